Context: an optimization exercise on an open-source flow, tuned for small area, a short achievable clock period and few clock cycles per item. The choices shown serve that exercise and are no tape-out recipe.
At most, simulation tests tie the RTL to the original design; equivalence was not proved.
Order is by start time. A run may have started before the one above it ended, and the first run may already hold edits.
Some runs may be left out. An edit can pass the tests and still lose a function that they never use.
For run 2, only the layout was checked, not whether the RTL still works.
Power and IR drop assume default switching activity.

==> flow/design.v <==
`timescale 1ns / 1ps
module calc_frac_bits(
    input [9:0] Frac_in,
    output [3:0] Frac_out
    );
    reg [3:0] frac;
    assign Frac_out = frac;
    always @(*) begin
        if(Frac_in[9]) frac <= Frac_in[8:5];
        else if(Frac_in[8]) frac <= Frac_in[7:4];
        else if(Frac_in[7]) frac <= Frac_in[6:3];
        else if(Frac_in[6]) frac <= Frac_in[5:2];
        else if(Frac_in[5]) frac <= Frac_in[4:1];
        else frac <= Frac_in[3:0];
    end
endmodule
`timescale 1ns / 1ps
module mac(
    input Clk,
    input [7:0] Ain,
    input [7:0] B,
    input [7:0] C,
    input Reset,
    input Load,
    output Done,
    output [7:0] Aout
    );
    reg [4:0] ns;
    wire [3:0] cs = ns[3:0];
    reg stop;
    wire [3:0] frac_wire;
    wire [7:0]BC;
    reg [2:0]expB;
    reg [2:0]expC;
    reg [12:0] sum;
    reg [12:0] operand;
    reg [2:0] sum_exp;
    reg sum_sign_bit;
    reg [2:0] shift;
    reg [9:0] product;
    reg [3:0] exp_adder;
    reg sign_bit;
    reg [3:0]sum_frac;
    reg [7:0] result;
    calc_frac_bits fraction(product, frac_wire);
    assign BC = {sign_bit, exp_adder[2:0], frac_wire};
    assign Aout = result;
    assign Done = stop;
    always @(posedge Clk) begin
        if(Reset) begin
            product <= 0;
            result <= Ain;
            sum <= 0;
            sum_exp <= 0;
            sum_sign_bit <= 0;
            exp_adder <= 0;
            sign_bit <= 0;
            expB <= 0;
            expC <= 0;
            ns <= 0;
        end
        else begin
            case(cs)
            0: begin
                stop <= 1;
                if(Load) ns <= 1;
                else ns <= 0;
                end
            1: begin 
                stop <= 0;
                if(B == 0 || C== 0) begin
                    sign_bit <= 0;
                    exp_adder <= 0;
                    product <= 0;
                    ns <= 3;
                end
                else begin 
                    product <= {7'h1, B[3:0]} * {7'h1, C[3:0]};
                    expB <= B[6:4]- 3;
                    expC <= C[6:4]- 3;
                    sign_bit <= B[7] ^ C[7];
                    ns <= 2;
                end
                end
            2: begin  
                ns <= 3;
                exp_adder <= expB + expC + 3 + product[9];
                end
            3: begin
                if(result == 0) begin 
                    result <= BC;
                    ns <= 0;
                end
                else if(BC == 0) begin
                    result <= result;
                    ns <= 0;
                end
                else begin
                    if(result[6:4] > BC[6:4])begin
                        sum <= {2'b01, result[3:0], 7'h00};
                        operand <= {2'b01, BC[3:0], 7'h00};
                        shift <= result[6:4] - BC[6:4];
                        sum_sign_bit <= result[7];
                        sum_exp <= result[6:4];
                    end
                    else if(BC[6:4] > result[6:4]) begin
                        sum <= {2'b01, BC[3:0], 7'h00};
                        operand <= {2'b01, result[3:0], 7'h00};
                        shift <= BC[6:4] - result[6:4];
                        sum_sign_bit <= BC[7];
                        sum_exp <= BC[6:4];
                    end
                    else if(result[3:0] > BC[3:0])begin
                        sum <= {2'b01, result[3:0], 7'h00};
                        operand <= {2'b01, BC[3:0], 7'h00};
                        shift <= result[6:4] - BC[6:4];
                        sum_sign_bit <= result[7];
                        sum_exp <= result[6:4];
                    end
                    else begin
                        sum <= {2'b01, BC[3:0], 7'h00};
                        operand <= {2'b01, result[3:0], 7'h00};
                        shift <= BC[6:4] - result[6:4];
                        sum_sign_bit <= BC[7];
                        sum_exp <= BC[6:4];
                    end
                    ns <= 7;
                end
                end
            4: begin 
                sum <= sum + operand;
                ns <= 6;
                end
            5: begin 
                sum <= sum - operand;
                ns <= 6;
                end
            6: begin 
                if(sum[12]) begin 
                    sum_exp <= sum_exp + 1;
                    sum_frac <= sum[11:8];
                end
                else if(sum[11]) begin
                    sum_exp <= sum_exp;
                    sum_frac <= sum[10:7];
                end
                else if(sum[10]) begin
                    sum_exp <= sum_exp - 1;
                    sum_frac <= sum[9:6];
                end
                else if(sum[9]) begin
                    sum_exp <= sum_exp - 2;
                    sum_frac <= sum[8:5];
                end
                else begin
                    sum_exp <= sum_exp - 3;
                    sum_frac <= sum[7:4];
                end
                ns <= 8;
                end
            7: begin 
                operand <= operand >> shift;
                if(result[7] == BC[7]) ns <= 4;
                else ns <= 5;
                end   
            8: begin 
                result <= {sum_sign_bit, sum_exp, sum_frac};
                ns <= 0;
            end
            default: begin
                ns <= 0;
                end
            endcase
        end
    end
endmodule
`timescale 1ns / 1ps
module matrix(
    input clk,
    input [7:0] A00,
    input [7:0] A01,
    input [7:0] A02,
    input [7:0] A10,
    input [7:0] A11,
    input [7:0] A12,
    input [7:0] A20,
    input [7:0] A21,
    input [7:0] A22,
    input [7:0] B00,
    input [7:0] B01,
    input [7:0] B02,
    input [7:0] B10,
    input [7:0] B11,
    input [7:0] B12,
    input [7:0] B20,
    input [7:0] B21,
    input [7:0] B22,
    output[7:0] Out00,
    output[7:0] Out01,
    output[7:0] Out02,
    output[7:0] Out10,
    output[7:0] Out11,
    output[7:0] Out12,
    output[7:0] Out20,
    output[7:0] Out21,
    output[7:0] Out22,
    input Reset,
    input Load,
    output reg Done
    );
    wire [7:0] Aout;
    reg [7:0] B_00;
    reg [7:0] B_01;
    reg [7:0] B_02;
    reg [7:0] B_10;
    reg [7:0] B_11;
    reg [7:0] B_12;
    reg [7:0] B_20;
    reg [7:0] B_21;
    reg [7:0] B_22;
    reg [7:0] C_00;
    reg [7:0] C_01;
    reg [7:0] C_02;
    reg [7:0] C_10;
    reg [7:0] C_11;
    reg [7:0] C_12;
    reg [7:0] C_20;
    reg [7:0] C_21;
    reg [7:0] C_22;
    reg [8:0] load_mac;
    wire [8:0] done_mac;
    reg [3:0] cs;
    reg [3:0] ns;
    reg [3:0] rs;
    mac mac_00(.Clk(clk), .Ain(8'd0), .B(B_00), .C(C_00), .Reset(Reset), .Load(load_mac[0]), .Done(done_mac[0]), .Aout(Out00));
    mac mac_01(.Clk(clk), .Ain(8'd0), .B(B_01), .C(C_01), .Reset(Reset), .Load(load_mac[1]), .Done(done_mac[1]), .Aout(Out01));
    mac mac_02(.Clk(clk), .Ain(8'd0), .B(B_02), .C(C_02), .Reset(Reset), .Load(load_mac[2]), .Done(done_mac[2]), .Aout(Out02));
    mac mac_10(.Clk(clk), .Ain(8'd0), .B(B_10), .C(C_10), .Reset(Reset), .Load(load_mac[3]), .Done(done_mac[3]), .Aout(Out10));
    mac mac_11(.Clk(clk), .Ain(8'd0), .B(B_11), .C(C_11), .Reset(Reset), .Load(load_mac[4]), .Done(done_mac[4]), .Aout(Out11));
    mac mac_12(.Clk(clk), .Ain(8'd0), .B(B_12), .C(C_12), .Reset(Reset), .Load(load_mac[5]), .Done(done_mac[5]), .Aout(Out12));
    mac mac_20(.Clk(clk), .Ain(8'd0), .B(B_20), .C(C_20), .Reset(Reset), .Load(load_mac[6]), .Done(done_mac[6]), .Aout(Out20));
    mac mac_21(.Clk(clk), .Ain(8'd0), .B(B_21), .C(C_21), .Reset(Reset), .Load(load_mac[7]), .Done(done_mac[7]), .Aout(Out21));
    mac mac_22(.Clk(clk), .Ain(8'd0), .B(B_22), .C(C_22), .Reset(Reset), .Load(load_mac[8]), .Done(done_mac[8]), .Aout(Out22));
    always @(*) begin
        ns = cs;
        load_mac = 9'b000000000;
        Done = (cs == 4'd0);
        if(Reset) begin
            ns = 4'd0;
        end
        else begin
            case(cs)
            0: ns = Load ? 4'd1 : 4'd0;
            1: begin
                load_mac = 9'b000000001;
                ns = 4'd8;
            end
            2: begin
                load_mac = 9'b000001011;
                ns = 4'd8;
            end
            3: begin
                load_mac = 9'b001011111;
                ns = 4'd8;
            end
            4: begin
                load_mac = 9'b011111110;
                ns = 4'd8;
            end
            5: begin
                load_mac = 9'b111110100;
                ns = 4'd8;
            end
            6: begin
                load_mac = 9'b110100000;
                ns = 4'd8;
            end
            7: begin
                load_mac = 9'b100000000;
                ns = 4'd8;
            end
            8: ns = 4'd9;
            9: ns = (done_mac == 9'h1FF) ? rs : 4'd9;
            default: ns = 4'd0;
            endcase
        end
    end
    always @(posedge clk) begin
        cs <= ns;
        case(cs)
            1: begin
                B_00 <= A00;
                C_00 <= B00;
                rs <= 4'd2;
            end
            2: begin
                B_00 <= B10;
                C_00 <= A01;
                B_01 <= B01;
                C_01 <= A00;
                B_10 <= B00;
                C_10 <= A10;
                rs <= 4'd3;
            end
            3: begin
                B_00 <= B20;
                C_00 <= A02;
                B_01 <= B11;
                C_01 <= A01;
                B_10 <= B10;
                C_10 <= A11;
                B_02 <= B02;
                C_02 <= A00;
                B_11 <= B01;
                C_11 <= A10;
                B_20 <= B00;
                C_20 <= A20;
                rs <= 4'd4;
            end
            4: begin
                B_01 <= B21;
                C_01 <= A02;
                B_10 <= B20;
                C_10 <= A12;
                B_02 <= B12;
                C_02 <= A01;
                B_11 <= B11;
                C_11 <= A11;
                B_20 <= B10;
                C_20 <= A21;
                B_12 <= B02;
                C_12 <= A10;
                B_21 <= B01;
                C_21 <= A20;
                rs <= 4'd5;
            end
            5: begin
                B_02 <= B22;
                C_02 <= A02;
                B_11 <= B21;
                C_11 <= A12;
                B_20 <= B20;
                C_20 <= A22;
                B_12 <= B12;
                C_12 <= A11;
                B_21 <= B11;
                C_21 <= A21;
                B_22 <= B02;
                C_22 <= A20;
                rs <= 4'd6;
            end
            6: begin
                B_12 <= B22;
                C_12 <= A12;
                B_21 <= B21;
                C_21 <= A22;
                B_22 <= B12;
                C_22 <= A21;
                rs <= 4'd7;
            end
            7: begin
                B_22 <= B22;
                C_22 <= A22;
                rs <= 4'd0;
            end
            default: ;
        endcase
    end
endmodule
==> flow/run.sh <==
#!/bin/bash
# synth_recipe.tcl (not shown) runs the flow's synth.tcl, then flattens the netlist and writes it again
# the make line also repeats each setting of config.mk as NAME=value (left out here)
make -C /OpenROAD-flow-scripts/flow DESIGN_CONFIG=/design/flow/config.mk WORK_HOME=/design/flow/orfs CLKGATE_MAP_FILE= SYNTH_SCRIPT=/design/flow/synth_recipe.tcl finish
==> flow/config.mk <==
export PLATFORM = sky130hd
export DESIGN_NAME = matrix
export DESIGN_NICKNAME = matrix
export VERILOG_FILES = /design/flow/design.v
export SDC_FILE = /design/flow/constraint.sdc
export NUM_CORES = 4
export LEC_CHECK = 0
export CAP_MARGIN = 20
export CORE_MARGIN = 2
export CORE_UTILIZATION = 40
export SLEW_MARGIN = 20
==> flow/constraint.sdc <==
create_clock -name core_clock -period 5.0 [get_ports {clk}]
set_input_delay 1.0000 -clock core_clock [delete_from_list [all_inputs] [get_ports {clk}]]
set_output_delay 1.0000 -clock core_clock [all_outputs]
set_load 0.01 [all_outputs]
==> results of run 1 <==
flip-flops by register name, indices dropped and copies added (netlist names), 13 cells and up:
name,count
mac_10.operand,13
mac_00.sum,13
mac_12.operand,13
mac_22.sum,13
mac_02.operand,13
mac_22.operand,13
mac_12.sum,13
mac_00.operand,13
mac_11.sum,13
mac_11.operand,13
mac_02.sum,13
mac_10.sum,13
mac_20.sum,13
mac_20.operand,13
mac_21.sum,13
mac_01.operand,13
mac_01.sum,13
mac_21.operand,13
stage by stage:
stage	instance area [um2]	utilization (%)
after global placement	62400	42.8
after CTS	65500	44.9
final	65500	44.9
after global routing	65500	44.9
after floorplan	58700	-
after detailed placement	62400	42.8
worst max-delay path: cells and delay by family (launching register included):
family,cells,cell delay (ns)
compound gates,4,1.08
fa+ha+maj,4,1.84
buf+inv,2,0.10
flops,1,0.49
simple gates,3,0.51
layout make-up:
type	count	area, um2
well taps	1917	2400
inverters	527	1980
clock inverters	36	269
repair buffers	282	2700
multi-input cells	5080	36300
clock buffers	143	2830
flip-flops and latches	781	19000
fillers	14200	80200
diodes	5	12.5
worst min path at each step:
stage / slack [ns] / cells past startpoint / end
finish: 0.45 / 2 / mac_01.product[0]
global placement: 0.43 / 1 / cs[1]
floorplan: 0.42 / 1 / cs[1]
CTS: 0.45 / 2 / mac_01.product[0]
detailed placement: 0.45 / 2 / mac_01.product[0]
global route: 0.47 / 2 / mac_01.product[0]
report_power, final:
| group | internal [uW] | switching, uW |
|---|---|---|
| registers | 6720 | 128 |
| clock network | 4010 | 2920 |
| logic | 718 | 997 |
| total | 11400 | 4040 |
metal layers:
layer  GRT usage, %  share of wire, %  up-vias
met1           30.8                46    23900
met2           34.8                45     1393
li1               -                 -    24400
met5              0              0.11        -
met3           3.72               6.8      228
met4           5.96               2.2       30
cell usage in the layout (no fill, tap or decap), types with 79 or more instances in the layout:
cell type and count:
and3_1 79, inv_1 519, ha_1 441, fa_1 117, nand3_1 178, xor2_1 81, a21oi_1 593, nand2_1 609
nor2b_1 87, dfxtp_1 444, xnor2_1 210, nor2_1 601, mux2i_1 230, and2_1 123, a22oi_1 151, nor3_1 153
edfxtp_1 336, clkdlybuf4s50_1 218, o21ai_0 259, clkbuf_16 101
logic make-up after synthesis:
family | share of synthesized area [%]
AND/OR/NAND/NOR | 18.4
adder cells (fa/ha/maj) | 13.4
AO/OA/AOI/OAI | 18.9
XOR/XNOR | 4.34
buffers and inverters | 5.99
flip-flops | 32.3
multiplexers | 6.66
==> out/results.tsv, run 1 <==
metric	value	unit
worstSetupStartpointType	register	
dieArea	150000	um2
yosysWarnings	3	
grt_pass1_vias	47900	
min_from	mac_01.product[0]	
worst-setup-path-type	reg -> reg	
min_period	4.09	ns
drc_errors	0	
max_stage_delay	0.56	ns
num_rows	140	
routed_via_density	5.70	
antenna_found_initial	29	
fin_nets	7473	
p_per_area	237	nW/um2
syn_nets	7474	
die_w	387	um
grt_max_degree	108	
relSlewSlack	27.4	%
worstSetupEndpointType	register	
syn_avg_cell_area	8.68	um2
post-synth-top-count-cell	nand2_1	
crit_start	C_21[3]	
grt.total_usage	22.0	%
setup_ws	0.915	ns
tightest_slew	1.09	ns
ys_types	114	
r2r_start	C_21[3]	
grt_pass1_wl	269	mm
vdd_drop_max	0.233	mV
cts_resized	0	
crit_required	5.63	ns
wl_per_cell	19.3	um
dieHeight	387	um
final_layout_size_suffix_gt1_share	6.45	%
ys.flop_type	dfxtp_1	
coreArea	146000	um2
p_leak	0.0253	uW
grt_overflow	0	
synth_top_area_cell	edfxtp_1	
postSynthCellCount	6769	
pre_cts_slack	0.977	ns
r2r_slack	0.91	ns
rr_worst_depth	13	
synth_common_cells	610 x nand2_1, 604 x nor2_1, 593 x a21oi_1, 521 x inv_1, 445 x dfxtp_1	
io_pins	220	
start_util	40.3	%
htreeDepth	3	
arrival	4.71	ns
ys_ff_latch	781	
instances_no_fill	8771	
synth_top_area_share	17.2	%
cts-root-buf	clkbuf_16	
cts_buffers	96	
cp_max_fo	6	
drt_iter0_drc	4015	
clock_path_buffers	3	
fin_skew	0.0452	ns
drt_first_pass_iters	8	
setup_violations	0	
worstPathCellList	and2_1 -> fa_1 -> inv_1 -> fa_1 -> fa_1 -> inv_1 -> ha_1 -> a21oi_1 -> o21bai_1 -> a2111oi_0 -> nor3_1 -> nand4b_1 -> a21oi_1	
syn_area	58700	um2
synthToLayoutAreaGrowth	11.5	%
drt-total-wl	169	mm
dp_cells	8586	
cts_tree	done	
max_freq	245	MHz
cts_sinks	781	
maxCapViolCount	0	
clk_pin_slew	0.06	ns
async_reset_ff_share	0	%
path_common_cell	fa_1	
fin_tns_setup	0	ns
rsz0062_at_grt	false	
timing.final.crit_share	81.7	%
synthTopCellsByArea	edfxtp_1 17%, dfxtp_1 15%, ha_1 9.4%, a21oi_1 5.1%, fa_1 4.0%	
globalplace.congestion	0.904	
critical_path.endpoint	mac_21.product[9]	
hold_viol	0	
detail-route-antenna-nets	0	
seq_area_frac_synth	32.3	%
slowest_stage	a2111oi_0	
io_buffers	219	
post_cts_buffers	0	
maxSlewViolCount	0	
clock_latency	0.71	ns
finalHoldWorstSlack	0.452	ns
cts_hold_buf	0	
dp_hpwl	127	mm
r2r_end	mac_21.product[9]	
synth-edff-count	336	
hold_class	reg -> reg	
status	complete, no violations	
num_vias	50000	
power	15500	uW
Testbench counts, summed over its fixed seeds: cycles 9,048, items 128.
==> run 2, diff against run 1 <==
==> flow/design.v (replaced) <==
module fmul(
    input  [7:0] b,
    input  [7:0] c,
    output [7:0] p,
    output       pz
    );
    wire       bz = (b == 8'd0) || (c == 8'd0);
    wire [9:0] m  = {1'b1, b[3:0]} * {1'b1, c[3:0]};
    wire [2:0] pe = b[6:4] + c[6:4] + 3'd5 + {2'b00, m[9]};
    wire [3:0] pf = m[9] ? m[8:5] : m[7:4];
    assign p  = {b[7] ^ c[7], pe, pf};
    assign pz = bz || (p == 8'd0);
endmodule
module calc_frac_bits(
    input  [7:0] r,
    input  [7:0] p,
    input        pz,
    output [7:0] y
    );
    wire rz = (r == 8'd0);
    wire r_big = pz || (!rz && (r[6:0] > p[6:0]));
    wire kill  = pz || rz;
    wire [2:0] eb = r_big ? r[6:4] : p[6:4];
    wire [3:0] fb = r_big ? r[3:0] : p[3:0];
    wire [3:0] fs = r_big ? p[3:0] : r[3:0];
    wire [2:0] d  = r_big ? r[6:4] - p[6:4] : p[6:4] - r[6:4];
    wire       sb = r_big ? r[7] : p[7];
    wire       sub = (r[7] != p[7]) && !kill;
    wire [4:0]  ms = kill ? 5'd0 : {1'b1, fs};
    wire [15:0] ysh = {1'b0, ms, 10'd0} >> d;    
    wire [8:0]  yv  = ysh[15:7];
    wire        stk = |ysh[6:0];
    wire [8:0]  xv  = {1'b0, 1'b1, fb, 3'd0};
    wire [8:0]  t   = sub ? xv - yv - {8'd0, stk} : xv + yv;
    reg [2:0] ne;
    reg [3:0] nf;
    always @(*) begin
        if (t[8])      begin ne = eb + 3'd1; nf = t[7:4]; end
        else if (t[7]) begin ne = eb;        nf = t[6:3]; end
        else if (t[6]) begin ne = eb - 3'd1; nf = t[5:2]; end
        else if (t[5]) begin ne = eb - 3'd2; nf = t[4:1]; end
        else           begin ne = eb - 3'd3; nf = t[3:0]; end
    end
    assign y = {sb, ne, nf};
endmodule
module mac(
    input            Clk,
    input            Reset,
    input            go,
    input      [7:0] B,
    input      [7:0] C,
    output reg [7:0] Aout
    );
    wire [7:0] p;
    wire       pz;
    reg  [7:0] P;
    reg        Pz;
    wire [7:0] nxt;
    fmul u_mul(.b(B), .c(C), .p(p), .pz(pz));
    calc_frac_bits u_step(.r(Aout), .p(P), .pz(Pz), .y(nxt));
    always @(posedge Clk) begin
        P  <= p;
        Pz <= pz || !go;
        if (Reset) Aout <= 8'd0;
        else       Aout <= nxt;
    end
endmodule
module matrix(
    input clk,
    input [7:0] A00,
    input [7:0] A01,
    input [7:0] A02,
    input [7:0] A10,
    input [7:0] A11,
    input [7:0] A12,
    input [7:0] A20,
    input [7:0] A21,
    input [7:0] A22,
    input [7:0] B00,
    input [7:0] B01,
    input [7:0] B02,
    input [7:0] B10,
    input [7:0] B11,
    input [7:0] B12,
    input [7:0] B20,
    input [7:0] B21,
    input [7:0] B22,
    output[7:0] Out00,
    output[7:0] Out01,
    output[7:0] Out02,
    output[7:0] Out10,
    output[7:0] Out11,
    output[7:0] Out12,
    output[7:0] Out20,
    output[7:0] Out21,
    output[7:0] Out22,
    input Reset,
    input Load,
    output Done
    );
    reg [1:0] ph;
    assign Done = (ph == 2'd0);
    wire go = !Reset && (Done ? Load : (ph != 2'd3));
    always @(posedge clk) begin
        if (Reset)     ph <= 2'd0;
        else if (Done) ph <= Load ? 2'd1 : 2'd0;
        else           ph <= ph + 2'd1;
    end
    wire s1 = (ph == 2'd1);
    wire s2 = (ph == 2'd2);
    wire [7:0] a0 = s1 ? A01 : s2 ? A02 : A00;
    wire [7:0] a1 = s1 ? A11 : s2 ? A12 : A10;
    wire [7:0] a2 = s1 ? A21 : s2 ? A22 : A20;
    wire [7:0] b0 = s1 ? B10 : s2 ? B20 : B00;
    wire [7:0] b1 = s1 ? B11 : s2 ? B21 : B01;
    wire [7:0] b2 = s1 ? B12 : s2 ? B22 : B02;
    mac mac_00(.Clk(clk), .Reset(Reset), .go(go), .B(a0), .C(b0), .Aout(Out00));
    mac mac_01(.Clk(clk), .Reset(Reset), .go(go), .B(a0), .C(b1), .Aout(Out01));
    mac mac_02(.Clk(clk), .Reset(Reset), .go(go), .B(a0), .C(b2), .Aout(Out02));
    mac mac_10(.Clk(clk), .Reset(Reset), .go(go), .B(a1), .C(b0), .Aout(Out10));
    mac mac_11(.Clk(clk), .Reset(Reset), .go(go), .B(a1), .C(b1), .Aout(Out11));
    mac mac_12(.Clk(clk), .Reset(Reset), .go(go), .B(a1), .C(b2), .Aout(Out12));
    mac mac_20(.Clk(clk), .Reset(Reset), .go(go), .B(a2), .C(b0), .Aout(Out20));
    mac mac_21(.Clk(clk), .Reset(Reset), .go(go), .B(a2), .C(b1), .Aout(Out21));
    mac mac_22(.Clk(clk), .Reset(Reset), .go(go), .B(a2), .C(b2), .Aout(Out22));
endmodule
==> run 2 against run 1 <==
Against the previous run:
- now fails the layout checks on negative setup slack
- clock-buffer cell count fell by 125
- via count shrank 38%
- global-route usage up 3.9 points
- flip-flop and latch count down 626
- non-clock buffer count grew 891
- register-to-register slack worse by 2.2 ns
- design area down 35%
- core utilization is 17 points higher
- final cell count decreased by 35%
- critical endpoint is now mac_20.Pz
- highest routed layer is now met4
==> out/results.tsv, run 2 <==
metric	value	unit
layout_commonest_cell	buf_4	
num_rows	96	
hold_path_end	mac_10.Aout[7]	
min_from	mac_10.P[7]	
drt_iter0_drc	1939	
drt_first_pass_iters	6	
grt_use_met3	3.76	%
cts-root-buf	clkbuf_16	
max_freq	158	MHz
grt.met2_usage	42.7	%
start_util	40.5	%
relSlewSlack	33.7	%
timing.final.crit_share	127	%
cts_hold_buf	0	
r2r_slack	-1.33	ns
synth_top_area_cell	ha_1	
antenna_found_initial	1	
final_layout_size_suffix_gt1_share	35.5	%
r2r_start	ph[0]	
clk_pin_slew	0.07	ns
cts_tree	done	
crit_start	ph[0]	
final_util	62.0	%
wl_per_cell	17.2	um
fin_tns_setup	-19.95	ns
hold_class	reg -> reg	
async_reset_ff_share	0	%
hold_depth	2	
dieHeight	268	um
cts_buffers	17	
so.violations	negative setup slack	
ys_ff_latch	155	
grt_max_degree	35	
fin_skew	0.00882	ns
synthTopCellsByArea	ha_1 19%, dfxtp_1 11%, fa_1 7.3%, inv_1 6.3%, a21oi_1 4.8%	
tightest_slew	0.982	ns
setup_violations	49	
syn_avg_cell_area	7.51	um2
postSynthCellCount	3722	
worstSetupEndpointType	register	
globalplace.congestion	0.940	
post-synth-top-count-cell	inv_1	
status	failed layout checks	
crit_required	5.44	ns
pre_cts_slack	-1.95	ns
io_pins	220	
mostFrequentLayoutCells	851 x buf_4, 423 x inv_1, 322 x ha_1, 314 x nor2_1, 296 x nand2_1	
cp_max_fo	6	
worst-setup-path-type	reg -> reg	
drt-total-wl	98.6	mm
ys_types	114	
routed_via_density	5.37	
maxCapViolCount	0	
die_w	268	um
hold_viol	0	
clock_latency	0.51	ns
maxSlewViolCount	0	
grt_pass1_wl	150	mm
arrival	6.77	ns
grt_pass1_vias	29300	
grt_overflow	0	
coreArea	68900	um2
detail-route-antenna-nets	0	
insertedDiodeCount	0	
yosysWarnings	3	
syn_area	28000	um2
worstSetupStartpointType	register	
synth_common_cells	468 x inv_1, 424 x ha_1, 348 x nor2_1, 314 x nand2_1, 268 x a21oi_1	
htreeDepth	4	
rsz0062_at_grt	true	
num_vias	30800	
seq_area_frac_synth	11.1	%
dieArea	72000	um2
fin_nets	5465	
grt.total_usage	25.9	%
min_period	6.33	ns
setup_ws	-1.33	ns
cts_sinks	155	
ys.flop_type	dfxtp_1	
synth-edff-count	0	
rr_worst_depth	27	
io_buffers	219	
dp_hpwl	76.0	mm
clock_path_buffers	2	
synthToLayoutAreaGrowth	52.8	%
grt-busiest-layer	met2	
r2r_end	mac_20.Pz	
syn_nets	4395	
drc_errors	0	
synth_top_area_share	19.0	%
use_met1	35.2	%
## run 2: cell types whose count changed after synthesis, sizes merged, moves of 117 or more
cell and delta:
clkbuf -223, a22oi -144, dfxtp -290, nand3 -131, nor2 -259, a21oi -324, edfxtp -336, nand2 -296
xnor2 -117
## run 2: how the worst max path moves through the flow
stage	to	cells after the start	slack [ns]
after floorplan	mac_02.Pz	32	-1.80
after global placement	mac_00.Pz	24	-1.83
after detailed placement	mac_00.Pz	24	-1.95
after CTS	mac_21.Pz	27	-1.33
after global routing	mac_01.Pz	29	-1.55
final	mac_20.Pz	27	-1.33
## run 2: cell families (layout without fill, tap and decap cells)
kind of cell    after synthesis  in the layout  share of synthesized area (%)
compound gates              999           1000                           23.8
xor+xnor                    143            143                           4.59
fa+ha+maj                   526            526                           26.3
buf+inv                     604           1686                           8.35
flops                       155            155                           11.1
mux                         174            174                           6.67
simple gates               1121           1121                           19.2
## run 2: area by class of cell
cell class,instances,area (um2)
repair buffers,1173,9910
clock buffers,18,439
inverters,481,1860
fillers,5991,26200
clock inverters,14,151
multi-input cells,2964,26000
well taps,931,1160
flip-flops and latches,155,3180
## run 2: metal layers
metal  up-vias  routed length, um
li1      15200                  -
met5         -                  0
met1     14600              45000
met2       906              45200
met3       136               6150
met4         0               2270
## run 2: worst max-delay path, cell delays in order, from the launching register on
cell      delay [ns]
dfxtp_2         0.33
inv_2           0.05
ha_4            0.19
buf_12          0.13
buf_12          0.13
mux2i_2         0.16
o21ai_4         0.24
buf_6           0.14
buf_12          0.10
buf_8           0.11
nand2b_4        0.05
fa_1            0.47
fa_1            0.51
fa_2            0.54
inv_2           0.04
ha_4            0.28
o21ai_4         0.06
o211ai_1        0.28
nand3b_4        0.13
xnor2_2         0.15
ha_2            0.19
fa_2            0.38
xnor2_2         0.15
xnor2_1         0.18
xnor2_1         0.10
or4_1           0.51
or4_1           0.52
o21ai_1         0.13
## run 2: repair_timing
action	4_1_cts	5_1_grt
setup buffers	109	103
setup endpoints to repair	90	127
cloned	1	3
pin swaps	143	274
resized for setup	284	520
## run 2: per-stage QoR
| step | hold WS (ns) | cell area, um2 | cells |
|---|---|---|---|
| after floorplan | 0.443 | 28700 | 3722 |
| after global placement | 0.462 | 37400 | 5528 |
| after detailed placement | 0.468 | 37400 | 5528 |
| after CTS | 0.481 | 40000 | 5661 |
| after global routing | 0.498 | 42700 | 5736 |
| final | 0.472 | 42700 | 5736 |
Power of run 2 is not shown: the default activity estimate is doubtful for this run.
==> run 3, diff against run 2 <==
--- a/flow/design.v
+++ b/flow/design.v
@@ -4,12 +4,62 @@
     output [7:0] p,
     output       pz
     );
-    wire       bz = (b == 8'd0) || (c == 8'd0);
-    wire [9:0] m  = {1'b1, b[3:0]} * {1'b1, c[3:0]};
-    wire [2:0] pe = b[6:4] + c[6:4] + 3'd5 + {2'b00, m[9]};
-    wire [3:0] pf = m[9] ? m[8:5] : m[7:4];
-    assign p  = {b[7] ^ c[7], pe, pf};
-    assign pz = bz || (p == 8'd0);
+    wire [3:0] u = b[3:0];
+    wire [3:0] v = c[3:0];
+    wire [7:0] uv = {u, v};
+    wire s0 = (u[1] & v[3]) ^ (u[2] & v[2]);
+    wire c0 = (u[1] & v[3]) & (u[2] & v[2]);
+    wire s1 = (u[2] & v[3]) ^ (u[3] & v[2]);
+    wire c1 = (u[2] & v[3]) & (u[3] & v[2]);
+    wire s2 = (u[0] & v[3]) ^ (u[1] & v[2]);
+    wire c2 = (u[0] & v[3]) & (u[1] & v[2]);
+    wire s3 = (u[3] & v[1]) ^ u[0] ^ v[0];
+    wire c3 = ((u[3] & v[1]) & u[0]) | ((u[3] & v[1]) & v[0]) | ((u[0] & v[0]));
+    wire s4 = u[1] ^ v[1] ^ c0;
+    wire c4 = ((u[1] & v[1])) | (u[1] & c0) | (v[1] & c0);
+    wire s5 = (u[3] & v[3]) ^ u[2] ^ v[2];
+    wire c5 = ((u[3] & v[3]) & u[2]) | ((u[3] & v[3]) & v[2]) | ((u[2] & v[2]));
+    wire s6 = (u[0] & v[2]) ^ (u[1] & v[1]);
+    wire c6 = (u[0] & v[2]) & (u[1] & v[1]);
+    wire s7 = (u[2] & v[1]) ^ (u[3] & v[0]) ^ s2;
+    wire c7 = ((u[2] & v[1]) & (u[3] & v[0])) | ((u[2] & v[1]) & s2) | ((u[3] & v[0]) & s2);
+    wire s8 = s0 ^ c2 ^ s3;
+    wire c8 = (s0 & c2) | (s0 & s3) | (c2 & s3);
+    wire s9 = s1 ^ c3 ^ s4;
+    wire c9 = (s1 & c3) | (s1 & s4) | (c3 & s4);
+    wire s10 = c1 ^ c4 ^ s5;
+    wire c10 = (c1 & c4) | (c1 & s5) | (c4 & s5);
+    wire s11 = u[3] ^ v[3] ^ c5;
+    wire c11 = ((u[3] & v[3])) | (u[3] & c5) | (v[3] & c5);
+    wire [9:0] r0 = {1'b0, 1'b1, c10, c9, c8, c7, c6, (u[2] & v[0]), (u[0] & v[1]), (u[0] & v[0])};
+    wire [9:0] r1 = {1'b0, c11, s11, s10, s9, s8, s7, s6, (u[1] & v[0]), 1'b0};
+    wire [9:0] m = r0 + r1;
+    wire [2:0] es  = b[6:4] + c[6:4];
+    wire [2:0] pe0 = es + 3'd5;
+    wire [2:0] pe1 = es + 3'd6;
+    assign p = {b[7] ^ c[7], m[9] ? pe1 : pe0, m[9] ? m[8:5] : m[7:4]};
+    wire f0n = (uv == 8'h00);
+    wire f0s = (uv == 8'h1f) ||
+        (uv == 8'h2d) ||
+        (uv == 8'h2e) ||
+        (uv == 8'h3b) ||
+        (uv == 8'h3c) ||
+        (uv == 8'h4a) ||
+        (uv == 8'h4b) ||
+        (uv == 8'h59) ||
+        (uv == 8'h68) ||
+        (uv == 8'h77) ||
+        (uv == 8'h86) ||
+        (uv == 8'h95) ||
+        (uv == 8'ha4) ||
+        (uv == 8'hb3) ||
+        (uv == 8'hb4) ||
+        (uv == 8'hc3) ||
+        (uv == 8'hd2) ||
+        (uv == 8'he2) ||
+        (uv == 8'hf1);
+    assign pz = (b == 8'd0) || (c == 8'd0) ||
+                (!(b[7] ^ c[7]) && ((f0n && es == 3'd3) || (f0s && es == 3'd2)));
 endmodule
 module calc_frac_bits(
     input  [7:0] r,
@@ -19,19 +69,19 @@
     );
     wire rz = (r == 8'd0);
     wire r_big = pz || (!rz && (r[6:0] > p[6:0]));
-    wire kill  = pz || rz;
+    wire [2:0] d_rp = r[6:4] - p[6:4];
+    wire [2:0] d_pr = p[6:4] - r[6:4];
+    wire [15:0] ya = {1'b0, !pz, p[3:0] & {4{!pz}}, 10'd0} >> d_rp;
+    wire [15:0] yb = {1'b0, !rz, r[3:0], 10'd0} >> d_pr;
+    wire [15:0] ysh = r_big ? ya : yb;
+    wire [8:0]  yv  = ysh[15:7];
+    wire        stk = |ysh[6:0];
     wire [2:0] eb = r_big ? r[6:4] : p[6:4];
     wire [3:0] fb = r_big ? r[3:0] : p[3:0];
-    wire [3:0] fs = r_big ? p[3:0] : r[3:0];
-    wire [2:0] d  = r_big ? r[6:4] - p[6:4] : p[6:4] - r[6:4];
     wire       sb = r_big ? r[7] : p[7];
-    wire       sub = (r[7] != p[7]) && !kill;
-    wire [4:0]  ms = kill ? 5'd0 : {1'b1, fs};
-    wire [15:0] ysh = {1'b0, ms, 10'd0} >> d;    
-    wire [8:0]  yv  = ysh[15:7];
-    wire        stk = |ysh[6:0];
-    wire [8:0]  xv  = {1'b0, 1'b1, fb, 3'd0};
-    wire [8:0]  t   = sub ? xv - yv - {8'd0, stk} : xv + yv;
+    wire       sub = r[7] ^ p[7];
+    wire [8:0] xv = {1'b0, 1'b1, fb, 3'd0};
+    wire [8:0] t  = sub ? xv - yv - {8'd0, stk} : xv + yv;
     reg [2:0] ne;
     reg [3:0] nf;
     always @(*) begin
@@ -101,19 +151,25 @@
     reg [1:0] ph;
     assign Done = (ph == 2'd0);
     wire go = !Reset && (Done ? Load : (ph != 2'd3));
+    reg [1:0] ph_n;
+    always @(*) begin
+        if (Reset)     ph_n = 2'd0;
+        else if (Done) ph_n = Load ? 2'd1 : 2'd0;
+        else           ph_n = ph + 2'd1;
+    end
+    reg s0, s1, s2;
     always @(posedge clk) begin
-        if (Reset)     ph <= 2'd0;
-        else if (Done) ph <= Load ? 2'd1 : 2'd0;
-        else           ph <= ph + 2'd1;
+        ph <= ph_n;
+        s0 <= (ph_n == 2'd0) || (ph_n == 2'd3);
+        s1 <= (ph_n == 2'd1);
+        s2 <= (ph_n == 2'd2);
     end
-    wire s1 = (ph == 2'd1);
-    wire s2 = (ph == 2'd2);
-    wire [7:0] a0 = s1 ? A01 : s2 ? A02 : A00;
-    wire [7:0] a1 = s1 ? A11 : s2 ? A12 : A10;
-    wire [7:0] a2 = s1 ? A21 : s2 ? A22 : A20;
-    wire [7:0] b0 = s1 ? B10 : s2 ? B20 : B00;
-    wire [7:0] b1 = s1 ? B11 : s2 ? B21 : B01;
-    wire [7:0] b2 = s1 ? B12 : s2 ? B22 : B02;
+    wire [7:0] a0 = ({8{s0}} & A00) | ({8{s1}} & A01) | ({8{s2}} & A02);
+    wire [7:0] a1 = ({8{s0}} & A10) | ({8{s1}} & A11) | ({8{s2}} & A12);
+    wire [7:0] a2 = ({8{s0}} & A20) | ({8{s1}} & A21) | ({8{s2}} & A22);
+    wire [7:0] b0 = ({8{s0}} & B00) | ({8{s1}} & B10) | ({8{s2}} & B20);
+    wire [7:0] b1 = ({8{s0}} & B01) | ({8{s1}} & B11) | ({8{s2}} & B21);
+    wire [7:0] b2 = ({8{s0}} & B02) | ({8{s1}} & B12) | ({8{s2}} & B22);
     mac mac_00(.Clk(clk), .Reset(Reset), .go(go), .B(a0), .C(b0), .Aout(Out00));
     mac mac_01(.Clk(clk), .Reset(Reset), .go(go), .B(a0), .C(b1), .Aout(Out01));
     mac mac_02(.Clk(clk), .Reset(Reset), .go(go), .B(a0), .C(b2), .Aout(Out02));
==> run 3 against run 2 <==
Against the previous run:
- the run now finishes clean
- flip-flop and latch count grew 3
- critical path depth shrank 10
- core utilization shrank 12 points
- clock skew grew 0.0018 ns
- register-to-register slack gained 1.6 ns
- critical endpoint is now mac_01.P[3]
==> out/results.tsv, run 3 <==
metric	value	unit
grt_max_degree	39	
cts_sinks	158	
hold_depth	2	
crit_required	5.43	ns
synth_top_area_cell	ha_1	
dieHeight	275	um
synth_common_cells	435 x inv_1, 409 x ha_1, 405 x nor2_1, 316 x nand2_1, 296 x a21oi_1	
worst-setup-path-type	in -> reg	
drt-total-wl	98.5	mm
layout_commonest_cell	inv_1	
synthToLayoutAreaGrowth	23.0	%
nFillCells	7343	
clk_pin_slew	0.06	ns
hold_class	reg -> reg	
worstSetupStartpointType	input port	
post-synth-top-count-cell	inv_1	
multiInputGateArea	24000	um2
relSlewSlack	32.7	%
max_freq	208	MHz
maxSlewViolCount	0	
die_w	275	um
ys_ff_latch	158	
drc_errors	0	
finalHoldWorstSlack	0.504	ns
globalplace.congestion	0.983	
ys_types	83	
syn_nets	4724	
hold_viol	0	
r2r_end	mac_01.Aout[6]	
fin_tns_setup	0	ns
synthTopCellsByArea	ha_1 17%, dfxtp_1 11%, fa_1 7.4%, inv_1 5.6%, nor2_1 5.2%	
fin_skew	0.0107	ns
wl_per_cell	17.9	um
setup_violations	0	
worstSetupEndpointType	register	
io_pins	220	
routed_via_density	5.70	
start_util	40.3	%
coreArea	72800	um2
use_met1	35.9	%
grt_pass1_vias	29500	
final_util	49.6	%
ys.flop_type	dfxtp_1	
synth-edff-count	0	
tightest_slew	1.00	ns
syn_avg_cell_area	7.23	um2
mostFrequentLayoutCells	434 x inv_1, 415 x buf_4, 405 x ha_1, 401 x nor2_1, 316 x nand2_1	
htreeDepth	4	
cts-root-buf	clkbuf_16	
final_layout_size_suffix_gt1_share	13.1	%
maxCapViolCount	0	
num_vias	31300	
antenna_found_initial	1	
grt_use_met3	4.08	%
clock_path_buffers	2	
grt_overflow	0	
drt_first_pass_iters	6	
io_buffers	219	
arrival	5.24	ns
r2r_slack	0.24	ns
min_from	mac_12.P[7]	
async_reset_ff_share	0	%
grt.met2_usage	40.3	%
fin_nets	5190	
timing.final.crit_share	96.2	%
syn_area	29400	um2
num_rows	99	
cts_buffers	17	
cts_tree	done	
grt-busiest-layer	met2	
drt_iter0_drc	2896	
postSynthCellCount	4060	
cp_max_fo	4	
min_period	4.81	ns
ff_latch_area	3170	um2
status	complete, no violations	
dp_hpwl	79.7	mm
insertedDiodeCount	0	
grt_pass1_wl	156	mm
r2r_start	mac_01.P[4]	
yosysWarnings	3	
detail-route-antenna-nets	0	
synth_top_area_share	17.4	%
dieArea	75600	um2
clock_latency	0.49	ns
grt.total_usage	25.5	%
rr_worst_depth	23	
seq_area_frac_synth	10.8	%
hold_path_end	mac_12.Aout[7]	
==> run 3: changes by cell type after synthesis, moves of 32 or more <==
cell	before	now
a222oi_1	2	34
clkbuf_1	87	164
inv_1	468	435
nand3_1	46	122
nand4_1	20	53
nor2_1	348	405
nor3_1	76	133
xnor2_1	90	123
==> run 3: what timing repair did <==
| item | CTS | global route |
|---|---|---|
| hold buffers | 0 | 0 |
| gates resized for setup | 0 | 64 |
| setup endpoints to repair | 0 | 51 |
| setup buffers | 0 | 3 |
| hold endpoints to repair | 0 | 0 |
==> run 3: area by class of cell <==
| class | count | area share, % |
|---|---|---|
| clock buffer | 19 | 1.23 |
| clock inverter | 13 | 0.457 |
| inverter | 450 | 4.68 |
| multi-input combinational | 3258 | 66.5 |
| sequential | 158 | 8.78 |
| tap | 959 | 3.32 |
| timing repair buffer | 641 | 15.1 |
==> run 3: cells by family (layout without fill, tap and decap cells) <==
group / count (synthesis) / in the layout / share of synthesized area (%)
simple gates: 1299 / 1299 / 20.7
compound gates: 1124 / 1125 / 25.3
buf+inv: 645 / 1123 / 8.28
fa+ha+maj: 517 / 517 / 24.8
xor+xnor: 181 / 181 / 5.40
flops: 158 / 158 / 10.8
mux: 136 / 136 / 4.78
==> run 3: routing by layer <==
metal / vias up / wire [um]
li1: 15400 / -
met1: 14600 / 45500
met2: 1091 / 43400
met3: 145 / 7350
met4: 2 / 2210
met5: - / 9
==> run 3: worst max-delay path by stage <==
stage / endpoint / slack, ns / depth (start not counted) / startpoint
2_1_floorplan: mac_01.P[1] / -0.04 / 19 / B11[3]
3_3_place_gp: mac_01.P[3] / -0.17 / 17 / B21[1]
3_5_place_dp: mac_01.P[3] / -0.23 / 17 / B21[1]
4_1_cts: mac_10.Aout[1] / 0.07 / 18 / mac_10.Aout[4]
5_1_grt: mac_01.Aout[6] / -0.05 / 23 / mac_01.P[4]
6_report: mac_01.P[3] / 0.19 / 17 / B21[1]
==> run 3: critical path: stages <==
cell and delay, ns:
clkdlybuf4s50_1 0.39, a222oi_1 0.50, buf_4 0.22, clkinv_1 0.12, nand2_1 0.10, fa_1 0.41, inv_1 0.08, fa_1 0.42
ha_1 0.35, nand2_1 0.07, nor3_1 0.04, a311o_1 0.40, a21o_1 0.20, and2_1 0.16, o21a_1 0.22, or4_1 0.47
nand2_1 0.07
==> run 3: per-stage QoR <==
stage               instance area, um2  setup slack (ns)  std cells
floorplan                        29400           -0.0363       4060
global placement                 35300            -0.165       5461
detailed placement               35300            -0.232       5461
CTS                              35900            0.0699       5493
global route                     36100           -0.0478       5498
finish                           36100             0.191       5498
Testbench counts for the RTL of run 3, summed over its fixed seeds: cycles 512, items 128.
Power of run 3 is left out: the tool's default activity adds up to more than one toggle a clock period on the data nets, which glitch-free logic cannot reach.
==> run 4, diff against run 3 <==
--- a/flow/design.v
+++ b/flow/design.v
@@ -69,19 +69,19 @@
     );
     wire rz = (r == 8'd0);
     wire r_big = pz || (!rz && (r[6:0] > p[6:0]));
-    wire [2:0] d_rp = r[6:4] - p[6:4];
-    wire [2:0] d_pr = p[6:4] - r[6:4];
-    wire [15:0] ya = {1'b0, !pz, p[3:0] & {4{!pz}}, 10'd0} >> d_rp;
-    wire [15:0] yb = {1'b0, !rz, r[3:0], 10'd0} >> d_pr;
-    wire [15:0] ysh = r_big ? ya : yb;
+    wire kill  = pz || rz;
+    wire [2:0] eb = r_big ? r[6:4] : p[6:4];
+    wire [3:0] fb = r_big ? r[3:0] : p[3:0];
+    wire [3:0] fs = r_big ? p[3:0] : r[3:0];
+    wire [2:0] d  = r_big ? r[6:4] - p[6:4] : p[6:4] - r[6:4];
+    wire       sb = r_big ? r[7] : p[7];
+    wire       sub = (r[7] != p[7]) && !kill;
+    wire [4:0]  ms = kill ? 5'd0 : {1'b1, fs};
+    wire [15:0] ysh = {1'b0, ms, 10'd0} >> d;    
     wire [8:0]  yv  = ysh[15:7];
     wire        stk = |ysh[6:0];
-    wire [2:0] eb = r_big ? r[6:4] : p[6:4];
-    wire [3:0] fb = r_big ? r[3:0] : p[3:0];
-    wire       sb = r_big ? r[7] : p[7];
-    wire       sub = r[7] ^ p[7];
-    wire [8:0] xv = {1'b0, 1'b1, fb, 3'd0};
-    wire [8:0] t  = sub ? xv - yv - {8'd0, stk} : xv + yv;
+    wire [8:0]  xv  = {1'b0, 1'b1, fb, 3'd0};
+    wire [8:0]  t   = xv + (yv ^ {9{sub}}) + {8'd0, sub & !stk};
     reg [2:0] ne;
     reg [3:0] nf;
     always @(*) begin
--- a/flow/config.mk
+++ b/flow/config.mk
@@ -5,6 +5,7 @@
 export SDC_FILE = /design/flow/constraint.sdc
 export NUM_CORES = 4
 export LEC_CHECK = 0
+export ABC_AREA = 1
 export CAP_MARGIN = 20
 export CORE_MARGIN = 2
 export CORE_UTILIZATION = 40
==> run 4 against run 3 <==
Against the previous run:
- design area down 16%
- worst setup slack better by 0.31 ns
- synthesized cell count up 2.9%
- clock-buffer cell count up 3
==> out/results.tsv, run 4 <==
metric	value	unit
rr_worst_depth	29	
cts_buffers	17	
cts_hold_buf	0	
dp_cells	5224	
clk_pin_slew	0.07	ns
synth-edff-count	0	
setup_violations	0	
routed_via_density	5.10	
fin_nets	4935	
mostFrequentLayoutCells	1095 x nand2_1, 671 x inv_1, 389 x nand3_1, 307 x ha_1, 268 x nor2_1	
rsz0062_at_grt	false	
place_area	29600	um2
fin_skew	0.0141	ns
grt.total_usage	24.2	%
synth_top_area_cell	nand2_1	
hold_path_end	ph[0]	
antenna_found_initial	0	
worstSetupEndpointType	register	
min_period	4.50	ns
seq_area_frac_synth	12.0	%
layout_commonest_cell	nand2_1	
grt_overflow	0	
ys_ff_latch	158	
io_pins	220	
insertedDiodeCount	0	
r2r_start	mac_11.Aout[4]	
drt-total-wl	82.0	mm
htreeDepth	4	
syn_area	26400	um2
r2r_slack	0.50	ns
clock_path_buffers	2	
cp_max_fo	25	
min_from	ph[0]	
fin_tns_setup	0	ns
yosysWarnings	3	
cts-root-buf	clkbuf_16	
max_freq	222	MHz
grt_pass1_wl	132	mm
synthToLayoutAreaGrowth	14.5	%
grt_pass1_vias	25100	
coreArea	65500	um2
dp_hpwl	67.3	mm
worst-setup-path-type	reg -> reg	
synthTopCellsByArea	nand2_1 16%, ha_1 15%, dfxtp_1 12%, inv_1 9.5%, fa_1 7.5%	
num_rows	94	
cts_resized	0	
hold_depth	1	
wl_per_cell	15.6	um
drt_iter0_drc	2098	
num_vias	26800	
crit_required	5.36	ns
grt_max_degree	52	
final_layout_size_suffix_gt1_share	7.51	%
path_common_cell	nand2_1	
async_reset_ff_share	0	%
globalplace.congestion	0.963	
ys_types	60	
status	complete, no violations	
maxSlewViolCount	0	
drc_errors	0	
synth_common_cells	1095 x nand2_1, 671 x inv_1, 389 x nand3_1, 310 x ha_1, 268 x nor2_1	
syn_nets	4732	
syn_avg_cell_area	6.32	um2
synth_top_area_share	15.6	%
cts_sinks	158	
start_util	40.3	%
clock_latency	0.49	ns
arrival	4.86	ns
tightest_slew	0.841	ns
detail-route-antenna-nets	0	
finalHoldWorstSlack	0.523	ns
worstSetupStartpointType	register	
ys.flop_type	dfxtp_1	
max_stage_delay	0.48	ns
hold_class	reg -> reg	
post_cts_buffers	0	
post-synth-top-count-cell	nand2_1	
io_buffers	219	
postSynthCellCount	4176	
crit_start	mac_11.Aout[4]	
cts_tree	done	
hold_viol	0	
instances_no_fill	5256	
maxCapViolCount	0	
dieHeight	261	um
timing.final.crit_share	90.0	%
slowest_stage	dfxtp_1	
relSlewSlack	44.0	%
r2r_end	mac_11.Aout[5]	
drt_first_pass_iters	5	
die_w	261	um
dieArea	68000	um2
final_cell_area	30200	um2
==> run 4: changes by cell type after synthesis, moves of 54 or more <==
cell	previous run	this run
nor2_1	405	268
nand2_2	0	72
nand3_1	122	389
inv_1	435	671
ha_1	409	310
mux2i_1	103	0
nor3_1	133	15
xnor2_1	123	69
clkbuf_1	164	39
a21o_1	57	1
o21ai_1	5	59
xor2_1	58	131
a21oi_1	296	178
nand2_1	316	1095
==> run 4: how the worst max path moves through the flow <==
stage,slack [ns],end,cells after the start
6_report,0.50,mac_11.Aout[5],29
5_1_grt,0.04,mac_22.Aout[4],26
4_1_cts,0.37,mac_20.Aout[3],23
3_5_place_dp,0.03,mac_00.P[6],20
3_3_place_gp,0.14,mac_00.P[0],16
2_1_floorplan,0.82,mac_10.P[5],19
==> run 4: worst max-delay path: cells and delay by family (launching register included) <==
kind | cells | cell delay, ns
and+or+nand+nor | 16 | 1.53
AOI/OAI and AO/OA | 5 | 0.96
adders and majority gates | 2 | 0.79
DFF | 1 | 0.48
buffers and inverters | 5 | 0.42
xor gates and xnor gates | 1 | 0.15
==> run 4: per-stage QoR <==
stage	util, %	worst slack (ns)
after floorplan	-	0.816
after global placement	45.2	0.140
after detailed placement	45.2	0.0302
after CTS	46.1	0.366
after global routing	46.1	0.0425
final	46.1	0.502
==> run 4: cells by family (layout without fill, tap and decap cells) <==
logic type | count (synthesis) | in the layout | share of synthesized area, %
and+or+nand+nor | 2004 | 2004 | 33.7
buffers and inverters | 825 | 1041 | 12.7
AOI/OAI and AO/OA | 579 | 579 | 12.7
adders and majority gates | 409 | 409 | 22.2
xor gates and xnor gates | 201 | 201 | 6.70
DFF | 158 | 158 | 12.0
==> run 4: layout make-up <==
| cell class | count | area [um2] |
|---|---|---|
| flip-flops and latches | 158 | 3170 |
| well taps | 864 | 1080 |
| multi-input cells | 3193 | 19900 |
| clock inverters | 10 | 138 |
| repair buffers | 274 | 2690 |
| inverters | 735 | 2770 |
| fillers | 6864 | 35300 |
| clock buffers | 22 | 464 |
==> run 4: per-layer routing <==
layer,part of all wire (%),vias up,global-route usage (%)
met3,6.0,89,3.54
met1,48,12300,34.0
met5,0,-,0
li1,-,13800,-
met2,44,705,39.0
met4,1.7,0,5.48
Testbench counts for the RTL of run 4, summed over its fixed seeds: cycles 512, items 128.
Power of run 4 is left out for the same reason.
==> run 5, diff against run 4 <==
--- a/flow/design.v
+++ b/flow/design.v
@@ -75,21 +75,21 @@
     wire [3:0] fs = r_big ? p[3:0] : r[3:0];
     wire [2:0] d  = r_big ? r[6:4] - p[6:4] : p[6:4] - r[6:4];
     wire       sb = r_big ? r[7] : p[7];
-    wire       sub = (r[7] != p[7]) && !kill;
-    wire [4:0]  ms = kill ? 5'd0 : {1'b1, fs};
-    wire [15:0] ysh = {1'b0, ms, 10'd0} >> d;    
-    wire [8:0]  yv  = ysh[15:7];
+    wire       sub = r[7] ^ p[7];
+    wire [4:0]  ms  = kill ? 5'd0 : {1'b1, fs};
+    wire [12:0] ysh = {ms, 8'd0} >> d;     
+    wire [6:0]  yv  = {1'b0, ysh[12:7]};
     wire        stk = |ysh[6:0];
-    wire [8:0]  xv  = {1'b0, 1'b1, fb, 3'd0};
-    wire [8:0]  t   = xv + (yv ^ {9{sub}}) + {8'd0, sub & !stk};
+    wire [6:0]  xv  = {1'b0, 1'b1, fb, 1'b0};
+    wire [6:0]  t   = xv + (yv ^ {7{sub}}) + {6'd0, sub & !stk};
     reg [2:0] ne;
     reg [3:0] nf;
     always @(*) begin
-        if (t[8])      begin ne = eb + 3'd1; nf = t[7:4]; end
-        else if (t[7]) begin ne = eb;        nf = t[6:3]; end
-        else if (t[6]) begin ne = eb - 3'd1; nf = t[5:2]; end
-        else if (t[5]) begin ne = eb - 3'd2; nf = t[4:1]; end
-        else           begin ne = eb - 3'd3; nf = t[3:0]; end
+        if (t[6])      begin ne = eb + 3'd1; nf = t[5:2]; end
+        else if (t[5]) begin ne = eb;        nf = t[4:1]; end
+        else if (t[4]) begin ne = eb - 3'd1; nf = t[3:0]; end
+        else if (t[3]) begin ne = eb - 3'd2; nf = {t[2:0], 1'b0}; end
+        else           begin ne = eb - 3'd3; nf = {t[1:0], 2'b00}; end
     end
     assign y = {sb, ne, nf};
 endmodule
==> run 5 against run 4 <==
Against the previous run:
- still clean
- critical path depth shrank 1
- register-to-register slack lost 0.05 ns
- design area shrank 3.9%
- core utilization grew 0.95 points
- final cell count shrank 4.6%
- flip-flop and latch count is the same
- first-iteration DRC count shrank 24%
- critical endpoint is now mac_00.Aout[1]
==> out/results.tsv, run 5 <==
metric	value	unit
status	complete, no violations	
setup_ws	0.452	ns
tightest_slew	0.797	ns
grt_overflow	0	
num_rows	91	
syn_nets	4467	
postSynthCellCount	3911	
seq_area_frac_synth	12.7	%
io_buffers	219	
slowest_stage	dfxtp_1	
crit_required	5.39	ns
async_reset_ff_share	0	%
htreeDepth	4	
cts-root-buf	clkbuf_16	
fin_nets	4718	
cts_hold_buf	0	
mostFrequentLayoutCells	996 x nand2_1, 667 x inv_1, 359 x nand3_1, 301 x ha_1, 300 x nor2_1	
die_w	254	um
final_layout_size_suffix_gt1_share	6.49	%
fin_tns_setup	0	ns
grt_pass1_vias	23300	
crit_start	mac_00.Aout[4]	
max_freq	220	MHz
worstSetupStartpointType	register	
r2r_start	mac_00.Aout[4]	
ys_ff_latch	158	
syn_avg_cell_area	6.38	um2
synth_top_area_share	15.1	%
hold_class	reg -> reg	
min_period	4.55	ns
layout_commonest_cell	nand2_1	
hold_viol	0	
grt.total_usage	24.0	%
clk_pin_slew	0.07	ns
cts_tree	done	
worst-setup-path-type	reg -> reg	
maxSlewViolCount	0	
synth_top_area_cell	ha_1	
syn_area	24900	um2
fin_skew	0.0143	ns
drt_iter0_drc	1589	
ys_types	47	
globalplace.congestion	1.00	
routed_via_density	4.97	
drt-total-wl	76.7	mm
min_from	mac_10.P[7]	
yosysWarnings	3	
arrival	4.94	ns
synth-edff-count	0	
insertedDiodeCount	0	
relSlewSlack	46.9	%
dp_hpwl	63.1	mm
synthToLayoutAreaGrowth	16.5	%
cts_sinks	158	
grt_max_degree	60	
max_stage_delay	0.42	ns
synth_common_cells	996 x nand2_1, 668 x inv_1, 359 x nand3_1, 301 x ha_1, 300 x nor2_1	
detail-route-antenna-nets	0	
coreArea	61700	um2
antenna_found_initial	1	
timing.final.crit_share	91.0	%
grt_pass1_wl	122	mm
ys.flop_type	dfxtp_1	
wl_per_cell	15.3	um
setup_violations	0	
cp_max_fo	17	
num_vias	24900	
post-synth-top-count-cell	nand2_1	
place_area	28400	um2
drt_first_pass_iters	6	
start_util	40.4	%
cts_buffers	17	
dieArea	64400	um2
dieHeight	254	um
synthTopCellsByArea	ha_1 15%, nand2_1 15%, dfxtp_1 13%, inv_1 10%, fa_1 8.7%	
io_pins	220	
clock_path_buffers	2	
clock_latency	0.49	ns
final_cell_area	29000	um2
maxCapViolCount	0	
pre_cts_slack	0.0900	ns
worstSetupEndpointType	register	
drc_errors	0	
[run 5: worst paths after layout]
kind                                       end  slack, ns  cells after the start
worst min-delay path            mac_10.Aout[7]       0.50                      2
worst min register to register  mac_10.Aout[7]       0.50                      2
worst max register to register  mac_00.Aout[1]       0.45                     28
worst max-delay path            mac_00.Aout[1]       0.45                     28
[run 5: worst max-delay path, delay by kind of cell (launching register included)]
kind	cells	cell delay, ns
and+or+nand+nor	12	1.31
adders and majority gates	3	1.06
AOI/OAI and AO/OA	6	0.80
buffers and inverters	5	0.43
xor gates and xnor gates	2	0.42
DFF	1	0.42
[run 5: layout make-up]
cell class | count | area [um2]
Fill cell | 6489 | 32700
Multi-Input combinational cell | 2999 | 18800
Sequential cell | 158 | 3170
Timing Repair Buffer | 292 | 2780
Inverter | 694 | 2610
Tap cell | 837 | 1050
Clock buffer | 17 | 425
Clock inverter | 15 | 218
[run 5: what timing repair did]
| item | 4_1_cts | 5_1_grt |
|---|---|---|
| setup buffers | 0 | 4 |
| resized for setup | 0 | 3 |
| setup endpoints to repair | 0 | 5 |
[run 5: layer usage]
metal / wire length (um) / GRT usage (%)
met1: 35800 / 32.2
met2: 34200 / 39.0
met3: 4850 / 4.36
met4: 1830 / 7.21
met5: 0 / 0
[run 5: kinds of logic (layout without fill, tap and decap cells)]
kind of cell	count (synthesis)	after routing	synth area share [%]
DFF	158	158	12.7
AOI/OAI and AO/OA	510	510	11.3
adders and majority gates	409	409	23.8
xor gates and xnor gates	168	168	5.99
and+or+nand+nor	1912	1912	34.2
buffers and inverters	754	1018	12.0
[run 5: through the flow]
| step | utilization (%) | hold slack, ns | cells |
|---|---|---|---|
| final | 47.1 | 0.501 | 5012 |
| after global routing | 47.1 | 0.541 | 5012 |
| after CTS | 47.0 | 0.501 | 5008 |
| after detailed placement | 46.0 | 0.487 | 4976 |
| after global placement | 46.0 | 0.490 | 4976 |
| after floorplan | - | 0.474 | 3911 |
Testbench counts for the RTL of run 5, summed over its fixed seeds: cycles 512, items 128.
Power of run 5 is left out for the same reason.
==> run 6, diff against run 5 <==
--- a/flow/config.mk
+++ b/flow/config.mk
@@ -9,4 +9,5 @@
 export CAP_MARGIN = 20
 export CORE_MARGIN = 2
 export CORE_UTILIZATION = 40
+export GPL_TIMING_DRIVEN = 0
 export SLEW_MARGIN = 20
==> run 6 against run 5 <==
Against the previous run:
- highest routed layer is now met5
- via count increased by 0.51%
- clock skew hardly changed
- core utilization down 0.29 points
- largest cell class unchanged
- worst setup slack got worse by 0.17 ns
==> out/results.tsv, run 6 <==
metric	value	unit
num_rows	91	
htreeDepth	4	
synth-compound-area-share	11.3	%
yosysWarnings	3	
dp_hpwl	65.4	mm
yosys.area_share.simple	34.2	%
pre_cts_slack	-0.580	ns
post-synth-top-count-cell	nand2_1	
cts_buffers	17	
async_reset_ff_share	0	%
clk_pin_slew	0.07	ns
fin_tns_setup	0	ns
cts-root-buf	clkbuf_16	
max_freq	212	MHz
crit_required	5.41	ns
cts_sinks	158	
ys_types	47	
hold_viol	0	
fin_skew	0.0139	ns
coreArea	61700	um2
synth-adder-area-share	23.8	%
syn_nets	4467	
cp_max_fo	14	
min_from	mac_20.Aout[7]	
die_w	254	um
instances_no_fill	4999	
mostFrequentLayoutCells	996 x nand2_1, 668 x inv_1, 358 x nand3_1, 301 x ha_1, 300 x nor2_1	
hold_class	reg -> reg	
dieHeight	254	um
seq_area_frac_synth	12.7	%
synth_top_area_cell	ha_1	
tightest_slew	1.17	ns
clock_latency	0.49	ns
final_layout_size_suffix_gt1_share	6.03	%
globalplace.congestion	1.06	
synthToLayoutAreaGrowth	15.8	%
status	complete, no violations	
synth_top_family_by_area	simple AND/OR/NAND/NOR gates	
worstSetupEndpointType	register	
grt_pass1_vias	23400	
clock_path_buffers	2	
ys.flop_type	dfxtp_1	
drc_errors	0	
wl_per_cell	16.0	um
grt_max_degree	21	
setup_violations	0	
io_buffers	219	
dieArea	64400	um2
arrival	5.13	ns
syn_area	24900	um2
cts_tree	done	
postSynthCellCount	3911	
maxCapViolCount	0	
synthXorXnorAreaFrac	5.99	%
worst-setup-path-type	in -> reg	
nFillCells	6608	
synth_mux_area_share	0	%
synth_common_cells	996 x nand2_1, 668 x inv_1, 359 x nand3_1, 301 x ha_1, 300 x nor2_1	
grt_overflow	0	
routed_via_density	5.01	
num_vias	25000	
synth-edff-count	0	
final_util	46.8	%
drt-total-wl	79.8	mm
drt_iter0_drc	1861	
drt_first_pass_iters	6	
maxSlewViolCount	0	
rsz0062_at_grt	false	
min_period	4.71	ns
worstSetupStartpointType	input port	
grt_pass1_wl	125	mm
crit_start	B12[3]	
antenna_found_initial	3	
timing.final.crit_share	94.3	%
dp_cells	4967	
setup_ws	0.286	ns
layout_commonest_cell	nand2_1	
r2r_start	mac_01.Aout[4]	
ys_ff_latch	158	
synth_top_area_share	15.1	%
grt.total_usage	24.8	%
synthTopCellsByArea	ha_1 15%, nand2_1 15%, dfxtp_1 13%, inv_1 10%, fa_1 8.7%	
relSlewSlack	21.4	%
fin_nets	4705	
start_util	40.4	%
syn_avg_cell_area	6.38	um2
detail-route-antenna-nets	0	
io_pins	220	
insertedDiodeCount	0	
-- run 6: cell counts after synthesis --
Identical to the previous run, type by type.
-- run 6: worst paths after layout --
check / cells past startpoint / endpoint / slack [ns]
setup reg to reg: 25 / mac_01.Aout[0] / 0.43
hold / removal: 2 / mac_20.Aout[7] / 0.51
hold reg to reg: 2 / mac_20.Aout[7] / 0.51
setup / recovery: 21 / mac_12.P[0] / 0.29
-- run 6: area by class of cell --
type                            count  area, um2  share of cell area [%]
Buffer                             58        402                    1.39
Tap cell                          837       1050                    3.63
Clock inverter                     15        150                   0.520
Inverter                          694       2610                    9.02
Timing Repair Buffer              221       2210                    7.64
Clock buffer                       17        425                    1.47
Sequential cell                   158       3170                    11.0
Multi-Input combinational cell   2999      18900                    65.4
-- run 6: logic make-up (layout without fill, tap and decap cells) --
group / count (synthesis) / after routing
buffers and inverters: 754 / 1005
DFF: 158 / 158
and+or+nand+nor: 1912 / 1912
adders and majority gates: 409 / 409
xor gates and xnor gates: 168 / 168
AOI/OAI and AO/OA: 510 / 510
-- run 6: timing repair --
item | 4_1_cts | 5_1_grt
cloned | 0 | 0
endpoints found under the setup margin | 4 | 69
setup buffers | 0 | 2
hold buffers | 0 | 0
pin swaps | 0 | 2
gates resized for setup | 1 | 45
-- run 6: per-stage QoR --
step / instance area (um2) / hold slack [ns]
6_report: 28900 / 0.511
5_1_grt: 28900 / 0.535
4_1_cts: 28800 / 0.513
3_5_place_dp: 28200 / 0.503
3_3_place_gp: 28200 / 0.487
2_1_floorplan: 24900 / 0.474
-- run 6: routing by layer --
metal  vias to the layer above  global-route usage (%)  share of wire [%]
li1                      12900                       -                  -
met2                       647                    39.8                 44
met1                     11400                    34.2                 47
met4                         2                    6.94                2.5
met5                         -                       0              0.014
met3                        94                    4.13                5.9
-- run 6: critical path, stage by stage --
cell and delay, ns:
clkdlybuf4s50_1 0.45, nand2_1 0.05, nand3_1 0.24, buf_2 0.44, nand2_1 0.11, inv_1 0.07, ha_1 0.13, inv_1 0.05
fa_1 0.47, fa_1 0.50, inv_1 0.04, ha_1 0.32, a21oi_1 0.14, o21a_1 0.13, nand2_1 0.09, a21o_1 0.19
a21oi_1 0.15, nand2_1 0.18, inv_2 0.18, nand2_1 0.06, o21ai_1 0.11
Power of run 6 is left out for the same reason.
==> run 7, diff against run 6 <==
--- a/flow/design.v
+++ b/flow/design.v
@@ -6,7 +6,6 @@
     );
     wire [3:0] u = b[3:0];
     wire [3:0] v = c[3:0];
-    wire [7:0] uv = {u, v};
     wire s0 = (u[1] & v[3]) ^ (u[2] & v[2]);
     wire c0 = (u[1] & v[3]) & (u[2] & v[2]);
     wire s1 = (u[2] & v[3]) ^ (u[3] & v[2]);
@@ -38,28 +37,7 @@
     wire [2:0] pe0 = es + 3'd5;
     wire [2:0] pe1 = es + 3'd6;
     assign p = {b[7] ^ c[7], m[9] ? pe1 : pe0, m[9] ? m[8:5] : m[7:4]};
-    wire f0n = (uv == 8'h00);
-    wire f0s = (uv == 8'h1f) ||
-        (uv == 8'h2d) ||
-        (uv == 8'h2e) ||
-        (uv == 8'h3b) ||
-        (uv == 8'h3c) ||
-        (uv == 8'h4a) ||
-        (uv == 8'h4b) ||
-        (uv == 8'h59) ||
-        (uv == 8'h68) ||
-        (uv == 8'h77) ||
-        (uv == 8'h86) ||
-        (uv == 8'h95) ||
-        (uv == 8'ha4) ||
-        (uv == 8'hb3) ||
-        (uv == 8'hb4) ||
-        (uv == 8'hc3) ||
-        (uv == 8'hd2) ||
-        (uv == 8'he2) ||
-        (uv == 8'hf1);
-    assign pz = (b == 8'd0) || (c == 8'd0) ||
-                (!(b[7] ^ c[7]) && ((f0n && es == 3'd3) || (f0s && es == 3'd2)));
+    assign pz = (b == 8'd0) || (c == 8'd0) || (p == 8'd0);
 endmodule
 module calc_frac_bits(
     input  [7:0] r,
--- a/flow/config.mk
+++ b/flow/config.mk
@@ -9,5 +9,4 @@
 export CAP_MARGIN = 20
 export CORE_MARGIN = 2
 export CORE_UTILIZATION = 40
-export GPL_TIMING_DRIVEN = 0
 export SLEW_MARGIN = 20
==> run 7 against run 6 <==
Against the previous run:
- worst hold slack worse by 0.013 ns
- worst setup slack better by 0.10 ns
- non-clock buffer count decreased by 1
- core utilization is 0.22 points lower
- design area is 1.0% lower
- clock skew grew 0.0045 ns
- final cell count fell by 1.7%
- via count down 3.0%
- first-iteration DRC count shrank 20%
- synthesized cell count is 0.54% lower
- die area shrank 0.82%
- sequential share of layout area up 0.12 points
- critical endpoint is now mac_21.Aout[2]
==> out/results.tsv, run 7 <==
metric	value	unit
cts-root-buf	clkbuf_16	
synth_common_cells	991 x nand2_1, 750 x inv_1, 401 x nand3_1, 283 x ha_1, 218 x o21ai_0	
clock_latency	0.51	ns
slowest_stage	fa_1	
hold_class	reg -> reg	
syn_nets	4428	
worst-setup-path-type	reg -> reg	
grt.total_usage	21.5	%
cp_max_fo	14	
clk_pin_slew	0.08	ns
seq_area_frac_synth	12.8	%
rsz0062_at_grt	false	
dp_hpwl	56.0	mm
ys.flop_type	dfxtp_1	
cts_buffers	17	
syn_area	24700	um2
cp_num_buf_inv	5	
crit_required	5.46	ns
syn_avg_cell_area	6.36	um2
grt_pass1_vias	22300	
arrival	5.07	ns
drt-total-wl	67.9	mm
clock_path_buffers	2	
grt_pass1_wl	111	mm
fin_tns_setup	0	ns
io_buffers	219	
start_util	40.3	%
yosysWarnings	3	
nFillCells	6460	
io_pins	220	
tightest_slew	0.851	ns
coreArea	61400	um2
wl_per_cell	13.8	um
drt_iter0_drc	1494	
worstSetupStartpointType	register	
synth-edff-count	0	
worstSetupEndpointType	register	
synth_top_area_cell	nand2_1	
synthTopCellsByArea	nand2_1 15%, ha_1 14%, dfxtp_1 13%, inv_1 11%, fa_1 8.7%	
ff_latch_area	3170	um2
insertedDiodeCount	0	
postSynthCellCount	3890	
num_rows	91	
status	complete, no violations	
path_common_cell	nand2_1	
grt_overflow	0	
maxSlewViolCount	0	
mostFrequentLayoutCells	990 x nand2_1, 749 x inv_1, 401 x nand3_1, 283 x ha_1, 219 x clkdlybuf4s50_1	
htreeDepth	4	
max_stage_delay	0.42	ns
dieArea	63800	um2
multiInputGateArea	18200	um2
synthToLayoutAreaGrowth	15.5	%
dieHeight	253	um
cts_tree	done	
timing.final.crit_share	92.2	%
async_reset_ff_share	0	%
routed_via_density	4.94	
drc_errors	0	
ys_types	45	
layout_commonest_cell	nand2_1	
globalplace.congestion	0.885	
ys_ff_latch	158	
drt_first_pass_iters	7	
fin_nets	4648	
final_layout_size_suffix_gt1_share	6.40	%
hold_viol	0	
cts_sinks	158	
maxCapViolCount	0	
max_freq	217	MHz
crit_family	simple AND/OR/NAND/NOR gates	
post_cts_buffers	0	
num_vias	24300	
grt_max_degree	36	
post-synth-top-count-cell	nand2_1	
synth_top_area_share	15.0	%
relSlewSlack	42.7	%
die_w	253	um
fin_skew	0.0184	ns
antenna_found_initial	0	
setup_violations	0	
min_period	4.61	ns
detail-route-antenna-nets	0	
-- run 7: per-layer routing --
| metal | routed length (um) | vias up | share of wire, % | track usage [%] |
|---|---|---|---|---|
| li1 | - | 12800 | - | - |
| met1 | 33100 | 11000 | 49 | 29.2 |
| met2 | 30900 | 486 | 45 | 35.7 |
| met3 | 3210 | 43 | 4.7 | 3.90 |
| met4 | 763 | 0 | 1.1 | 3.92 |
| met5 | 0 | - | 0 | 0 |
-- run 7: final cells by class --
class	count	share of cell area, %
timing repair buffer	278	9.62
clock inverter	13	0.547
clock buffer	19	1.55
tap	790	3.46
sequential	158	11.1
multi-input combinational	2881	63.6
inverter	774	10.2
-- run 7: per-stage QoR --
step	worst slack, ns	cell area (um2)	util [%]	hold WS, ns	std cells
CTS	0.287	28600	46.5	0.506	4913
global route	0.00953	28600	46.6	0.515	4913
detailed placement	0.143	28000	45.6	0.496	4881
floorplan	0.695	24700	-	0.470	3890
finish	0.388	28600	46.6	0.498	4913
global placement	0.161	28000	45.6	0.495	4881
-- run 7: tightest hold or removal path, cell delays in order, from the launching register on --
cell and delay, ns:
dfxtp_1 0.32, nand3_1 0.08, a21oi_1 0.06
-- run 7: kinds of logic (layout without fill, tap and decap cells) --
| kind of cell | Yosys count | after routing | synth area share [%] |
|---|---|---|---|
| xor gates and xnor gates | 137 | 137 | 5.03 |
| muxes | 1 | 1 | 0.0405 |
| DFF | 158 | 158 | 12.8 |
| buffers and inverters | 851 | 1084 | 13.8 |
| adders and majority gates | 391 | 391 | 23.1 |
| and+or+nand+nor | 1848 | 1848 | 34.0 |
| AOI/OAI and AO/OA | 504 | 504 | 11.2 |
-- run 7: path summary, 6_finish.rpt --
| kind | start | to | slack [ns] | depth (start not counted) |
|---|---|---|---|---|
| worst max-delay path | mac_21.Aout[4] | mac_21.Aout[2] | 0.39 | 30 |
| worst min-delay path | mac_12.P[7] | mac_12.Aout[7] | 0.50 | 2 |
| worst max register to register | mac_21.Aout[4] | mac_21.Aout[2] | 0.39 | 30 |
| worst min register to register | mac_12.P[7] | mac_12.Aout[7] | 0.50 | 2 |
-- run 7: timing repair --
item                       4_1_cts  5_1_grt
resized for setup                0        6
hold buffers                     0        0
setup endpoints to repair        0        5
Testbench counts for the RTL of run 7, summed over its fixed seeds: cycles 512, items 128.
Power of run 7 is left out for the same reason.
==> run 8, diff against run 7 <==
==> flow/flow/run.sh (new file) <==
#!/bin/bash
# The standard layout, with each port buffered by a sky130_fd_sc_hd__buf_1
# instead of the default port buffer cell.
set -euo pipefail
export BUFFER_PORTS_ARGS="-buffer_cell sky130_fd_sc_hd__buf_1"
bash standard.sh finish > standard_flow.log 2>&1
==> flow/standard.sh (new file) <==
#!/bin/bash
# synth_recipe.tcl (not shown) runs the flow's synth.tcl, then flattens the netlist and writes it again
# the make line also repeats each setting of config.mk as NAME=value (left out here)
make -C /OpenROAD-flow-scripts/flow DESIGN_CONFIG=/design/flow/config.mk WORK_HOME=/design/flow/orfs CLKGATE_MAP_FILE= SYNTH_SCRIPT=/design/flow/synth_recipe.tcl "${@:-finish}"
removed: flow/run.sh
==> run 8 against run 7 <==
Against the previous run:
- clock-buffer cell count is 2 lower
- global-route usage is 0.31 points lower
- via count is 0.23% lower
- die area stayed put
- design area is 5.2% lower
- critical path depth is 10 lower
- still clean on timing, DRC and antenna
- final cell count is 0.12% higher
- synthesized area stayed put
==> out/results.tsv, run 8 <==
metric	value	unit
hold_class	reg -> reg	
drt_first_pass_iters	5	
drt_iter0_drc	1467	
syn_avg_cell_area	6.36	um2
relSlewSlack	38.0	%
io_buffers	219	
synth_mux_area_share	0.0405	%
synth-edff-count	0	
fin_nets	4654	
synth_top_family_by_area	simple AND/OR/NAND/NOR gates	
routed_via_density	4.92	
synth_common_cells	991 x nand2_1, 750 x inv_1, 401 x nand3_1, 283 x ha_1, 218 x o21ai_0	
postSynthCellCount	3890	
synth-adder-area-share	23.1	%
cts_tree	done	
start_util	40.3	%
grt_max_degree	66	
cp_max_fo	28	
seq_area_frac_synth	12.8	%
maxSlewViolCount	0	
hold_viol	0	
max_freq	219	MHz
clock_latency	0.49	ns
num_vias	24200	
synthXorXnorAreaFrac	5.03	%
dieArea	63800	um2
grt_overflow	0	
io_pins	220	
die_w	253	um
detail-route-antenna-nets	0	
tightest_slew	0.930	ns
rr_worst_depth	20	
maxCapViolCount	0	
fin_skew	0.0125	ns
final_util	44.2	%
htreeDepth	4	
hold_depth	2	
dieHeight	253	um
syn_area	24700	um2
synth_top_area_cell	nand2_1	
synthToLayoutAreaGrowth	9.58	%
clk_pin_slew	0.07	ns
worstSetupStartpointType	register	
timing.final.crit_share	91.1	%
grt.met2_usage	35.4	%
synth-compound-area-share	11.2	%
syn_nets	4428	
cts-root-buf	clkbuf_16	
antenna_found_initial	0	
fin_tns_setup	0	ns
worst-setup-path-type	reg -> reg	
drc_errors	0	
ys_ff_latch	158	
drt-total-wl	67.1	mm
clock_path_buffers	2	
nFillCells	6552	
synth_top_area_share	15.0	%
grt_pass1_vias	22100	
yosysWarnings	3	
final_layout_size_suffix_gt1_share	6.51	%
globalplace.congestion	0.892	
min_period	4.56	ns
rsz0062_at_grt	true	
synthTopCellsByArea	nand2_1 15%, ha_1 14%, dfxtp_1 13%, inv_1 11%, fa_1 8.7%	
dp_cells	4887	
use_met1	29.0	%
grt.total_usage	21.2	%
setup_violations	0	
ys.flop_type	dfxtp_1	
insertedDiodeCount	0	
worstSetupEndpointType	register	
instances_no_fill	4919	
grt-busiest-layer	met2	
cts_buffers	17	
dp_hpwl	55.7	mm
wl_per_cell	13.6	um
post-synth-top-count-cell	nand2_1	
finalHoldWorstSlack	0.506	ns
num_rows	91	
ys_types	45	
status	complete, no violations	
mostFrequentLayoutCells	990 x nand2_1, 749 x inv_1, 401 x nand3_1, 283 x ha_1, 219 x buf_1	
async_reset_ff_share	0	%
arrival	4.93	ns
coreArea	61400	um2
layout_commonest_cell	nand2_1	
grt_use_met3	3.08	%
cts_sinks	158	
yosys.area_share.simple	34.0	%
cts_hold_buf	0	
crit_required	5.37	ns
grt_pass1_wl	109	mm
-- run 8: cell counts after synthesis --
No cell type changed its count.
-- run 8: final timing paths --
kind         slack [ns]   startpoint        endpoint
max                0.44           s2       mac_10.Pz
min                0.51  mac_22.P[7]  mac_22.Aout[7]
max reg2reg        0.44           s2       mac_10.Pz
min reg2reg        0.51  mac_22.P[7]  mac_22.Aout[7]
-- run 8: repair_timing --
| item | 4_1_cts | 5_1_grt |
|---|---|---|
| gates resized for setup | 0 | 2 |
| endpoints found under the setup margin | 0 | 4 |
| buffers inserted | 0 | 0 |
-- run 8: layout make-up --
class / instances / area (um2) / share of cell area (%)
tap: 790 / 988 / 3.65
inverter: 774 / 2910 / 10.7
sequential: 158 / 3170 / 11.7
clock buffer: 17 / 425 / 1.57
multi-input combinational: 2881 / 18200 / 67.0
timing repair buffer: 284 / 1340 / 4.93
clock inverter: 15 / 125 / 0.462
-- run 8: logic make-up after synthesis --
| kind of cell | count (synthesis) |
|---|---|
| flops | 158 |
| compound gates | 504 |
| buf+inv | 851 |
| simple gates | 1848 |
| mux | 1 |
| xor+xnor | 137 |
| fa+ha+maj | 391 |
-- run 8: stage by stage --
step / worst slack, ns / cell area [um2]
finish: 0.443 / 27100
CTS: 0.382 / 27100
global placement: 0.272 / 26500
floorplan: 0.695 / 24700
detailed placement: 0.262 / 26500
global route: -0.0230 / 27100
-- run 8: per-layer routing --
layer | wire length, um | part of all wire (%) | vias to the layer above
li1 | - | - | 12800
met1 | 32900 | 49 | 11000
met2 | 30600 | 46 | 453
met3 | 2810 | 4.2 | 51
met4 | 796 | 1.2 | 0
met5 | 0 | 0 | -
-- run 8: critical path, stage by stage (launching register included) --
cell and delay (ns):
dfxtp_2 0.83, buf_4 0.28, nand2_1 0.06, nand3_1 0.39, inv_1 0.23, fa_1 0.54, inv_1 0.05, fa_1 0.46
ha_1 0.37, nand2_1 0.11, nor2_1 0.06, a211oi_1 0.20, nand2_1 0.14, nand2_2 0.11, nand3_4 0.13, o21ai_1 0.19
inv_1 0.05, nand2_1 0.05, nor2_1 0.04, nand2_1 0.06, nand2_1 0.05
Power of run 8 is left out for the same reason.
==> run 9, diff against run 8 <==
--- a/flow/config.mk
+++ b/flow/config.mk
@@ -8,5 +8,6 @@
 export ABC_AREA = 1
 export CAP_MARGIN = 20
 export CORE_MARGIN = 2
-export CORE_UTILIZATION = 40
+export CORE_UTILIZATION = 60
+export PLACE_DENSITY = 0.7
 export SLEW_MARGIN = 20
==> run 9 against run 8 <==
Against the previous run:
- global-route usage increased by 8.9 points
- routed wire length down 4.3%
- via count about the same
- worst setup slack worse by 0.011 ns
- flip-flop and latch count did not move
- non-clock buffer count is 8 lower
- synthesized cell count unchanged
- worst hold slack gained 0.0025 ns
- largest cell class unchanged
- highest routed layer unchanged
==> out/results.tsv, run 9 <==
metric	value	unit
status	complete, no violations	
seq_area_frac_synth	12.8	%
cts_hold_buf	0	
r2r_slack	0.43	ns
clock_path_buffers	2	
fin_tns_setup	0	ns
synth_top_area_share	15.0	%
crit_required	5.38	ns
cp_max_fo	14	
postSynthCellCount	3890	
dp_hpwl	52.5	mm
path_common_cell	nand2_1	
setup_violations	0	
min_from	mac_01.P[7]	
insertedDiodeCount	0	
maxSlewViolCount	0	
start_util	60.7	%
worstSetupStartpointType	register	
drt_iter0_drc	1575	
syn_nets	4428	
min_period	4.57	ns
die_w	207	um
yosysWarnings	3	
fin_skew	0.0135	ns
worst-setup-path-type	reg -> reg	
grt_max_degree	66	
syn_area	24700	um2
ys_types	45	
wl_per_cell	13.8	um
io_buffers	219	
num_rows	74	
r2r_start	mac_21.Aout[4]	
routed_via_density	5.21	
final_layout_size_suffix_gt1_share	6.38	%
syn_avg_cell_area	6.36	um2
finalHoldWorstSlack	0.509	ns
antenna_found_initial	0	
htreeDepth	4	
clk_pin_slew	0.08	ns
cts-root-buf	clkbuf_16	
rsz0062_at_grt	false	
globalplace.congestion	0.931	
post-synth-top-count-cell	nand2_1	
slowest_stage	dfxtp_1	
grt.total_usage	30.1	%
max_stage_delay	0.41	ns
mostFrequentLayoutCells	990 x nand2_1, 749 x inv_1, 401 x nand3_1, 283 x ha_1, 219 x buf_1	
drc_errors	0	
dieHeight	207	um
ys_ff_latch	158	
fin_nets	4646	
worstSetupEndpointType	register	
hold_depth	2	
rr_worst_depth	30	
synthTopCellsByArea	nand2_1 15%, ha_1 14%, dfxtp_1 13%, inv_1 11%, fa_1 8.7%	
hold_class	reg -> reg	
drt-total-wl	64.2	mm
detail-route-antenna-nets	0	
layout_commonest_cell	nand2_1	
synth-edff-count	0	
r2r_end	mac_21.Aout[6]	
synth_top_area_cell	nand2_1	
tightest_slew	0.955	ns
maxCapViolCount	0	
cts_sinks	158	
relSlewSlack	35.8	%
cts_buffers	17	
clock_latency	0.49	ns
grt_overflow	0	
grt_pass1_wl	107	mm
synthToLayoutAreaGrowth	8.03	%
async_reset_ff_share	0	%
synth_common_cells	991 x nand2_1, 750 x inv_1, 401 x nand3_1, 283 x ha_1, 218 x o21ai_0	
cts_tree	done	
drt_first_pass_iters	5	
hold_path_end	mac_01.Aout[7]	
hold_viol	0	
arrival	4.95	ns
ys.flop_type	dfxtp_1	
max_freq	219	MHz
timing.final.crit_share	91.4	%
dieArea	42900	um2
num_vias	24200	
nFillCells	3957	
io_pins	220	
coreArea	40700	um2
grt_pass1_vias	22000	
## run 9: routing by layer
metal | GRT usage, % | vias up | share of wire, %
li1 | - | 12700 | -
met1 | 41.9 | 10800 | 48
met2 | 48.9 | 591 | 45
met3 | 4.18 | 63 | 5.4
met4 | 8.20 | 0 | 2.0
met5 | 0 | - | 0
## run 9: worst max-delay path by stage
| stage | startpoint | to | slack [ns] |
|---|---|---|---|
| global placement | A21[2] | mac_22.Pz | 0.37 |
| detailed placement | A21[2] | mac_22.Pz | 0.30 |
| CTS | mac_21.Aout[4] | mac_21.Aout[4] | 0.36 |
| floorplan | B12[3] | mac_02.Pz | 0.70 |
| global route | mac_00.Aout[4] | mac_00.Aout[6] | 0.00004 |
| finish | mac_21.Aout[4] | mac_21.Aout[6] | 0.43 |
## run 9: metrics by stage
stage | worst slack (ns) | utilization [%] | instances | instance area (um2)
2_1_floorplan | 0.695 | - | 3890 | 24700
5_1_grt | 0.0000422 | 65.6 | 4653 | 26700
3_3_place_gp | 0.372 | 64.2 | 4621 | 26100
3_5_place_dp | 0.296 | 64.2 | 4621 | 26100
4_1_cts | 0.356 | 65.5 | 4653 | 26700
6_report | 0.432 | 65.6 | 4653 | 26700
## run 9: cells by family (layout without fill, tap and decap cells)
| kind of cell | count (synthesis) | count (layout) | synth area share (%) |
|---|---|---|---|
| fa+ha+maj | 391 | 391 | 23.1 |
| buf+inv | 851 | 1082 | 13.8 |
| mux | 1 | 1 | 0.0405 |
| simple gates | 1848 | 1848 | 34.0 |
| xor+xnor | 137 | 137 | 5.03 |
| compound gates | 504 | 504 | 11.2 |
| flops | 158 | 158 | 12.8 |
## run 9: cell type report
type	count	area, um2	area share (%)
clock buffers	18	439	1.64
clock inverters	14	123	0.459
inverters	774	2910	10.9
multi-input cells	2881	18200	68.0
flip-flops and latches	158	3170	11.9
well taps	532	666	2.49
repair buffers	276	1250	4.68
## run 9: repair_timing
| item | in CTS | in global routing |
|---|---|---|
| gates resized for setup | 0 | 5 |
| buffers inserted | 0 | 0 |
| setup endpoints to repair | 0 | 8 |
## run 9: critical path: cells and delay by family (launching register included)
kind | cells | cell delay (ns)
adder cells (fa/ha/maj) | 3 | 1.04
buffers and inverters | 4 | 0.32
flip-flops | 1 | 0.41
AND/OR/NAND/NOR | 18 | 2.20
AO/OA/AOI/OAI | 4 | 0.40
XOR/XNOR | 1 | 0.10
Power of run 9 is left out for the same reason.
==> run 10, diff against run 9 <==
--- a/flow/config.mk
+++ b/flow/config.mk
@@ -8,6 +8,6 @@
 export ABC_AREA = 1
 export CAP_MARGIN = 20
 export CORE_MARGIN = 2
-export CORE_UTILIZATION = 60
-export PLACE_DENSITY = 0.7
+export CORE_UTILIZATION = 40
+export SETUP_SLACK_MARGIN = 0.3
 export SLEW_MARGIN = 20
==> run 10 against run 9 <==
Against the previous run:
- global-route usage fell by 8.9 points
- first-iteration DRC count fell by 16%
- flip-flop and latch count did not move
- core utilization fell by 21 points
- clock-buffer cell count fell by 1
- die area rose by 49%
- final cell count rose by 5.7%
- worst setup slack improved by 0.25 ns
- register-to-register slack improved by 0.25 ns
- sequential share of layout area fell by 0.20 points
- worst hold slack got worse by 0.0027 ns
==> out/results.tsv, run 10 <==
metric	value	unit
yosysWarnings	3	
worst-setup-path-type	reg -> reg	
routed_via_density	4.93	
num_rows	91	
cts_tree	done	
pre_cts_slack	0.262	ns
ys_ff_latch	158	
globalplace.congestion	0.892	
rr_worst_depth	23	
r2r_end	mac_10.Pz	
maxSlewViolCount	0	
ys.flop_type	dfxtp_1	
worstSetupStartpointType	register	
hold_depth	2	
synth_top_area_share	15.0	%
status	complete, no violations	
die_w	253	um
drt_first_pass_iters	7	
clock_latency	0.50	ns
drc_errors	0	
fin_nets	4655	
max_freq	232	MHz
cts_hold_buf	0	
synthToLayoutAreaGrowth	10.2	%
dieArea	63800	um2
r2r_start	s0	
coreArea	61400	um2
dieHeight	253	um
htreeDepth	4	
cts-root-buf	clkbuf_16	
synth-edff-count	0	
min_period	4.32	ns
crit_required	5.37	ns
maxCapViolCount	0	
clk_pin_slew	0.07	ns
drt_iter0_drc	1322	
postSynthCellCount	3890	
r2r_slack	0.68	ns
layout_commonest_cell	nand2_1	
grt.total_usage	21.2	%
grt_pass1_wl	109	mm
start_util	40.3	%
syn_area	24700	um2
arrival	4.69	ns
async_reset_ff_share	0	%
synth_common_cells	991 x nand2_1, 750 x inv_1, 401 x nand3_1, 283 x ha_1, 218 x o21ai_0	
timing.final.crit_share	86.3	%
grt_overflow	0	
fin_skew	0.0125	ns
worstSetupEndpointType	register	
place_area	26500	um2
final_layout_size_suffix_gt1_share	7.29	%
clock_path_buffers	2	
cts_sinks	158	
hold_class	reg -> reg	
relSlewSlack	38.9	%
rsz0062_at_grt	false	
nFillCells	6549	
seq_area_frac_synth	12.8	%
antenna_found_initial	0	
syn_nets	4428	
hold_viol	0	
post-synth-top-count-cell	nand2_1	
detail-route-antenna-nets	0	
setup_ws	0.683	ns
setup_violations	0	
insertedDiodeCount	0	
synthTopCellsByArea	nand2_1 15%, ha_1 14%, dfxtp_1 13%, inv_1 11%, fa_1 8.7%	
synth_top_area_cell	nand2_1	
final_cell_area	27200	um2
fin_tns_setup	0	ns
multiInputGateArea	18300	um2
tightest_slew	0.916	ns
drt-total-wl	67.2	mm
cts_buffers	17	
grt_pass1_vias	22100	
io_pins	220	
syn_avg_cell_area	6.36	um2
mostFrequentLayoutCells	981 x nand2_1, 748 x inv_1, 400 x nand3_1, 279 x ha_1, 219 x buf_1	
hold_path_end	mac_22.Aout[7]	
cp_max_fo	27	
wl_per_cell	13.7	um
num_vias	24300	
ys_types	45	
min_from	mac_22.P[7]	
io_buffers	219	
ff_latch_area	3180	um2
dp_hpwl	55.7	mm
grt_max_degree	66	
## run 10: cell counts after synthesis
No cell type changed its count.
## run 10: how the worst max path moves through the flow
stage,start,end,slack [ns],depth (start not counted)
after floorplan,B12[3],mac_02.Pz,0.70,22
after global placement,A21[2],mac_22.Pz,0.27,23
after detailed placement,A20[2],mac_22.Pz,0.26,23
after CTS,mac_21.Aout[4],mac_21.Aout[4],0.38,28
after global routing,mac_00.Aout[4],mac_00.Aout[5],0.30,28
final,s0,mac_10.Pz,0.68,23
## run 10: critical path, stage by stage (launching register included)
cell	delay [ns]
dfxtp_2	0.66
buf_12	0.24
nand2_1	0.07
nand3_1	0.31
nand2_1	0.10
inv_1	0.08
ha_1	0.14
inv_1	0.05
fa_1	0.45
fa_1	0.50
inv_1	0.04
ha_1	0.34
nand2_1	0.10
nor2_1	0.06
a211oi_1	0.21
nand2_1	0.15
nand2_2	0.11
nand3_4	0.13
o21ai_1	0.19
inv_1	0.05
nand2_1	0.05
nor2_1	0.04
nand2_1	0.06
nand2_1	0.05
## run 10: per-stage QoR
| step | utilization [%] | hold slack [ns] | cells |
|---|---|---|---|
| floorplan | - | 0.470 | 3890 |
| global placement | 43.3 | 0.490 | 4887 |
| detailed placement | 43.3 | 0.498 | 4887 |
| CTS | 44.2 | 0.509 | 4919 |
| global route | 44.4 | 0.536 | 4920 |
| finish | 44.4 | 0.506 | 4920 |
## run 10: repair_timing
action,CTS,global route
setup endpoints to repair,0,55
endpoints found under the hold margin,0,0
gates resized for setup,0,42
buffers inserted,0,1
## run 10: cells by family (layout without fill, tap and decap cells)
family | Yosys count | after routing | synth area share [%]
AOI/OAI and AO/OA | 504 | 504 | 11.2
xor gates and xnor gates | 137 | 137 | 5.03
adders and majority gates | 391 | 391 | 23.1
buffers and inverters | 851 | 1091 | 13.8
DFF | 158 | 158 | 12.8
muxes | 1 | 1 | 0.0405
and+or+nand+nor | 1848 | 1848 | 34.0
## run 10: area by class of cell
type	count	share of cell area (%)
Multi-Input combinational cell	2881	67.1
Tap cell	790	3.63
Clock inverter	15	0.459
Sequential cell	158	11.7
Clock buffer	17	1.56
Timing Repair Buffer	285	4.93
Inverter	774	10.7
## run 10: routing by layer
layer / vias to the layer above / share of wire, % / wire length (um) / track usage (%)
li1: 12800 / - / - / -
met1: 11000 / 49 / 32800 / 29.0
met5: - / 0 / 0 / 0
met3: 51 / 4.3 / 2880 / 3.08
met2: 484 / 46 / 30700 / 35.4
met4: 0 / 1.2 / 774 / 4.01
Power of run 10 is left out for the same reason.
==> run 11, diff against run 10 <==
--- a/flow/design.v
+++ b/flow/design.v
@@ -46,16 +46,19 @@
     output [7:0] y
     );
     wire rz = (r == 8'd0);
-    wire r_big = pz || (!rz && (r[6:0] > p[6:0]));
+    wire gt = (r[6:4] > p[6:4]) || ((r[6:4] == p[6:4]) && (r[3:0] > p[3:0]));
+    wire r_big = pz || (!rz && gt);
     wire kill  = pz || rz;
     wire [2:0] eb = r_big ? r[6:4] : p[6:4];
     wire [3:0] fb = r_big ? r[3:0] : p[3:0];
     wire [3:0] fs = r_big ? p[3:0] : r[3:0];
-    wire [2:0] d  = r_big ? r[6:4] - p[6:4] : p[6:4] - r[6:4];
+    wire [3:0] de = {1'b0, r[6:4]} - {1'b0, p[6:4]};
+    wire [2:0] d  = de[3] ? 3'd0 - de[2:0] : de[2:0];
     wire       sb = r_big ? r[7] : p[7];
     wire       sub = r[7] ^ p[7];
-    wire [4:0]  ms  = kill ? 5'd0 : {1'b1, fs};
-    wire [12:0] ysh = {ms, 8'd0} >> d;     
+    wire [12:0] ya  = {!pz, p[3:0] & {4{!pz}}, 8'd0} >> d;
+    wire [12:0] yb  = {!rz, r[3:0], 8'd0} >> d;
+    wire [12:0] ysh = r_big ? ya : yb;
     wire [6:0]  yv  = {1'b0, ysh[12:7]};
     wire        stk = |ysh[6:0];
     wire [6:0]  xv  = {1'b0, 1'b1, fb, 1'b0};
==> flow/flow/run.sh (replaced) <==
#!/bin/bash
# The standard layout, with two changes: each port is buffered by a
# sky130_fd_sc_hd__buf_1 instead of the default port buffer cell, and
# synthesis leaves adders to ABC instead of mapping them to the library's
# full/half-adder cells first (ADDER_MAP_FILE empty). Registers are the
# standard synthesis's.
set -euo pipefail
export BUFFER_PORTS_ARGS="-buffer_cell sky130_fd_sc_hd__buf_1"
bash standard.sh ADDER_MAP_FILE= finish > standard_flow.log 2>&1
--- a/flow/config.mk
+++ b/flow/config.mk
@@ -9,5 +9,5 @@
 export CAP_MARGIN = 20
 export CORE_MARGIN = 2
 export CORE_UTILIZATION = 40
-export SETUP_SLACK_MARGIN = 0.3
+export SETUP_SLACK_MARGIN = 0.5
 export SLEW_MARGIN = 20
==> run 11 against run 10 <==
Against the previous run:
- synthesized area is 8.4% lower
- flip-flop and latch count unchanged
- final cell count grew 6.3%
- register-to-register slack improved by 0.61 ns
- still clean
- routed wire length increased by 3.0%
- highest routed layer unchanged
- critical endpoint is now mac_11.Pz
- design area is 9.5% lower
==> out/results.tsv, run 11 <==
metric	value	unit
post-synth-top-count-cell	nand2_1	
detail-route-antenna-nets	0	
cp_max_fo	25	
hold_class	reg -> reg	
r2r_end	mac_11.Pz	
final_layout_size_suffix_gt1_share	6.30	%
worstSetupStartpointType	register	
cts_hold_buf	0	
drc_errors	0	
htreeDepth	4	
cts_resized	0	
dp_hpwl	56.1	mm
io_buffers	219	
cts_tree	done	
grt_overflow	0	
timing.final.crit_share	74.2	%
critical_path.endpoint	mac_11.Pz	
clk_pin_slew	0.07	ns
dieHeight	242	um
seq_area_frac_synth	14.0	%
synthTopCellsByArea	nand2_1 28%, dfxtp_1 14%, nand3_1 13%, inv_1 7.9%, xor2_1 5.1%	
mostFrequentLayoutCells	1672 x nand2_1, 586 x nand3_1, 476 x inv_1, 306 x nor2_1, 218 x buf_1	
drt-total-wl	69.2	mm
antenna_found_initial	2	
layout_commonest_cell	nand2_1	
async_reset_ff_share	0	%
r2r_slack	1.29	ns
hold_depth	1	
die_w	242	um
num_vias	26500	
drt_iter0_drc	1901	
setup_violations	0	
r2r_start	s0	
cts-root-buf	clkbuf_16	
cts_sinks	158	
syn_avg_cell_area	5.29	um2
grt_pass1_vias	22800	
cts_buffers	17	
postSynthCellCount	4281	
nFillCells	6234	
globalplace.congestion	0.922	
tightest_slew	0.816	ns
max_freq	270	MHz
yosysWarnings	3	
io_pins	220	
insertedDiodeCount	0	
wl_per_cell	13.2	um
routed_via_density	5.07	
place_area	24000	um2
crit_start	s0	
clock_path_buffers	2	
synthToLayoutAreaGrowth	8.90	%
min_period	3.71	ns
relSlewSlack	45.2	%
synth_common_cells	1672 x nand2_1, 586 x nand3_1, 476 x inv_1, 306 x nor2_1, 205 x o21ai_0	
drt_first_pass_iters	7	
rr_worst_depth	21	
maxSlewViolCount	0	
crit_required	5.38	ns
syn_area	22600	um2
rsz0062_at_grt	false	
synth_top_area_cell	nand2_1	
grt_pass1_wl	112	mm
grt_max_degree	32	
num_rows	87	
coreArea	56200	um2
worstSetupEndpointType	register	
synth-edff-count	0	
fin_nets	4607	
hold_viol	0	
ys_types	63	
syn_nets	4428	
arrival	4.09	ns
grt.total_usage	23.1	%
maxCapViolCount	0	
fin_tns_setup	0	ns
fin_skew	0.0116	ns
ys.flop_type	dfxtp_1	
synth_top_area_share	27.7	%
worst-setup-path-type	reg -> reg	
final_util	43.9	%
final_cell_area	24700	um2
dieArea	58500	um2
clock_latency	0.50	ns
start_util	40.3	%
status	complete, no violations	
post_cts_buffers	0	
ys_ff_latch	158	
run 11: changes by cell type after synthesis, moves of 25 or more:
cell,delta
fa_1,-108
ha_1,-283
inv_1,-274
inv_2,+33
nand2_1,+681
nand2_2,+26
nand2_4,-25
nand3_1,+185
nor2_1,+98
o211ai_1,-29
xor2_1,+51
run 11: cell type report:
type	count	area [um2]	share of cell area (%)
clock buffers	19	433	1.76
well taps	756	946	3.84
repair buffers	230	918	3.72
inverters	533	2010	8.13
flip-flops and latches	158	3170	12.8
multi-input cells	3520	17000	69.0
clock inverters	13	180	0.731
run 11: worst min-delay path by stage:
stage	end	start
2_1_floorplan	ph[0]	ph[0]
3_3_place_gp	ph[0]	ph[0]
3_5_place_dp	ph[0]	ph[0]
4_1_cts	ph[0]	ph[0]
5_1_grt	ph[0]	ph[0]
6_report	ph[0]	ph[0]
run 11: per-layer routing:
layer / part of all wire [%] / GRT usage [%] / up-vias
met5: 0 / 0 / -
met4: 2.4 / 7.01 / 0
met3: 6.2 / 3.82 / 83
met2: 45 / 38.3 / 697
met1: 47 / 30.8 / 11700
li1: - / - / 14100
run 11: logic make-up (layout without fill, tap and decap cells):
family,Yosys count,after routing,share of synthesized area [%]
AOI/OAI and AO/OA,459,459,11.3
xor gates and xnor gates,205,205,8.73
adders and majority gates,1,1,0.0497
buffers and inverters,603,795,10.9
DFF,158,158,14.0
and+or+nand+nor,2855,2855,55.1
run 11: through the flow:
stage | hold slack, ns | cells | setup WS, ns
global placement | 0.442 | 5196 | 1.16
finish | 0.457 | 5229 | 1.29
global route | 0.473 | 5229 | 0.884
detailed placement | 0.444 | 5197 | 1.09
CTS | 0.457 | 5229 | 1.32
floorplan | 0.427 | 4281 | 1.76
run 11: worst max-delay path, stage by stage (launching register included):
cell,delay (ns)
dfxtp_2,0.79
nand2_1,0.27
nand3_2,0.35
nand2_1,0.14
nor2_1,0.13
inv_1,0.08
or2_1,0.25
nand2_1,0.08
xor2_1,0.17
or2_2,0.14
nand2_1,0.07
o21ai_1,0.19
nand2_1,0.07
nand2_1,0.09
nand2_1,0.07
nand2_1,0.08
nand2_2,0.08
a21oi_1,0.21
o21bai_1,0.17
nor2_1,0.06
nand3_1,0.06
nand2_1,0.05
Testbench counts for the RTL of run 11, summed over its fixed seeds: cycles 512, items 128.
Power of run 11 is left out for the same reason.
==> run 12, diff against run 11 <==
--- a/flow/config.mk
+++ b/flow/config.mk
@@ -9,5 +9,5 @@
 export CAP_MARGIN = 20
 export CORE_MARGIN = 2
 export CORE_UTILIZATION = 40
-export SETUP_SLACK_MARGIN = 0.5
+export SETUP_SLACK_MARGIN = 1.0
 export SLEW_MARGIN = 20
==> run 12 against run 11 <==
Against the previous run:
- fmax increased by 7.0%
- largest cell class unchanged
- worst hold slack gained 0.0012 ns
- flip-flop and latch count stayed put
- still clean
- synthesized cell count did not move
- die area unchanged
- critical path depth unchanged
- synthesized area did not move
==> out/results.tsv, run 12 <==
metric	value	unit
status	complete, no violations	
dieArea	58500	um2
yosysWarnings	3	
worstSetupEndpointType	register	
clock_path_buffers	2	
ff_latch_area	3170	um2
hold_viol	0	
io_pins	220	
crit_required	5.39	ns
start_util	40.3	%
min_period	3.47	ns
post_cts_buffers	0	
fin_nets	4607	
post-synth-top-count-cell	nand2_1	
io_buffers	219	
dp_cells	5197	
drt_first_pass_iters	5	
routed_via_density	5.06	
drt-total-wl	69.3	mm
worst-setup-path-type	reg -> reg	
slowest_stage	xnor2_2	
arrival	3.86	ns
grt_overflow	0	
cts_hold_buf	0	
globalplace.congestion	0.922	
rr_worst_depth	21	
synth-edff-count	0	
antenna_found_initial	2	
drt_iter0_drc	1985	
ys_types	63	
die_w	242	um
maxSlewViolCount	0	
max_freq	288	MHz
dieHeight	242	um
syn_area	22600	um2
fin_skew	0.0125	ns
instances_no_fill	5229	
worstSetupStartpointType	register	
cts_buffers	17	
grt_max_degree	32	
cts-root-buf	clkbuf_16	
async_reset_ff_share	0	%
fin_tns_setup	0	ns
htreeDepth	4	
num_rows	87	
synthToLayoutAreaGrowth	8.94	%
syn_avg_cell_area	5.29	um2
ys_ff_latch	158	
cp_max_fo	11	
r2r_slack	1.53	ns
drc_errors	0	
layout_commonest_cell	nand2_1	
finalHoldWorstSlack	0.458	ns
cts_resized	0	
nFillCells	6234	
multiInputGateArea	17000	um2
grt_pass1_wl	112	mm
synth_top_area_cell	nand2_1	
grt_pass1_vias	22800	
seq_area_frac_synth	14.0	%
tightest_slew	0.816	ns
cts_tree	done	
synth_top_area_share	27.7	%
dp_hpwl	56.1	mm
synth_common_cells	1672 x nand2_1, 586 x nand3_1, 476 x inv_1, 306 x nor2_1, 205 x o21ai_0	
hold_class	reg -> reg	
r2r_start	mac_00.Aout[4]	
rsz0062_at_grt	false	
relSlewSlack	45.2	%
coreArea	56200	um2
num_vias	26500	
crit_start	mac_00.Aout[4]	
synthTopCellsByArea	nand2_1 28%, dfxtp_1 14%, nand3_1 13%, inv_1 7.9%, xor2_1 5.1%	
cts_sinks	158	
clk_pin_slew	0.07	ns
critical_path.endpoint	mac_00.Aout[6]	
r2r_end	mac_00.Aout[6]	
wl_per_cell	13.2	um
clock_latency	0.50	ns
insertedDiodeCount	0	
syn_nets	4428	
path_common_cell	nand2_1	
max_stage_delay	0.43	ns
maxCapViolCount	0	
grt.total_usage	23.1	%
mostFrequentLayoutCells	1671 x nand2_1, 586 x nand3_1, 476 x inv_1, 306 x nor2_1, 218 x buf_1	
final_layout_size_suffix_gt1_share	6.33	%
setup_violations	0	
ys.flop_type	dfxtp_1	
timing.final.crit_share	69.4	%
postSynthCellCount	4281	
worstPathCellList	inv_1 -> nand2_1 -> nand2_2 -> inv_1 -> nand3_1 -> xnor2_2 -> nand3_1 -> nand2_1 -> nand3_1 -> nand3b_1 -> nand2_2 -> nor2_1 -> nand4_1 -> nand2_1 -> nand2_1 -> nand2_1 -> inv_1 -> nand2_1 -> nand2_1 -> a21oi_1 -> nor2_1	
detail-route-antenna-nets	0	
run 12: cell counts after synthesis:
No cell type changed its count.
run 12: final cells by class:
| cell class | instances | area share (%) |
|---|---|---|
| tap | 756 | 3.83 |
| timing repair buffer | 230 | 3.72 |
| clock buffer | 19 | 1.75 |
| clock inverter | 13 | 0.730 |
| multi-input combinational | 3520 | 69.0 |
| inverter | 533 | 8.13 |
| sequential | 158 | 12.9 |
run 12: worst min-delay path by stage:
stage                      from  endpoint  slack (ns)  cells past startpoint
after floorplan           ph[0]     ph[0]        0.43                      1
after global placement    ph[0]     ph[0]        0.44                      1
after detailed placement  ph[0]     ph[0]        0.44                      1
after CTS                 ph[0]     ph[0]        0.46                      1
final                     ph[0]     ph[0]        0.46                      1
after global routing      ph[0]     ph[0]        0.47                      1
run 12: kinds of logic (layout without fill, tap and decap cells):
kind of cell | after synthesis | after routing | synth area share [%]
simple gates | 2855 | 2855 | 55.1
buf+inv | 603 | 795 | 10.9
compound gates | 459 | 459 | 11.3
xor+xnor | 205 | 205 | 8.73
flops | 158 | 158 | 14.0
fa+ha+maj | 1 | 1 | 0.0497
run 12: per-stage QoR:
stage,setup WS [ns],utilization (%),instance area [um2]
floorplan,1.76,-,22600
global placement,1.16,42.8,24000
detailed placement,1.09,42.8,24000
CTS,1.32,43.9,24700
global route,1.04,43.9,24700
finish,1.53,43.9,24700
run 12: layer usage:
| layer | GRT usage [%] | part of all wire, % | vias up |
|---|---|---|---|
| met5 | 0 | 0 | - |
| met4 | 7.01 | 2.5 | 0 |
| met3 | 3.82 | 6.1 | 81 |
| met2 | 38.3 | 45 | 673 |
| met1 | 30.8 | 47 | 11600 |
| li1 | - | - | 14100 |
run 12: worst max-delay path, delay by kind of cell (launching register included):
kind | cells | cell delay [ns]
AOI/OAI and AO/OA | 1 | 0.17
and+or+nand+nor | 16 | 1.92
xor gates and xnor gates | 1 | 0.43
DFF | 1 | 0.37
buffers and inverters | 3 | 0.46
Power of run 12 is left out for the same reason.
==> run 13, diff against run 12 <==
--- a/flow/config.mk
+++ b/flow/config.mk
@@ -9,5 +9,5 @@
 export CAP_MARGIN = 20
 export CORE_MARGIN = 2
 export CORE_UTILIZATION = 40
-export SETUP_SLACK_MARGIN = 1.0
+export SETUP_SLACK_MARGIN = 2.0
 export SLEW_MARGIN = 20
==> run 13 against run 12 <==
Against the previous run:
- via count up 17%
- worst setup slack better by 0.13 ns
- core utilization rose by 20 points
- first-iteration DRC count up 36%
- clock skew fell by 0.0035 ns
- critical path depth grew 1
- fmax is 4.0% higher
- flip-flop and latch count unchanged
- clock-buffer cell count increased by 1
- synthesized cell count unchanged
==> out/results.tsv, run 13 <==
metric	value	unit
yosysWarnings	3	
synthTopCellsByArea	nand2_1 28%, dfxtp_1 14%, nand3_1 13%, inv_1 7.9%, xor2_1 5.1%	
cts_buffers	17	
worstSetupStartpointType	input port	
syn_avg_cell_area	5.29	um2
dp_hpwl	55.3	mm
async_reset_ff_share	0	%
detail-route-antenna-nets	0	
setup_violations	0	
synth_common_cells	1672 x nand2_1, 586 x nand3_1, 476 x inv_1, 306 x nor2_1, 205 x o21ai_0	
min_period	3.33	ns
nFillCells	4843	
place_area	24300	um2
ys_types	63	
die_w	242	um
synth_top_area_share	27.7	%
drt_iter0_drc	2707	
finalHoldWorstSlack	0.456	ns
synthToLayoutAreaGrowth	58.2	%
crit_required	5.39	ns
start_util	40.3	%
min_from	ph[0]	
grt_pass1_vias	24900	
clock_path_buffers	2	
num_vias	31000	
fin_nets	5094	
hold_viol	0	
final_layout_size_suffix_gt1_share	39.7	%
fin_skew	0.00908	ns
synth-edff-count	0	
r2r_start	s2	
worstSetupEndpointType	register	
arrival	3.72	ns
drc_errors	0	
maxSlewViolCount	0	
ys.flop_type	dfxtp_1	
coreArea	56200	um2
drt_first_pass_iters	11	
maxCapViolCount	0	
drt-total-wl	94.0	mm
globalplace.congestion	0.923	
post-synth-top-count-cell	nand2_1	
cts-root-buf	clkbuf_16	
cts_tree	done	
r2r_slack	1.70	ns
max_stage_delay	0.26	ns
insertedDiodeCount	0	
antenna_found_initial	1	
cts_sinks	158	
htreeDepth	4	
path_common_cell	nand2_1	
tightest_slew	1.04	ns
grt_pass1_wl	125	mm
layout_commonest_cell	nand2_1	
io_pins	220	
status	complete, no violations	
dieArea	58500	um2
final_util	63.8	%
timing.final.crit_share	66.7	%
dieHeight	242	um
clock_latency	0.50	ns
mostFrequentLayoutCells	1160 x nand2_1, 373 x inv_1, 367 x buf_4, 361 x nand2_2, 334 x nand3_1	
fin_tns_setup	0	ns
routed_via_density	5.43	
seq_area_frac_synth	14.0	%
wl_per_cell	16.4	um
cp_max_fo	7	
slowest_stage	xor2_2	
postSynthCellCount	4281	
syn_area	22600	um2
worst-setup-path-type	in -> reg	
grt_overflow	0	
relSlewSlack	31.0	%
num_rows	87	
io_buffers	219	
syn_nets	4428	
clk_pin_slew	0.06	ns
grt_max_degree	56	
rsz0062_at_grt	true	
max_freq	300	MHz
synth_top_area_cell	nand2_1	
grt.total_usage	26.1	%
worstPathCellList	buf_1 -> nand2_2 -> nand3_4 -> buf_6 -> nand2_1 -> nand2_1 -> nand2_1 -> xor2_2 -> xor2_2 -> or2_4 -> nand3_2 -> nand2_2 -> nand2_2 -> nand2_1 -> nand2_1 -> nand2_1 -> nand3_2 -> nand3_4 -> inv_4 -> buf_4 -> buf_4 -> o21ai_0	
hold_class	reg -> reg	
crit_start	B02[1]	
final_cell_area	35800	um2
ys_ff_latch	158	
## run 13: cell counts after synthesis
Identical to the previous run, type by type.
## run 13: kinds of logic (layout without fill, tap and decap cells)
group | after synthesis | after routing | synth area share, %
DFF | 158 | 158 | 14.0
AOI/OAI and AO/OA | 459 | 459 | 11.3
buffers and inverters | 603 | 1255 | 10.9
xor gates and xnor gates | 205 | 205 | 8.73
adders and majority gates | 1 | 1 | 0.0497
and+or+nand+nor | 2855 | 2880 | 55.1
## run 13: path summary, 6_finish.rpt
kind,to,cells after the start
hold reg to reg,ph[0],1
hold / removal,ph[0],1
setup reg to reg,mac_02.P[2],19
setup / recovery,mac_02.P[2],22
## run 13: through the flow
stage / setup slack [ns] / std cells
floorplan: 1.83 / 4281
global placement: 1.11 / 5193
detailed placement: 1.04 / 5193
CTS: 1.87 / 5420
global route: 1.54 / 5714
finish: 1.67 / 5714
## run 13: worst max-delay path, delay by kind of cell
family	cells	cell delay, ns
simple gates	14	1.43
buf+inv	5	0.58
xor+xnor	2	0.46
compound gates	1	0.23
## run 13: timing repair
item                                    4_1_cts  5_1_grt
pin swaps                                   113      584
endpoints found under the setup margin      135      128
resized for setup                           341     1486
gates cloned                                 20       10
buffers inserted                            177      284
hold buffers                                  0        0
## run 13: layer usage
| metal | global-route usage [%] | up-vias | part of all wire (%) |
|---|---|---|---|
| li1 | - | 15100 | - |
| met1 | 34.4 | 14300 | 41 |
| met2 | 42.5 | 1256 | 47 |
| met3 | 6.04 | 300 | 8.8 |
| met4 | 7.48 | 4 | 3.4 |
| met5 | 0 | - | 0.12 |
## run 13: cell type report
class | count | area [um2] | share of cell area [%]
Timing Repair Buffer | 691 | 5190 | 14.5
Timing Repair inverter | 1 | 5.00 | 0.0140
Clock buffer | 20 | 457 | 1.27
Inverter | 533 | 2200 | 6.15
Clock inverter | 10 | 163 | 0.454
Multi-Input combinational cell | 3545 | 23500 | 65.6
Tap cell | 756 | 946 | 2.64
Sequential cell | 158 | 3380 | 9.43
Power of run 13 is left out for the same reason.
==> run 14, diff against run 13 <==
==> flow/flow/run.sh (replaced) <==
#!/bin/bash
# The standard layout, with three changes:
# - each port is buffered by a sky130_fd_sc_hd__buf_1 instead of the default
#   port buffer cell;
# - synthesis leaves adders to ABC instead of mapping them to the library's
#   full/half-adder cells first (ADDER_MAP_FILE empty);
# - ABC maps with flow/abc_amap.script (area-oriented amap) instead of the
#   standard area script.
# Everything else is the standard flow's synthesis (synth_recipe.tcl), so the registers
# are the standard synthesis's.
set -euo pipefail
W=$PWD
cat > "$W/own_synth.tcl" <<EOT
proc abc {args} {
  set i [lsearch -exact \$args -script]
  if {\$i >= 0} { lset args [expr {\$i + 1}] {$W/flow/abc_amap.script} }
  yosys abc {*}\$args
}
source {$W/synth_recipe.tcl}
EOT
export BUFFER_PORTS_ARGS="-buffer_cell sky130_fd_sc_hd__buf_1"
bash standard.sh ADDER_MAP_FILE= SYNTH_SCRIPT="$W/own_synth.tcl" finish > standard_flow.log 2>&1
==> flow/flow/abc_amap.script (new file) <==
strash
dch
amap
topo
stime -c
buffer -c
upsize -c
dnsize -c
--- a/flow/config.mk
+++ b/flow/config.mk
@@ -9,5 +9,5 @@
 export CAP_MARGIN = 20
 export CORE_MARGIN = 2
 export CORE_UTILIZATION = 40
-export SETUP_SLACK_MARGIN = 2.0
+export SETUP_SLACK_MARGIN = 1.0
 export SLEW_MARGIN = 20
==> run 14 against run 13 <==
Against the previous run:
- first-iteration DRC count shrank 14%
- still clean on timing, DRC and antenna
- die area shrank 22%
- clock skew grew 0.0029 ns
- critical path type is now reg -> reg
- critical endpoint is now mac_12.Aout[1]
==> out/results.tsv, run 14 <==
metric	value	unit
status	complete, no violations	
synth-edff-count	0	
final_layout_size_suffix_gt1_share	38.8	%
clk_pin_slew	0.07	ns
worstSetupStartpointType	register	
drc_errors	0	
clock_path_buffers	2	
coreArea	43200	um2
detail-route-antenna-nets	0	
fin_nets	3743	
grt_max_degree	54	
ys.flop_type	dfxtp_1	
yosysWarnings	3	
relSlewSlack	24.2	%
syn_nets	3078	
seq_area_frac_synth	18.0	%
globalplace.congestion	0.941	
grt_overflow	0	
arrival	5.05	ns
maxCapViolCount	0	
maxSlewViolCount	0	
drt_iter0_drc	2328	
rsz0062_at_grt	true	
num_rows	76	
tightest_slew	1.13	ns
timing.final.crit_share	93.9	%
num_vias	25000	
synthToLayoutAreaGrowth	55.7	%
cts-root-buf	clkbuf_16	
final_util	63.3	%
io_buffers	219	
grt_pass1_wl	109	mm
post-synth-top-count-cell	nor2_1	
hold_viol	0	
max_stage_delay	0.46	ns
async_reset_ff_share	0	%
grt_pass1_vias	22000	
cts_tree	done	
layout_commonest_cell	nor2_1	
postSynthCellCount	2931	
syn_area	17500	um2
synth_common_cells	627 x nor2_1, 340 x nand2_1, 279 x o21ai_0, 263 x a21oi_1, 261 x inv_1	
mostFrequentLayoutCells	509 x nor2_1, 405 x buf_4, 262 x nand2_1, 217 x buf_1, 198 x inv_1	
dp_hpwl	48.7	mm
syn_avg_cell_area	5.98	um2
worst-setup-path-type	reg -> reg	
ys_types	69	
max_freq	213	MHz
slowest_stage	dfxtp_1	
fin_skew	0.0120	ns
routed_via_density	5.96	
setup_violations	0	
crit_required	5.35	ns
cp_max_fo	7	
antenna_found_initial	1	
drt_first_pass_iters	13	
worstSetupEndpointType	register	
die_w	213	um
htreeDepth	4	
dieArea	45500	um2
synth_top_area_share	18.0	%
clock_latency	0.47	ns
ys_ff_latch	158	
cts_sinks	158	
grt.total_usage	29.8	%
cts_buffers	17	
path_common_cell	nor2_4	
min_period	4.70	ns
drt-total-wl	75.6	mm
start_util	40.6	%
wl_per_cell	18.0	um
io_pins	220	
hold_class	reg -> reg	
synth_top_area_cell	dfxtp_1	
synthTopCellsByArea	dfxtp_1 18%, nor2_1 13%, o21ai_0 8.0%, a21oi_1 7.5%, nand2_1 7.3%	
cts_hold_buf	0	
dieHeight	213	um
-- run 14: cell types whose count changed after synthesis, moves of 45 or more --
cell and change:
a21oi_1 +127, a222oi_1 +52, inv_1 -215, nand2_1 -1332, nand2_2 -58, nand3_1 -580
nand4_1 -63, nor2_1 +321, o21ai_0 +74, o22ai_1 +197, xnor2_1 -45, xor2_1 -125
-- run 14: final cells by class --
cell class,instances,area [um2]
repair inverters,1,7.51
fillers,3809,15900
clock buffers,20,447
multi-input cells,2375,16300
flip-flops and latches,158,3260
repair buffers,716,5050
inverters,327,1350
diodes,3,7.51
well taps,585,732
clock inverters,12,136
-- run 14: logic make-up after synthesis --
group           share of synthesized area, %
compound gates                          45.5
simple gates                            26.8
buf+inv                                 9.04
flops                                   18.0
xor+xnor                               0.649
-- run 14: what timing repair did --
action,CTS,global route
gates resized for setup,441,509
pin swaps,230,270
setup endpoints to repair,84,88
cloned,3,1
buffers inserted,258,158
-- run 14: final timing paths --
path	startpoint	endpoint	slack, ns	depth (start not counted)
setup / recovery	mac_12.Aout[0]	mac_12.Aout[1]	0.30	31
hold / removal	ph[0]	ph[0]	0.46	1
setup reg to reg	mac_12.Aout[0]	mac_12.Aout[1]	0.30	31
hold reg to reg	ph[0]	ph[0]	0.46	1
-- run 14: critical path: cells and delay by family, from the launching register on --
family | cells | cell delay (ns)
buf+inv | 4 | 0.49
compound gates | 16 | 2.56
flops | 1 | 0.46
simple gates | 11 | 1.07
-- run 14: through the flow --
stage | setup TNS (ns) | instances | setup WS, ns | cell area, um2 | hold WS [ns]
6_report | 0 | 4197 | 0.305 | 27300 | 0.457
5_1_grt | 0 | 4194 | 0.0790 | 27300 | 0.487
4_1_cts | 0 | 4035 | 0.586 | 24200 | 0.454
3_5_place_dp | -0.365 | 3742 | -0.107 | 19800 | 0.444
3_3_place_gp | 0 | 3742 | 0.125 | 19800 | 0.439
2_1_floorplan | 0 | 2931 | 0.462 | 18100 | 0.429
-- run 14: per-layer routing --
metal	part of all wire, %	global-route usage (%)	vias to the layer above	wire [um]
li1	-	-	12100	-
met1	41	37.9	11600	30900
met2	47	50.1	1128	35800
met3	8.2	5.13	218	6220
met4	3.4	11.6	0	2580
met5	0	0	-	0
Power of run 14 is left out for the same reason.
==> run 15, diff against run 14 <==
--- a/flow/flow/run.sh
+++ b/flow/flow/run.sh
@@ -4,7 +4,7 @@
 #   port buffer cell;
 # - synthesis leaves adders to ABC instead of mapping them to the library's
 #   full/half-adder cells first (ADDER_MAP_FILE empty);
-# - ABC maps with flow/abc_amap.script (area-oriented amap) instead of the
+# - ABC maps with flow/abc_map.script (two rounds of dch and map, with mfs2 between) instead of the
 #   standard area script.
 # Everything else is the standard flow's synthesis (synth_recipe.tcl), so the registers
 # are the standard synthesis's.
@@ -13,7 +13,7 @@
 cat > "$W/own_synth.tcl" <<EOT
 proc abc {args} {
   set i [lsearch -exact \$args -script]
-  if {\$i >= 0} { lset args [expr {\$i + 1}] {$W/flow/abc_amap.script} }
+  if {\$i >= 0} { lset args [expr {\$i + 1}] {$W/flow/abc_map.script} }
   yosys abc {*}\$args
 }
 source {$W/synth_recipe.tcl}
==> flow/flow/abc_map.script (new file) <==
strash
dc2
dch -f
map -B 0.9
mfs2
strash
dch -f
map -B 0.9
topo
stime -c
buffer -c
upsize -c
dnsize -c
removed: flow/flow/abc_amap.script
==> run 15 against run 14 <==
Against the previous run:
- first-iteration DRC count is 15% lower
- largest cell class unchanged
- synthesized cell count is 35% higher
- global-route usage is 6.0 points lower
- via count is 2.1% lower
==> out/results.tsv, run 15 <==
metric	value	unit
status	complete, no violations	
hold_viol	0	
ys.flop_type	dfxtp_1	
drt_first_pass_iters	7	
drc_errors	0	
syn_nets	4094	
grt_pass1_vias	21200	
htreeDepth	4	
ys_ff_latch	158	
clock_path_buffers	2	
dieArea	54300	um2
ys_types	56	
nFillCells	5715	
relSlewSlack	53.3	%
worstSetupStartpointType	register	
hold_class	reg -> reg	
setup_violations	0	
die_w	233	um
layout_commonest_cell	nand2_1	
tightest_slew	0.699	ns
synth_top_area_cell	nand2_1	
syn_area	21000	um2
cp_max_fo	25	
dieHeight	233	um
synth-edff-count	0	
synth_top_family_by_area	simple AND/OR/NAND/NOR gates	
maxCapViolCount	0	
io_buffers	219	
fin_skew	0.0130	ns
arrival	4.08	ns
grt.total_usage	23.8	%
synth_mux_area_share	0	%
final_layout_size_suffix_gt1_share	6.80	%
start_util	40.7	%
detail-route-antenna-nets	0	
r2r_slack	1.35	ns
dp_hpwl	51.6	mm
synth_common_cells	1540 x nand2_1, 514 x nand3_1, 459 x inv_1, 247 x nor2_1, 190 x o21ai_0	
antenna_found_initial	3	
fin_nets	4279	
coreArea	51600	um2
cts_tree	done	
multiInputGateArea	15700	um2
grt_pass1_wl	104	mm
routed_via_density	5.08	
rsz0062_at_grt	true	
synthXorXnorAreaFrac	8.99	%
cts_hold_buf	0	
worstSetupEndpointType	register	
num_vias	24500	
cts-root-buf	clkbuf_16	
synthTopCellsByArea	nand2_1 28%, dfxtp_1 15%, nand3_1 12%, inv_1 8.2%, xor2_1 5.8%	
maxSlewViolCount	0	
mostFrequentLayoutCells	1528 x nand2_1, 513 x nand3_1, 458 x inv_1, 247 x nor2_1, 218 x buf_1	
synthToLayoutAreaGrowth	10.0	%
drt-total-wl	64.9	mm
yosysWarnings	3	
fin_tns_setup	0	ns
num_rows	83	
synth_top_area_share	27.5	%
yosys.area_share.simple	53.8	%
io_pins	220	
timing.final.crit_share	73.1	%
min_period	3.65	ns
drt_iter0_drc	1982	
wl_per_cell	13.5	um
max_freq	274	MHz
postSynthCellCount	3947	
cts_sinks	158	
post-synth-top-count-cell	nand2_1	
globalplace.congestion	0.964	
synth-adder-area-share	0.107	%
clk_pin_slew	0.07	ns
grt_max_degree	28	
crit_required	5.42	ns
cts_buffers	17	
seq_area_frac_synth	15.1	%
syn_avg_cell_area	5.32	um2
async_reset_ff_share	0	%
synth-compound-area-share	11.2	%
ff_latch_area	3170	um2
worst-setup-path-type	reg -> reg	
clock_latency	0.50	ns
grt_overflow	0	
## run 15: cell types whose count changed after synthesis, sizes merged, moves of 139 or more
cell	before	now
nand3	6	550
xor2	7	146
nand2	346	1613
a21oi	290	151
o22ai	204	5
inv	321	495
nor2	643	263
## run 15: final timing paths
| kind | start | cells after the start | endpoint |
|---|---|---|---|
| worst min register to register | ph[0] | 1 | ph[0] |
| worst max register to register | s1 | 21 | mac_00.Pz |
| worst min-delay path | ph[0] | 1 | ph[0] |
| worst max-delay path | s1 | 21 | mac_00.Pz |
## run 15: per-layer routing
layer / routed length [um] / share of wire, % / vias to the layer above / track usage, %
met5: 27 / 0.042 / - / 0
met4: 1590 / 2.4 / 4 / 7.52
met3: 4810 / 7.4 / 86 / 5.18
met2: 27900 / 43 / 701 / 37.6
met1: 30600 / 47 / 10700 / 32.1
li1: - / - / 13000 / -
## run 15: area by class of cell
| class | count | share of cell area [%] |
|---|---|---|
| Multi-Input combinational cell | 3224 | 67.8 |
| Inverter | 501 | 8.16 |
| Timing Repair Buffer | 230 | 4.04 |
| Tap cell | 680 | 3.68 |
| Clock buffer | 18 | 1.86 |
| Clock inverter | 14 | 0.693 |
| Antenna cell | 1 | 0.0108 |
| Sequential cell | 158 | 13.7 |
## run 15: timing repair
action                     CTS  global route
resized for setup            0            41
buffers inserted             0             3
setup endpoints to repair    0            68
## run 15: logic make-up after synthesis
| logic type | after synthesis |
|---|---|
| xor+xnor | 204 |
| buf+inv | 565 |
| flops | 158 |
| simple gates | 2588 |
| compound gates | 430 |
| fa+ha+maj | 2 |
## run 15: stage by stage
stage	hold slack [ns]	instance area [um2]	std cells	setup slack, ns	util (%)
finish	0.474	23100	4826	1.35	44.8
detailed placement	0.456	22400	4790	0.845	43.3
floorplan	0.426	21000	3947	1.65	-
CTS	0.472	22900	4822	1.03	44.5
global placement	0.442	22400	4790	0.891	43.3
global route	0.485	23100	4825	0.883	44.8
## run 15: critical path, cell delays in order (launching register included)
cell and delay, ns:
dfxtp_4 0.51, buf_8 0.27, nand2_1 0.10, nand3_2 0.29, clkinvlp_4 0.26, buf_4 0.21
or4_1 0.54, nand2_1 0.12, nand3_1 0.08, nand2_1 0.09, nand2_1 0.08, nand2_1 0.06
nand2_1 0.08, nand2_1 0.08, nand2_2 0.08, nand3b_4 0.12, inv_1 0.07, nand2_1 0.06
nand2_1 0.07, nor3_1 0.23, nand4_1 0.11, nand3_1 0.07
Power of run 15 is left out for the same reason.
==> run 16, diff against run 15 <==
--- a/flow/config.mk
+++ b/flow/config.mk
@@ -9,5 +9,5 @@
 export CAP_MARGIN = 20
 export CORE_MARGIN = 2
 export CORE_UTILIZATION = 40
-export SETUP_SLACK_MARGIN = 1.0
+export SETUP_SLACK_MARGIN = 1.5
 export SLEW_MARGIN = 20
==> run 16 against run 15 <==
Against the previous run:
- still clean
- critical path depth rose by 8
- non-clock buffer count grew 198
- routed wire length is 17% higher
- die area unchanged
- design area rose by 17%
- synthesized cell count unchanged
- first-iteration DRC count grew 15%
- register-to-register slack better by 0.28 ns
- worst hold slack worse by 0.0015 ns
- clock skew increased by 0.0015 ns
- core utilization up 7.7 points
- critical endpoint is now mac_11.Aout[1]
- largest cell class unchanged
==> out/results.tsv, run 16 <==
metric	value	unit
status	complete, no violations	
coreArea	51600	um2
cts_buffers	17	
grt.met2_usage	38.0	%
use_met1	32.3	%
post-synth-top-count-cell	nand2_1	
grt_overflow	0	
globalplace.congestion	0.964	
slowest_stage	dfxtp_4	
wl_per_cell	15.0	um
fin_skew	0.0144	ns
maxCapViolCount	0	
synth_top_area_cell	nand2_1	
dieArea	54300	um2
postSynthCellCount	3947	
io_pins	220	
timing.final.crit_share	67.5	%
max_freq	296	MHz
max_stage_delay	0.38	ns
synthTopCellsByArea	nand2_1 28%, dfxtp_1 15%, nand3_1 12%, inv_1 8.2%, xor2_1 5.8%	
synthToLayoutAreaGrowth	29.0	%
cts-root-buf	clkbuf_16	
seq_area_frac_synth	15.1	%
rsz0062_at_grt	true	
path_common_cell	nand2_2	
detail-route-antenna-nets	0	
hold_viol	0	
worstSetupEndpointType	register	
synth-edff-count	0	
fin_tns_setup	0	ns
syn_avg_cell_area	5.32	um2
io_buffers	219	
min_period	3.38	ns
start_util	40.7	%
routed_via_density	5.20	
clock_latency	0.51	ns
crit_start	mac_11.Aout[5]	
min_from	ph[0]	
syn_area	21000	um2
arrival	3.78	ns
grt_pass1_wl	105	mm
grt-busiest-layer	met2	
drt-total-wl	75.8	mm
synth_top_area_share	27.5	%
cts_sinks	158	
finalHoldWorstSlack	0.473	ns
hold_class	reg -> reg	
grt_use_met3	4.70	%
final_layout_size_suffix_gt1_share	20.8	%
htreeDepth	4	
dp_hpwl	51.6	mm
relSlewSlack	51.3	%
layout_commonest_cell	nand2_1	
grt_pass1_vias	21300	
drc_errors	0	
maxSlewViolCount	0	
antenna_found_initial	3	
dieHeight	233	um
worst-setup-path-type	reg -> reg	
grt_max_degree	28	
yosysWarnings	3	
mostFrequentLayoutCells	1352 x nand2_1, 461 x nand3_1, 425 x inv_1, 227 x nor2_1, 215 x buf_1	
ys_ff_latch	158	
clk_pin_slew	0.07	ns
cts_tree	done	
async_reset_ff_share	0	%
crit_required	5.40	ns
r2r_start	mac_11.Aout[5]	
synth_common_cells	1540 x nand2_1, 514 x nand3_1, 459 x inv_1, 247 x nor2_1, 190 x o21ai_0	
num_rows	83	
cp_max_fo	8	
clock_path_buffers	2	
ys_types	56	
fin_nets	4500	
num_vias	26300	
die_w	233	um
syn_nets	4094	
tightest_slew	0.729	ns
worstSetupStartpointType	register	
setup_violations	0	
drt_first_pass_iters	7	
nFillCells	5332	
grt.total_usage	23.9	%
drt_iter0_drc	2271	
ys.flop_type	dfxtp_1	
==> run 16: cell type report <==
cell class              count  area [um2]  area share (%)
well taps                 680         851            3.14
diodes                      1        2.50         0.00924
repair buffers            428        2650            9.80
clock buffers              18         429            1.58
inverters                 501        1930            7.11
clock inverters            14         160           0.591
multi-input cells        3247       17800            65.7
flip-flops and latches    158        3260            12.0
==> run 16: metal layers <==
| metal | wire length (um) | share of wire [%] |
|---|---|---|
| met1 | 33600 | 44 |
| met2 | 33200 | 44 |
| met3 | 7100 | 9.4 |
| met4 | 1890 | 2.5 |
| met5 | 27 | 0.036 |
==> run 16: timing repair <==
| action | CTS | global route |
|---|---|---|
| pin swaps | 0 | 138 |
| buffers inserted | 2 | 197 |
| cloned | 0 | 25 |
| hold buffers | 0 | 0 |
| setup endpoints to repair | 71 | 109 |
| resized for setup | 35 | 596 |
==> run 16: logic make-up (layout without fill, tap and decap cells) <==
logic type | Yosys count | after routing | synth area share, %
AOI/OAI and AO/OA | 430 | 430 | 11.2
xor gates and xnor gates | 204 | 205 | 8.99
adders and majority gates | 2 | 2 | 0.107
buffers and inverters | 565 | 961 | 10.8
DFF | 158 | 158 | 15.1
other | 0 | 1 | 0
and+or+nand+nor | 2588 | 2610 | 53.8
==> run 16: final timing paths <==
kind                         end  slack, ns  cells after the start
setup / recovery  mac_11.Aout[1]       1.62                     29
hold / removal             ph[0]       0.47                      1
setup reg to reg  mac_11.Aout[1]       1.62                     29
hold reg to reg            ph[0]       0.47                      1
==> run 16: critical path: cells and delay by family, from the launching register on <==
family                 cells  cell delay (ns)
AO/OA/AOI/OAI              3             0.39
AND/OR/NAND/NOR           22             2.09
flip-flops                 1             0.38
buffers and inverters      4             0.39
==> run 16: metrics by stage <==
step	worst slack [ns]	std cells	instance area [um2]	util, %
4_1_cts	1.49	4824	23100	44.7
3_5_place_dp	0.845	4790	22400	43.3
6_report	1.62	5047	27100	52.5
5_1_grt	1.39	5046	27100	52.5
3_3_place_gp	0.891	4790	22400	43.3
2_1_floorplan	1.65	3947	21000	-
Power of run 16 is left out for the same reason.
==> run 17, diff against run 16 <==
==> flow/flow/run.sh (replaced) <==
#!/bin/bash
# The standard layout, with four changes:
# - each port is buffered by a sky130_fd_sc_hd__buf_1 instead of the default
#   port buffer cell;
# - synthesis leaves adders to ABC instead of mapping them to the library's
#   full/half-adder cells first (ADDER_MAP_FILE empty);
# - ABC maps with flow/abc_map.script (two rounds of dch and map, with mfs2 between) instead of the
#   standard area script.
# - timing repair aims at a setup slack of 1.5 ns up to clock tree synthesis
#   and of 0.8 ns after it (SETUP_SLACK_MARGIN), so that the repair after
#   global routing does not upsize much.
# Everything else is the standard flow's synthesis (synth_recipe.tcl), so the registers
# are the standard synthesis's.
set -euo pipefail
W=$PWD
cat > "$W/own_synth.tcl" <<EOT
proc abc {args} {
  set i [lsearch -exact \$args -script]
  if {\$i >= 0} { lset args [expr {\$i + 1}] {$W/flow/abc_map.script} }
  yosys abc {*}\$args
}
source {$W/synth_recipe.tcl}
EOT
export BUFFER_PORTS_ARGS="-buffer_cell sky130_fd_sc_hd__buf_1"
bash standard.sh ADDER_MAP_FILE= SYNTH_SCRIPT="$W/own_synth.tcl" SETUP_SLACK_MARGIN=1.5 cts > standard_flow_cts.log 2>&1
bash standard.sh ADDER_MAP_FILE= SYNTH_SCRIPT="$W/own_synth.tcl" SETUP_SLACK_MARGIN=0.8 finish > standard_flow_finish.log 2>&1
--- a/flow/config.mk
+++ b/flow/config.mk
@@ -9,5 +9,4 @@
 export CAP_MARGIN = 20
 export CORE_MARGIN = 2
 export CORE_UTILIZATION = 40
-export SETUP_SLACK_MARGIN = 1.5
 export SLEW_MARGIN = 20
==> run 17 against run 16 <==
Against the previous run:
- via count down 7.2%
- first-iteration DRC count fell by 10%
- worst setup slack worse by 0.20 ns
- synthesized area stayed put
- clock-buffer cell count did not move
- non-clock buffer count down 199
- global-route usage unchanged
- routed wire length shrank 14%
- critical path depth shrank 4
- clock skew fell by 0.0015 ns
- design area down 15%
==> out/results.tsv, run 17 <==
metric	value	unit
final_layout_size_suffix_gt1_share	6.73	%
io_pins	220	
path_common_cell	nand2_1	
num_vias	24400	
synth_top_area_cell	nand2_1	
layout_commonest_cell	nand2_1	
status	complete, no violations	
mostFrequentLayoutCells	1530 x nand2_1, 513 x nand3_1, 458 x inv_1, 247 x nor2_1, 218 x buf_1	
yosysWarnings	3	
hold_viol	0	
globalplace.congestion	0.964	
maxSlewViolCount	0	
syn_area	21000	um2
drt-total-wl	65.2	mm
clock_path_buffers	2	
dieArea	54300	um2
critical_path.endpoint	mac_11.Pz	
max_freq	280	MHz
coreArea	51600	um2
drt_iter0_drc	2036	
final_cell_area	23100	um2
maxCapViolCount	0	
dieHeight	233	um
post-synth-top-count-cell	nand2_1	
async_reset_ff_share	0	%
num_rows	83	
r2r_end	mac_21.Pz	
grt-busiest-layer	met2	
cp_max_fo	13	
worstSetupStartpointType	input port	
cp_num_buf_inv	3	
io_buffers	219	
detail-route-antenna-nets	0	
r2r_start	s0	
worst-setup-path-type	in -> reg	
grt_overflow	0	
ys_types	56	
postSynthCellCount	3947	
r2r_slack	1.47	ns
htreeDepth	4	
cts_buffers	17	
clk_pin_slew	0.07	ns
rsz0062_at_grt	false	
syn_avg_cell_area	5.32	um2
fin_skew	0.0129	ns
worstSetupEndpointType	register	
grt.total_usage	23.9	%
timing.final.crit_share	71.5	%
wl_per_cell	13.5	um
seq_area_frac_synth	15.1	%
ys_ff_latch	158	
grt_pass1_vias	21300	
dp_cells	4790	
dp_hpwl	51.6	mm
fin_nets	4278	
crit_cells	25	
final_util	44.7	%
antenna_found_initial	3	
arrival	4.01	ns
min_period	3.58	ns
tightest_slew	0.715	ns
crit_family	simple AND/OR/NAND/NOR gates	
synth-edff-count	0	
instances_no_fill	4825	
grt_pass1_wl	105	mm
syn_nets	4094	
die_w	233	um
drt_first_pass_iters	5	
hold_class	reg -> reg	
rr_worst_depth	20	
multiInputGateArea	15700	um2
slowest_stage	nand2_1	
use_met1	32.3	%
drc_errors	0	
place_area	22400	um2
crit_required	5.44	ns
cts_tree	done	
routed_via_density	5.05	
max_stage_delay	0.36	ns
relSlewSlack	52.2	%
cts_sinks	158	
cts_hold_buf	0	
ys.flop_type	dfxtp_1	
synthToLayoutAreaGrowth	9.94	%
fin_tns_setup	0	ns
grt_max_degree	28	
crit_start	B01[2]	
nFillCells	5702	
setup_violations	0	
synthTopCellsByArea	nand2_1 28%, dfxtp_1 15%, nand3_1 12%, inv_1 8.2%, xor2_1 5.8%	
ff_latch_area	3170	um2
cts-root-buf	clkbuf_16	
synth_common_cells	1540 x nand2_1, 514 x nand3_1, 459 x inv_1, 247 x nor2_1, 190 x o21ai_0	
clock_latency	0.50	ns
start_util	40.7	%
grt.met2_usage	38.0	%
grt_use_met3	4.70	%
synth_top_area_share	27.5	%
==> run 17: cell count changes in the layout (fill, tap and decap cells not counted), moves of 20 or more <==
cell / previous run / this run
nand2_4: 67 / 8
nand3_1: 461 / 513
buf_4: 181 / 7
nand2_1: 1352 / 1530
inv_1: 425 / 458
inv_2: 57 / 37
dfxtp_1: 104 / 155
o21ai_0: 160 / 182
nand2_2: 196 / 75
dfxtp_2: 43 / 0
nor2_1: 227 / 247
nand3_4: 36 / 7
nand3_2: 67 / 30
==> run 17: how the worst min path moves through the flow <==
stage / startpoint / to / slack (ns) / cells after the start
6_report: ph[0] / ph[0] / 0.47 / 1
3_3_place_gp: ph[0] / ph[0] / 0.44 / 1
3_5_place_dp: ph[0] / ph[0] / 0.46 / 1
4_1_cts: ph[0] / ph[0] / 0.47 / 1
5_1_grt: ph[0] / ph[0] / 0.49 / 1
2_1_floorplan: ph[0] / ph[0] / 0.43 / 1
==> run 17: layer usage <==
layer	wire length [um]	up-vias	part of all wire, %
met5	27	-	0.041
met2	28000	682	43
li1	-	13000	-
met3	4880	90	7.5
met1	30800	10600	47
met4	1500	4	2.3
==> run 17: final cells by class <==
type / count / share of cell area (%)
multi-input cells: 3224 / 67.9
flip-flops and latches: 158 / 13.7
inverters: 501 / 8.15
clock buffers: 18 / 1.86
repair buffers: 229 / 3.98
well taps: 680 / 3.69
diodes: 1 / 0.0108
clock inverters: 14 / 0.694
==> run 17: what timing repair did <==
| action | CTS | global route |
|---|---|---|
| resized for setup | 35 | 0 |
| buffers inserted | 2 | 0 |
| endpoints found under the setup margin | 71 | 0 |
==> run 17: logic make-up (layout without fill, tap and decap cells) <==
kind of cell               Yosys count  count (layout)  share of synthesized area [%]
buffers and inverters              565             762                           10.8
DFF                                158             158                           15.1
adders and majority gates            2               2                          0.107
other                                0               1                              0
AOI/OAI and AO/OA                  430             430                           11.2
and+or+nand+nor                   2588            2588                           53.8
xor gates and xnor gates           204             204                           8.99
==> run 17: metrics by stage <==
stage | hold slack [ns] | setup slack (ns)
floorplan | 0.426 | 1.65
global placement | 0.442 | 0.891
detailed placement | 0.456 | 0.845
CTS | 0.472 | 1.49
global route | 0.485 | 0.866
finish | 0.474 | 1.42
Power of run 17 is left out for the same reason.
==> run 18, diff against run 17 <==
==> flow/flow/run.sh (replaced) <==
#!/bin/bash
# The standard layout, with four changes:
# - each port is buffered by a sky130_fd_sc_hd__buf_1 instead of the default
#   port buffer cell;
# - synthesis leaves adders to ABC instead of mapping them to the library's
#   full/half-adder cells first (ADDER_MAP_FILE empty);
# - ABC maps with flow/abc_map.script (two rounds of dch and map, with mfs2 between) instead of the
#   standard area script.
# - timing repair aims at a setup slack of 2.0 ns up to clock tree synthesis
#   and of 1.0 ns after it (SETUP_SLACK_MARGIN), so that the repair after
#   global routing does not upsize much.
# Everything else is the standard flow's synthesis (synth_recipe.tcl), so the registers
# are the standard synthesis's.
set -euo pipefail
W=$PWD
cat > "$W/own_synth.tcl" <<EOT
proc abc {args} {
  set i [lsearch -exact \$args -script]
  if {\$i >= 0} { lset args [expr {\$i + 1}] {$W/flow/abc_map.script} }
  yosys abc {*}\$args
}
source {$W/synth_recipe.tcl}
EOT
export BUFFER_PORTS_ARGS="-buffer_cell sky130_fd_sc_hd__buf_1"
bash standard.sh ADDER_MAP_FILE= SYNTH_SCRIPT="$W/own_synth.tcl" SETUP_SLACK_MARGIN=2.0 cts > standard_flow_cts.log 2>&1
bash standard.sh ADDER_MAP_FILE= SYNTH_SCRIPT="$W/own_synth.tcl" SETUP_SLACK_MARGIN=1.0 finish > standard_flow_finish.log 2>&1
==> run 18 against run 17 <==
Against the previous run:
- fmax increased by 9.2%
- worst setup slack improved by 0.30 ns
- design area increased by 28%
- non-clock buffer count increased by 334
- flip-flop and latch count unchanged
- clock-buffer cell count increased by 2
- critical path depth unchanged
- register-to-register slack improved by 0.25 ns
- critical endpoint is now mac_11.Aout[2]
==> out/results.tsv, run 18 <==
metric	value	unit
cts_hold_buf	0	
ys_ff_latch	158	
cts_sinks	158	
drt_first_pass_iters	6	
final_layout_size_suffix_gt1_share	28.5	%
dp_hpwl	52.3	mm
tightest_slew	0.842	ns
globalplace.congestion	0.925	
path_common_cell	nand2_2	
antenna_found_initial	1	
hold_viol	0	
cts_buffers	17	
setup_violations	0	
layout_commonest_cell	nand2_1	
grt.total_usage	28.8	%
synth_common_cells	1540 x nand2_1, 514 x nand3_1, 459 x inv_1, 247 x nor2_1, 190 x o21ai_0	
htreeDepth	4	
insertedDiodeCount	0	
die_w	233	um
synthToLayoutAreaGrowth	40.8	%
io_pins	220	
r2r_start	mac_11.P[5]	
drt_iter0_drc	2454	
io_buffers	219	
fin_skew	0.0133	ns
status	complete, no violations	
timing.final.crit_share	65.5	%
synth_top_area_cell	nand2_1	
grt_pass1_wl	126	mm
grt_pass1_vias	25100	
cp_num_buf_inv	4	
seq_area_frac_synth	15.1	%
max_freq	305	MHz
num_vias	27200	
drt-total-wl	78.5	mm
ys.flop_type	dfxtp_1	
maxCapViolCount	0	
post-synth-top-count-cell	nand2_1	
hold_class	reg -> reg	
slowest_stage	dfxtp_2	
clock_latency	0.51	ns
worst-setup-path-type	reg -> reg	
min_from	ph[1]	
syn_area	21000	um2
clk_pin_slew	0.07	ns
fin_tns_setup	0	ns
crit_start	mac_11.P[5]	
dieHeight	233	um
num_rows	83	
max_stage_delay	0.36	ns
grt_max_degree	48	
cts_tree	done	
dieArea	54300	um2
synth-edff-count	0	
clock_path_buffers	2	
worstSetupStartpointType	register	
crit_required	5.44	ns
postSynthCellCount	3947	
routed_via_density	5.26	
syn_avg_cell_area	5.32	um2
start_util	40.7	%
worstSetupEndpointType	register	
min_period	3.28	ns
rsz0062_at_grt	false	
cp_max_fo	7	
wl_per_cell	15.2	um
relSlewSlack	43.3	%
detail-route-antenna-nets	0	
grt_overflow	0	
maxSlewViolCount	0	
synthTopCellsByArea	nand2_1 28%, dfxtp_1 15%, nand3_1 12%, inv_1 8.2%, xor2_1 5.8%	
yosysWarnings	3	
nFillCells	5044	
mostFrequentLayoutCells	1254 x nand2_1, 397 x inv_1, 392 x nand3_1, 283 x buf_4, 244 x nand2_2	
syn_nets	4094	
arrival	3.71	ns
ys_types	56	
fin_nets	4633	
drc_errors	0	
cts-root-buf	clkbuf_16	
async_reset_ff_share	0	%
synth_top_area_share	27.5	%
coreArea	51600	um2
crit_family	simple AND/OR/NAND/NOR gates	
[run 18: worst register-to-register path, cell delays in order, from the launching register on]
cell and delay (ns):
dfxtp_2 0.36, inv_1 0.06, nand2_2 0.11, nand3_2 0.09
nand2_2 0.12, nand2_2 0.09, nand2_4 0.14, nand2_4 0.09
nand2_1 0.09, nand3_1 0.11, nand2_1 0.08, nand3_1 0.07
nand2_2 0.09, nand2_2 0.07, xor2_2 0.18, xor2_1 0.22
buf_4 0.15, buf_4 0.09, nand3_1 0.06, nand2_1 0.18
inv_1 0.13, nor3_1 0.35, nand3_2 0.10, nand2_1 0.06
nor2_1 0.04, nor2_1 0.09
[run 18: timing repair]
item	4_1_cts	5_1_grt
buffers inserted	336	0
resized for setup	938	0
endpoints found under the setup margin	135	0
[run 18: worst paths after layout]
path / slack (ns) / endpoint / cells past startpoint
setup / recovery: 1.72 / mac_11.Aout[2] / 25
hold / removal: 0.47 / s2 / 1
setup reg to reg: 1.72 / mac_11.Aout[2] / 25
hold reg to reg: 0.47 / s2 / 1
[run 18: layout make-up]
cell class | instances | area [um2] | area share [%]
inverter | 501 | 1950 | 6.61
multi-input combinational | 3245 | 19000 | 64.1
clock inverter | 12 | 183 | 0.618
sequential | 158 | 3310 | 11.2
timing repair buffer | 563 | 3850 | 13.0
clock buffer | 20 | 467 | 1.58
tap | 680 | 851 | 2.88
[run 18: layer usage]
layer	vias up	wire [um]	share of wire [%]	track usage [%]
met5	-	13	0.017	0
met4	2	2090	2.7	9.41
met3	166	6580	8.4	6.73
met2	1038	35100	45	47.1
met1	12300	34600	44	37.2
li1	13700	-	-	-
[run 18: cells by family after synthesis]
kind of cell | share of synthesized area (%)
and+or+nand+nor | 53.8
buffers and inverters | 10.8
adders and majority gates | 0.107
xor gates and xnor gates | 8.99
DFF | 15.1
AOI/OAI and AO/OA | 11.2
[run 18: per-stage QoR]
step	util [%]	hold WS [ns]	worst slack (ns)	instance area [um2]	std cells
after floorplan	-	0.426	1.68	21400	3947
after global placement	44.0	0.446	0.930	22700	4790
after detailed placement	44.0	0.455	0.857	22700	4790
after CTS	57.3	0.469	1.82	29600	5179
after global routing	57.3	0.493	1.40	29600	5179
final	57.3	0.465	1.72	29600	5179
Power of run 18 is left out for the same reason.
==> run 19, diff against run 18 <==
==> flow/flow/run.sh (replaced) <==
#!/bin/bash
# The standard layout, with four changes:
# - each port is buffered by a sky130_fd_sc_hd__buf_1 instead of the default
#   port buffer cell;
# - synthesis leaves adders to ABC instead of mapping them to the library's
#   full/half-adder cells first (ADDER_MAP_FILE empty);
# - ABC maps with flow/abc_map.script (two rounds of dch and map, with mfs2 between) instead of the
#   standard area script.
# - timing repair aims at a setup slack of 1.5 ns up to clock tree synthesis
#   and of 0.8 ns after it (SETUP_SLACK_MARGIN), so that the repair after
#   global routing does not upsize much.
# Everything else is the standard flow's synthesis (synth_recipe.tcl), so the registers
# are the standard synthesis's.
set -euo pipefail
W=$PWD
cat > "$W/own_synth.tcl" <<EOT
proc abc {args} {
  set i [lsearch -exact \$args -script]
  if {\$i >= 0} { lset args [expr {\$i + 1}] {$W/flow/abc_map.script} }
  yosys abc {*}\$args
}
source {$W/synth_recipe.tcl}
EOT
export BUFFER_PORTS_ARGS="-buffer_cell sky130_fd_sc_hd__buf_1"
bash standard.sh ADDER_MAP_FILE= SYNTH_SCRIPT="$W/own_synth.tcl" SETUP_SLACK_MARGIN=1.5 cts > standard_flow_cts.log 2>&1
bash standard.sh ADDER_MAP_FILE= SYNTH_SCRIPT="$W/own_synth.tcl" SETUP_SLACK_MARGIN=0.8 finish > standard_flow_finish.log 2>&1
--- a/flow/config.mk
+++ b/flow/config.mk
@@ -9,4 +9,5 @@
 export CAP_MARGIN = 20
 export CORE_MARGIN = 2
 export CORE_UTILIZATION = 40
+export CTS_BUF_LIST = sky130_fd_sc_hd__clkbuf_4 sky130_fd_sc_hd__clkbuf_8
 export SLEW_MARGIN = 20
==> run 19 against run 18 <==
Against the previous run:
- design area decreased by 22%
- synthesized area unchanged
- core utilization decreased by 13 points
- flip-flop and latch count unchanged
- final cell count decreased by 6.8%
- via count decreased by 10%
- critical path depth increased by 5
- sequential share of layout area increased by 2.6 points
- fmax decreased by 7.4%
- clock skew increased by 0.0049 ns
- synthesized cell count unchanged
- register-to-register slack got worse by 0.26 ns
- largest cell class unchanged
==> out/results.tsv, run 19 <==
metric	value	unit
status	complete, no violations	
fin_nets	4278	
slowest_stage	dfxtp_1	
seq_area_frac_synth	15.1	%
synth_top_area_share	27.5	%
dieHeight	233	um
synthTopCellsByArea	nand2_1 28%, dfxtp_1 15%, nand3_1 12%, inv_1 8.2%, xor2_1 5.8%	
pre_cts_slack	0.845	ns
ys_types	56	
routed_via_density	5.06	
maxCapViolCount	0	
final_layout_size_suffix_gt1_share	6.73	%
fin_tns_setup	0	ns
crit_required	5.47	ns
async_reset_ff_share	0	%
worst-setup-path-type	reg -> reg	
grt_overflow	0	
drt_iter0_drc	1897	
ys.flop_type	dfxtp_1	
rsz0062_at_grt	false	
syn_nets	4094	
io_pins	220	
clk_pin_slew	0.09	ns
layout_commonest_cell	nand2_1	
path_common_cell	nand2_1	
rr_worst_depth	30	
cts_hold_buf	0	
dp_cells	4790	
max_stage_delay	0.36	ns
r2r_slack	1.46	ns
final_util	44.4	%
drt-total-wl	65.1	mm
dieArea	54300	um2
syn_area	21000	um2
fin_skew	0.0182	ns
setup_ws	1.46	ns
nFillCells	5726	
num_vias	24400	
start_util	40.7	%
synth_top_area_cell	nand2_1	
cts_sinks	158	
timing.final.crit_share	70.8	%
die_w	233	um
clock_path_buffers	2	
cts_tree	done	
synth_common_cells	1540 x nand2_1, 514 x nand3_1, 459 x inv_1, 247 x nor2_1, 190 x o21ai_0	
num_rows	83	
min_from	ph[0]	
yosysWarnings	3	
synthToLayoutAreaGrowth	9.18	%
maxSlewViolCount	0	
grt_max_degree	28	
cp_max_fo	11	
tightest_slew	0.692	ns
grt.total_usage	23.9	%
antenna_found_initial	3	
mostFrequentLayoutCells	1531 x nand2_1, 513 x nand3_1, 458 x inv_1, 247 x nor2_1, 218 x buf_1	
instances_no_fill	4825	
hold_class	reg -> reg	
syn_avg_cell_area	5.32	um2
dp_hpwl	51.6	mm
min_period	3.54	ns
post-synth-top-count-cell	nand2_1	
wl_per_cell	13.5	um
cts_buffers	17	
worstSetupEndpointType	register	
detail-route-antenna-nets	0	
r2r_start	mac_01.Aout[4]	
hold_viol	0	
clock_latency	0.57	ns
drc_errors	0	
r2r_end	mac_01.Aout[5]	
ys_ff_latch	158	
drt_first_pass_iters	6	
cts-root-buf	clkbuf_8	
worstSetupStartpointType	register	
crit_family	simple AND/OR/NAND/NOR gates	
relSlewSlack	53.6	%
hold_path_end	ph[0]	
synth-edff-count	0	
io_buffers	219	
hold_depth	1	
coreArea	51600	um2
htreeDepth	4	
globalplace.congestion	0.964	
cp_num_buf_inv	2	
setup_violations	0	
grt_pass1_wl	104	mm
max_freq	283	MHz
arrival	4.01	ns
postSynthCellCount	3947	
grt_pass1_vias	21300	
[run 19: how the worst max path moves through the flow]
stage | start | end | slack [ns] | cells after the start
global route | mac_20.Aout[4] | mac_20.Aout[6] | 0.85 | 26
detailed placement | A11[0] | mac_10.Pz | 0.85 | 24
floorplan | B20[3] | mac_00.Pz | 1.65 | 23
finish | mac_01.Aout[4] | mac_01.Aout[5] | 1.46 | 30
global placement | B00[1] | mac_20.Pz | 0.89 | 26
CTS | s2 | mac_20.Pz | 1.50 | 26
[run 19: cell type report]
class	instances	area [um2]	share of cell area, %
inverter	501	1880	8.21
antenna	1	2.50	0.0109
timing repair buffer	229	918	4.01
tap	680	851	3.71
sequential	158	3170	13.8
clock buffer	18	241	1.05
clock inverter	14	160	0.699
multi-input combinational	3224	15700	68.5
[run 19: kinds of logic after synthesis]
| group | synth area share, % |
|---|---|
| simple gates | 53.8 |
| flops | 15.1 |
| xor+xnor | 8.99 |
| compound gates | 11.2 |
| fa+ha+maj | 0.107 |
| buf+inv | 10.8 |
[run 19: through the flow]
step	area, um2	hold slack, ns
finish	22900	0.478
global route	22900	0.490
CTS	22900	0.476
detailed placement	22400	0.456
global placement	22400	0.442
floorplan	21000	0.426
[run 19: what timing repair did]
| item | CTS | global route |
|---|---|---|
| buffers inserted | 2 | 0 |
| setup endpoints to repair | 73 | 0 |
| resized for setup | 38 | 0 |
[run 19: per-layer routing]
| metal | vias up | global-route usage, % | share of wire, % |
|---|---|---|---|
| met5 | - | 0 | 0.041 |
| met2 | 631 | 38.0 | 43 |
| li1 | 13000 | - | - |
| met4 | 4 | 7.27 | 2.2 |
| met3 | 82 | 5.02 | 6.9 |
| met1 | 10700 | 32.2 | 48 |
Power of run 19 is left out for the same reason.
==> run 20, diff against run 19 <==
==> flow/config.mk (replaced) <==
export PLATFORM = sky130hd
export DESIGN_NAME = matrix
export DESIGN_NICKNAME = matrix
export VERILOG_FILES = /design/flow/design.v
export SDC_FILE = /design/flow/constraint.sdc
export NUM_CORES = 4
export LEC_CHECK = 0
export ABC_AREA = 1
export CAP_MARGIN = 0
export CORE_MARGIN = 2
export CORE_UTILIZATION = 40
export SLEW_MARGIN = 0
==> run 20 against run 19 <==
Against the previous run:
- largest cell class unchanged
- critical path depth decreased by 5
- fmax decreased by 1.0%
- clock-buffer cell count unchanged
- highest routed layer unchanged
- synthesized area unchanged
- critical path type is now in -> reg
==> out/results.tsv, run 20 <==
metric	value	unit
detail-route-antenna-nets	0	
clk_pin_slew	0.07	ns
syn_area	21000	um2
final_layout_size_suffix_gt1_share	6.73	%
coreArea	51600	um2
hold_viol	0	
relSlewSlack	52.2	%
globalplace.congestion	0.964	
fin_skew	0.0129	ns
ys_ff_latch	158	
synthTopCellsByArea	nand2_1 28%, dfxtp_1 15%, nand3_1 12%, inv_1 8.2%, xor2_1 5.8%	
multiInputGateArea	15700	um2
clock_path_buffers	2	
status	complete, no violations	
timing.final.crit_share	71.5	%
synth_common_cells	1540 x nand2_1, 514 x nand3_1, 459 x inv_1, 247 x nor2_1, 190 x o21ai_0	
grt_pass1_vias	21300	
cts_sinks	158	
rr_worst_depth	20	
syn_avg_cell_area	5.32	um2
crit_family	simple AND/OR/NAND/NOR gates	
ys_types	56	
layout_commonest_cell	nand2_1	
path_common_cell	nand2_1	
r2r_start	s0	
cp_max_fo	13	
hold_path_end	ph[0]	
final_cell_area	23100	um2
drt_iter0_drc	2036	
hold_depth	1	
drt_first_pass_iters	5	
cts-root-buf	clkbuf_16	
min_period	3.58	ns
worstSetupStartpointType	input port	
synthToLayoutAreaGrowth	9.94	%
ff_latch_area	3170	um2
dp_hpwl	51.6	mm
fin_tns_setup	0	ns
tightest_slew	0.715	ns
post-synth-top-count-cell	nand2_1	
setup_violations	0	
drc_errors	0	
grt_overflow	0	
cts_buffers	17	
dieArea	54300	um2
grt-busiest-layer	met2	
pre_cts_slack	0.845	ns
async_reset_ff_share	0	%
drt-total-wl	65.2	mm
crit_required	5.44	ns
dieHeight	233	um
grt.total_usage	23.9	%
slowest_stage	nand2_1	
maxSlewViolCount	0	
max_stage_delay	0.36	ns
wl_per_cell	13.5	um
grt_pass1_wl	105	mm
synth-edff-count	0	
antenna_found_initial	3	
cp_num_buf_inv	3	
cts_hold_buf	0	
fin_nets	4278	
min_from	ph[0]	
die_w	233	um
arrival	4.01	ns
use_met1	32.3	%
num_rows	83	
grt.met2_usage	38.0	%
place_area	22400	um2
mostFrequentLayoutCells	1530 x nand2_1, 513 x nand3_1, 458 x inv_1, 247 x nor2_1, 218 x buf_1	
num_vias	24400	
io_buffers	219	
ys.flop_type	dfxtp_1	
routed_via_density	5.05	
worst-setup-path-type	in -> reg	
r2r_slack	1.47	ns
maxCapViolCount	0	
syn_nets	4094	
grt_max_degree	28	
hold_class	reg -> reg	
start_util	40.7	%
worstSetupEndpointType	register	
rsz0062_at_grt	false	
yosysWarnings	3	
nFillCells	5702	
seq_area_frac_synth	15.1	%
setup_ws	1.42	ns
synth_top_area_share	27.5	%
htreeDepth	4	
r2r_end	mac_21.Pz	
postSynthCellCount	3947	
grt_use_met3	4.70	%
max_freq	280	MHz
io_pins	220	
clock_latency	0.50	ns
cts_tree	done	
synth_top_area_cell	nand2_1	
## run 20: timing repair
item	CTS	global route
setup endpoints to repair	71	0
setup buffers	2	0
resized for setup	35	0
## run 20: layer usage
layer	routed length, um	vias to the layer above
li1	-	13000
met1	30800	10600
met2	28000	682
met3	4880	90
met4	1500	4
met5	27	-
## run 20: logic make-up (layout without fill, tap and decap cells)
family | Yosys count | count (layout) | synth area share [%]
AOI/OAI and AO/OA | 430 | 430 | 11.2
other | 0 | 1 | 0
adders and majority gates | 2 | 2 | 0.107
DFF | 158 | 158 | 15.1
and+or+nand+nor | 2588 | 2588 | 53.8
buffers and inverters | 565 | 762 | 10.8
xor gates and xnor gates | 204 | 204 | 8.99
## run 20: layout make-up
class	instances	share of cell area, %
multi-input cells	3224	67.9
clock buffers	18	1.86
flip-flops and latches	158	13.7
well taps	680	3.69
inverters	501	8.15
diodes	1	0.0108
clock inverters	14	0.694
repair buffers	229	3.98
## run 20: how the worst max path moves through the flow
| stage | slack (ns) | cells after the start | end | startpoint |
|---|---|---|---|---|
| after floorplan | 1.65 | 23 | mac_00.Pz | B20[3] |
| after global placement | 0.89 | 26 | mac_20.Pz | B00[1] |
| after detailed placement | 0.85 | 24 | mac_10.Pz | A11[0] |
| after CTS | 1.49 | 25 | mac_00.Pz | s0 |
| after global routing | 0.87 | 26 | mac_20.Aout[6] | mac_20.Aout[4] |
| final | 1.42 | 25 | mac_11.Pz | B01[2] |
## run 20: metrics by stage
step	hold WS, ns	utilization, %	std cells
3_3_place_gp	0.442	43.3	4790
2_1_floorplan	0.426	-	3947
6_report	0.474	44.7	4825
5_1_grt	0.485	44.7	4824
4_1_cts	0.472	44.7	4824
3_5_place_dp	0.456	43.3	4790
Power of run 20 is left out for the same reason.
==> run 21, diff against run 20 <==
--- a/flow/config.mk
+++ b/flow/config.mk
@@ -6,7 +6,9 @@
 export NUM_CORES = 4
 export LEC_CHECK = 0
 export ABC_AREA = 1
-export CAP_MARGIN = 0
+export CAP_MARGIN = 20
 export CORE_MARGIN = 2
-export CORE_UTILIZATION = 40
-export SLEW_MARGIN = 0
+export CORE_UTILIZATION = 55
+export CTS_BUF_LIST = sky130_fd_sc_hd__clkbuf_4 sky130_fd_sc_hd__clkbuf_8
+export PLACE_DENSITY = 0.65
+export SLEW_MARGIN = 20
==> run 21 against run 20 <==
Against the previous run:
- worst setup slack gained 0.050 ns
- routed wire length shrank 3.4%
- synthesized cell count is the same
- critical path depth shrank 1
- critical endpoint is now mac_01.Aout[5]
- design area shrank 1.5%
- flip-flop and latch count is the same
- clock-buffer cell count grew 4
- highest routed layer is now met4
- fmax grew 1.4%
==> out/results.tsv, run 21 <==
metric	value	unit
status	complete, no violations	
timing.final.crit_share	70.5	%
max_freq	284	MHz
layout_commonest_cell	nand2_1	
fin_tns_setup	0	ns
io_buffers	219	
start_util	55.8	%
num_rows	71	
clock_latency	0.55	ns
htreeDepth	4	
grt.total_usage	31.6	%
fin_skew	0.0166	ns
final_layout_size_suffix_gt1_share	6.73	%
yosysWarnings	3	
wl_per_cell	13.5	um
cts_tree	done	
fin_nets	4280	
clk_pin_slew	0.09	ns
ys.flop_type	dfxtp_1	
die_w	199	um
mostFrequentLayoutCells	1531 x nand2_1, 513 x nand3_1, 458 x inv_1, 247 x nor2_1, 218 x buf_1	
syn_nets	4094	
worstSetupEndpointType	register	
detail-route-antenna-nets	0	
tightest_slew	0.702	ns
routed_via_density	5.26	
synth_common_cells	1540 x nand2_1, 514 x nand3_1, 459 x inv_1, 247 x nor2_1, 190 x o21ai_0	
globalplace.congestion	0.965	
dieHeight	199	um
rsz0062_at_grt	false	
syn_area	21000	um2
synthTopCellsByArea	nand2_1 28%, dfxtp_1 15%, nand3_1 12%, inv_1 8.2%, xor2_1 5.8%	
drc_errors	0	
hold_class	reg -> reg	
dp_hpwl	49.9	mm
worst-setup-path-type	reg -> reg	
post-synth-top-count-cell	nand2_1	
synth-edff-count	0	
io_pins	220	
coreArea	37700	um2
synth_top_area_share	27.5	%
dp_cells	4622	
synth_top_area_cell	nand2_1	
seq_area_frac_synth	15.1	%
relSlewSlack	53.0	%
crit_family	simple AND/OR/NAND/NOR gates	
min_period	3.53	ns
worstSetupStartpointType	register	
arrival	3.97	ns
cts-root-buf	clkbuf_8	
drt-total-wl	63.0	mm
max_stage_delay	0.35	ns
synthToLayoutAreaGrowth	8.28	%
pre_cts_slack	0.886	ns
insertedDiodeCount	0	
grt_max_degree	48	
hold_viol	0	
syn_avg_cell_area	5.32	um2
dieArea	39800	um2
grt_pass1_vias	21400	
slowest_stage	dfxtp_1	
ys_types	56	
postSynthCellCount	3947	
grt_pass1_wl	102	mm
cts_sinks	158	
num_vias	24500	
grt_overflow	0	
maxCapViolCount	0	
cp_num_buf_inv	2	
worstPathCellList	inv_1 -> nand2_1 -> nand2_2 -> nand3_1 -> nor2_1 -> nand2_1 -> nand2_4 -> nand2_1 -> o21ai_1 -> nand3_1 -> nand2_1 -> nand3_2 -> nand2_1 -> nand2_2 -> nand2_2 -> nand2_4 -> nand2_4 -> nand2_4 -> nand2_2 -> inv_1 -> nor2_1 -> nand2_1 -> a21oi_1 -> nor2_1	
clock_path_buffers	2	
async_reset_ff_share	0	%
antenna_found_initial	0	
cts_buffers	17	
drt_first_pass_iters	8	
setup_violations	0	
ys_ff_latch	158	
maxSlewViolCount	0	
finalHoldWorstSlack	0.466	ns
setup_ws	1.47	ns
instances_no_fill	4655	
path_common_cell	nand2_1	
crit_required	5.44	ns
cp_max_fo	15	
drt_iter0_drc	1509	
run 21: cell count changes in the layout (fill, tap and decap cells not counted), moves of 2 or more:
cell,previous run,this run
clkinv_4,3,1
inv_6,4,2
clkbuf_16,17,0
clkbuf_4,0,2
buf_16,0,2
clkbuf_8,0,20
run 21: what timing repair did:
action,in CTS,in global routing
hold buffers,0,0
gates resized for setup,31,0
setup buffers,3,0
setup endpoints to repair,78,0
run 21: metal layers:
metal  share of wire [%]  vias up  GRT usage (%)
met5                   0        -              0
met4                 1.9        0           8.37
met3                 7.5       79           4.64
met2                  44      816           52.2
met1                  47    10600           43.1
li1                    -    13000              -
run 21: layout make-up:
class	count	area (um2)
multi-input cells	3224	15700
flip-flops and latches	158	3170
clock buffers	22	290
well taps	511	639
inverters	501	1880
fillers	4039	14900
repair buffers	231	961
clock inverters	8	131
run 21: per-stage QoR:
step           instance area (um2)  utilization [%]
2_1_floorplan                21000                -
3_3_place_gp                 22200             58.8
3_5_place_dp                 22200             58.8
4_1_cts                      22700             60.4
5_1_grt                      22700             60.4
6_report                     22700             60.4
run 21: path summary, 6_finish.rpt:
path | startpoint | endpoint | slack [ns] | depth (start not counted)
max | mac_01.Aout[4] | mac_01.Aout[5] | 1.47 | 24
min | ph[1] | s2 | 0.47 | 1
max reg2reg | mac_01.Aout[4] | mac_01.Aout[5] | 1.47 | 24
min reg2reg | ph[1] | s2 | 0.47 | 1
run 21: cell families after synthesis:
family | after synthesis | synth area share (%)
and+or+nand+nor | 2588 | 53.8
adders and majority gates | 2 | 0.107
AOI/OAI and AO/OA | 430 | 11.2
buffers and inverters | 565 | 10.8
xor gates and xnor gates | 204 | 8.99
DFF | 158 | 15.1
Power of run 21 is left out for the same reason.
==> run 22, diff against run 21 <==
--- a/flow/design.v
+++ b/flow/design.v
@@ -45,32 +45,33 @@
     input        pz,
     output [7:0] y
     );
-    wire rz = (r == 8'd0);
-    wire gt = (r[6:4] > p[6:4]) || ((r[6:4] == p[6:4]) && (r[3:0] > p[3:0]));
-    wire r_big = pz || (!rz && gt);
-    wire kill  = pz || rz;
-    wire [2:0] eb = r_big ? r[6:4] : p[6:4];
-    wire [3:0] fb = r_big ? r[3:0] : p[3:0];
-    wire [3:0] fs = r_big ? p[3:0] : r[3:0];
-    wire [3:0] de = {1'b0, r[6:4]} - {1'b0, p[6:4]};
-    wire [2:0] d  = de[3] ? 3'd0 - de[2:0] : de[2:0];
-    wire       sb = r_big ? r[7] : p[7];
-    wire       sub = r[7] ^ p[7];
-    wire [12:0] ya  = {!pz, p[3:0] & {4{!pz}}, 8'd0} >> d;
-    wire [12:0] yb  = {!rz, r[3:0], 8'd0} >> d;
-    wire [12:0] ysh = r_big ? ya : yb;
+    wire rz   = (r == 8'd0);
+    wire kill = pz || rz;     
+    wire sub  = r[7] ^ p[7];
+    wire       ge = (r[6:4] >= p[6:4]);
+    wire       xr = pz || (!rz && ge);
+    wire [2:0] d  = ge ? r[6:4] - p[6:4] : p[6:4] - r[6:4];
+    wire [2:0] ex = xr ? r[6:4] : p[6:4];
+    wire [3:0] fx = xr ? r[3:0] : p[3:0];
+    wire [3:0] fy = xr ? p[3:0] : r[3:0];
+    wire [4:0]  ms  = kill ? 5'd0 : {1'b1, fy};
+    wire [12:0] ysh = {ms, 8'd0} >> d;     
     wire [6:0]  yv  = {1'b0, ysh[12:7]};
     wire        stk = |ysh[6:0];
-    wire [6:0]  xv  = {1'b0, 1'b1, fb, 1'b0};
-    wire [6:0]  t   = xv + (yv ^ {7{sub}}) + {6'd0, sub & !stk};
+    wire [6:0]  xv  = {1'b0, 1'b1, fx, 1'b0};
+    wire [6:0]  t1  = xv + (yv ^ {7{sub}}) + {6'd0, sub & !stk};
+    wire       eqs = !kill && sub && (r[6:4] == p[6:4]) && (p[3:0] >= r[3:0]);
+    wire [3:0] fd  = p[3:0] - r[3:0];
+    wire [6:0] t   = eqs ? {2'b00, fd, 1'b0} : t1;
+    wire       sb  = (xr && !eqs) ? r[7] : p[7];
     reg [2:0] ne;
     reg [3:0] nf;
     always @(*) begin
-        if (t[6])      begin ne = eb + 3'd1; nf = t[5:2]; end
-        else if (t[5]) begin ne = eb;        nf = t[4:1]; end
-        else if (t[4]) begin ne = eb - 3'd1; nf = t[3:0]; end
-        else if (t[3]) begin ne = eb - 3'd2; nf = {t[2:0], 1'b0}; end
-        else           begin ne = eb - 3'd3; nf = {t[1:0], 2'b00}; end
+        if (t[6])      begin ne = ex + 3'd1; nf = t[5:2]; end
+        else if (t[5]) begin ne = ex;        nf = t[4:1]; end
+        else if (t[4]) begin ne = ex - 3'd1; nf = t[3:0]; end
+        else if (t[3]) begin ne = ex - 3'd2; nf = {t[2:0], 1'b0}; end
+        else           begin ne = ex - 3'd3; nf = {t[1:0], 2'b00}; end
     end
     assign y = {sb, ne, nf};
 endmodule
--- a/flow/config.mk
+++ b/flow/config.mk
@@ -8,7 +8,6 @@
 export ABC_AREA = 1
 export CAP_MARGIN = 20
 export CORE_MARGIN = 2
-export CORE_UTILIZATION = 55
+export CORE_UTILIZATION = 40
 export CTS_BUF_LIST = sky130_fd_sc_hd__clkbuf_4 sky130_fd_sc_hd__clkbuf_8
-export PLACE_DENSITY = 0.65
 export SLEW_MARGIN = 20
==> run 22 against run 21 <==
Against the previous run:
- still clean on timing, DRC and antenna
- fmax up 0.17%
- clock skew grew 0.0032 ns
- worst hold slack got worse by 0.0014 ns
- worst setup slack improved by 0.0059 ns
- die area up 38%
- design area grew 1.2%
- clock-buffer cell count shrank 4
- sequential share of layout area decreased by 0.17 points
- synthesized area increased by 0.87%
- via count down 0.31%
- register-to-register slack hardly changed
- non-clock buffer count down 4
- largest cell class unchanged
==> out/results.tsv, run 22 <==
metric	value	unit
crit_required	5.48	ns
grt_overflow	0	
fin_nets	4339	
maxSlewViolCount	0	
path_common_cell	nand2_1	
worstPathCellList	buf_1 -> nand2_1 -> nand3_1 -> inv_1 -> nand2_1 -> a22o_1 -> nand2_1 -> xnor2_1 -> xor2_1 -> inv_1 -> nand2_1 -> nand2_1 -> nand2_2 -> nand2_1 -> nand2_2 -> nand2_2 -> nor2_4 -> o21ai_2 -> nand2_1 -> xor2_1 -> inv_1 -> o21ai_1	
yosysWarnings	3	
cts_sinks	158	
syn_area	21200	um2
drt_iter0_drc	1784	
io_buffers	219	
maxCapViolCount	0	
post_cts_buffers	0	
ys_types	57	
tightest_slew	1.13	ns
synthToLayoutAreaGrowth	8.64	%
grt_pass1_vias	20800	
worstSetupEndpointType	register	
die_w	234	um
cts_hold_buf	0	
clock_path_buffers	2	
htreeDepth	4	
slowest_stage	nand3_1	
hold_class	reg -> reg	
cp_max_fo	12	
cts_tree	done	
fin_tns_setup	0	ns
ys_ff_latch	158	
clock_latency	0.57	ns
multiInputGateArea	15600	um2
grt_pass1_wl	103	mm
cp_num_buf_inv	4	
synth_common_cells	1524 x nand2_1, 492 x inv_1, 435 x nand3_1, 371 x nor2_1, 187 x o21ai_0	
synth_top_area_cell	nand2_1	
globalplace.congestion	0.914	
mostFrequentLayoutCells	1520 x nand2_1, 492 x inv_1, 432 x nand3_1, 371 x nor2_1, 218 x buf_1	
coreArea	52400	um2
post-synth-top-count-cell	nand2_1	
final_layout_size_suffix_gt1_share	5.73	%
drt-total-wl	64.6	mm
synth-edff-count	0	
num_vias	24400	
crit_family	simple AND/OR/NAND/NOR gates	
timing.final.crit_share	70.4	%
relSlewSlack	23.6	%
max_stage_delay	0.47	ns
synthTopCellsByArea	nand2_1 27%, dfxtp_1 15%, nand3_1 10%, inv_1 8.7%, nor2_1 6.6%	
detail-route-antenna-nets	0	
worstSetupStartpointType	input port	
synth_top_area_share	27.0	%
dp_hpwl	52.1	mm
grt_max_degree	55	
io_pins	220	
ys.flop_type	dfxtp_1	
rsz0062_at_grt	false	
syn_avg_cell_area	5.27	um2
dieArea	54800	um2
wl_per_cell	13.2	um
postSynthCellCount	4019	
max_freq	284	MHz
seq_area_frac_synth	14.9	%
drt_first_pass_iters	6	
grt.total_usage	23.3	%
nFillCells	5865	
dieHeight	234	um
async_reset_ff_share	0	%
syn_nets	4166	
ff_latch_area	3170	um2
layout_commonest_cell	nand2_1	
antenna_found_initial	1	
status	complete, no violations	
worst-setup-path-type	in -> reg	
drc_errors	0	
fin_skew	0.0198	ns
cts_buffers	17	
clk_pin_slew	0.09	ns
routed_via_density	4.99	
min_period	3.52	ns
num_rows	84	
hold_viol	0	
cts-root-buf	clkbuf_8	
setup_violations	0	
arrival	4.00	ns
start_util	40.4	%
==> run 22: metal layers <==
layer	GRT usage, %	up-vias	routed length (um)
li1	-	13000	-
met1	31.5	10600	30900
met2	37.8	697	28200
met3	4.00	89	4030
met4	6.63	0	1370
met5	0	-	0
==> run 22: area by class of cell <==
class / instances / area share, %
repair buffers: 227 / 3.93
clock inverters: 14 / 0.941
inverters: 529 / 8.63
well taps: 688 / 3.74
clock buffers: 18 / 1.05
diodes: 1 / 0.0109
flip-flops and latches: 158 / 13.8
multi-input cells: 3259 / 67.9
==> run 22: worst register-to-register path: stages (launching register included) <==
cell and delay, ns:
dfxtp_4 0.53, buf_8 0.26, nand2_2 0.10, nand3_4 0.28
nand3_2 0.18, nand2_1 0.12, xor2_1 0.23, xor2_1 0.24
xor2_1 0.24, inv_1 0.06, nand2_1 0.07, a21o_1 0.12
nand2_1 0.07, nand2_1 0.08, nand2_1 0.06, nand2_2 0.09
nand3_4 0.11, o21ai_0 0.24, nand2_1 0.08, nor3_1 0.15
nand3_1 0.09, nand3_1 0.07
==> run 22: final timing paths <==
| kind | from | to | cells past startpoint | slack [ns] |
|---|---|---|---|---|
| worst max-delay path | B10[0] | mac_00.Pz | 22 | 1.48 |
| worst min-delay path | ph[1] | s2 | 1 | 0.46 |
| worst max register to register | s1 | mac_01.Pz | 21 | 1.48 |
| worst min register to register | ph[1] | s2 | 1 | 0.46 |
==> run 22: logic make-up after synthesis <==
family / share of synthesized area, %
buffers and inverters: 11.6
adders and majority gates: 0.284
and+or+nand+nor: 52.8
DFF: 14.9
xor gates and xnor gates: 9.26
AOI/OAI and AO/OA: 11.1
==> run 22: repair_timing <==
action | in CTS | in global routing
resized for setup | 25 | 0
endpoints found under the hold margin | 0 | 0
setup endpoints to repair | 59 | 0
==> run 22: through the flow <==
step                instances  hold slack [ns]  area, um2  setup WS, ns  util (%)
floorplan                4019            0.426      21200          1.62         -
global placement         4861            0.445      22500         0.852      42.8
detailed placement       4861            0.454      22500         0.816      42.8
CTS                      4893            0.469      23000          1.45      43.9
global route             4894            0.486      23000         0.855      43.9
finish                   4894            0.464      23000          1.48      43.9
Testbench counts for the RTL of run 22, summed over its fixed seeds: cycles 512, items 128.
Power of run 22 is left out for the same reason.
==> run 23, diff against run 22 <==
--- a/flow/design.v
+++ b/flow/design.v
@@ -45,33 +45,32 @@
     input        pz,
     output [7:0] y
     );
-    wire rz   = (r == 8'd0);
-    wire kill = pz || rz;     
-    wire sub  = r[7] ^ p[7];
-    wire       ge = (r[6:4] >= p[6:4]);
-    wire       xr = pz || (!rz && ge);
-    wire [2:0] d  = ge ? r[6:4] - p[6:4] : p[6:4] - r[6:4];
-    wire [2:0] ex = xr ? r[6:4] : p[6:4];
-    wire [3:0] fx = xr ? r[3:0] : p[3:0];
-    wire [3:0] fy = xr ? p[3:0] : r[3:0];
-    wire [4:0]  ms  = kill ? 5'd0 : {1'b1, fy};
-    wire [12:0] ysh = {ms, 8'd0} >> d;     
+    wire rz = (r == 8'd0);
+    wire gt = (r[6:4] > p[6:4]) || ((r[6:4] == p[6:4]) && (r[3:0] > p[3:0]));
+    wire r_big = pz || (!rz && gt);
+    wire kill  = pz || rz;
+    wire [2:0] eb = r_big ? r[6:4] : p[6:4];
+    wire [3:0] fb = r_big ? r[3:0] : p[3:0];
+    wire [3:0] fs = r_big ? p[3:0] : r[3:0];
+    wire [3:0] de = {1'b0, r[6:4]} - {1'b0, p[6:4]};
+    wire [2:0] d  = de[3] ? 3'd0 - de[2:0] : de[2:0];
+    wire       sb = r_big ? r[7] : p[7];
+    wire       sub = r[7] ^ p[7];
+    wire [12:0] ya  = {!pz, p[3:0] & {4{!pz}}, 8'd0} >> d;
+    wire [12:0] yb  = {!rz, r[3:0], 8'd0} >> d;
+    wire [12:0] ysh = r_big ? ya : yb;
     wire [6:0]  yv  = {1'b0, ysh[12:7]};
     wire        stk = |ysh[6:0];
-    wire [6:0]  xv  = {1'b0, 1'b1, fx, 1'b0};
-    wire [6:0]  t1  = xv + (yv ^ {7{sub}}) + {6'd0, sub & !stk};
-    wire       eqs = !kill && sub && (r[6:4] == p[6:4]) && (p[3:0] >= r[3:0]);
-    wire [3:0] fd  = p[3:0] - r[3:0];
-    wire [6:0] t   = eqs ? {2'b00, fd, 1'b0} : t1;
-    wire       sb  = (xr && !eqs) ? r[7] : p[7];
+    wire [6:0]  xv  = {1'b0, 1'b1, fb, 1'b0};
+    wire [6:0]  t   = xv + (yv ^ {7{sub}}) + {6'd0, sub & !stk};
     reg [2:0] ne;
     reg [3:0] nf;
     always @(*) begin
-        if (t[6])      begin ne = ex + 3'd1; nf = t[5:2]; end
-        else if (t[5]) begin ne = ex;        nf = t[4:1]; end
-        else if (t[4]) begin ne = ex - 3'd1; nf = t[3:0]; end
-        else if (t[3]) begin ne = ex - 3'd2; nf = {t[2:0], 1'b0}; end
-        else           begin ne = ex - 3'd3; nf = {t[1:0], 2'b00}; end
+        if (t[6])      begin ne = eb + 3'd1; nf = t[5:2]; end
+        else if (t[5]) begin ne = eb;        nf = t[4:1]; end
+        else if (t[4]) begin ne = eb - 3'd1; nf = t[3:0]; end
+        else if (t[3]) begin ne = eb - 3'd2; nf = {t[2:0], 1'b0}; end
+        else           begin ne = eb - 3'd3; nf = {t[1:0], 2'b00}; end
     end
     assign y = {sb, ne, nf};
 endmodule
@@ -140,18 +139,22 @@
         else           ph_n = ph + 2'd1;
     end
     reg s0, s1, s2;
+    reg n0, n1, n2;
     always @(posedge clk) begin
         ph <= ph_n;
         s0 <= (ph_n == 2'd0) || (ph_n == 2'd3);
         s1 <= (ph_n == 2'd1);
         s2 <= (ph_n == 2'd2);
+        n0 <= !((ph_n == 2'd0) || (ph_n == 2'd3));
+        n1 <= !(ph_n == 2'd1);
+        n2 <= !(ph_n == 2'd2);
     end
     wire [7:0] a0 = ({8{s0}} & A00) | ({8{s1}} & A01) | ({8{s2}} & A02);
     wire [7:0] a1 = ({8{s0}} & A10) | ({8{s1}} & A11) | ({8{s2}} & A12);
     wire [7:0] a2 = ({8{s0}} & A20) | ({8{s1}} & A21) | ({8{s2}} & A22);
-    wire [7:0] b0 = ({8{s0}} & B00) | ({8{s1}} & B10) | ({8{s2}} & B20);
-    wire [7:0] b1 = ({8{s0}} & B01) | ({8{s1}} & B11) | ({8{s2}} & B21);
-    wire [7:0] b2 = ({8{s0}} & B02) | ({8{s1}} & B12) | ({8{s2}} & B22);
+    wire [7:0] b0 = ({8{!n0}} & B00) | ({8{!n1}} & B10) | ({8{!n2}} & B20);
+    wire [7:0] b1 = ({8{!n0}} & B01) | ({8{!n1}} & B11) | ({8{!n2}} & B21);
+    wire [7:0] b2 = ({8{!n0}} & B02) | ({8{!n1}} & B12) | ({8{!n2}} & B22);
     mac mac_00(.Clk(clk), .Reset(Reset), .go(go), .B(a0), .C(b0), .Aout(Out00));
     mac mac_01(.Clk(clk), .Reset(Reset), .go(go), .B(a0), .C(b1), .Aout(Out01));
     mac mac_02(.Clk(clk), .Reset(Reset), .go(go), .B(a0), .C(b2), .Aout(Out02));
--- a/flow/config.mk
+++ b/flow/config.mk
@@ -8,6 +8,7 @@
 export ABC_AREA = 1
 export CAP_MARGIN = 20
 export CORE_MARGIN = 2
-export CORE_UTILIZATION = 40
+export CORE_UTILIZATION = 55
 export CTS_BUF_LIST = sky130_fd_sc_hd__clkbuf_4 sky130_fd_sc_hd__clkbuf_8
+export PLACE_DENSITY = 0.65
 export SLEW_MARGIN = 20
==> run 23 against run 22 <==
Against the previous run:
- fmax decreased by 3.9%
- critical path type is now reg -> reg
- global-route usage increased by 8.8 points
- sequential share of layout area grew 0.22 points
- register-to-register slack lost 0.14 ns
- via count grew 1.8%
- final cell count shrank 6.6%
- synthesized cell count fell by 4.6%
- largest cell class unchanged
==> out/results.tsv, run 23 <==
metric	value	unit
detail-route-antenna-nets	0	
ys.flop_type	dfxtp_1	
num_vias	24800	
wl_met3	6.21	mm
globalplace.congestion	0.988	
grt_max_degree	50	
finalHoldWorstSlack	0.491	ns
maxSlewViolCount	0	
syn_avg_cell_area	5.52	um2
syn_nets	3981	
synth_common_cells	1366 x nand2_1, 443 x inv_1, 402 x nand3_1, 275 x nor2_1, 188 x o21ai_0	
mostFrequentLayoutCells	1359 x nand2_1, 436 x inv_1, 397 x nand3_1, 275 x nor2_1, 218 x buf_1	
synth_mux_area_share	0	%
max_freq	273	MHz
min_period	3.66	ns
synthToLayoutAreaGrowth	9.42	%
fin_nets	4191	
final_layout_size_suffix_gt1_share	10.7	%
dieHeight	200	um
nFillCells	3810	
wl_per_cell	14.4	um
setup_violations	0	
crit_required	5.49	ns
ys_ff_latch	161	
synth_top_area_share	24.2	%
coreArea	37800	um2
grt_pass1_vias	22400	
synth_top_family_by_area	simple AND/OR/NAND/NOR gates	
grt_pass1_wl	106	mm
worstSetupStartpointType	register	
fin_tns_setup	0	ns
worst-setup-path-type	reg -> reg	
synth_top_area_cell	nand2_1	
synth-adder-area-share	0.154	%
async_reset_ff_share	0	%
die_w	200	um
num_rows	71	
timing.final.crit_share	73.3	%
clock_path_buffers	2	
synth-compound-area-share	12.6	%
clock_latency	0.56	ns
htreeDepth	4	
synthXorXnorAreaFrac	10.2	%
postSynthCellCount	3834	
cts_buffers	17	
top_layer	met4	
drt_iter0_drc	1833	
cts_sinks	161	
wl_met1	29.3	mm
worstSetupEndpointType	register	
ys_types	56	
grt.total_usage	32.1	%
syn_area	21200	um2
synth-edff-count	0	
r2r_slack	1.34	ns
io_pins	220	
post-synth-top-count-cell	nand2_1	
layout_commonest_cell	nand2_1	
yosys.area_share.simple	50.3	%
tightest_slew	1.19	ns
drt-total-wl	65.9	mm
hold_viol	0	
cts_tree	done	
cp_max_fo	24	
pre_cts_slack	0.596	ns
hold_class	reg -> reg	
grt_overflow	0	
drc_errors	0	
io_buffers	219	
start_util	56.1	%
yosysWarnings	3	
maxCapViolCount	0	
dp_hpwl	51.9	mm
fin_skew	0.0226	ns
synthTopCellsByArea	nand2_1 24%, dfxtp_1 15%, nand3_1 9.5%, inv_1 7.9%, xor2_1 5.9%	
routed_via_density	5.43	
status	complete, no violations	
drt_first_pass_iters	6	
cts-root-buf	clkbuf_8	
setup_ws	1.34	ns
relSlewSlack	20.9	%
dieArea	40100	um2
rsz0062_at_grt	false	
antenna_found_initial	4	
arrival	4.16	ns
seq_area_frac_synth	15.2	%
wl_met2	29.0	mm
clk_pin_slew	0.09	ns
==> run 23: layout make-up <==
| class | instances | area [um2] | share of cell area [%] |
|---|---|---|---|
| flip-flops and latches | 161 | 3250 | 14.0 |
| inverters | 506 | 1930 | 8.34 |
| multi-input cells | 3089 | 15700 | 67.6 |
| diodes | 1 | 2.50 | 0.0108 |
| repair buffers | 267 | 1220 | 5.25 |
| repair inverters | 2 | 7.51 | 0.0324 |
| clock buffers | 19 | 262 | 1.13 |
| clock inverters | 13 | 199 | 0.859 |
| well taps | 511 | 639 | 2.76 |
==> run 23: path summary, 6_finish.rpt <==
path	startpoint	endpoint	cells past startpoint
max	n0	mac_20.Pz	20
min	ph[0]	n2	1
max reg2reg	n0	mac_20.Pz	20
min reg2reg	ph[0]	n2	1
==> run 23: kinds of logic after synthesis <==
family / count (synthesis)
AO/OA/AOI/OAI: 476
XOR/XNOR: 218
adder cells (fa/ha/maj): 3
buffers and inverters: 584
flip-flops: 161
AND/OR/NAND/NOR: 2392
==> run 23: timing repair <==
| item | CTS | global route |
|---|---|---|
| endpoints found under the setup margin | 101 | 0 |
| gates resized for setup | 67 | 0 |
| setup buffers | 26 | 0 |
| hold endpoints to repair | 0 | 0 |
| hold buffers | 0 | 0 |
==> run 23: per-layer routing <==
layer / track usage [%] / up-vias
li1: - / 12600
met1: 42.4 / 11100
met2: 52.0 / 971
met3: 7.03 / 115
met4: 9.97 / 0
met5: 0 / -
==> run 23: worst max-delay path: stages (launching register included) <==
cell,delay (ns)
dfxtp_1,0.35
inv_6,0.21
nand2_1,0.16
nand3_4,0.25
inv_1,0.22
o21ai_0,0.39
nand2_1,0.15
xnor2_1,0.22
a21oi_1,0.05
or2_2,0.30
o21ai_1,0.21
nand2_1,0.10
nand3_1,0.10
nand4_1,0.10
nand2_1,0.11
nor2_2,0.07
nand2_1,0.06
o21ai_0,0.09
nor4_1,0.28
nand3_1,0.10
nand2_1,0.07
==> run 23: per-stage QoR <==
stage | cell area [um2] | util, % | instances
after floorplan | 21200 | - | 3834
after global placement | 22300 | 59.0 | 4508
after detailed placement | 22300 | 59.0 | 4508
after CTS | 23200 | 61.4 | 4568
after global routing | 23200 | 61.4 | 4568
final | 23200 | 61.4 | 4569
Testbench counts for the RTL of run 23, summed over its fixed seeds: cycles 512, items 128.
Power of run 23 is left out for the same reason.
==> run 24, diff against run 23 <==
--- a/flow/design.v
+++ b/flow/design.v
@@ -139,22 +139,18 @@
         else           ph_n = ph + 2'd1;
     end
     reg s0, s1, s2;
-    reg n0, n1, n2;
     always @(posedge clk) begin
         ph <= ph_n;
         s0 <= (ph_n == 2'd0) || (ph_n == 2'd3);
         s1 <= (ph_n == 2'd1);
         s2 <= (ph_n == 2'd2);
-        n0 <= !((ph_n == 2'd0) || (ph_n == 2'd3));
-        n1 <= !(ph_n == 2'd1);
-        n2 <= !(ph_n == 2'd2);
     end
     wire [7:0] a0 = ({8{s0}} & A00) | ({8{s1}} & A01) | ({8{s2}} & A02);
     wire [7:0] a1 = ({8{s0}} & A10) | ({8{s1}} & A11) | ({8{s2}} & A12);
     wire [7:0] a2 = ({8{s0}} & A20) | ({8{s1}} & A21) | ({8{s2}} & A22);
-    wire [7:0] b0 = ({8{!n0}} & B00) | ({8{!n1}} & B10) | ({8{!n2}} & B20);
-    wire [7:0] b1 = ({8{!n0}} & B01) | ({8{!n1}} & B11) | ({8{!n2}} & B21);
-    wire [7:0] b2 = ({8{!n0}} & B02) | ({8{!n1}} & B12) | ({8{!n2}} & B22);
+    wire [7:0] b0 = ({8{s0}} & B00) | ({8{s1}} & B10) | ({8{s2}} & B20);
+    wire [7:0] b1 = ({8{s0}} & B01) | ({8{s1}} & B11) | ({8{s2}} & B21);
+    wire [7:0] b2 = ({8{s0}} & B02) | ({8{s1}} & B12) | ({8{s2}} & B22);
     mac mac_00(.Clk(clk), .Reset(Reset), .go(go), .B(a0), .C(b0), .Aout(Out00));
     mac mac_01(.Clk(clk), .Reset(Reset), .go(go), .B(a0), .C(b1), .Aout(Out01));
     mac mac_02(.Clk(clk), .Reset(Reset), .go(go), .B(a0), .C(b2), .Aout(Out02));
--- a/flow/flow/run.sh
+++ b/flow/flow/run.sh
@@ -6,7 +6,7 @@
 #   full/half-adder cells first (ADDER_MAP_FILE empty);
 # - ABC maps with flow/abc_map.script (two rounds of dch and map, with mfs2 between) instead of the
 #   standard area script.
-# - timing repair aims at a setup slack of 1.5 ns up to clock tree synthesis
+# - timing repair aims at a setup slack of 1.6 ns up to clock tree synthesis
 #   and of 0.8 ns after it (SETUP_SLACK_MARGIN), so that the repair after
 #   global routing does not upsize much.
 # Everything else is the standard flow's synthesis (synth_recipe.tcl), so the registers
@@ -22,5 +22,5 @@
 source {$W/synth_recipe.tcl}
 EOT
 export BUFFER_PORTS_ARGS="-buffer_cell sky130_fd_sc_hd__buf_1"
-bash standard.sh ADDER_MAP_FILE= SYNTH_SCRIPT="$W/own_synth.tcl" SETUP_SLACK_MARGIN=1.5 cts > standard_flow_cts.log 2>&1
+bash standard.sh ADDER_MAP_FILE= SYNTH_SCRIPT="$W/own_synth.tcl" SETUP_SLACK_MARGIN=1.6 cts > standard_flow_cts.log 2>&1
 bash standard.sh ADDER_MAP_FILE= SYNTH_SCRIPT="$W/own_synth.tcl" SETUP_SLACK_MARGIN=0.8 finish > standard_flow_finish.log 2>&1
==> run 24 against run 23 <==
Against the previous run:
- non-clock buffer count shrank 34
- via count is 1.2% lower
- flip-flop and latch count fell by 3
- worst hold slack lost 0.024 ns
- sequential share of layout area is 0.11 points lower
- clock-buffer cell count grew 3
- global-route usage shrank 0.40 points
- register-to-register slack gained 0.18 ns
- clock skew fell by 0.0072 ns
- critical path type is now in -> reg
==> out/results.tsv, run 24 <==
metric	value	unit
htreeDepth	4	
ff_latch_area	3180	um2
r2r_start	mac_00.Aout[4]	
drt-total-wl	63.2	mm
syn_avg_cell_area	5.32	um2
grt_overflow	0	
finalHoldWorstSlack	0.467	ns
cp_max_fo	12	
status	complete, no violations	
ys.flop_type	dfxtp_1	
synthTopCellsByArea	nand2_1 28%, dfxtp_1 15%, nand3_1 12%, inv_1 8.2%, xor2_1 5.8%	
syn_nets	4094	
seq_area_frac_synth	15.1	%
grt_max_degree	48	
worst-setup-path-type	in -> reg	
io_pins	220	
max_freq	287	MHz
post-synth-top-count-cell	nand2_1	
antenna_found_initial	0	
drc_errors	0	
crit_required	5.49	ns
coreArea	37700	um2
layout_commonest_cell	nand2_1	
detail-route-antenna-nets	0	
tightest_slew	0.697	ns
synth_top_area_cell	nand2_1	
postSynthCellCount	3947	
pre_cts_slack	0.886	ns
hold_path_end	s2	
async_reset_ff_share	0	%
drt_first_pass_iters	6	
globalplace.congestion	0.965	
syn_area	21000	um2
r2r_end	mac_00.Aout[2]	
num_rows	71	
grt_pass1_wl	102	mm
arrival	3.98	ns
insertedDiodeCount	0	
cp_num_buf_inv	3	
fin_tns_setup	0	ns
mostFrequentLayoutCells	1529 x nand2_1, 513 x nand3_1, 458 x inv_1, 247 x nor2_1, 218 x buf_1	
r2r_slack	1.52	ns
fin_nets	4282	
timing.final.crit_share	69.8	%
cts_hold_buf	0	
slowest_stage	nand2_1	
synth_top_area_share	27.5	%
fin_skew	0.0154	ns
cts_tree	done	
yosysWarnings	3	
crit_start	A10[2]	
rsz0062_at_grt	false	
dieArea	39800	um2
worstSetupEndpointType	register	
setup_ws	1.51	ns
synth_common_cells	1540 x nand2_1, 514 x nand3_1, 459 x inv_1, 247 x nor2_1, 190 x o21ai_0	
hold_viol	0	
setup_violations	0	
routed_via_density	5.27	
synth-edff-count	0	
die_w	199	um
grt_pass1_vias	21400	
dp_hpwl	49.9	mm
cts_sinks	158	
clock_latency	0.55	ns
maxSlewViolCount	0	
maxCapViolCount	0	
hold_depth	1	
multiInputGateArea	15800	um2
synthToLayoutAreaGrowth	8.91	%
num_vias	24500	
nFillCells	4031	
drt_iter0_drc	1451	
clock_path_buffers	2	
dieHeight	199	um
path_common_cell	nand2_1	
worstSetupStartpointType	input port	
ys_ff_latch	158	
wl_per_cell	13.6	um
rr_worst_depth	23	
io_buffers	219	
max_stage_delay	0.35	ns
crit_family	simple AND/OR/NAND/NOR gates	
clk_pin_slew	0.09	ns
hold_class	reg -> reg	
ys_types	56	
grt.total_usage	31.7	%
relSlewSlack	53.3	%
start_util	55.8	%
cts_buffers	17	
min_period	3.49	ns
min_from	ph[1]	
cts-root-buf	clkbuf_8	
final_layout_size_suffix_gt1_share	6.92	%
-- run 24: worst max path at each step --
stage / end / slack, ns / depth (start not counted)
floorplan: mac_00.Pz / 1.65 / 23
global placement: mac_11.Pz / 0.97 / 23
detailed placement: mac_11.Pz / 0.89 / 23
CTS: mac_20.Pz / 1.58 / 26
global route: mac_00.Aout[2] / 1.02 / 26
finish: mac_11.Pz / 1.51 / 25
-- run 24: through the flow --
stage,utilization (%),instance area [um2],instances
final,60.7,22900,4657
after global routing,60.7,22900,4657
after CTS,60.7,22900,4657
after detailed placement,58.8,22200,4622
after global placement,58.8,22200,4622
after floorplan,-,21000,3947
-- run 24: timing repair --
item	4_1_cts	5_1_grt
endpoints found under the setup margin	116	0
buffers inserted	5	0
gates resized for setup	58	0
-- run 24: logic make-up (layout without fill, tap and decap cells) --
group                      count (synthesis)  count (layout)  synth area share, %
adders and majority gates                  2               2                0.107
AOI/OAI and AO/OA                        430             430                 11.2
xor gates and xnor gates                 204             204                 8.99
buffers and inverters                    565             764                 10.8
and+or+nand+nor                         2588            2588                 53.8
DFF                                      158             158                 15.1
-- run 24: layout make-up --
| cell class | count | share of cell area [%] |
|---|---|---|
| Tap cell | 511 | 2.80 |
| Inverter | 501 | 8.23 |
| Sequential cell | 158 | 13.9 |
| Clock inverter | 8 | 0.574 |
| Timing Repair Buffer | 233 | 4.28 |
| Multi-Input combinational cell | 3224 | 69.0 |
| Clock buffer | 22 | 1.27 |
-- run 24: metal layers --
metal  track usage (%)  share of wire (%)
met4              8.40                2.0
met2              52.3                 44
met5                 0                  0
met1              43.1                 47
met3              4.68                7.3
Testbench counts for the RTL of run 24, summed over its fixed seeds: cycles 512, items 128.
Power of run 24 is left out for the same reason.
==> run 25, diff against run 24 <==
--- a/flow/flow/run.sh
+++ b/flow/flow/run.sh
@@ -6,7 +6,7 @@
 #   full/half-adder cells first (ADDER_MAP_FILE empty);
 # - ABC maps with flow/abc_map.script (two rounds of dch and map, with mfs2 between) instead of the
 #   standard area script.
-# - timing repair aims at a setup slack of 1.6 ns up to clock tree synthesis
+# - timing repair aims at a setup slack of 1.75 ns up to clock tree synthesis
 #   and of 0.8 ns after it (SETUP_SLACK_MARGIN), so that the repair after
 #   global routing does not upsize much.
 # Everything else is the standard flow's synthesis (synth_recipe.tcl), so the registers
@@ -22,5 +22,5 @@
 source {$W/synth_recipe.tcl}
 EOT
 export BUFFER_PORTS_ARGS="-buffer_cell sky130_fd_sc_hd__buf_1"
-bash standard.sh ADDER_MAP_FILE= SYNTH_SCRIPT="$W/own_synth.tcl" SETUP_SLACK_MARGIN=1.6 cts > standard_flow_cts.log 2>&1
+bash standard.sh ADDER_MAP_FILE= SYNTH_SCRIPT="$W/own_synth.tcl" SETUP_SLACK_MARGIN=1.75 cts > standard_flow_cts.log 2>&1
 bash standard.sh ADDER_MAP_FILE= SYNTH_SCRIPT="$W/own_synth.tcl" SETUP_SLACK_MARGIN=0.8 finish > standard_flow_finish.log 2>&1
==> run 25 against run 24 <==
Against the previous run:
- critical path type is now reg -> reg
- design area grew 6.8%
- synthesized cell count unchanged
- highest routed layer unchanged
- worst setup slack better by 0.097 ns
- largest cell class unchanged
==> out/results.tsv, run 25 <==
metric	value	unit
r2r_start	s1	
setup_violations	0	
fin_tns_setup	0	ns
synth_top_area_cell	nand2_1	
syn_area	21000	um2
cts_tree	done	
final_layout_size_suffix_gt1_share	12.0	%
post-synth-top-count-cell	nand2_1	
rsz0062_at_grt	false	
rr_worst_depth	24	
crit_start	s1	
timing.final.crit_share	67.8	%
htreeDepth	4	
tightest_slew	0.732	ns
layout_commonest_cell	nand2_1	
synthToLayoutAreaGrowth	16.3	%
wl_per_cell	14.1	um
synth-edff-count	0	
num_vias	25400	
globalplace.congestion	0.941	
worstPathCellList	buf_4 -> nand2_1 -> nand3_4 -> inv_1 -> o22ai_1 -> nand2_1 -> inv_1 -> or2_1 -> nand2_1 -> xnor2_1 -> xor2_1 -> clkinv_1 -> nand2_1 -> nand2_1 -> nand2_1 -> nand2_1 -> nand2_2 -> nand3_4 -> inv_2 -> o21ai_2 -> nand2_1 -> xor2_1 -> nand3_1 -> nand2_1	
antenna_found_initial	0	
drc_errors	0	
synth_common_cells	1540 x nand2_1, 514 x nand3_1, 459 x inv_1, 247 x nor2_1, 190 x o21ai_0	
min_period	3.39	ns
synth_top_area_share	27.5	%
grt.total_usage	34.1	%
worstSetupStartpointType	register	
cp_max_fo	14	
maxSlewViolCount	0	
hold_class	reg -> reg	
worst-setup-path-type	reg -> reg	
routed_via_density	5.34	
arrival	3.89	ns
start_util	55.8	%
synth-compound-area-share	11.2	%
synthTopCellsByArea	nand2_1 28%, dfxtp_1 15%, nand3_1 12%, inv_1 8.2%, xor2_1 5.8%	
drt_first_pass_iters	6	
clk_pin_slew	0.08	ns
r2r_end	mac_12.Pz	
yosysWarnings	3	
max_stage_delay	0.38	ns
grt_max_degree	48	
synthXorXnorAreaFrac	8.99	%
clock_latency	0.56	ns
critical_path.endpoint	mac_12.Pz	
cts-root-buf	clkbuf_8	
grt_pass1_vias	22500	
ys_types	56	
fin_skew	0.0125	ns
slowest_stage	dfxtp_4	
cts_buffers	17	
yosys.area_share.simple	53.8	%
insertedDiodeCount	0	
status	complete, no violations	
ys.flop_type	dfxtp_1	
r2r_slack	1.61	ns
die_w	199	um
detail-route-antenna-nets	0	
hold_viol	0	
drt-total-wl	67.3	mm
coreArea	37700	um2
seq_area_frac_synth	15.1	%
cts_sinks	158	
grt_pass1_wl	109	mm
num_rows	71	
io_buffers	219	
dieArea	39800	um2
drt_iter0_drc	1739	
postSynthCellCount	3947	
relSlewSlack	51.0	%
syn_avg_cell_area	5.32	um2
max_freq	295	MHz
fin_nets	4387	
cts_hold_buf	0	
nFillCells	3827	
clock_path_buffers	2	
worstSetupEndpointType	register	
synth_top_family_by_area	simple AND/OR/NAND/NOR gates	
io_pins	220	
synth-adder-area-share	0.107	%
path_common_cell	nand2_1	
syn_nets	4094	
ys_ff_latch	158	
grt_overflow	0	
async_reset_ff_share	0	%
dieHeight	199	um
dp_hpwl	49.5	mm
crit_required	5.50	ns
maxCapViolCount	0	
mostFrequentLayoutCells	1477 x nand2_1, 503 x nand3_1, 444 x inv_1, 244 x nor2_1, 218 x buf_1	
synth_mux_area_share	0	%
==> run 25: what timing repair did <==
action,CTS,global route
setup buffers,105,0
gates resized for setup,206,0
setup endpoints to repair,135,0
==> run 25: cells by family (layout without fill, tap and decap cells) <==
| family | Yosys count | in the layout |
|---|---|---|
| AOI/OAI and AO/OA | 430 | 430 |
| DFF | 158 | 158 |
| xor gates and xnor gates | 204 | 204 |
| and+or+nand+nor | 2588 | 2594 |
| adders and majority gates | 2 | 2 |
| buffers and inverters | 565 | 864 |
==> run 25: worst min path at each step <==
stage           from  endpoint  slack, ns  cells after the start
2_1_floorplan  ph[0]     ph[0]       0.43                      1
3_3_place_gp   ph[0]     ph[0]       0.44                      1
3_5_place_dp   ph[0]     ph[0]       0.45                      1
4_1_cts        ph[0]     ph[0]       0.47                      1
5_1_grt        ph[0]     ph[0]       0.49                      1
6_report       ph[1]        s2       0.48                      1
==> run 25: per-stage QoR <==
| stage | cells | util [%] | hold WS, ns | cell area (um2) | setup slack, ns |
|---|---|---|---|---|---|
| 2_1_floorplan | 3947 | - | 0.426 | 21200 | 1.68 |
| 3_3_place_gp | 4621 | 59.2 | 0.439 | 22300 | 0.939 |
| 3_5_place_dp | 4621 | 59.2 | 0.450 | 22300 | 0.850 |
| 4_1_cts | 4763 | 64.8 | 0.467 | 24400 | 1.72 |
| 5_1_grt | 4763 | 64.8 | 0.493 | 24400 | 1.06 |
| 6_report | 4763 | 64.8 | 0.481 | 24400 | 1.61 |
==> run 25: worst max-delay path: cells and delay by family (launching register included) <==
| family | cells | cell delay (ns) |
|---|---|---|
| xor gates and xnor gates | 3 | 0.54 |
| and+or+nand+nor | 14 | 1.51 |
| DFF | 1 | 0.38 |
| AOI/OAI and AO/OA | 2 | 0.20 |
| buffers and inverters | 5 | 0.67 |
==> run 25: metal layers <==
| metal | wire length (um) | part of all wire, % | vias to the layer above | GRT usage (%) |
|---|---|---|---|---|
| met4 | 2350 | 3.5 | 0 | 13.6 |
| met1 | 30600 | 45 | 11100 | 45.5 |
| li1 | - | - | 13200 | - |
| met5 | 0 | 0 | - | 0 |
| met3 | 5240 | 7.8 | 122 | 6.14 |
| met2 | 29100 | 43 | 926 | 54.5 |
==> run 25: cell type report <==
class	count	area (um2)	share of cell area [%]
timing repair buffer	332	1830	7.49
multi-input combinational	3230	16400	67.2
tap	511	639	2.62
clock inverter	10	164	0.671
sequential	158	3200	13.1
clock buffer	21	270	1.11
inverter	501	1890	7.76
Power of run 25 is left out for the same reason.

[port drivers added, routing unchanged]
In the flow no input, the clock included, has a driving cell. The finished layouts below were timed again as built, in two steps.
Step 1 assumes that a clkbuf_16 drives the clock port and a buf_2 every other input.
Step 2 also shifts input and output timing later by t, the mid clock arrival at the registers, as if the neighbouring blocks saw the same clock.
a / b / c = ideal / step 1 / step 2; a / b = the first two.
run | t, ns | setup WS [ns] | worst setup path at the end
run 1 | 0.762 | 0.915 / 0.915 / 0.915 | register to register
run 2 | 0.560 | -1.325 / -1.450 / -2.011 | input to register
run 3 | 0.548 | 0.191 / 0.235 / -0.314 | input to register
run 4 | 0.544 | 0.502 / 0.502 / 0.027 | input to register
run 5 | 0.546 | 0.452 / 0.452 / 0.025 | input to register
run 6 | 0.546 | 0.286 / 0.320 / -0.226 | input to register
run 7 | 0.561 | 0.388 / 0.388 / 0.111 | input to register
run 8 | 0.548 | 0.443 / 0.443 / 0.209 | input to register
run 9 | 0.544 | 0.432 / 0.432 / 0.298 | input to register
run 10 | 0.550 | 0.683 / 0.683 / 0.275 | input to register
run 11 | 0.552 | 1.290 / 1.290 / 1.052 | input to register
run 12 | 0.550 | 1.532 / 1.532 / 1.068 | input to register
run 13 | 0.564 | 1.667 / 1.696 / 1.152 | input to register
run 14 | 0.532 | 0.305 / 0.305 / 0.266 | input to register
run 15 | 0.554 | 1.347 / 1.347 / 0.905 | input to register
run 16 | 0.568 | 1.624 / 1.624 / 1.123 | input to register
run 17 | 0.555 | 1.423 / 1.464 / 0.909 | input to register
run 18 | 0.568 | 1.724 / 1.724 / 1.202 | input to register
run 19 | 0.624 | 1.461 / 1.461 / 0.897 | input to register
run 20 | 0.555 | 1.423 / 1.464 / 0.909 | input to register
run 21 | 0.598 | 1.473 / 1.473 / 0.947 | input to register
run 22 | 0.605 | 1.479 / 1.482 / 0.905 | input to register
run 23 | 0.604 | 1.336 / 1.336 / 0.773 | input to register
run 24 | 0.595 | 1.512 / 1.522 / 0.941 | input to register
run 25 | 0.613 | 1.609 / 1.608 / 1.066 | input to register
Met with ideal ports but missed after step 2: setup timing in run 3 and run 6. For run 2, which loses most, drivers alone change the setup slack by -0.125 ns; drivers and shift together by -0.686 ns.
